This is an optimization exercise on Yosys and OpenROAD, whose aim is small area and a short achievable clock period, not a production implementation.
At most, simulation tests tie the RTL to the original design; equivalence was not proved.
Runs are listed by start time; runs that overlapped did not see each other's results, and the first one shown may already differ from the original design.
The series may have gaps, and a smaller design here may also do less where the tests do not look.
For run 1, only the layout was checked, not whether the RTL still works.

## run.sh

```bash
#!/bin/bash
# synth_recipe.tcl (not shown) runs the flow's synth.tcl, then flattens the netlist and writes it again
# the make line also repeats each setting of config.mk as NAME=value (left out here)
make -C /OpenROAD-flow-scripts/flow DESIGN_CONFIG=/design/flow/config.mk WORK_HOME=/design/flow/orfs CLKGATE_MAP_FILE= SYNTH_SCRIPT=/design/flow/synth_recipe.tcl finish
```

## config.mk

```make
export PLATFORM = sky130hd
export DESIGN_NAME = dlfloat16_fpu
export DESIGN_NICKNAME = dlfloat16_fpu
export VERILOG_FILES = /design/flow/design.v
export SDC_FILE = /design/flow/constraint.sdc
export NUM_CORES = 4
export LEC_CHECK = 0
export CAP_MARGIN = 20
export CORE_MARGIN = 2
export CORE_UTILIZATION = 40
export SLEW_MARGIN = 20
```

## constraint.sdc

```tcl
create_clock -name core_clock -period 200.0 [get_ports {clk}]
set_input_delay 40.0000 -clock core_clock [delete_from_list [all_inputs] [get_ports {clk}]]
set_output_delay 40.0000 -clock core_clock [all_outputs]
set_load 0.01 [all_outputs]
```

## design.v

```verilog
module dl_add_sub(input [15:0] a, input [15:0] b,input op,output reg [19:0] c_out, input clk);
  reg [19:0] c_add;
    reg    [5:0] Num_shift_80; 
    reg    [5:0]  Larger_exp_80,Final_expo_80;
    reg    [9:0] Small_exp_mantissa_80,S_mantissa_80,L_mantissa_80,Large_mantissa_80;
  reg    [12:0] Final_mant_80;
    reg    [10:0] Add_mant_80,Add1_mant_80;
    reg    [5:0]  e1_80,e2_80;
    reg    [8:0] m1_80,m2_80;
    reg          s1_80,s2_80,Final_sign_80;
    reg    [8:0]  renorm_shift_80;
    reg signed [5:0] renorm_exp_80;
    reg signed [5:0] larger_expo_neg;
  always@(posedge clk)
    begin
      c_out<=c_add;
    end
    always@(*) begin
     	     e1_80 = a[14:9];
    	     e2_80 = b[14:9];
             m1_80 = a[8:0];
     	     m2_80 = b[8:0];
             s1_80 = a[15];
           if(op) begin
             s2_80 = ~b[15];  
           end
           else begin
              s2_80 = b[15];
            end
	       Num_shift_80=6'b0;
           if (e1_80  > e2_80) begin
              Num_shift_80           = e1_80 - e2_80;
              Larger_exp_80          = e1_80;                     
              Small_exp_mantissa_80  = {1'b1,m2_80};
              Large_mantissa_80      = {1'b1,m1_80};
           end
           else begin
             Num_shift_80           = e2_80 - e1_80;
             Larger_exp_80          = e2_80;
             Small_exp_mantissa_80  = {1'b1,m1_80};
             Large_mantissa_80      = {1'b1,m2_80};
           end
	    if (e1_80 == 0 | e2_80 ==0) begin
	        Num_shift_80 = 0;
	       Small_exp_mantissa_80 = 10'd512;  
	    end
	    else begin
	        Num_shift_80 = Num_shift_80;
	    end
	    Small_exp_mantissa_80  = (Small_exp_mantissa_80 >> Num_shift_80);
            if (Small_exp_mantissa_80  < Large_mantissa_80) begin
		   S_mantissa_80 = Small_exp_mantissa_80;
	    	   L_mantissa_80 = Large_mantissa_80;
            end
            else begin
		   S_mantissa_80 = Large_mantissa_80;
		   L_mantissa_80 = Small_exp_mantissa_80;
            end       
            Add_mant_80=11'b0;
	    if (e1_80!=0 & e2_80!=0) begin
		   if (s1_80 == s2_80) begin
        		Add_mant_80 = S_mantissa_80 + L_mantissa_80;
		    end else begin
			   Add_mant_80 = L_mantissa_80 - S_mantissa_80;
		    end
	    end	
 	    else begin
		    Add_mant_80 ={1'b0, L_mantissa_80};
	    end
	   renorm_exp_80=6'd0;
	   renorm_shift_80=9'd0;
	   Add1_mant_80=Add1_mant_80;
           if (Add_mant_80[10] ) begin
		   Add1_mant_80= Add_mant_80 >> 1;
		   renorm_exp_80 = 6'd1;
	   end
           else begin 
              if (Add_mant_80[9])begin
	   	     renorm_shift_80 = 0;
	   	     renorm_exp_80 = 0;		
	      end
              else if (Add_mant_80[8])begin
	   	     renorm_shift_80 = 9'd1; 
	   	     renorm_exp_80 = -1;
	      end 
              else if (Add_mant_80[7])begin
	      	      renorm_shift_80 = 9'd2; 
	      	      renorm_exp_80 = -2;		
	      end  
              else if (Add_mant_80[6])begin
	    	      renorm_shift_80 = 9'd3; 
	    	      renorm_exp_80 = -3;		
	      end
              else if (Add_mant_80[5])begin
	    	      renorm_shift_80 = 9'd4; 
	   	      renorm_exp_80 = -4;		
	      end
              else if (Add_mant_80[4])begin
	    	      renorm_shift_80 = 9'd5; 
	    	      renorm_exp_80 = -5;		
	      end
              else if (Add_mant_80[3])begin
	   	      renorm_shift_80 = 9'd6; 
	   	      renorm_exp_80 = -6;		
	      end
              else if (Add_mant_80[2])begin
	   	      renorm_shift_80 = 9'd7; 
	   	      renorm_exp_80 = -7;		
	       end
              else if (Add_mant_80[1])begin
	   	      renorm_shift_80 = 9'd8; 
	    	      renorm_exp_80 = -8;		
	      end
              else if (Add_mant_80[0])begin
	    	      renorm_shift_80 = 9'd9; 
	    	      renorm_exp_80 = -9;		
	      end
	      else begin
		      renorm_exp_80=6'd0;
	              renorm_shift_80=9'd0;
	              Add1_mant_80=Add1_mant_80;
	      end
              Add1_mant_80 = Add_mant_80 << renorm_shift_80;
          end
          Final_expo_80 = 6'd0; 
	      Final_mant_80 = 9'd0; 
	      Final_sign_80=0; 
          larger_expo_neg = -Larger_exp_80;
	       if (s1_80 == s2_80) begin
		     Final_sign_80 = s1_80;
	       end 
	       else begin    
	          if (e1_80 > e2_80) begin
	       	     Final_sign_80 = s1_80;	
	          end 
	          else if (e2_80 > e1_80) begin
		     Final_sign_80 = s2_80;
	          end
	          else begin
                     if (m1_80 > m2_80) begin
			            Final_sign_80 = s1_80;		
		             end
		            else if (m1_80 < m2_80) begin
			           Final_sign_80 = s2_80;
		            end
		           else begin
		              Final_sign_80 = 0;
		           end	  
                 end
	           end
               Final_expo_80 =  Larger_exp_80 + renorm_exp_80;
      	       if(Final_expo_80 == 6'b0) begin
                     c_add=16'b0;
               end
               else if( Final_expo_80 == 63) begin
                     c_add=16'hFFFF;
               end      
      Final_mant_80 = {Add1_mant_80,2'b00}; 
               if( a==16'hFFFF | b==16'hFFFF) begin
                 c_add = 16'hFFFF;
               end
               else begin
                 c_add = (a==0 & b==0)?0:{Final_sign_80,Final_expo_80,Final_mant_80};
               end 
  end  
endmodule
module dl_mult(a,b,c_mul,clk);
  input  [15:0]a,b;
  input clk;
  output  reg[19:0]c_mul;
    reg [9:0]ma,mb;  
  reg [12:0] mant;
    reg [19:0]m_temp;  
    reg [5:0] ea,eb,e_temp,exp;
    reg sa,sb,s;
  reg [19:0] c_mul1;
  always @(posedge clk) begin
      c_mul<=c_mul1;
  end	
  always@(*) begin
        ma ={1'b1,a[8:0]};
        mb= {1'b1,b[8:0]};
        sa = a[15];
        sb = b[15];
        ea = a[14:9];
        eb = b[14:9];
  	e_temp = 6'b0;
  	m_temp = 20'b0;
  	mant=9'b0;
  	exp= 6'b0;
  	s=0;
    if (  (ea + eb) <= 31 ) begin
  		c_mul1=16'b0; 
  	end
    else if ( (ea + eb) > 94) begin
      if( (sa ^ sb) ) begin
          c_mul1=16'hFDFE; 
        end
      else begin
          c_mul1=16'h7DFE; 
      end
    end
  	else if ( (ea + eb) == 94 ) begin
		c_mul1=16'hFFFF; 
 	end
        else begin	
        e_temp = ea + eb - 31;
        m_temp = ma * mb;
          mant = m_temp[19] ? m_temp[18:6] : m_temp[17:5];
        exp = m_temp[19] ? e_temp+1'b1 : e_temp;	
        s=sa ^ sb;
         if( a==16'hFFFF | b==16'hFFFF ) begin
            c_mul1 =16'hFFFF;
         end
        else begin
           c_mul1 = (a==0 | b==0) ? 0 :{s,exp,mant};
         end 
 	end 
    end 
	wire _unused = &{m_temp[8:0], 9'b0};
endmodule 
module dlfloat_div(
    input [15:0] a, b,
    input clk, rst_n,
    output reg [19:0] c_div,          
    output reg [4:0] exception_flags 
);
    reg [9:0] ma, mb;       
    reg [12:0] mant;        
  reg [15:0] m_temp;     
    reg [5:0] ea, eb, e_temp, exp;
    reg sa, sb, s;
    reg [19:0] c_div1;      
    reg div_by_zero, underflow, overflow, inexact, invalid;
    always @(posedge clk) begin
        if (!rst_n) begin
            c_div <= 20'b0;
            exception_flags <= 5'b0;
        end else begin
            c_div <= c_div1;
            exception_flags <= {invalid, inexact, overflow, underflow, div_by_zero};
        end
    end
    always @(*) begin
        ma = {1'b1, a[8:0]}; 
        mb = {1'b1, b[8:0]}; 
        sa = a[15];
        sb = b[15];
        ea = a[14:9];
        eb = b[14:9];
        e_temp = 6'b0;
        m_temp = 16'b0;
        mant = 13'b0;
        exp = 6'b0;
        s = 0;
        c_div1 = 20'b0; 
        div_by_zero = 1'b0;
        underflow = 1'b0;
        overflow = 1'b0;
        inexact = 1'b0;
        invalid = 1'b0;
        if(( b == 16'b0 || b==16'b1000000000000000) &&(a==16'b0 || a==16'b1000000000000000))  
            begin
              c_div1 = {sa ^sb,15'b111111111111111,4'b0};
              invalid = 1'b1;
            end
        else if (b == 16'b0 || b == 16'b1000000000000000) begin  
            div_by_zero = 1'b1;
            c_div1 = {sa ^ sb, 15'b111111111111111, 4'b0};
        end else if (a == 16'hffff || a == 16'h7fff) begin  
            if (b == 16'hFfff || b == 16'h7fff) begin  
                invalid = 1'b1;
            c_div1 = {sa ^sb,15'b111111111111111,4'b0}; 
            end else begin
                c_div1 = {sa ^ sb, 15'b111111111111111, 4'b0}; 
            end
        end else if (b == 16'hffff || b == 16'h7fff) begin  
            c_div1 = {sa ^ sb, 19'b0};
        end else if (a == 16'b0 || a == 16'b1000000000000000) begin
            c_div1 = {sa ^ sb, 19'b0};
        end else begin
            e_temp = ea - eb + 31;
          m_temp = {ma, 15'b0} / mb; 
          if (m_temp[15]) begin
            mant = m_temp[14:2]; 
                exp = e_temp + 1'b1;
            end else begin
              mant = m_temp[13:1]; 
                exp = e_temp;
            end
            s = sa ^ sb;
          if (m_temp[3:0] != 4'b0) begin
                inexact = 1'b1;
            end
            if (exp < 0) begin
                underflow = 1'b1;
                c_div1 = 20'b0; 
            end else if (exp > 63) begin
                overflow = 1'b1;
                c_div1 = s ? 20'hFDFE0 : 20'h7DFE0; 
            end else begin
                c_div1 = {s, exp, mant};
            end
        end
    end
endmodule
module dlfloat16_sqrt (
    input  [15:0] dl_in,
    output reg [19:0] dl_out,
    output reg [4:0] exception_flags
);
    wire sign = dl_in[15];
    wire [5:0] exp_in = dl_in[14:9];
    wire [8:0] mant_in = dl_in[8:0];
    wire [9:0] mant_norm = {1'b1, mant_in};
    reg [5:0] exp_out;
    reg [13:0] root;
    reg [27:0] rad;
    reg [15:0] rem;
    reg [15:0] trial;
    integer i;
    reg invalid, overflow, underflow, inexact;
    wire div_by_zero = 1'b0;
    always @(*) begin
        invalid = 0;
        overflow = 0;
        underflow = 0;
        inexact = 0;
        exp_out = 6'b0;
        root = 14'b0;
        rem = 16'b0;
        trial = 16'b0;
        rad = exp_in[0] ? {mant_norm, 18'b0} >> 1 : {mant_norm, 18'b0};
        for (i = 13; i >= 0; i = i - 1) begin
            rem = {rem[13:0], rad[2*i+1 -: 2]};
            trial = {root[13:0], 2'b01};
            if (rem >= trial) begin
                rem = rem - trial;
                root = {root[12:0], 1'b1};
            end else begin
                root = {root[12:0], 1'b0};
            end
        end
        if (dl_in == 16'h0000) begin
            dl_out = 20'h00000;   
        end else if (sign == 1'b1) begin
            dl_out = 20'hFFFFF;   
            invalid = 1'b1;
        end else if (exp_in == 6'b0) begin
            underflow = 1'b1;
            dl_out = 20'h00000;
        end else if (exp_in == 6'b111111) begin
            dl_out = {dl_in, 4'b0};
        end else begin
            exp_out = ({1'b0, exp_in} + 7'd31) >> 1;
            inexact = (rem != 16'b0);
            dl_out = {1'b0, exp_out, root[12:0]};
        end
        exception_flags = {invalid, inexact, overflow, underflow, div_by_zero};
    end
endmodule
module dl_mac(a,b,d,c_out,clk);
  input clk;
  input [15:0]a,b,d;
  output reg [19:0]c_out;
  wire [15:0]fprod,fadd;
  reg [19:0] c_mac;
  fpmac_mult mul(a,b,fprod);
  fpmac_adder add(fprod,d,c_mac);
  always@(posedge clk)
    c_out<=c_mac;
endmodule 
module fpmac_mult(a,b,c_mul1);
  input  [15:0]a,b;
  output  reg[15:0]c_mul1;
    reg [9:0]ma,mb;  
    reg [8:0] mant;
    reg [19:0]m_temp;  
    reg [5:0] ea,eb,e_temp,exp;
    reg sa,sb,s;
  always@(*) begin
        ma ={1'b1,a[8:0]};
        mb= {1'b1,b[8:0]};
        sa = a[15];
        sb = b[15];
        ea = a[14:9];
        eb = b[14:9];
  	e_temp = 6'b0;
  	m_temp = 20'b0;
  	mant=9'b0;
  	exp= 6'b0;
  	s=0;
    if (  (ea + eb) <= 31 ) begin
  		c_mul1=16'b0; 
  	end
    else if ( (ea + eb) > 94) begin
      if( (sa ^ sb) ) begin
          c_mul1=16'hFDFE; 
        end
      else begin
          c_mul1=16'h7DFE; 
      end
    end
  	else if ( (ea + eb) == 94 ) begin
		c_mul1=16'hFFFF; 
 	end
        else begin	
        e_temp = ea + eb - 31;
        m_temp = ma * mb;
        mant = m_temp[19] ? m_temp[18:10] : m_temp[17:9];
        exp = m_temp[19] ? e_temp+1'b1 : e_temp;	
        s=sa ^ sb;
         if( a==16'hFFFF | b==16'hFFFF ) begin
            c_mul1 =16'hFFFF;
         end
        else begin
           c_mul1 = (a==0 | b==0) ? 0 :{s,exp,mant};
         end 
 	end 
    end 
	wire _unused = &{m_temp[8:0], 9'b0};
endmodule 
module fpmac_adder(input [15:0] a1, input [15:0] b1,output reg [19:0] c_add);
    reg    [5:0] Num_shift_80; 
    reg    [5:0]  Larger_exp_80,Final_expo_80;
    reg    [9:0] Small_exp_mantissa_80,S_mantissa_80,L_mantissa_80,Large_mantissa_80;
    reg    [8:0] Final_mant_80;
    reg    [10:0] Add_mant_80,Add1_mant_80;
    reg    [5:0]  e1_80,e2_80;
    reg    [8:0] m1_80,m2_80;
    reg          s1_80,s2_80,Final_sign_80;
    reg    [8:0]  renorm_shift_80;
    reg signed [5:0] renorm_exp_80;
    reg signed [5:0] larger_expo_neg;
    always@(*) begin
     	     e1_80 = a1[14:9];
    	     e2_80 = b1[14:9];
             m1_80 = a1[8:0];
     	     m2_80 = b1[8:0];
             s1_80 = a1[15];
       	     s2_80 = b1[15];
	    Num_shift_80=6'b0;
           if (e1_80  > e2_80) begin
              Num_shift_80           = e1_80 - e2_80;
              Larger_exp_80          = e1_80;                     
              Small_exp_mantissa_80  = {1'b1,m2_80};
              Large_mantissa_80      = {1'b1,m1_80};
           end
           else begin
             Num_shift_80           = e2_80 - e1_80;
             Larger_exp_80          = e2_80;
             Small_exp_mantissa_80  = {1'b1,m1_80};
             Large_mantissa_80      = {1'b1,m2_80};
           end
	    if (e1_80 == 0 | e2_80 ==0) begin
	        Num_shift_80 = 0;
	        Small_exp_mantissa_80 = 10'd512;  
	    end
	    else begin
	        Num_shift_80 = Num_shift_80;
	    end
	    Small_exp_mantissa_80  = (Small_exp_mantissa_80 >> Num_shift_80);
            if (Small_exp_mantissa_80  < Large_mantissa_80) begin
		   S_mantissa_80 = Small_exp_mantissa_80;
	    	   L_mantissa_80 = Large_mantissa_80;
            end
            else begin
		   S_mantissa_80 = Large_mantissa_80;
		   L_mantissa_80 = Small_exp_mantissa_80;
            end       
            Add_mant_80=11'b0;
	    if (e1_80!=0 & e2_80!=0) begin
		   if (s1_80 == s2_80) begin
        		Add_mant_80 = S_mantissa_80 + L_mantissa_80;
		    end else begin
			   Add_mant_80 = L_mantissa_80 - S_mantissa_80;
		    end
	    end	
 	    else begin
		    Add_mant_80 ={1'b0, L_mantissa_80};
	    end
	   renorm_exp_80=6'd0;
	   renorm_shift_80=9'd0;
	   Add1_mant_80=Add1_mant_80;
           if (Add_mant_80[10] ) begin
		   Add1_mant_80= Add_mant_80 >> 1;
		   renorm_exp_80 = 6'd1;
	   end
           else begin 
              if (Add_mant_80[9])begin
	   	     renorm_shift_80 = 0;
	   	     renorm_exp_80 = 0;		
	      end
              else if (Add_mant_80[8])begin
	   	     renorm_shift_80 = 9'd1; 
	   	     renorm_exp_80 = -1;
	      end 
              else if (Add_mant_80[7])begin
	      	      renorm_shift_80 = 9'd2; 
	      	      renorm_exp_80 = -2;		
	      end  
              else if (Add_mant_80[6])begin
	    	      renorm_shift_80 = 9'd3; 
	    	      renorm_exp_80 = -3;		
	      end
              else if (Add_mant_80[5])begin
	    	      renorm_shift_80 = 9'd4; 
	   	      renorm_exp_80 = -4;		
	      end
              else if (Add_mant_80[4])begin
	    	      renorm_shift_80 = 9'd5; 
	    	      renorm_exp_80 = -5;		
	      end
              else if (Add_mant_80[3])begin
	   	      renorm_shift_80 = 9'd6; 
	   	      renorm_exp_80 = -6;		
	      end
              else if (Add_mant_80[2])begin
	   	      renorm_shift_80 = 9'd7; 
	   	      renorm_exp_80 = -7;		
	       end
              else if (Add_mant_80[1])begin
	   	      renorm_shift_80 = 9'd8; 
	    	      renorm_exp_80 = -8;		
	      end
              else if (Add_mant_80[0])begin
	    	      renorm_shift_80 = 9'd9; 
	    	      renorm_exp_80 = -9;		
	      end
	      else begin
		      renorm_exp_80=6'd0;
	              renorm_shift_80=9'd0;
	              Add1_mant_80=Add1_mant_80;
	      end
              Add1_mant_80 = Add_mant_80 << renorm_shift_80;
          end
          Final_expo_80 = 6'd0; 
	  Final_mant_80 = 9'd0; 
	  Final_sign_80=0; 
          larger_expo_neg = -Larger_exp_80;
	       if (s1_80 == s2_80) begin
		     Final_sign_80 = s1_80;
	       end 
	       else begin    
	          if (e1_80 > e2_80) begin
	       	     Final_sign_80 = s1_80;	
	          end 
	          else if (e2_80 > e1_80) begin
		     Final_sign_80 = s2_80;
	          end
	          else begin
                     if (m1_80 > m2_80) begin
			            Final_sign_80 = s1_80;		
		             end
		            else if (m1_80 < m2_80) begin
			           Final_sign_80 = s2_80;
		            end
		           else begin
		              Final_sign_80 = 0;
		           end	  
                 end
	       end
           if(  Larger_exp_80 == 63 & renorm_exp_80 == 1) begin  
             if (  Final_sign_80 ) begin
                c_add=16'hFDFE; 
             end
             else begin
               c_add=16'h7DFE; 
             end
           end
           else if ((Larger_exp_80 >= 1) & (Larger_exp_80 <= 8) & (renorm_exp_80 <  larger_expo_neg)) begin  
             if (  Final_sign_80 ) begin
               c_add=16'h8201; 
               end
             else begin
               c_add=16'd513; 
             end
            end 
           else begin
               Final_expo_80 =  Larger_exp_80 + renorm_exp_80;
      	       if(Final_expo_80 == 6'b0) begin
                     c_add=16'b0;
               end
               else if( Final_expo_80 == 63) begin
                     c_add=16'hFFFF;
               end      
             Final_mant_80 = {Add1_mant_80,2'b00}; 
               if( a1==16'hFFFF | b1==16'hFFFF) begin
                 c_add = 16'hFFFF;
               end
               else begin
                 c_add = (a1==0 & b1==0)?0:{Final_sign_80,Final_expo_80,Final_mant_80};
               end 
           end 
  end  
endmodule
module invert_sign (
  input [15:0] in1, 
  input [15:0] in2,  
  input [1:0] sel,
  input clk,
  output reg [15:0] out
);
  reg [15:0] out_comb;
  always @(*) begin
    case (sel)
      2'b00: out_comb = {~in1[15], in1[14:0]};  
      2'b01: out_comb = {in1[15], in2[14:0]};   
      2'b10: out_comb = {~in1[15], in2[14:0]};  
      2'b11: out_comb = {in1[15] ^ in2[15], in2[14:0]};  
      default: out_comb = 16'h0000;
    endcase
  end
  always @(posedge clk) begin
    out <= out_comb;
  end
endmodule
module fp_compare( input [15:0] a1,
                  input [15:0] b1,
                  input [1:0] opcode,
                  input clk,
                  output reg [15:0] c_out
                 );
  wire lt_80,gt_80,eq_80;
  wire [15:0] c_1;
  compare fp_comp ( a1,b1,lt_80,gt_80,eq_80 );
  compare_out comp_out ( lt_80,gt_80,eq_80,opcode,c_1);
 always @(posedge clk) begin
  c_out <= c_1;
 end
endmodule
module compare( input [15:0]in1,
               input [15:0]in2,
               output reg lt,
               output reg eq,
               output reg gt
              );
  reg s1, s2;
  reg [5:0] exp1, exp2;  
  reg [8:0] mant1, mant2;
  always @(*) begin
    s1 = in1[15];
    s2 = in2[15];
    exp1 = in1[14:9];
    exp2 = in2[14:9];
    mant1 = in1[8:0];
    mant2 = in2[8:0];
    lt=0;
    gt=0;
    eq=0;
    if(s1 != s2) begin
      if(s1) begin
        lt = 1;
      end else begin
        gt = 1;
      end
    end 
    else begin
      if(exp1 > exp2) begin
         gt = !s1;
         lt = s1;
      end
      else if (exp1 < exp2) begin
        lt = !s1;
        gt = s1;
      end
      else begin
        if(mant1 > mant2) begin
          gt = !s1;
          lt = s1;
        end 
        else if (mant1 < mant2) begin
          lt = !s1;
          gt = s1;
        end
        else begin
          eq = 1;
        end
      end
    end
  end
endmodule
module compare_out ( 
      input lt,gt,eq,
      input [1:0] opcode,
      output reg [15:0] out 
    );
      always @(*) begin
        case (opcode)
          2'b00: out = {16{lt}}; 
          2'b01: out = {16{gt}};
          2'b10: out = {16{eq}};
          default: out = 16'b0;
        endcase
      end
endmodule
module fp_int2float(
  input signed [31:0] in_int, 
  input clk,
  output reg [15:0] float_out1  
);
    reg [5:0] exponent;   
    reg [8:0] mantissa;    
    reg sign;             
    reg [31:0] abs_input;
    reg [15:0] float_out;
    integer i;
    always @(posedge clk) begin
       float_out1 <= float_out;
     end 
    always @(*) begin
      if (in_int == 32'b0) begin
        float_out = 16'b0;
      end
      sign = (in_int < 0) ? 1 : 0;
      abs_input = (in_int < 0) ? -in_int : in_int;
        exponent = 0;
        mantissa = 0;
       for (i = 0; i < 32 ; i = i + 1) begin
        if (abs_input >= (1 << (exponent + 1))) begin
            exponent = exponent + 1; 
        end
       end        
        if ( exponent <= 9) begin
          mantissa = abs_input << (9 - exponent);   
           end else begin
             mantissa = abs_input >> (exponent - 9); 
           end
        exponent = exponent + 31;
      float_out = {sign,exponent,mantissa};
      end 
endmodule
module float16_to_int32(
  input [15:0] float_in,
  output reg signed [31:0] int_out
);
  reg sign;
  reg [5:0] exponent;
  reg [9:0] mantissa; 
  reg signed [5:0] actual_exponent;
  reg signed [31:0] result;
  always @(*) begin
    sign = float_in[15];
    exponent = float_in[14:9];
    mantissa = {1'b1, float_in[8:0]}; 
    actual_exponent = 6'sd0;
    result = 32'sd0;
    if (exponent == 0) begin
      int_out = 0;
    end  
    else if (exponent == 6'b111111) begin
      int_out = sign ? -32'h80000000 : 32'h7FFFFFFF;
    end else begin
      actual_exponent = exponent - 31;  
      if (actual_exponent <=9) begin
        result = {23'b0, mantissa >> ( 9 - actual_exponent)};
        end else begin
        result = mantissa << (actual_exponent - 9);
      end 
      int_out = sign ? -result : result;
      if (int_out > 32'h7FFFFFFF) int_out = 32'h7FFFFFFF;
      if (int_out < -32'h80000000) int_out = -32'h80000000; 
    end
  end
endmodule
module fp_round_unit ( input [19:0] in1,
                      input [2:0] rm,
                      input rst_n,
                      input clk,
                      output reg [15:0] out);
  reg G_bit,R_bit, S1_bit , S2_bit, S_bit;
  reg [15:0]out1;
  reg sign;
  reg [5:0] exp;
  reg [9:0] mant1;
  reg [8:0] mant;
  reg [2:0] rm1;
  always@(posedge clk) begin
    if(!rst_n) begin
      out<= 16'b0;
    end else begin
      out <= out1; 
    end
  end
    always@(*) begin   
      G_bit  = in1[3];
      R_bit  = in1[2];
      S1_bit = in1[1];
      S2_bit = in1[0];
      mant1  = {1'b0, in1[12:4]};
      exp    = in1[18:13];
      sign   = in1[19];
      rm1    = rm;
      mant   = mant1[8:0];
      S_bit  = S1_bit | S2_bit;
      case(rm) 
        000: begin
          if(!G_bit) begin
            mant = mant1[8:0]; 
          end
          else begin
            if ( R_bit + S_bit) begin
              if(in1[4])begin  
                mant1 = mant1 + 1;
                mant = mant1[8:0];
                exp = mant1[9]? exp+1'b1: exp;
              end
              else begin
                mant = mant1[8:0]; 
              end
            end
            else begin  
                mant1 = mant1 + 1;
                mant = mant1[8:0];
                exp = mant1[9]? exp+1'b1: exp;
            end
          end 
        end 
        001: begin 
          mant = mant1[8:0]; 
        end  
        010: begin
          if (G_bit + R_bit + S_bit) begin
            if(!sign)begin  
                mant1 = mant1 + 1;
                mant = mant1[8:0];
                exp = mant1[9]? exp+1'b1: exp;
            end
            else begin  
              mant = mant1[8:0];
            end
          end
          else begin  
            mant = mant1[8:0];
          end
       end 
        011: begin
           if (G_bit + R_bit + S_bit) begin
             if(sign)begin  
                mant1 = mant1 + 1;
                mant = mant1[8:0];
                exp = mant1[9]? exp+1'b1: exp;
             end
            else begin  
              mant = mant1[8:0];
            end
          end
          else begin  
            mant = mant1[8:0];
          end
        end 
        default: rm1 = 3'b0;
      endcase
      out1 = {sign,exp,mant}; 
    end
endmodule  
module dlfloat16_fpu (
  input             clk,
  input             rst_n,
  input      [3:0]  op,
  input      [2:0]  rm,
  input      [31:0] op1,
  input      [15:0] op2,
  input      [15:0] op3,
  output     [31:0] result,
  output            invalid,
  output            inexact,
  output            overflow,
  output            underflow,
  output            div_by_zero
);
  localparam OP_ADD   = 4'd0;
  localparam OP_SUB   = 4'd1;
  localparam OP_MUL   = 4'd2;
  localparam OP_DIV   = 4'd3;
  localparam OP_SQRT  = 4'd4;
  localparam OP_FMA   = 4'd5;
  localparam OP_FMS   = 4'd6;
  localparam OP_SGNJ  = 4'd7;
  localparam OP_SGNJN = 4'd8;
  localparam OP_SGNJX = 4'd9;
  localparam OP_NEG   = 4'd10;
  localparam OP_FLT   = 4'd11;
  localparam OP_FEQ   = 4'd12;
  localparam OP_FGT   = 4'd13;
  localparam OP_F2I   = 4'd14;
  localparam OP_I2F   = 4'd15;
  wire [15:0] src1 = op1[15:0];
  wire [15:0] src2 = op2;
  wire [15:0] src3 = op3;
  reg [1:0] sel_sign;
  reg [1:0] sel_cmp;
  always @(*) begin
    case (op)
      OP_SGNJ:  sel_sign = 2'b01;
      OP_SGNJN: sel_sign = 2'b10;
      OP_SGNJX: sel_sign = 2'b11;
      default:  sel_sign = 2'b00;
    endcase
    case (op)
      OP_FEQ:  sel_cmp = 2'b01;
      OP_FGT:  sel_cmp = 2'b10;
      default: sel_cmp = 2'b00;
    endcase
  end
  wire [15:0] addend = (op == OP_FMS) ? {~src3[15], src3[14:0]} : src3;
  wire [19:0] out_add_sub, out_mul, out_div, out_mac;
  wire [15:0] out_sign, out_cmp, out_i2f;
  wire [4:0]  div_flags;
  wire [19:0] sqrt_c;
  wire [4:0]  sqrt_c_flags;
  wire [31:0] f2i_c;
  dl_add_sub u_add_sub (.a(src1), .b(src2), .op(op == OP_SUB), .c_out(out_add_sub), .clk(clk));
  dl_mult u_mul (.a(src1), .b(src2), .c_mul(out_mul), .clk(clk));
  dlfloat_div u_div (.a(src1), .b(src2), .clk(clk), .rst_n(rst_n), .c_div(out_div), .exception_flags(div_flags));
  dl_mac u_mac (.a(src1), .b(src2), .d(addend), .c_out(out_mac), .clk(clk));
  invert_sign u_sign (.in1(src1), .in2(src2), .sel(sel_sign), .clk(clk), .out(out_sign));
  fp_compare u_cmp (.a1(src1), .b1(src2), .opcode(sel_cmp), .clk(clk), .c_out(out_cmp));
  fp_int2float u_i2f (.in_int(op1), .clk(clk), .float_out1(out_i2f));
  dlfloat16_sqrt u_sqrt (.dl_in(src1), .dl_out(sqrt_c), .exception_flags(sqrt_c_flags));
  float16_to_int32 u_f2i (.float_in(src1), .int_out(f2i_c));
  reg [19:0] out_sqrt;
  reg [4:0]  sqrt_flags;
  reg [31:0] out_f2i;
  reg [3:0]  op_s1;
  reg [2:0]  rm_s1;
  always @(posedge clk) begin
    out_sqrt   <= sqrt_c;
    sqrt_flags <= sqrt_c_flags;
    out_f2i    <= f2i_c;
    op_s1      <= op;
    rm_s1      <= rm;
  end
  reg [19:0] to_round;
  reg        use_round;
  reg [31:0] direct;
  reg [4:0]  flags_s1;
  always @(*) begin
    to_round  = 20'b0;
    use_round = 1'b1;
    direct    = 32'b0;
    flags_s1  = 5'b0;
    case (op_s1)
      OP_ADD, OP_SUB: to_round = out_add_sub;
      OP_MUL:         to_round = out_mul;
      OP_DIV:         begin to_round = out_div; flags_s1 = div_flags; end
      OP_SQRT:        begin to_round = out_sqrt; flags_s1 = sqrt_flags; end
      OP_FMA, OP_FMS: to_round = out_mac;
      OP_SGNJ, OP_SGNJN, OP_SGNJX, OP_NEG:
                      begin use_round = 1'b0; direct = {16'b0, out_sign}; end
      OP_FLT, OP_FEQ, OP_FGT:
                      begin use_round = 1'b0; direct = {16'b0, out_cmp}; end
      OP_F2I:         begin use_round = 1'b0; direct = out_f2i; end
      default:        begin use_round = 1'b0; direct = {16'b0, out_i2f}; end
    endcase
  end
  wire [15:0] rounded;
  fp_round_unit u_round (.in1(to_round), .rm(rm_s1), .rst_n(rst_n), .clk(clk), .out(rounded));
  reg        use_round_s2;
  reg [31:0] direct_s2;
  reg [4:0]  flags_s2;
  always @(posedge clk) begin
    if (!rst_n) begin
      use_round_s2 <= 1'b1;
      direct_s2    <= 32'b0;
      flags_s2     <= 5'b0;
    end else begin
      use_round_s2 <= use_round;
      direct_s2    <= direct;
      flags_s2     <= flags_s1;
    end
  end
  assign result = use_round_s2 ? {16'b0, rounded} : direct_s2;
  assign {invalid, inexact, overflow, underflow, div_by_zero} = flags_s2;
endmodule
```

==> impl_metrics.json, run 1 <==
{
  "final_common_cell": "ha_1",
  "r2r_end": "u_round.out[13]$_SDFF_PN0_",
  "fin_nets": 11400,
  "htree_levels": 1,
  "start_util_pct": 40.4,
  "report.final.hold_viol_count": 0,
  "grt_pass1_vias": 69200,
  "die_area_um2": 179000,
  "drtIter0Drc": 5143,
  "synth_xor_area_share_pct": 7.86,
  "synth_flop_cell": "dfxtp_1",
  "grt_use_total_pct": 25.6,
  "finalSetupViolations": 0,
  "clockRootBuffer": "clkbuf_16",
  "clock_latency_ns": 0.57,
  "crit_cells": 1135,
  "synth_area_leaders": "ha_1, nand2_1, dfxtp_1",
  "synthSimpleGateAreaFrac_pct": 26.8,
  "synth_top_area_share_pct": 25.5,
  "period_needed_ns": 188.34,
  "core_area_um2": 174000,
  "tightest_slew_ns": 1.08,
  "yosysUniqueCellTypes": 137,
  "worst-path-buf-inv": 38,
  "min_path_cells": 1,
  "status": "timing/DRC/antenna clean",
  "start_kind": "primary input",
  "crit_required_ns": 200.43,
  "fin_crit_sh_pct": 94.2,
  "cts_tree": "yes",
  "worstSetupPathType": "in -> reg",
  "mostFrequentLayoutCells": "ha_1, nand2_1, nor2_1",
  "syn_area_per_cell_um2": 7.27,
  "routedWlPerCell_um": 19.7,
  "crit_family": "compound AO/OA/AOI/OAI gates",
  "syn-instance-count": 9687,
  "drtAntennaViolNets": 0,
  "arrival_ns": 188.77,
  "cap_violations": 0,
  "cp_max_fo": 36,
  "pin_count": 110,
  "fp-row-count": 153,
  "finalWirelength_um": 240000,
  "finClkSkew_ns": 0.0242,
  "synth-adder-area-share_pct": 27.7,
  "ys_ff_latch": 227,
  "syn_area_um2": 70400,
  "cp_common_cell": "a21o_1",
  "critPathSlowestCell": "nor4_4",
  "dieWidth_um": 424,
  "port_buffers": 109,
  "synth_edf_count": 0,
  "min_from": "u_div.exception_flags[2]$_SDFF_PP0_",
  "r2r_slack_ns": 196.33,
  "clock_path_buffers": 3,
  "synthArstFlopShare_pct": 0,
  "fillCellCount": 18000,
  "hold_end": "flags_s2[2]$_SDFF_PN0_",
  "rr_startpoint": "op_s1[3]$_DFF_P_",
  "drive_gt1_share_pct": 6.15,
  "grt_max_degree": 60,
  "synth_mux_area_share_pct": 3.72,
  "cp_slowest_stage_delay_ns": 0.61,
  "globalplace.congestion": 0.951,
  "yosysTopAreaCell": "ha_1",
  "clk_pin_slew_ns": 0.06,
  "drtPass1Iterations": 8,
  "end_kind": "register",
  "finalMaxSlewViolations": 0,
  "dieHeight_um": 424,
  "fmax_mhz": 5.31,
  "drc": 0,
  "via_per_inst": 5.87,
  "rr_worst_depth": 12,
  "synth_top_family_by_area": "adder cells",
  "hold_path.class": "reg -> reg",
  "cts.sinks": 227,
  "crit_path_end": "u_i2f.float_out1[5]$_DFF_P_",
  "numCtsBuffers": 26,
  "cp-startpoint": "op1[2]",
  "antenna_found_initial": 4,
  "final_util_pct": 44.0,
  "dr_total_vias": 71700,
  "relSlewSlack_pct": 27.5,
  "ctsHoldBuffers": 0,
  "areaGrowthSynthToFinish_pct": 8.95,
  "ys_warn_count": 15,
  "synth_compound_area_share_pct": 23.5,
  "grt-ovfl-total": 0,
  "grt_pass1_wl_um": 378000,
  "dp_hpwl_um": 183000,
  "seq_area_frac_synth_pct": 6.45
}
## final cells by class
class	instances	area [um2]	area share [%]
clock inverters	14	174	0.227
multi-input cells	8911	64500	84.1
well taps	2325	2910	3.79
repair inverters	2	12.5	0.0163
diodes	4	10.0	0.0130
inverters	423	1600	2.08
flip-flops and latches	227	4540	5.92
clock buffers	33	697	0.908
repair buffers	267	2280	2.98
## cell families after synthesis
kind of cell	after synthesis
simple gates	3905
mux	244
xor+xnor	554
fa+ha+maj	1514
compound gates	2529
buf+inv	712
other cells	2
flops	227
## cell usage after synthesis (22+ instances only)
cell type,count
a211o_1,33
o21a_1,99
and2_1,221
or3_1,58
nor2b_1,238
nand2b_1,232
o21bai_1,59
a31oi_1,58
buf_1,68
nand4_1,157
xor2_1,184
dfxtp_1,227
nor3_1,238
nor2_1,711
a22oi_1,65
inv_1,402
o31ai_1,70
a211oi_1,85
clkbuf_1,183
xnor2_1,318
a21o_1,449
o211ai_1,71
o21ai_0,522
mux2i_1,144
or2_2,50
a221oi_1,33
mux2_2,86
nor4_1,59
o22ai_1,35
nand2_1,1430
ha_1,1434
and3_1,116
buf_2,27
nand3_1,238
o21ai_1,36
a21oi_1,631
fa_1,77
o2111ai_1,22
a21boi_0,22
## repair_timing
action / CTS / global route
resized for setup: 0 / 92
endpoints found under the setup margin: 0 / 15
buffers inserted: 0 / 25
## per-stage QoR
stage                     worst slack (ns)  TNS, ns  hold WS, ns  cell area, um2  std cells
after floorplan                      21.58        0        0.422           71000       9850
after global placement                8.07        0        0.436           75000      12100
after detailed placement              3.39        0        0.434           75100      12100
after CTS                             3.37        0        0.448           75900      12200
after global routing                -0.414    -2.82        0.464           76700      12200
final                                11.66        0        0.448           76700      12200
## state kept, by name, summed over array words and instances (netlist names)
signal,cells
out_sqrt,20
direct_s2,32
u_sign.out,16
sqrt_flags,2
u_div.c_div,20
out_f2i,32
flags_s2,5
u_mul.c_mul,20
rm_s1,3
u_mac.c_out,16
use_round_s2,1
u_add_sub.c_out,19
u_round.out,16
u_div.exception_flags,4
op_s1,4
u_cmp.c_out,1
u_i2f.float_out1,16
## routing by layer
layer,wire length [um],track usage [%],part of all wire (%)
met5,0,0,0
met4,9740,9.69,4.1
met3,12600,2.54,5.2
met2,113000,44.3,47
met1,105000,32.7,44
Power of run 1 is not shown: the default activity estimate is doubtful for this run.
==> run 2, diff against run 1 <==
==> design.v (replaced) <==
module fp_add (
  input  [15:0] x,
  input  [15:0] y,
  input         ys,
  output [19:0] add_pre,
  output [19:0] fma_pre
);
  wire [5:0] e1 = x[14:9];
  wire [5:0] e2 = y[14:9];
  wire [8:0] m1 = x[8:0];
  wire [8:0] m2 = y[8:0];
  wire       s1 = x[15];
  wire       s2 = ys;
  wire [6:0] d12 = {1'b0, e1} - {1'b0, e2};
  wire       gt  = ~d12[6] & (d12[5:0] != 6'd0);    
  wire       eqe = (e1 == e2);
  wire [5:0] nsh = gt ? d12[5:0] : (6'd0 - d12[5:0]);
  wire       m_lt = (m1 < m2);
  wire       m_eq = (m1 == m2);
  wire       z   = (e1 == 6'd0) | (e2 == 6'd0);
  wire       same = (s1 == s2);
  wire       xbig = gt | (eqe & ~m_lt & ~z);
  wire [5:0] lexp = gt ? e1 : e2;
  wire [9:0] big  = xbig ? {1'b1, m1} : {1'b1, m2};
  wire [9:0] sml  = xbig ? {1'b1, m2} : {1'b1, m1};
  wire [9:0] smlsh = z ? 10'd0 : (sml >> nsh);
  wire       dosub = ~same & ~z;
  wire [10:0] sum = dosub ? ({1'b0, big} - {1'b0, smlsh}) : ({1'b0, big} + {1'b0, smlsh});
  reg [3:0] lsh;
  always @(*) begin
    casez (sum[9:0])
      10'b1?????????: lsh = 4'd0;
      10'b01????????: lsh = 4'd1;
      10'b001???????: lsh = 4'd2;
      10'b0001??????: lsh = 4'd3;
      10'b00001?????: lsh = 4'd4;
      10'b000001????: lsh = 4'd5;
      10'b0000001???: lsh = 4'd6;
      10'b00000001??: lsh = 4'd7;
      10'b000000001?: lsh = 4'd8;
      10'b0000000001: lsh = 4'd9;
      default:        lsh = 4'd0;
    endcase
  end
  wire [9:0] nrm = sum[10] ? sum[10:1] : (sum[9:0] << lsh);
  wire [5:0] fexp = sum[10] ? lexp + 6'd1 : lexp - {2'b0, lsh};
  wire sgn = same ? s1 : (~eqe ? (gt ? s1 : s2) : (m_eq ? 1'b0 : (m_lt ? s2 : s1)));
  wire add_inf  = (x == 16'hFFFF) | (y == 16'hFFFF);
  wire add_zero = (x == 16'h0000) & (y == 16'h0000);
  assign add_pre = add_inf ? 20'h0FFFF : add_zero ? 20'h0 : {sgn, fexp, 1'b0, nrm, 2'b00};
  wire ovf = (lexp == 6'd63) & sum[10];
  wire unf = (lexp >= 6'd1) & (lexp <= 6'd8) & ~sum[10] & ({2'b0, lsh} > lexp);
  wire [15:0] f16 = ovf ? (sgn ? 16'hFDFE : 16'h7DFE)
                  : unf ? (sgn ? 16'h8201 : 16'h0201)
                  : add_inf ? 16'hFFFF : add_zero ? 16'h0000 : {sgn, fexp, nrm[6:0], 2'b00};
  assign fma_pre = {4'b0, f16};
endmodule
module fp_mul (
  input  [15:0] a,
  input  [15:0] b,
  output [19:0] mul_pre,    
  output [15:0] fprod       
);
  wire [9:0] ma = {1'b1, a[8:0]};
  wire [9:0] mb = {1'b1, b[8:0]};
  wire       s  = a[15] ^ b[15];
  wire [6:0] esum = {1'b0, a[14:9]} + {1'b0, b[14:9]};
  wire [19:0] p = ma * mb;
  wire [5:0] e_temp = esum[5:0] - 6'd31;
  wire [5:0] exp = e_temp + {5'b0, p[19]};
  wire [12:0] mant = p[19] ? p[18:6] : p[17:5];
  reg        spec;
  reg [15:0] k;
  always @(*) begin
    spec = 1'b1;
    if (esum <= 7'd31)                    k = 16'h0000;
    else if (esum > 7'd94)                k = s ? 16'hFDFE : 16'h7DFE;
    else if (esum == 7'd94)               k = 16'hFFFF;
    else if (a == 16'hFFFF || b == 16'hFFFF) k = 16'hFFFF;
    else if (a == 16'h0000 || b == 16'h0000) k = 16'h0000;
    else begin spec = 1'b0; k = 16'h0000; end
  end
  assign mul_pre = spec ? {4'b0, k} : {s, exp, mant};
  assign fprod   = spec ? k : {s, exp, mant[12:4]};
endmodule
module fp_div (
  input  [15:0] a,
  input  [15:0] b,
  output reg [19:0] pre,
  output reg [4:0]  flags     
);
  wire [9:0] ma = {1'b1, a[8:0]};
  wire [9:0] mb = {1'b1, b[8:0]};
  wire s = a[15] ^ b[15];
  wire az = (a[14:0] == 15'd0);
  wire bz = (b[14:0] == 15'd0);
  wire ainf = (a[14:0] == 15'h7FFF);
  wire binf = (b[14:0] == 15'h7FFF);
  reg [15:0] q;
  reg [9:0]  r;
  reg [10:0] t, d;
  integer i;
  always @(*) begin
    q[15] = (ma >= mb);
    r = q[15] ? (ma - mb) : ma;
    for (i = 14; i >= 0; i = i - 1) begin
      t = {r, 1'b0};
      d = t - {1'b0, mb};
      q[i] = (t >= {1'b0, mb});
      r = q[i] ? d[9:0] : t[9:0];
    end
  end
  wire [5:0]  e_temp = a[14:9] - b[14:9] + 6'd31;
  wire [5:0]  exp  = e_temp + {5'b0, q[15]};
  wire [12:0] mant = q[15] ? q[14:2] : q[13:1];
  always @(*) begin
    flags = 5'b0;
    if (bz & az)        begin pre = {s, 15'h7FFF, 4'b0}; flags[4] = 1'b1; end
    else if (bz)        begin pre = {s, 15'h7FFF, 4'b0}; flags[0] = 1'b1; end
    else if (ainf)      begin pre = {s, 15'h7FFF, 4'b0}; flags[4] = binf; end
    else if (binf | az) begin pre = {s, 19'b0}; end
    else                begin pre = {s, exp, mant}; flags[3] = (q[3:0] != 4'b0); end
  end
endmodule
module fp_sqrt (
  input  [15:0] a,
  output reg [19:0] pre,
  output reg [4:0]  flags     
);
  wire [5:0]  e = a[14:9];
  wire [27:0] rad = e[0] ? {1'b0, 1'b1, a[8:0], 17'b0} : {1'b1, a[8:0], 18'b0};
  reg [13:0] root;
  reg [15:0] rem, trial;
  integer i;
  always @(*) begin
    root = 14'b0;
    rem  = 16'b0;
    for (i = 13; i >= 0; i = i - 1) begin
      rem = {rem[13:0], rad[2*i+1 -: 2]};
      trial = {root[13:0], 2'b01};
      if (rem >= trial) begin
        rem  = rem - trial;
        root = {root[12:0], 1'b1};
      end else begin
        root = {root[12:0], 1'b0};
      end
    end
  end
  wire [6:0] eo = ({1'b0, e} + 7'd31) >> 1;
  always @(*) begin
    flags = 5'b0;
    if (a == 16'h0000)      pre = 20'h00000;
    else if (a[15])         begin pre = 20'hFFFFF; flags[4] = 1'b1; end
    else if (e == 6'd0)     begin pre = 20'h00000; flags[1] = 1'b1; end
    else if (e == 6'd63)    pre = {a, 4'b0};
    else                    begin pre = {1'b0, eo[5:0], root[12:0]}; flags[3] = (rem != 16'b0); end
  end
endmodule
module fp_sign (
  input  [15:0] a,
  input  [15:0] b,
  input  [1:0]  op,
  output [15:0] out
);
  wire neg = (op == 2'b10);
  wire sgn = (op == 2'b11) ? a[15] : (op == 2'b00) ? ~a[15] : (op == 2'b01) ? (a[15] ^ b[15]) : ~a[15];
  assign out = {sgn, neg ? a[14:0] : b[14:0]};
endmodule
module fp_cmp (
  input  [15:0] a,
  input  [15:0] b,
  input  [1:0]  op,
  output [15:0] out
);
  wire mgt = (a[14:0] > b[14:0]);
  wire meq = (a[14:0] == b[14:0]);
  wire eq  = (a[15] == b[15]) & meq;
  wire gt  = (a[15] != b[15]) ? ~a[15] : (~meq & (mgt ^ a[15]));
  wire lt  = ~eq & ~gt;
  wire r = (op == 2'b11) ? lt : (op == 2'b00) ? eq : gt;
  assign out = {16{r}};
endmodule
module fp_i2f (
  input  [31:0] in_int,
  output [15:0] out
);
  wire sign = in_int[31];
  wire [31:0] ab = sign ? (32'd0 - in_int) : in_int;
  wire [31:0] n0 = ab;
  wire s4 = (n0[31:16] == 16'd0);
  wire [31:0] n1 = s4 ? {n0[15:0], 16'd0} : n0;
  wire s3 = (n1[31:24] == 8'd0);
  wire [31:0] n2 = s3 ? {n1[23:0], 8'd0} : n1;
  wire s2 = (n2[31:28] == 4'd0);
  wire [31:0] n3 = s2 ? {n2[27:0], 4'd0} : n2;
  wire s1 = (n3[31:30] == 2'd0);
  wire [31:0] n4 = s1 ? {n3[29:0], 2'd0} : n3;
  wire s0 = ~n4[31];
  wire [31:0] n5 = s0 ? {n4[30:0], 1'd0} : n4;
  wire [4:0] lz = {s4, s3, s2, s1, s0};
  wire intmin = ab[31];
  wire [5:0] ex = (ab == 32'd0) ? 6'd31 : 6'd62 - {1'b0, lz};
  assign out = intmin ? 16'hFF00 : {sign, ex, n5[30:22]};
endmodule
module fp_f2i (
  input  [15:0] a,
  output hi31,    
  output hi,      
  output lo       
);
  wire ez = (a[14:9] == 6'd0);
  wire pinf = (a[14:9] == 6'd63) & ~a[15];
  assign hi31 = ~ez & ~pinf;
  assign hi = pinf;
  assign lo = pinf;
endmodule
module fp_round (
  input  [19:0] in1,
  input         rn,
  output [15:0] out
);
  wire g = in1[3];
  wire r = in1[2];
  wire s = in1[1] | in1[0];
  wire inc = rn & g & (~(r ^ s) | in1[4]);
  assign out = {in1[19], in1[18:4] + {14'b0, inc}};
endmodule
module dlfloat16_fpu (
  input             clk,
  input             rst_n,
  input      [3:0]  op,
  input      [2:0]  rm,
  input      [31:0] op1,
  input      [15:0] op2,
  input      [15:0] op3,
  output     [31:0] result,
  output            invalid,
  output            inexact,
  output            overflow,
  output            underflow,
  output            div_by_zero
);
  localparam OP_ADD   = 4'd0;
  localparam OP_SUB   = 4'd1;
  localparam OP_MUL   = 4'd2;
  localparam OP_DIV   = 4'd3;
  localparam OP_SQRT  = 4'd4;
  localparam OP_FMA   = 4'd5;
  localparam OP_FMS   = 4'd6;
  localparam OP_SGNJ  = 4'd7;
  localparam OP_SGNJN = 4'd8;
  localparam OP_SGNJX = 4'd9;
  localparam OP_NEG   = 4'd10;
  localparam OP_FLT   = 4'd11;
  localparam OP_FEQ   = 4'd12;
  localparam OP_FGT   = 4'd13;
  localparam OP_F2I   = 4'd14;
  localparam OP_I2F   = 4'd15;
  reg [3:0]  q_op;
  reg        q_rn;
  reg [15:0] q_a, q_b, q_c;
  always @(posedge clk) begin
    q_op <= op;
    q_rn <= (rm == 3'd0);
    q_a  <= op1[15:0];
    q_b  <= op2;
    q_c  <= (op == OP_I2F) ? op1[31:16] : op3;
  end
  wire is_sub  = (q_op == OP_SUB);
  wire is_fma  = (q_op == OP_FMA) | (q_op == OP_FMS);
  wire is_fms  = (q_op == OP_FMS);
  wire [19:0] mul_pre;
  wire [15:0] fprod;
  fp_mul u_mul (.a(q_a), .b(q_b), .mul_pre(mul_pre), .fprod(fprod));
  wire [15:0] addend = {q_c[15] ^ is_fms, q_c[14:0]};
  wire [15:0] ax = is_fma ? fprod  : q_a;
  wire [15:0] ay = is_fma ? addend : q_b;
  wire        ys = is_fma ? addend[15] : (q_b[15] ^ is_sub);
  wire [19:0] add_pre, fma_pre;
  fp_add u_add (.x(ax), .y(ay), .ys(ys), .add_pre(add_pre), .fma_pre(fma_pre));
  wire [19:0] div_pre, sqrt_pre;
  wire [4:0]  div_flags, sqrt_flags;
  fp_div  u_div  (.a(q_a), .b(q_b), .pre(div_pre), .flags(div_flags));
  fp_sqrt u_sqrt (.a(q_a), .pre(sqrt_pre), .flags(sqrt_flags));
  reg [19:0] to_round;
  always @(*) begin
    case (q_op)
      OP_ADD, OP_SUB: to_round = add_pre;
      OP_MUL:         to_round = mul_pre;
      OP_DIV:         to_round = div_pre;
      OP_SQRT:        to_round = sqrt_pre;
      default:        to_round = fma_pre;
    endcase
  end
  wire [15:0] rounded;
  fp_round u_round (.in1(to_round), .rn(q_rn), .out(rounded));
  wire [15:0] sgn_out;
  fp_sign u_sign (.a(q_a), .b(q_b), .op(q_op[1:0]), .out(sgn_out));
  wire [15:0] cmp_out;
  fp_cmp u_cmp (.a(q_a), .b(q_b), .op(q_op[1:0]), .out(cmp_out));
  wire [15:0] i2f_out;
  fp_i2f u_i2f (.in_int({q_c, q_a}), .out(i2f_out));
  wire f2i_hi31, f2i_hi, f2i_lo;
  fp_f2i u_f2i (.a(q_a), .hi31(f2i_hi31), .hi(f2i_hi), .lo(f2i_lo));
  reg [15:0] res_lo;
  always @(*) begin
    case (q_op)
      OP_SGNJ, OP_SGNJN, OP_SGNJX, OP_NEG: res_lo = sgn_out;
      OP_FLT, OP_FEQ, OP_FGT:              res_lo = cmp_out;
      OP_F2I:                              res_lo = {16{f2i_lo}};
      OP_I2F:                              res_lo = i2f_out;
      default:                             res_lo = rounded;
    endcase
  end
  wire is_f2i  = (q_op == OP_F2I);
  wire is_div  = (q_op == OP_DIV);
  wire is_sqrt = (q_op == OP_SQRT);
  wire [4:0] flags = is_div ? div_flags : is_sqrt ? sqrt_flags : 5'b0;
  reg [15:0] r_lo;
  reg        r_31, r_hi;
  reg        r_inv, r_inx, r_unf, r_dbz;
  always @(posedge clk) begin
    if (!rst_n) begin
      r_lo <= 16'b0; r_31 <= 1'b0; r_hi <= 1'b0;
      r_inv <= 1'b0; r_inx <= 1'b0; r_unf <= 1'b0; r_dbz <= 1'b0;
    end else begin
      r_lo  <= res_lo;
      r_31  <= is_f2i & f2i_hi31;
      r_hi  <= is_f2i & f2i_hi;
      r_inv <= flags[4];
      r_inx <= flags[3];
      r_unf <= flags[1];
      r_dbz <= flags[0];
    end
  end
  assign result      = {r_31, {15{r_hi}}, r_lo};
  assign invalid     = r_inv;
  assign inexact     = r_inx;
  assign overflow    = 1'b0;    
  assign underflow   = r_unf;
  assign div_by_zero = r_dbz;
endmodule
==> run 2 against run 1 <==
Effect of this change:
- still clean on timing, DRC and antenna
- critical path depth shrank 934
- sequential share of layout area shrank 0.97 points
- flip-flop and latch count shrank 152
- global-route usage grew 1.2 points
- clock skew grew 0.011 ns
- utilization shrank 0.43 points
- critical path type is now reg -> reg
==> impl_metrics.json, run 2 <==
{
  "syn_area_um2": 28000,
  "mostFrequentLayoutCells": "ha_1, a21oi_1, nor2_1",
  "cp_common_cell": "a21o_1",
  "use_met3_pct": 3.35,
  "arrival_ns": 43.45,
  "synth_top_area_share_pct": 15.5,
  "grt_use_total_pct": 26.9,
  "end_kind": "register",
  "finClkSkew_ns": 0.0355,
  "fin_nets": 4386,
  "report.final.hold_viol_count": 0,
  "areaGrowthSynthToFinish_pct": 8.29,
  "synth.most_common_cell": "ha_1",
  "synth_edf_count": 0,
  "routedWlPerCell_um": 20.5,
  "synth_common_cells": "ha_1, a21oi_1, nor2_1",
  "status": "timing/DRC/antenna clean",
  "finalMaxSlewViolations": 0,
  "numCtsBuffers": 9,
  "ys_ff_latch": 75,
  "seq_area_frac_synth_pct": 5.36,
  "tightest_slew_ns": 1.06,
  "cp_slowest_stage_delay_ns": 0.83,
  "finalWirelength_um": 99000,
  "die_area_um2": 72200,
  "dieWidth_um": 269,
  "start_kind": "register",
  "worstSetupPathType": "reg -> reg",
  "dp_hpwl_um": 78100,
  "drc": 0,
  "syn-instance-count": 3869,
  "antenna_found_initial": 3,
  "finalSetupViolations": 0,
  "htree_levels": 3,
  "post_cts_buffers": 0,
  "final_common_cell": "ha_1",
  "grt_use_met2_pct": 44.0,
  "synthArstFlopShare_pct": 0,
  "cap_violations": 0,
  "cp-startpoint": "q_b[1]$_DFF_P_",
  "synth_area_leaders": "ha_1, a21oi_1, dfxtp_1",
  "rr_startpoint": "q_b[1]$_DFF_P_",
  "fillCellCount": 7274,
  "pin_count": 110,
  "grt_max_degree": 40,
  "fin_crit_sh_pct": 21.6,
  "fmax_mhz": 23.1,
  "drive_gt1_share_pct": 7.18,
  "rsz0062_at_grt": "false",
  "cts-resized-gates": 0,
  "period_needed_ns": 43.20,
  "ys_warn_count": 5,
  "drtPass1Iterations": 6,
  "yosysUniqueCellTypes": 115,
  "syn_area_per_cell_um2": 7.24,
  "ctsHoldBuffers": 0,
  "dr_total_vias": 29300,
  "clock_path_buffers": 2,
  "clockRootBuffer": "clkbuf_16",
  "core_area_um2": 69700,
  "antenna_cells": 0,
  "dieHeight_um": 269,
  "clock_latency_ns": 0.41,
  "drtAntennaViolNets": 0,
  "via_per_inst": 6.05,
  "cp_max_fo": 20,
  "port_buffers": 108,
  "start_util_pct": 40.2,
  "cts.sinks": 75,
  "min_from": "q_rn$_DFF_P_",
  "globalplace.congestion": 1.03,
  "grt_pass1_wl_um": 155000,
  "synth_flop_cell": "dfxtp_1",
  "critPathSlowestCell": "a211oi_2",
  "grt_pass1_vias": 27600,
  "relSlewSlack_pct": 27.3,
  "fin_tns_setup_ns": 0,
  "grt_busiest_layer": "met2",
  "drtIter0Drc": 2299,
  "cts_tree": "yes",
  "grtUsageMet1_pct": 36.5,
  "fp-row-count": 97,
  "hold_path.class": "reg -> reg",
  "yosysTopAreaCell": "ha_1",
  "crit_required_ns": 200.25,
  "clk_pin_slew_ns": 0.09,
  "grt-ovfl-total": 0
}
## run 2: cell families (layout without fill, tap and decap cells)
kind of cell,after synthesis,in the layout,share of synthesized area [%]
other cells,2,14,0.0268
buf+inv,401,419,5.87
compound gates,1272,1272,30.6
fa+ha+maj,419,419,20.6
xor+xnor,246,246,7.74
mux,198,198,7.63
flops,75,75,5.36
simple gates,1256,1256,22.1
## run 2: final timing paths
| check | end | slack, ns | depth (start not counted) |
|---|---|---|---|
| max reg2reg | r_inx$_SDFF_PN0_ | 156.80 | 201 |
| min | r_lo[0]$_SDFF_PN0_ | 0.78 | 3 |
| max | r_inx$_SDFF_PN0_ | 156.80 | 201 |
| min reg2reg | r_lo[0]$_SDFF_PN0_ | 0.78 | 3 |
## run 2: worst max-delay path, delay by kind of cell, from the launching register on
| family | cells | cell delay, ns |
|---|---|---|
| buffers and inverters | 7 | 1.49 |
| and+or+nand+nor | 44 | 8.56 |
| AOI/OAI and AO/OA | 127 | 25.20 |
| DFF | 1 | 0.32 |
| muxes | 7 | 2.08 |
| adders and majority gates | 16 | 5.33 |
## run 2: area by class of cell
| type | instances | area (um2) | share of cell area [%] |
|---|---|---|---|
| clock inverters | 7 | 93.8 | 0.309 |
| clock buffers | 9 | 225 | 0.742 |
| flip-flops and latches | 75 | 1500 | 4.95 |
| inverters | 246 | 923 | 3.04 |
| well taps | 940 | 1180 | 3.88 |
| repair buffers | 157 | 1450 | 4.77 |
| multi-input cells | 3405 | 25000 | 82.3 |
## run 2: per-layer routing
layer  wire (um)  share of wire, %
met5           0                 0
met1       44900                45
met2       44500                45
met3        6630               6.7
met4        3020               3.1
## run 2: metrics by stage
step	cell area, um2	hold slack (ns)	worst slack, ns	cells	util (%)
after floorplan	28100	0.596	158.93	3881	-
after global routing	30300	0.815	152.90	4839	43.6
final	30300	0.781	156.80	4839	43.6
after global placement	30000	0.757	157.98	4823	43.1
after detailed placement	30000	0.751	157.37	4823	43.1
after CTS	30300	0.775	157.26	4839	43.5
Power of run 2 is left out: the tool's default activity adds up to more than one toggle a clock period on the data nets, which glitch-free logic cannot reach.
==> run 3, diff against run 2 <==
--- a/config.mk
+++ b/config.mk
@@ -6,6 +6,7 @@
 export NUM_CORES = 4
 export LEC_CHECK = 0
+export ABC_AREA = 1
 export CAP_MARGIN = 20
 export CORE_MARGIN = 2
-export CORE_UTILIZATION = 40
+export CORE_UTILIZATION = 60
 export SLEW_MARGIN = 20
==> run 3 against run 2 <==
Effect of this change:
- cell area down 5.6%
- first-iteration DRC count up 23%
- final cell count up 5.1%
- non-clock buffer count down 13
- still clean
- highest routed layer unchanged
- register-to-register slack better by 3.3 ns
- flip-flop and latch count unchanged
- clock skew down 0.026 ns
- wire length down 14%
- die area down 36%
- count of clock-buffer cells in the layout unchanged
- critical path type is now reg -> out
- critical endpoint is now result[29]
- utilization up 21 points
- worst hold slack better by 0.058 ns
==> impl_metrics.json, run 3 <==
{
  "finalMaxSlewViolations": 0,
  "fin_tns_setup_ns": 0,
  "drc": 0,
  "fin_crit_sh_pct": 20.8,
  "crit_family": "buffers and inverters",
  "fmax_mhz": 24.1,
  "finalSetupViolations": 0,
  "dp_hpwl_um": 68700,
  "ys_ff_latch": 75,
  "cp_slowest_stage_delay_ns": 0.63,
  "fp-row-count": 77,
  "hold_end": "r_31$_SDFF_PN0_",
  "grt_pass1_wl_um": 139000,
  "post_cts_buffers": 0,
  "status": "timing/DRC/antenna clean",
  "fin_nets": 4982,
  "mostFrequentLayoutCells": "nand2_1, inv_1, o21ai_0",
  "tightest_slew_ns": 0.935,
  "grt_max_degree": 39,
  "dr_total_vias": 29400,
  "synthArstFlopShare_pct": 0,
  "start_util_pct": 60.7,
  "synth_top_area_share_pct": 16.2,
  "clock_latency_ns": 0.37,
  "areaGrowthSynthToFinish_pct": 6.82,
  "dieWidth_um": 215,
  "worstSetupPathType": "reg -> out",
  "arrival_ns": 1.55,
  "htree_levels": 3,
  "ys_warn_count": 5,
  "clk_pin_slew_ns": 0.06,
  "cts-resized-gates": 0,
  "pin_count": 110,
  "min_path_cells": 4,
  "grt_use_total_pct": 36.5,
  "synth_area_leaders": "ha_1, nand2_1, inv_1",
  "report.final.hold_viol_count": 0,
  "finalWirelength_um": 85400,
  "r2r_slack_ns": 160.10,
  "final_common_cell": "nand2_1",
  "relSlewSlack_pct": 37.7,
  "grt-ovfl-total": 0,
  "numCtsBuffers": 9,
  "cts_tree": "yes",
  "rr_startpoint": "q_b[2]$_DFF_P_",
  "yosysUniqueCellTypes": 70,
  "r2r_end": "r_inx$_SDFF_PN0_",
  "end_kind": "output port",
  "via_per_inst": 5.77,
  "core_area_um2": 44200,
  "globalplace.congestion": 1.03,
  "drtPass1Iterations": 7,
  "drive_gt1_share_pct": 4.76,
  "port_buffers": 108,
  "antenna_found_initial": 0,
  "finClkSkew_ns": 0.00971,
  "start_kind": "register",
  "yosysTopAreaCell": "ha_1",
  "syn_area_um2": 26800,
  "grt_pass1_vias": 27300,
  "rr_worst_depth": 226,
  "period_needed_ns": 41.55,
  "drtAntennaViolNets": 0,
  "synth_common_cells": "nand2_1, inv_1, o21ai_0",
  "critPathSlowestCell": "clkdlybuf4s50_1",
  "rsz0062_at_grt": "false",
  "cts.sinks": 75,
  "worst-path-buf-inv": 1,
  "die_area_um2": 46400,
  "seq_area_frac_synth_pct": 5.60,
  "hold_path.class": "reg -> reg",
  "cp_max_fo": 15,
  "clockRootBuffer": "clkbuf_16",
  "synth_flop_cell": "dfxtp_1",
  "syn-instance-count": 4444,
  "cap_violations": 0,
  "syn_area_per_cell_um2": 6.04,
  "ctsHoldBuffers": 0,
  "synth.most_common_cell": "nand2_1",
  "routedWlPerCell_um": 16.8,
  "min_from": "q_op[3]$_DFF_P_",
  "drtIter0Drc": 2828,
  "synth_edf_count": 0,
  "antenna_cells": 0,
  "dieHeight_um": 215,
  "crit_required_ns": 160.00,
  "path_cells": "clkdlybuf4s50_1",
  "clock_path_buffers": 2
}
-- run 3: changes by cell type after synthesis, sizes merged, moves of 67 or more --
cell and delta:
nand2 +801, inv +432, nand3 +237, o21ai +156
a21o -116, mux2i -90, xor2 +86, mux2 -85
xnor2 -80, and2 -67
-- run 3: area by class of cell --
type,count,area [um2]
Inverter,681,2560
Clock inverter,7,80.1
Multi-Input combinational cell,3579,22200
Tap cell,592,741
Sequential cell,75,1500
Clock buffer,9,225
Timing Repair Buffer,144,1350
Fill cell,4370,15600
-- run 3: layer usage --
metal / global-route usage (%) / wire length (um) / vias up / part of all wire [%]
li1: - / - / 14800 / -
met1: 49.3 / 37500 / 13200 / 44
met2: 60.3 / 37600 / 1193 / 44
met3: 5.55 / 7900 / 156 / 9.2
met4: 10.2 / 2440 / 0 / 2.9
met5: 0 / 0 / - / 0
-- run 3: kinds of logic after synthesis --
family	count (synthesis)	synth area share, %
flops	75	5.60
xor+xnor	251	8.19
mux	22	0.895
compound gates	903	19.3
buf+inv	802	11.8
fa+ha+maj	419	21.6
other cells	2	0.0280
simple gates	1970	32.6
-- run 3: how the worst max path moves through the flow --
stage	startpoint	endpoint	slack [ns]	cells past startpoint
after global routing	q_b[2]$_DFF_P_	r_inx$_SDFF_PN0_	155.48	233
after floorplan	op[3]	q_c[10]$_DFF_P_	158.77	4
after detailed placement	rst_n	r_unf$_SDFF_PP0_	158.44	3
final	r_hi$_SDFF_PN0_	result[29]	158.45	1
after CTS	r_hi$_SDFF_PN0_	result[29]	158.42	1
after global placement	rst_n	r_lo[4]$_SDFF_PN0_	158.48	5
-- run 3: worst reg2reg max path, delay by kind of cell, from the launching register on --
family	cells	cell delay, ns
flops	1	0.83
fa+ha+maj	16	6.07
simple gates	57	7.25
buf+inv	23	5.97
compound gates	130	19.61
-- run 3: through the flow --
stage | util, % | std cells | setup slack [ns] | hold WS, ns | cell area [um2]
final | 64.8 | 5087 | 158.45 | 0.840 | 28700
after global routing | 64.8 | 5087 | 155.48 | 0.857 | 28700
after CTS | 64.8 | 5087 | 158.42 | 0.799 | 28700
after detailed placement | 64.1 | 5071 | 158.44 | 0.800 | 28400
after global placement | 64.1 | 5071 | 158.48 | 0.787 | 28400
after floorplan | - | 4456 | 158.77 | 0.556 | 26900
Power of run 3 is left out for the same reason.
==> run 4, diff against run 3 <==
--- a/design.v
+++ b/design.v
@@ -1,2 +1,20 @@
+module rc_add #(parameter W = 8) (
+  input  [W-1:0] a,
+  input  [W-1:0] b,
+  input          ci,
+  output [W-1:0] s,
+  output         co
+);
+  wire [W:0] c;
+  assign c[0] = ci;
+  genvar i;
+  generate
+    for (i = 0; i < W; i = i + 1) begin : bc
+      assign s[i]   = a[i] ^ b[i] ^ c[i];
+      assign c[i+1] = (a[i] & b[i]) | (c[i] & (a[i] ^ b[i]));
+    end
+  endgenerate
+  assign co = c[W];
+endmodule
 module fp_add (
   input  [15:0] x,
@@ -12,19 +30,33 @@
   wire       s1 = x[15];
   wire       s2 = ys;
-  wire [6:0] d12 = {1'b0, e1} - {1'b0, e2};
-  wire       gt  = ~d12[6] & (d12[5:0] != 6'd0);    
-  wire       eqe = (e1 == e2);
-  wire [5:0] nsh = gt ? d12[5:0] : (6'd0 - d12[5:0]);
-  wire       m_lt = (m1 < m2);
-  wire       m_eq = (m1 == m2);
-  wire       z   = (e1 == 6'd0) | (e2 == 6'd0);
+  wire [5:0] u;
+  wire       gt;
+  rc_add #(6) u_ediff (.a(e1), .b(~e2), .ci(1'b0), .s(u), .co(gt));
+  wire       eqe = &u;
+  wire       m_lt, m_eq;
+  wire [8:0] mdif;
+  wire       mge;
+  rc_add #(9) u_mcmp (.a(m1), .b(~m2), .ci(1'b1), .s(mdif), .co(mge));
+  assign m_lt = ~mge;
+  assign m_eq = (m1 == m2);
+  wire       z    = (e1 == 6'd0) | (e2 == 6'd0);
   wire       same = (s1 == s2);
-  wire       xbig = gt | (eqe & ~m_lt & ~z);
+  wire       xbig = gt | (eqe & mge & ~z);
   wire [5:0] lexp = gt ? e1 : e2;
-  wire [9:0] big  = xbig ? {1'b1, m1} : {1'b1, m2};
-  wire [9:0] sml  = xbig ? {1'b1, m2} : {1'b1, m1};
-  wire [9:0] smlsh = z ? 10'd0 : (sml >> nsh);
+  wire [8:0] bigm = xbig ? m1 : m2;
+  wire [9:0] smlp = gt ? {2'b01, m2[8:1]} : {1'b1, (xbig ? m2 : m1)};
+  wire [5:0] amt  = gt ? u : ~u;
+  wire       far  = (amt[5:4] != 2'b00) | (amt[3] & (amt[2] | amt[1]));
+  wire [9:0] sh1  = amt[0] ? {1'b0, smlp[9:1]} : smlp;
+  wire [9:0] sh2  = amt[1] ? {2'b0, sh1[9:2]} : sh1;
+  wire [9:0] sh4  = amt[2] ? {4'b0, sh2[9:4]} : sh2;
+  wire [9:0] sh8  = amt[3] ? {8'b0, sh4[9:8]} : sh4;
+  wire [9:0] smlsh = (z | far) ? 10'd0 : sh8;
   wire       dosub = ~same & ~z;
-  wire [10:0] sum = dosub ? ({1'b0, big} - {1'b0, smlsh}) : ({1'b0, big} + {1'b0, smlsh});
+  wire [9:0] sum_l;
+  wire       sum_c;
+  rc_add #(10) u_add (.a({1'b1, bigm}), .b(smlsh ^ {10{dosub}}), .ci(dosub), .s(sum_l), .co(sum_c));
+  wire       sum10 = sum_c & ~dosub;
+  wire [10:0] sum = {sum10, sum_l};
   reg [3:0] lsh;
   always @(*) begin
@@ -43,12 +75,19 @@
     endcase
   end
-  wire [9:0] nrm = sum[10] ? sum[10:1] : (sum[9:0] << lsh);
-  wire [5:0] fexp = sum[10] ? lexp + 6'd1 : lexp - {2'b0, lsh};
-  wire sgn = same ? s1 : (~eqe ? (gt ? s1 : s2) : (m_eq ? 1'b0 : (m_lt ? s2 : s1)));
-  wire add_inf  = (x == 16'hFFFF) | (y == 16'hFFFF);
-  wire add_zero = (x == 16'h0000) & (y == 16'h0000);
+  wire [3:0] lshe = sum10 ? 4'd0 : lsh;
+  wire [9:0] n0 = sum10 ? sum[10:1] : sum[9:0];
+  wire [9:0] n1 = lshe[0] ? {n0[8:0], 1'b0} : n0;
+  wire [9:0] n2 = lshe[1] ? {n1[7:0], 2'b0} : n1;
+  wire [9:0] n3 = lshe[2] ? {n2[5:0], 4'b0} : n2;
+  wire [9:0] nrm = lshe[3] ? {n3[1:0], 8'b0} : n3;
+  wire [5:0] fexp;
+  wire       fexp_c;
+  rc_add #(6) u_fexp (.a(lexp), .b(sum10 ? 6'd0 : ~{2'b0, lsh}), .ci(1'b1), .s(fexp), .co(fexp_c));
+  wire sgn = same ? s1 : (eqe & m_eq) ? 1'b0 : (gt | (eqe & mge)) ? s1 : s2;
+  wire add_inf  = (&x) | (&y);
+  wire add_zero = ~(|x) & ~(|y);
   assign add_pre = add_inf ? 20'h0FFFF : add_zero ? 20'h0 : {sgn, fexp, 1'b0, nrm, 2'b00};
-  wire ovf = (lexp == 6'd63) & sum[10];
-  wire unf = (lexp >= 6'd1) & (lexp <= 6'd8) & ~sum[10] & ({2'b0, lsh} > lexp);
+  wire ovf = (lexp == 6'd63) & sum10;
+  wire unf = (lexp >= 6'd1) & (lexp <= 6'd8) & ~sum10 & ({2'b0, lsh} > lexp);
   wire [15:0] f16 = ovf ? (sgn ? 16'hFDFE : 16'h7DFE)
                   : unf ? (sgn ? 16'h8201 : 16'h0201)
@@ -66,21 +105,42 @@
   wire       s  = a[15] ^ b[15];
   wire [6:0] esum = {1'b0, a[14:9]} + {1'b0, b[14:9]};
-  wire [19:0] p = ma * mb;
-  wire [5:0] e_temp = esum[5:0] - 6'd31;
-  wire [5:0] exp = e_temp + {5'b0, p[19]};
+  wire [9:0]  acc [0:9];
+  wire [9:0]  cy;
+  wire [19:0] p;
+  assign acc[0] = ma & {10{mb[0]}};
+  assign cy[0]  = 1'b0;
+  assign p[0]   = acc[0][0];
+  genvar j, k;
+  generate
+    for (j = 1; j < 10; j = j + 1) begin : row
+      wire [9:0]  x = {cy[j-1], acc[j-1][9:1]};
+      wire [9:0]  y = ma & {10{mb[j]}};
+      wire [10:0] c;
+      assign c[0] = 1'b0;
+      for (k = 0; k < 10; k = k + 1) begin : bc
+        assign acc[j][k] = x[k] ^ y[k] ^ c[k];
+        assign c[k+1]    = (x[k] & y[k]) | (c[k] & (x[k] ^ y[k]));
+      end
+      assign cy[j] = c[10];
+      assign p[j]  = acc[j][0];
+    end
+  endgenerate
+  assign p[19:10] = {cy[9], acc[9][9:1]};
+  wire [5:0]  e_temp = esum[5:0] - 6'd31;
+  wire [5:0]  exp = e_temp + {5'b0, p[19]};
   wire [12:0] mant = p[19] ? p[18:6] : p[17:5];
   reg        spec;
-  reg [15:0] k;
+  reg [15:0] kc;
   always @(*) begin
     spec = 1'b1;
-    if (esum <= 7'd31)                    k = 16'h0000;
-    else if (esum > 7'd94)                k = s ? 16'hFDFE : 16'h7DFE;
-    else if (esum == 7'd94)               k = 16'hFFFF;
-    else if (a == 16'hFFFF || b == 16'hFFFF) k = 16'hFFFF;
-    else if (a == 16'h0000 || b == 16'h0000) k = 16'h0000;
-    else begin spec = 1'b0; k = 16'h0000; end
+    if (esum <= 7'd31)                       kc = 16'h0000;
+    else if (esum > 7'd94)                   kc = s ? 16'hFDFE : 16'h7DFE;
+    else if (esum == 7'd94)                  kc = 16'hFFFF;
+    else if (a == 16'hFFFF || b == 16'hFFFF) kc = 16'hFFFF;
+    else if (a == 16'h0000 || b == 16'h0000) kc = 16'h0000;
+    else begin spec = 1'b0; kc = 16'h0000; end
   end
-  assign mul_pre = spec ? {4'b0, k} : {s, exp, mant};
-  assign fprod   = spec ? k : {s, exp, mant[12:4]};
+  assign mul_pre = spec ? {4'b0, kc} : {s, exp, mant};
+  assign fprod   = spec ? kc : {s, exp, mant[12:4]};
 endmodule
 module fp_div (
@@ -123,4 +183,60 @@
   end
 endmodule
+module sub_w #(parameter W = 4, parameter FAST = 1) (input [W-1:0] a, input [W-1:0] b, input ci, output [W-1:0] d, output ok);
+  generate if (FAST) begin : f
+    wire [W:0] t = {1'b0, a} + {1'b0, ~b} + {{W{1'b0}}, ci};
+    assign d = t[W-1:0];
+    assign ok = t[W];
+  end else begin : r
+    wire [W:0] c;
+    wire [W-1:0] nb = ~b;
+    assign c[0] = ci;
+    genvar i;
+    for (i = 0; i < W; i = i + 1) begin : bc
+      assign d[i] = a[i] ^ nb[i] ^ c[i];
+      assign c[i+1] = (a[i] & nb[i]) | (c[i] & (a[i] ^ nb[i]));
+    end
+    assign ok = c[W];
+  end endgenerate
+endmodule
+module sq_core #(parameter FASTMASK = 13'h1F00) (input [9:0] i, output [13:0] o);
+  wire odd = i[9];
+  wire [8:0] m = i[8:0];
+  wire [1:0] pr [0:12];
+  assign pr[12] = odd ? m[8:7] : m[7:6];
+  assign pr[11] = odd ? m[6:5] : m[5:4];
+  assign pr[10] = odd ? m[4:3] : m[3:2];
+  assign pr[9]  = odd ? m[2:1] : m[1:0];
+  assign pr[8]  = {odd & m[0], 1'b0};
+  wire [13:0] rt;
+  assign rt[13] = 1'b1;
+  wire [15:0] rem [0:13];
+  assign rem[13] = {14'd0, ~odd & m[8], ~odd & ~m[8]};
+  genvar k;
+  generate
+    for (k = 12; k >= 0; k = k - 1) begin : row
+      localparam NB = 13 - k;           
+      wire [NB-1:0] root = rt[13 -: NB];
+      wire [NB:0]   rp = rem[k+1][NB:0];
+      if (k >= 8) begin : d
+        wire [NB+2:0] rin = {rp, pr[k]};
+        wire [NB+2:0] dif;
+        wire q;
+        sub_w #(NB+3, FASTMASK[k]) s(.a(rin), .b({1'b0, root, 2'b01}), .ci(1'b1), .d(dif), .ok(q));
+        assign rt[k] = q;
+        wire [NB+1:0] nr = q ? dif[NB+1:0] : rin[NB+1:0];
+        assign rem[k] = {{(16-NB-2){1'b0}}, nr};
+      end else begin : z
+        wire [NB:0] dif;
+        wire q;
+        sub_w #(NB+1, FASTMASK[k]) s(.a(rp), .b({1'b0, root}), .ci(1'b0), .d(dif), .ok(q));
+        assign rt[k] = q;
+        wire [NB+1:0] nr = q ? {dif[NB-1:0], 2'b11} : {rp, 2'b00};
+        assign rem[k] = {{(16-NB-2){1'b0}}, nr};
+      end
+    end
+  endgenerate
+  assign o = {rt[0] | (rem[1] != 16'd0), rt[12:0]};
+endmodule
 module fp_sqrt (
   input  [15:0] a,
@@ -129,22 +245,6 @@
 );
   wire [5:0]  e = a[14:9];
-  wire [27:0] rad = e[0] ? {1'b0, 1'b1, a[8:0], 17'b0} : {1'b1, a[8:0], 18'b0};
-  reg [13:0] root;
-  reg [15:0] rem, trial;
-  integer i;
-  always @(*) begin
-    root = 14'b0;
-    rem  = 16'b0;
-    for (i = 13; i >= 0; i = i - 1) begin
-      rem = {rem[13:0], rad[2*i+1 -: 2]};
-      trial = {root[13:0], 2'b01};
-      if (rem >= trial) begin
-        rem  = rem - trial;
-        root = {root[12:0], 1'b1};
-      end else begin
-        root = {root[12:0], 1'b0};
-      end
-    end
-  end
+  wire [13:0] sq;
+  sq_core u_core (.i({e[0], a[8:0]}), .o(sq));
   wire [6:0] eo = ({1'b0, e} + 7'd31) >> 1;
   always @(*) begin
@@ -154,5 +254,5 @@
     else if (e == 6'd0)     begin pre = 20'h00000; flags[1] = 1'b1; end
     else if (e == 6'd63)    pre = {a, 4'b0};
-    else                    begin pre = {1'b0, eo[5:0], root[12:0]}; flags[3] = (rem != 16'b0); end
+    else                    begin pre = {1'b0, eo[5:0], sq[12:0]}; flags[3] = sq[13]; end
   end
 endmodule
==> run 4 against run 3 <==
Effect of this change:
- first-iteration DRC count shrank 15%
- worst hold slack lost 0.026 ns
- register-to-register slack gained 2.3 ns
- non-clock buffer count shrank 5
- synthesized cell count shrank 20%
- sequential share of layout area grew 0.98 points
- flip-flop and latch count is the same
- clock skew shrank 0.0061 ns
- via count shrank 16%
- critical path type unchanged
==> impl_metrics.json, run 4 <==
{
  "numCtsBuffers": 9,
  "finish.instance_area_um2": 24200,
  "post_cts_buffers": 0,
  "report.final.hold_viol_count": 0,
  "multiInputGateArea_um2": 18400,
  "dieHeight_um": 198,
  "drtAntennaViolNets": 0,
  "routedWlPerCell_um": 18.9,
  "syn-instance-count": 3556,
  "dieWidth_um": 198,
  "fin_tns_setup_ns": 0,
  "crit_required_ns": 160.00,
  "finalMaxSlewViolations": 0,
  "regArea_um2": 1500,
  "syn_area_um2": 22500,
  "arrival_ns": 1.54,
  "start_kind": "register",
  "grtUsageMet1_pct": 50.4,
  "cap_violations": 0,
  "grt_pass1_wl_um": 122000,
  "cts.sinks": 75,
  "clock_latency_ns": 0.36,
  "final_util_pct": 65.7,
  "fin_nets": 4031,
  "mostFrequentLayoutCells": "nand2_1, inv_1, o21ai_0",
  "synth_top_area_share_pct": 14.9,
  "crit_family": "buffers and inverters",
  "grt_max_degree": 48,
  "globalplace.congestion": 1.11,
  "grt_use_met2_pct": 65.0,
  "grt_pass1_vias": 23600,
  "fmax_mhz": 24.1,
  "grt-ovfl-total": 0,
  "final_common_cell": "nand2_1",
  "ys_warn_count": 6,
  "rsz0062_at_grt": "false",
  "clk_pin_slew_ns": 0.06,
  "yosysUniqueCellTypes": 70,
  "seq_area_frac_synth_pct": 6.68,
  "die_area_um2": 39000,
  "drtPass1Iterations": 8,
  "synth_flop_cell": "dfxtp_1",
  "finalWirelength_um": 76800,
  "drc": 0,
  "antenna_found_initial": 1,
  "cp_max_fo": 15,
  "finalSetupViolations": 0,
  "pin_count": 110,
  "hold_path.class": "reg -> reg",
  "clock_path_buffers": 2,
  "start_util_pct": 61.1,
  "worst-path-buf-inv": 1,
  "cp_slowest_stage_delay_ns": 0.62,
  "critPathSlowestCell": "clkdlybuf4s50_1",
  "drtIter0Drc": 2394,
  "via_per_inst": 6.04,
  "dp_hpwl_um": 62500,
  "synth_area_leaders": "nand2_1, ha_1, fa_1",
  "path_cells": "clkdlybuf4s50_1",
  "grt_busiest_layer": "met2",
  "htree_levels": 3,
  "fin_crit_sh_pct": 20.8,
  "finClkSkew_ns": 0.00364,
  "cts_tree": "yes",
  "fillCellCount": 3383,
  "ys_ff_latch": 75,
  "core_area_um2": 36800,
  "relSlewSlack_pct": 14.8,
  "dpl_cell_area_um2": 23800,
  "period_needed_ns": 41.54,
  "dr_total_vias": 24600,
  "synth_common_cells": "nand2_1, inv_1, o21ai_0",
  "use_met3_pct": 8.84,
  "synthArstFlopShare_pct": 0,
  "areaGrowthSynthToFinish_pct": 7.46,
  "ctsHoldBuffers": 0,
  "yosysTopAreaCell": "nand2_1",
  "status": "timing/DRC/antenna clean",
  "tightest_slew_ns": 1.25,
  "synth.most_common_cell": "nand2_1",
  "grt_use_total_pct": 39.5,
  "synth_edf_count": 0,
  "drive_gt1_share_pct": 5.61,
  "port_buffers": 108,
  "end_kind": "output port",
  "fp-row-count": 70,
  "syn_area_per_cell_um2": 6.32,
  "cts-resized-gates": 0,
  "worstSetupPathType": "reg -> out",
  "clockRootBuffer": "clkbuf_16"
}
==> run 4: cells by family (layout without fill, tap and decap cells) <==
logic type	Yosys count	count (layout)	share of synthesized area (%)
other cells	1	2	0.0167
compound gates	688	688	17.8
xor+xnor	183	183	7.13
buf+inv	657	701	11.6
flops	75	75	6.68
fa+ha+maj	363	363	24.8
simple gates	1560	1560	30.6
mux	29	29	1.38
==> run 4: stage by stage <==
stage	instances	setup WS (ns)	hold WS [ns]
final	4069	158.46	0.813
after global placement	4052	158.05	0.768
after floorplan	3556	158.77	0.572
after global routing	4068	158.37	0.844
after detailed placement	4052	157.95	0.770
after CTS	4068	158.32	0.779
==> run 4: path summary, 6_finish.rpt <==
path	endpoint	from	depth (start not counted)	slack [ns]
max	result[27]	r_hi$_SDFF_PN0_	1	158.46
min	r_31$_SDFF_PN0_	q_op[3]$_DFF_P_	4	0.81
max reg2reg	r_inx$_SDFF_PN0_	q_a[0]$_DFF_P_	221	162.40
min reg2reg	r_31$_SDFF_PN0_	q_op[3]$_DFF_P_	4	0.81
==> run 4: area by class of cell <==
type,instances,area share [%]
multi-input cells,2824,76.1
inverters,546,8.49
flip-flops and latches,75,6.22
repair buffers,139,5.44
well taps,468,2.42
clock buffers,11,0.964
clock inverters,5,0.352
diodes,1,0.0104
==> run 4: per-layer routing <==
layer  routed length (um)  vias up
met2                34600     1235
li1                     -    11700
met5                    0        -
met4                 3040        0
met1                31300    11400
met3                 7940      228
Power of run 4 is left out for the same reason.
==> run 5, diff against run 4 <==
--- a/design.v
+++ b/design.v
@@ -22,5 +22,7 @@
   input         ys,
   output [19:0] add_pre,
-  output [19:0] fma_pre
+  output [19:0] fma_pre,
+  output        mag_gt,     
+  output        mag_eq      
 );
   wire [5:0] e1 = x[14:9];
@@ -40,4 +42,6 @@
   assign m_lt = ~mge;
   assign m_eq = (m1 == m2);
+  assign mag_gt = gt | (eqe & mge & ~m_eq);
+  assign mag_eq = eqe & m_eq;
   wire       z    = (e1 == 6'd0) | (e2 == 6'd0);
   wire       same = (s1 == s2);
@@ -268,13 +272,13 @@
 endmodule
 module fp_cmp (
-  input  [15:0] a,
-  input  [15:0] b,
+  input         sa,
+  input         sb,
+  input         mgt,
+  input         meq,
   input  [1:0]  op,
   output [15:0] out
 );
-  wire mgt = (a[14:0] > b[14:0]);
-  wire meq = (a[14:0] == b[14:0]);
-  wire eq  = (a[15] == b[15]) & meq;
-  wire gt  = (a[15] != b[15]) ? ~a[15] : (~meq & (mgt ^ a[15]));
+  wire eq  = (sa == sb) & meq;
+  wire gt  = (sa != sb) ? ~sa : (~meq & (mgt ^ sa));
   wire lt  = ~eq & ~gt;
   wire r = (op == 2'b11) ? lt : (op == 2'b00) ? eq : gt;
@@ -286,20 +290,26 @@
 );
   wire sign = in_int[31];
-  wire [31:0] ab = sign ? (32'd0 - in_int) : in_int;
-  wire [31:0] n0 = ab;
-  wire s4 = (n0[31:16] == 16'd0);
-  wire [31:0] n1 = s4 ? {n0[15:0], 16'd0} : n0;
-  wire s3 = (n1[31:24] == 8'd0);
+  wire [31:0] low;    
+  wire [31:0] ab;
+  assign low[0] = 1'b0;
+  genvar i;
+  generate
+    for (i = 1; i < 32; i = i + 1) begin : lo
+      assign low[i] = low[i-1] | in_int[i-1];
+    end
+  endgenerate
+  assign ab = in_int ^ ({32{sign}} & low);
+  wire s4 = ~|ab[31:16];
+  wire [31:0] n1 = s4 ? {ab[15:0], 16'd0} : ab;
+  wire s3 = ~|n1[31:24];
   wire [31:0] n2 = s3 ? {n1[23:0], 8'd0} : n1;
-  wire s2 = (n2[31:28] == 4'd0);
+  wire s2 = ~|n2[31:28];
   wire [31:0] n3 = s2 ? {n2[27:0], 4'd0} : n2;
-  wire s1 = (n3[31:30] == 2'd0);
+  wire s1 = ~|n3[31:30];
   wire [31:0] n4 = s1 ? {n3[29:0], 2'd0} : n3;
   wire s0 = ~n4[31];
   wire [31:0] n5 = s0 ? {n4[30:0], 1'd0} : n4;
-  wire [4:0] lz = {s4, s3, s2, s1, s0};
-  wire intmin = ab[31];
-  wire [5:0] ex = (ab == 32'd0) ? 6'd31 : 6'd62 - {1'b0, lz};
-  assign out = intmin ? 16'hFF00 : {sign, ex, n5[30:22]};
+  wire [5:0] ex = 6'd62 - {1'b0, s4, s3, s2, s1, s0};
+  assign out = ab[31] ? 16'hFF00 : {sign, ex, n5[30:22]};
 endmodule
 module fp_f2i (
@@ -378,5 +388,6 @@
   wire        ys = is_fma ? addend[15] : (q_b[15] ^ is_sub);
   wire [19:0] add_pre, fma_pre;
-  fp_add u_add (.x(ax), .y(ay), .ys(ys), .add_pre(add_pre), .fma_pre(fma_pre));
+  wire mag_gt, mag_eq;
+  fp_add u_add (.x(ax), .y(ay), .ys(ys), .add_pre(add_pre), .fma_pre(fma_pre), .mag_gt(mag_gt), .mag_eq(mag_eq));
   wire [19:0] div_pre, sqrt_pre;
   wire [4:0]  div_flags, sqrt_flags;
@@ -398,5 +409,5 @@
   fp_sign u_sign (.a(q_a), .b(q_b), .op(q_op[1:0]), .out(sgn_out));
   wire [15:0] cmp_out;
-  fp_cmp u_cmp (.a(q_a), .b(q_b), .op(q_op[1:0]), .out(cmp_out));
+  fp_cmp u_cmp (.sa(q_a[15]), .sb(q_b[15]), .mgt(mag_gt), .meq(mag_eq), .op(q_op[1:0]), .out(cmp_out));
   wire [15:0] i2f_out;
   fp_i2f u_i2f (.in_int({q_c, q_a}), .out(i2f_out));
==> flow/run.sh (new file) <==
#!/bin/bash
# Own flow: the standard layout (standard.sh, all steps), with one change in synthesis:
# ABC maps the logic with flow/area.abc, an area-oriented script, instead of ORFS's script.
# Everything else (Yosys passes, flattening, renaming, registers, floorplan to routing) is
# the standard flow's own.
set -euo pipefail
W="$(cd "$(dirname "${BASH_SOURCE[0]}")/.." && pwd)"
cd "$W"
{
  head -n 1 synth_recipe.tcl
  echo "proc abc {args} { set i [lsearch \$args -script]; lset args [expr {\$i + 1}] {$W/flow/area.abc}; yosys abc {*}\$args }"
  tail -n +2 synth_recipe.tcl
} > own_synth.tcl
sed "s#SYNTH_SCRIPT=[^ ]*#SYNTH_SCRIPT=$W/own_synth.tcl#" standard.sh > own_standard.sh
grep -q "SYNTH_SCRIPT=$W/own_synth.tcl" own_standard.sh
bash own_standard.sh > own_flow.log 2>&1
==> flow/area.abc (new file) <==
strash
dch
map -a
topo
stime -c
dnsize -c
==> standard.sh (new file) <==
#!/bin/bash
# synth_recipe.tcl (not shown) runs the flow's synth.tcl, then flattens the netlist and writes it again
# the make line also repeats each setting of config.mk as NAME=value (left out here)
make -C /OpenROAD-flow-scripts/flow DESIGN_CONFIG=/design/flow/config.mk WORK_HOME=/design/flow/orfs CLKGATE_MAP_FILE= SYNTH_SCRIPT=/design/flow/synth_recipe.tcl "${@:-finish}"
--- a/config.mk
+++ b/config.mk
@@ -6,5 +6,4 @@
 export NUM_CORES = 4
 export LEC_CHECK = 0
-export ABC_AREA = 1
 export CAP_MARGIN = 20
 export CORE_MARGIN = 2
removed: run.sh
==> run 5 against run 4 <==
Effect of this change:
- non-clock buffer count increased by 9
- area after synthesis fell by 11%
- clock skew grew 0.024 ns
- final cell count decreased by 11%
- sequential share of layout area grew 0.60 points
- wire length fell by 8.5%
- via count decreased by 8.1%
- critical path depth rose by 2
- synthesized cell count shrank 14%
- cell area decreased by 8.8%
- critical endpoint is now r_unf$_SDFF_PP0_
- global-route usage increased by 1.6 points
- still clean on timing, DRC and antenna
- first-iteration DRC count fell by 11%
==> impl_metrics.json, run 5 <==
{
  "port_buffers": 108,
  "syn-instance-count": 3044,
  "globalplace.congestion": 1.10,
  "drc": 0,
  "clock_latency_ns": 0.40,
  "syn_area_um2": 19900,
  "antenna_found_initial": 1,
  "cp_max_fo": 19,
  "fin_crit_sh_pct": 20.9,
  "synth_common_cells": "nor2_1, nand2_1, clkinv_1",
  "arrival_ns": 42.04,
  "finalMaxSlewViolations": 0,
  "status": "timing/DRC/antenna clean",
  "hold_ws_ns": 0.723,
  "numCtsBuffers": 9,
  "clock_path_buffers": 2,
  "drtAntennaViolNets": 0,
  "worstSetupPathType": "in -> reg",
  "seq_area_frac_synth_pct": 7.54,
  "rr_worst_depth": 274,
  "antenna_cells": 0,
  "grt_pass1_vias": 21400,
  "clk_pin_slew_ns": 0.07,
  "fmax_mhz": 23.9,
  "cts.sinks": 75,
  "min_path_cells": 2,
  "synth_edf_count": 0,
  "crit_required_ns": 200.27,
  "finClkSkew_ns": 0.0275,
  "cts_tree": "yes",
  "fin_nets": 3617,
  "clockRootBuffer": "clkbuf_16",
  "synthArstFlopShare_pct": 0,
  "cts-resized-gates": 0,
  "finish.instance_area_um2": 22000,
  "hold_path.class": "reg -> reg",
  "dr_total_vias": 22600,
  "drtIter0Drc": 2132,
  "dieHeight_um": 186,
  "routedWlPerCell_um": 19.4,
  "fillCellCount": 2935,
  "fp-row-count": 66,
  "ys_warn_count": 6,
  "grt-ovfl-total": 0,
  "dp_hpwl_um": 55800,
  "period_needed_ns": 41.77,
  "finalWirelength_um": 70300,
  "final_common_cell": "nor2_1",
  "areaGrowthSynthToFinish_pct": 10.6,
  "dpl_cell_area_um2": 21700,
  "post_cts_buffers": 0,
  "rsz0062_at_grt": "false",
  "synth.most_common_cell": "nor2_1",
  "grt_use_total_pct": 41.1,
  "finalSetupViolations": 0,
  "yosysUniqueCellTypes": 48,
  "synth_flop_cell": "dfxtp_1",
  "drtPass1Iterations": 8,
  "tightest_slew_ns": 1.09,
  "grt_pass1_wl_um": 111000,
  "synth_top_area_share_pct": 13.9,
  "relSlewSlack_pct": 26.6,
  "htree_levels": 3,
  "die_area_um2": 34700,
  "synth_area_leaders": "ha_1, fa_1, nor2_1",
  "dieWidth_um": 186,
  "fin_tns_setup_ns": 0,
  "drive_gt1_share_pct": 3.32,
  "via_per_inst": 6.21,
  "core_area_um2": 32600,
  "ys_ff_latch": 75,
  "cap_violations": 0,
  "mostFrequentLayoutCells": "nor2_1, nand2_1, clkinv_1",
  "ctsHoldBuffers": 0,
  "pin_count": 110,
  "syn_area_per_cell_um2": 6.55,
  "report.final.hold_viol_count": 0,
  "start_kind": "primary input",
  "yosysTopAreaCell": "ha_1",
  "start_util_pct": 61.1,
  "end_kind": "register",
  "grt_max_degree": 39
}
==> run 5: path summary, 6_finish.rpt <==
path,slack (ns),startpoint,to
max,158.23,rst_n,r_unf$_SDFF_PP0_
min reg2reg,0.72,q_b[5]$_DFF_P_,r_lo[5]$_SDFF_PN0_
min,0.72,q_b[5]$_DFF_P_,r_lo[5]$_SDFF_PN0_
max reg2reg,158.29,q_b[3]$_DFF_P_,r_inx$_SDFF_PN0_
==> run 5: cell families after synthesis <==
kind of cell,after synthesis,share of synthesized area (%)
AO/OA/AOI/OAI,788,22.6
AND/OR/NAND/NOR,1221,25.2
multiplexers,30,1.61
XOR/XNOR,172,7.56
adder cells (fa/ha/maj),358,27.6
other,1,0.0188
flip-flops,75,7.54
buffers and inverters,399,7.84
==> run 5: cell type report <==
class	count	area, um2	share of cell area (%)
multi-input combinational	2570	16900	76.6
sequential	75	1500	6.81
inverter	382	1430	6.51
timing repair buffer	148	1390	6.29
tap	442	553	2.51
clock buffer	9	225	1.02
clock inverter	7	65.1	0.295
==> run 5: routing by layer <==
layer  GRT usage, %  routed length [um]  part of all wire (%)
met2           65.4               30500                    43
met1           53.2               28800                    41
met3           11.2                8380                    12
met5              0                   0                     0
met4           15.5                2610                   3.7
==> run 5: critical path, cell delays in order <==
cell             delay [ns]
clkdlybuf4s50_1        0.68
clkinv_1               0.79
nor4_1                 0.57
==> run 5: stage by stage <==
| stage | utilization, % | setup WS [ns] | std cells |
|---|---|---|---|
| final | 67.6 | 158.23 | 3633 |
| after global routing | 67.6 | 153.52 | 3633 |
| after CTS | 67.5 | 158.37 | 3632 |
| after detailed placement | 66.6 | 157.96 | 3616 |
| after global placement | 66.6 | 158.08 | 3616 |
| after floorplan | - | 158.95 | 3044 |
Power of run 5 is left out for the same reason.
==> run 6, diff against run 5 <==
--- a/design.v
+++ b/design.v
@@ -161,21 +161,24 @@
   wire ainf = (a[14:0] == 15'h7FFF);
   wire binf = (b[14:0] == 15'h7FFF);
-  reg [15:0] q;
-  reg [9:0]  r;
-  reg [10:0] t, d;
-  integer i;
-  always @(*) begin
-    q[15] = (ma >= mb);
-    r = q[15] ? (ma - mb) : ma;
-    for (i = 14; i >= 0; i = i - 1) begin
-      t = {r, 1'b0};
-      d = t - {1'b0, mb};
-      q[i] = (t >= {1'b0, mb});
-      r = q[i] ? d[9:0] : t[9:0];
+  wire [15:3] q;
+  wire [9:0]  r [3:15];
+  wire [10:0] d15 = {1'b0, ma} - {1'b0, mb};
+  assign q[15] = ~d15[10];
+  assign r[15] = q[15] ? d15[9:0] : ma;
+  genvar i;
+  generate
+    for (i = 14; i >= 3; i = i - 1) begin : row
+      wire [10:0] t = {r[i+1], 1'b0};
+      wire [11:0] dif = {1'b0, t} - {2'b0, mb};
+      assign q[i] = ~dif[11];
+      assign r[i] = q[i] ? dif[9:0] : t[9:0];
     end
-  end
+  endgenerate
+  wire st_hi = ({r[4], 2'b00} >= {2'b00, mb});
+  wire st_lo = ({r[3], 2'b00} >= {2'b00, mb});
+  wire nz4   = ({r[4], 4'b0000} >= {4'b0000, mb});
   wire [5:0]  e_temp = a[14:9] - b[14:9] + 6'd31;
   wire [5:0]  exp  = e_temp + {5'b0, q[15]};
-  wire [12:0] mant = q[15] ? q[14:2] : q[13:1];
+  wire [12:0] mant = q[15] ? {q[14:4], st_hi, 1'b0} : {q[13:3], st_lo, 1'b0};
   always @(*) begin
     flags = 5'b0;
@@ -184,5 +187,5 @@
     else if (ainf)      begin pre = {s, 15'h7FFF, 4'b0}; flags[4] = binf; end
     else if (binf | az) begin pre = {s, 19'b0}; end
-    else                begin pre = {s, exp, mant}; flags[3] = (q[3:0] != 4'b0); end
+    else                begin pre = {s, exp, mant}; flags[3] = nz4; end
   end
 endmodule
@@ -375,5 +378,5 @@
     q_a  <= op1[15:0];
     q_b  <= op2;
-    q_c  <= (op == OP_I2F) ? op1[31:16] : op3;
+    q_c  <= op[3] ? op1[31:16] : op3;    
   end
   wire is_sub  = (q_op == OP_SUB);
==> flow/area.abc (replaced) <==
strash
ifraig
scorr
dc2
strash
dch -f
map -a
topo
stime -c
dnsize -c
==> run 6 against run 5 <==
Effect of this change:
- worst hold slack improved by 0.0026 ns
- flip-flop and latch count unchanged
- area after synthesis is 6.0% lower
- sequential share of layout area is 0.41 points higher
- critical path depth shrank 2
==> impl_metrics.json, run 6 <==
{
  "yosysUniqueCellTypes": 50,
  "synth_common_cells": "nand2_1, nor2_1, clkinv_1",
  "synth_xor_area_share_pct": 7.29,
  "worst-path-buf-inv": 1,
  "crit_required_ns": 160.00,
  "tightest_slew_ns": 1.16,
  "numCtsBuffers": 9,
  "fin_tns_setup_ns": 0,
  "dr_total_vias": 21000,
  "syn-instance-count": 2836,
  "end_kind": "output port",
  "cts-resized-gates": 0,
  "grt_pass1_wl_um": 107000,
  "status": "timing/DRC/antenna clean",
  "synth_compound_area_share_pct": 23.1,
  "syn_area_um2": 18700,
  "synth_flop_cell": "dfxtp_1",
  "synth_top_family_by_area": "adder cells",
  "grt_max_degree": 48,
  "dp_hpwl_um": 54000,
  "start_kind": "register",
  "start_util_pct": 61.1,
  "ctsHoldBuffers": 0,
  "dieWidth_um": 181,
  "synth-adder-area-share_pct": 29.0,
  "synth_mux_area_share_pct": 1.74,
  "pin_count": 110,
  "rsz0062_at_grt": "false",
  "grt_use_total_pct": 41.0,
  "relSlewSlack_pct": 21.7,
  "critPathSlowestCell": "clkdlybuf4s50_1",
  "seq_area_frac_synth_pct": 8.02,
  "finalSetupViolations": 0,
  "cap_violations": 0,
  "cp_slowest_stage_delay_ns": 0.63,
  "fin_crit_sh_pct": 20.8,
  "period_needed_ns": 41.57,
  "die_area_um2": 32600,
  "cts.sinks": 75,
  "clockRootBuffer": "clkbuf_16",
  "setup_slack_ns": 158.43,
  "fp-row-count": 64,
  "globalplace.congestion": 1.04,
  "crit_family": "buffers and inverters",
  "pre_cts_slack_ns": 158.24,
  "report.final.hold_viol_count": 0,
  "htree_levels": 3,
  "dieHeight_um": 181,
  "synth_top_area_share_pct": 14.5,
  "ys_warn_count": 6,
  "synth.most_common_cell": "nand2_1",
  "finalMaxSlewViolations": 0,
  "core_area_um2": 30700,
  "clock_path_buffers": 2,
  "mostFrequentLayoutCells": "nand2_1, nor2_1, clkinv_1",
  "via_per_inst": 6.22,
  "fillCellCount": 2730,
  "ys_ff_latch": 75,
  "cp_max_fo": 15,
  "post_cts_buffers": 0,
  "drtAntennaViolNets": 0,
  "yosysTopAreaCell": "fa_1",
  "port_buffers": 108,
  "path_cells": "clkdlybuf4s50_1",
  "antenna_found_initial": 0,
  "grt-ovfl-total": 0,
  "finClkSkew_ns": 0.0205,
  "areaGrowthSynthToFinish_pct": 11.0,
  "fin_nets": 3403,
  "clk_pin_slew_ns": 0.08,
  "finalWirelength_um": 67900,
  "final_common_cell": "nand2_1",
  "synth_edf_count": 0,
  "clock_latency_ns": 0.39,
  "worstSetupPathType": "reg -> out",
  "routedWlPerCell_um": 20.1,
  "fmax_mhz": 24.1,
  "grt_busiest_layer": "met2",
  "grt_pass1_vias": 20100,
  "cts_tree": "yes",
  "synthSimpleGateAreaFrac_pct": 22.8,
  "arrival_ns": 1.57,
  "drc": 0,
  "hold_path.class": "reg -> reg",
  "drtPass1Iterations": 6,
  "use_met3_pct": 8.45,
  "synthArstFlopShare_pct": 0,
  "drtIter0Drc": 2134,
  "syn_area_per_cell_um2": 6.60,
  "grt_use_met2_pct": 66.3,
  "grtUsageMet1_pct": 52.1,
  "synth_area_leaders": "fa_1, ha_1, nand2_1",
  "drive_gt1_share_pct": 3.35
}
## run 6: final cells by class
type | instances | area [um2] | share of cell area [%]
antenna | 3 | 7.51 | 0.0361
clock inverter | 7 | 75.1 | 0.361
tap | 396 | 495 | 2.38
timing repair buffer | 149 | 1390 | 6.68
inverter | 370 | 1390 | 6.68
clock buffer | 9 | 225 | 1.08
multi-input combinational | 2373 | 15700 | 75.6
sequential | 75 | 1500 | 7.22
## run 6: worst min-delay path, stage by stage, from the launching register on
cell and delay, ns:
dfxtp_1 0.34, nand2_1 0.11, nor2_1 0.11, nand3_1 0.09, nor2_1 0.05
## run 6: final timing paths
check	startpoint	to	slack (ns)	cells past startpoint
hold reg to reg	q_op[2]$_DFF_P_	r_31$_SDFF_PN0_	0.73	4
hold / removal	q_op[2]$_DFF_P_	r_31$_SDFF_PN0_	0.73	4
setup reg to reg	q_b[1]$_DFF_P_	r_lo[0]$_SDFF_PN0_	163.21	188
setup / recovery	r_hi$_SDFF_PN0_	result[30]	158.43	1
## run 6: logic make-up (layout without fill, tap and decap cells)
family,after synthesis,in the layout
muxes,30,30
AOI/OAI and AO/OA,787,787
xor gates and xnor gates,156,156
buffers and inverters,388,535
and+or+nand+nor,1047,1047
other,1,4
DFF,75,75
adders and majority gates,352,352
## run 6: per-stage QoR
stage                     hold WS [ns]  cell area (um2)  std cells  utilization (%)
final                            0.726            20800       3382             67.8
after global routing             0.746            20800       3379             67.8
after CTS                        0.715            20800       3379             67.8
after detailed placement         0.728            20500       3363             66.8
after global placement           0.727            20500       3363             66.8
after floorplan                  0.565            18700       2836                -
## run 6: metal layers
layer,vias to the layer above,wire [um]
met5,-,0
met1,9743,26600
met3,252,7180
li1,9887,-
met2,1143,30600
met4,0,3480
Power of run 6 is left out for the same reason.
==> run 7, diff against run 6 <==
==> flow/run.sh (replaced) <==
#!/bin/bash
# Own flow: the standard layout (standard.sh, all steps) with these changes:
#  - synthesis keeps the large units (SYNTH_HIERARCHICAL 1, SYNTH_MINIMUM_KEEP_SIZE 1000)
#    until ABC has mapped them, then flattens as synth_recipe.tcl does;
#  - ABC maps the divider (module fp_div, the critical path) with flow/fast.abc and every
#    other module with flow/area.abc, an area-oriented script, instead of ORFS's script;
#  - no full-adder extraction before ABC (ADDER_MAP_FILE empty), so ABC maps the adders;
#  - port buffers are sky130_fd_sc_hd__buf_1 (BUFFER_PORTS_ARGS) instead of the default.
# Registers, floorplan, placement, CTS and routing are the standard flow's own.
set -euo pipefail
W="$(cd "$(dirname "${BASH_SOURCE[0]}")/.." && pwd)"
cd "$W"
{
  head -n 1 synth_recipe.tcl
  cat <<TCL
proc abc {args} {
  set i [lsearch \$args -script]
  set fast \$args
  lset fast [expr {\$i + 1}] {$W/flow/fast.abc}
  set area \$args
  lset area [expr {\$i + 1}] {$W/flow/area.abc}
  yosys tee -o {$W/abc_modules.log} ls
  if {[catch { yosys abc {*}\$fast fp_div } err]} { puts "abc fp_div: \$err" }
  foreach m {dlfloat16_fpu fp_sqrt sq_core fp_mul fp_add fp_i2f fp_round fp_sign fp_cmp fp_f2i} {
    if {[catch { yosys abc {*}\$area \$m } err]} { puts "abc \$m: \$err" }
  }
}
TCL
  tail -n +2 synth_recipe.tcl
} > own_synth.tcl
sed -e "s#SYNTH_SCRIPT=[^ ]*#SYNTH_SCRIPT=$W/own_synth.tcl SYNTH_HIERARCHICAL=1 SYNTH_MINIMUM_KEEP_SIZE=1000 ADDER_MAP_FILE= BUFFER_PORTS_ARGS='-buffer_cell sky130_fd_sc_hd__buf_1'#" standard.sh > own_standard.sh
grep -q "SYNTH_SCRIPT=$W/own_synth.tcl" own_standard.sh
bash own_standard.sh > own_flow.log 2>&1
==> flow/area.abc (replaced) <==
strash
balance
rewrite
refactor
balance
rewrite
rewrite -z
balance
refactor -z
rewrite -z
balance
dch -f
amap
topo
stime -c
dnsize -c
==> flow/fast.abc (new file) <==
strash
ifraig
scorr
dc2
strash
dch -f
map -a
topo
stime -c
dnsize -c
--- a/config.mk
+++ b/config.mk
@@ -8,4 +8,5 @@
 export CAP_MARGIN = 20
 export CORE_MARGIN = 2
-export CORE_UTILIZATION = 60
+export CORE_UTILIZATION = 70
+export PLACE_DENSITY = 0.8
 export SLEW_MARGIN = 20
==> run 7 against run 6 <==
Effect of this change:
- synthesized cell count increased by 20%
- register-to-register slack got worse by 0.02 ns
- clock skew increased by 0.012 ns
- first-iteration DRC count increased by 100%
- cell area decreased by 7.0%
- critical path type is now in -> reg
- area after synthesis decreased by 3.5%
- critical path depth increased by 2
- die area decreased by 17%
- worst setup slack improved by 0.19 ns
- highest routed layer unchanged
==> impl_metrics.json, run 7 <==
{
  "final_common_cell": "nand2_1",
  "areaGrowthSynthToFinish_pct": 6.92,
  "drive_gt1_share_pct": 2.41,
  "cts.sinks": 75,
  "critPathSlowestCell": "clkinv_1",
  "cts-resized-gates": 0,
  "fmax_mhz": 24.2,
  "drtIter0Drc": 4368,
  "grt_use_total_pct": 51.0,
  "syn-instance-count": 3393,
  "grt_max_degree": 36,
  "globalplace.congestion": 1.04,
  "antenna_found_initial": 1,
  "rr_startpoint": "q_b[0]$_DFF_P_",
  "worstSetupPathType": "in -> reg",
  "dieHeight_um": 165,
  "ys_warn_count": 20,
  "min_from": "q_op[3]$_DFF_P_",
  "start_kind": "primary input",
  "clock_path_buffers": 2,
  "finalSetupViolations": 0,
  "fp-row-count": 58,
  "cp_max_fo": 19,
  "fin_crit_sh_pct": 20.7,
  "dr_total_vias": 26600,
  "crit_required_ns": 200.23,
  "rsz0062_at_grt": "false",
  "cts_tree": "yes",
  "die_area_um2": 27100,
  "path_cells": "buf_1 > clkinv_1 > a221oi_1",
  "clock_latency_ns": 0.39,
  "antenna_cells": 0,
  "drtPass1Iterations": 12,
  "relSlewSlack_pct": 29.8,
  "hold_path.class": "reg -> reg",
  "cap_violations": 0,
  "via_per_inst": 6.89,
  "status": "timing/DRC/antenna clean",
  "grt-ovfl-total": 0,
  "fin_tns_setup_ns": 0,
  "grt_pass1_wl_um": 113000,
  "syn_area_um2": 18100,
  "grt_pass1_vias": 24000,
  "numCtsBuffers": 9,
  "crit_family": "buffers and inverters",
  "report.final.hold_viol_count": 0,
  "worst-path-buf-inv": 2,
  "drtAntennaViolNets": 0,
  "ctsHoldBuffers": 0,
  "core_area_um2": 25300,
  "port_buffers": 108,
  "syn_area_per_cell_um2": 5.33,
  "start_util_pct": 71.6,
  "finalWirelength_um": 71500,
  "htree_levels": 3,
  "finalMaxSlewViolations": 0,
  "cp_slowest_stage_delay_ns": 0.85,
  "fin_nets": 3601,
  "mostFrequentLayoutCells": "nand2_1, nor2_1, clkinv_1",
  "tightest_slew_ns": 1.05,
  "pin_count": 110,
  "arrival_ns": 41.61,
  "cp-startpoint": "rst_n",
  "clk_pin_slew_ns": 0.08,
  "drc": 0,
  "end_kind": "register",
  "dp_hpwl_um": 53000,
  "period_needed_ns": 41.38,
  "finClkSkew_ns": 0.0327,
  "dieWidth_um": 165,
  "routedWlPerCell_um": 18.5,
  "clockRootBuffer": "clkbuf_16",
  "post_cts_buffers": 0
}
==> run 7: layer usage <==
layer	routed length, um	GRT usage [%]	vias to the layer above	share of wire, %
li1	-	-	12300	-
met3	10800	17.4	672	15
met1	25000	58.8	11500	35
met4	5680	33.5	0	7.9
met5	0	0	-	0
met2	29900	80.2	2131	42
==> run 7: area by class of cell <==
cell class              count  area, um2
multi-input cells        2896      14900
fillers                  2048       5920
flip-flops and latches     75       1500
inverters                 400       1500
repair buffers            146        691
well taps                 330        413
clock buffers               9        225
clock inverters             7       66.3
==> run 7: worst register-to-register path: cells and delay by family, from the launching register on <==
kind / cells / cell delay, ns
AOI/OAI and AO/OA: 62 / 13.89
DFF: 1 / 0.34
and+or+nand+nor: 101 / 14.48
buffers and inverters: 33 / 7.84
xor gates and xnor gates: 1 / 0.14
==> run 7: path summary, 6_finish.rpt <==
path	end	slack (ns)	cells after the start
hold reg to reg	r_31$_SDFF_PN0_	0.56	2
hold / removal	r_31$_SDFF_PN0_	0.56	2
setup / recovery	r_lo[1]$_SDFF_PN0_	158.62	3
setup reg to reg	r_lo[0]$_SDFF_PN0_	163.19	197
==> run 7: through the flow <==
step / util, % / instance area, um2 / instances / hold slack (ns) / setup slack (ns)
after floorplan: - / 18100 / 3394 / 0.490 / 159.30
after CTS: 76.5 / 19300 / 3863 / 0.563 / 158.78
final: 76.5 / 19300 / 3863 / 0.560 / 158.62
after global routing: 76.5 / 19300 / 3863 / 0.580 / 158.62
after detailed placement: 75.4 / 19000 / 3847 / 0.545 / 158.43
after global placement: 75.4 / 19000 / 3847 / 0.547 / 158.54
Power of run 7 is left out for the same reason.
==> run 8, diff against run 7 <==
==> flow/fast.abc (replaced) <==
strash
dc2
dch -f
map -a
topo
stime -c
dnsize -c
--- a/config.mk
+++ b/config.mk
@@ -8,5 +8,4 @@
 export CAP_MARGIN = 20
 export CORE_MARGIN = 2
-export CORE_UTILIZATION = 70
-export PLACE_DENSITY = 0.8
+export CORE_UTILIZATION = 60
 export SLEW_MARGIN = 20
==> run 8 against run 7 <==
Effect of this change:
- still clean on timing, DRC and antenna
- utilization down 11 points
- synthesized cell count shrank 4.6%
- die area up 12%
- worst setup slack better by 0.19 ns
- global-route usage fell by 9.1 points
- sequential share of layout area is 0.20 points higher
- largest cell class unchanged
- highest routed layer is now met5
==> impl_metrics.json, run 8 <==
{
  "status": "timing/DRC/antenna clean",
  "grt_pass1_wl_um": 105000,
  "crit_family": "buffers and inverters",
  "tightest_slew_ns": 1.11,
  "cts.sinks": 75,
  "htree_levels": 3,
  "dieHeight_um": 175,
  "start_util_pct": 60.8,
  "drtPass1Iterations": 10,
  "period_needed_ns": 41.19,
  "ctsHoldBuffers": 0,
  "cts_tree": "yes",
  "syn_area_per_cell_um2": 5.39,
  "path_cells": "buf_1 > clkinv_1 > nor4_1",
  "finalWirelength_um": 67300,
  "report.final.hold_viol_count": 0,
  "die_area_um2": 30500,
  "clockRootBuffer": "clkbuf_16",
  "syn_area_um2": 17400,
  "fin_crit_sh_pct": 20.6,
  "dp_hpwl_um": 50800,
  "clock_path_buffers": 2,
  "dieWidth_um": 175,
  "cp_max_fo": 19,
  "core_area_um2": 28700,
  "finClkSkew_ns": 0.0162,
  "final_common_cell": "nand2_1",
  "pin_count": 110,
  "grt-ovfl-total": 0,
  "finish.instance_area_um2": 18800,
  "relSlewSlack_pct": 25.9,
  "cap_violations": 0,
  "finalSetupViolations": 0,
  "cts-resized-gates": 0,
  "post_cts_buffers": 0,
  "worstSetupPathType": "in -> reg",
  "cp_slowest_stage_delay_ns": 0.76,
  "routedWlPerCell_um": 17.9,
  "fmax_mhz": 24.3,
  "antenna_found_initial": 0,
  "mostFrequentLayoutCells": "nand2_1, nor2_1, clkinv_1",
  "grt_use_total_pct": 41.9,
  "drive_gt1_share_pct": 2.40,
  "worst-path-buf-inv": 2,
  "fin_nets": 3449,
  "via_per_inst": 6.52,
  "fin_tns_setup_ns": 0,
  "drtIter0Drc": 2882,
  "port_buffers": 108,
  "start_kind": "primary input",
  "dpl_cell_area_um2": 18500,
  "clk_pin_slew_ns": 0.06,
  "hold_path.class": "reg -> reg",
  "areaGrowthSynthToFinish_pct": 8.02,
  "antenna_cells": 0,
  "final_util_pct": 65.7,
  "ys_warn_count": 20,
  "globalplace.congestion": 1.06,
  "clock_latency_ns": 0.37,
  "critPathSlowestCell": "clkinv_1",
  "crit_required_ns": 200.25,
  "grt_max_degree": 36,
  "rsz0062_at_grt": "false",
  "arrival_ns": 41.44,
  "fp-row-count": 62,
  "fillCellCount": 2752,
  "grt_pass1_vias": 21300,
  "drc": 0,
  "syn-instance-count": 3237,
  "drtAntennaViolNets": 0,
  "end_kind": "register",
  "finalMaxSlewViolations": 0,
  "dr_total_vias": 24500,
  "numCtsBuffers": 9
}
-- run 8: final timing paths --
| kind | from | end | depth (start not counted) | slack [ns] |
|---|---|---|---|---|
| max | rst_n | r_31$_SDFF_PN0_ | 3 | 158.81 |
| min | q_op[3]$_DFF_P_ | r_31$_SDFF_PN0_ | 2 | 0.66 |
| max reg2reg | q_b[0]$_DFF_P_ | r_lo[0]$_SDFF_PN0_ | 222 | 161.46 |
| min reg2reg | q_op[3]$_DFF_P_ | r_31$_SDFF_PN0_ | 2 | 0.66 |
-- run 8: area by class of cell --
type	count	area, um2	share of cell area [%]
multi-input cells	2792	14500	76.9
flip-flops and latches	75	1500	7.97
inverters	348	1310	6.93
repair buffers	150	721	3.82
well taps	384	480	2.55
clock buffers	11	243	1.29
clock inverters	4	98.8	0.525
-- run 8: worst register-to-register path: cells and delay by family, from the launching register on --
family	cells	cell delay (ns)
AND/OR/NAND/NOR	116	15.10
AO/OA/AOI/OAI	68	14.84
buffers and inverters	35	7.27
flip-flops	1	0.31
adder cells (fa/ha/maj)	2	0.77
XOR/XNOR	1	0.23
-- run 8: layer usage --
metal  up-vias  global-route usage [%]  wire length [um]
met4         2                    27.1              4980
met5         -                       0                20
met1     10900                    51.3             25800
met2      1510                    68.0             29000
li1      11800                       -                 -
met3       398                    7.11              7540
-- run 8: per-stage QoR --
stage / setup slack [ns] / std cells / hold WS, ns
floorplan: 159.30 / 3238 / 0.490
global placement: 158.58 / 3749 / 0.611
detailed placement: 158.46 / 3749 / 0.604
CTS: 158.83 / 3764 / 0.611
global route: 156.92 / 3764 / 0.635
finish: 158.81 / 3764 / 0.658
Power of run 8 is left out for the same reason.
==> run 9, diff against run 8 <==
--- a/flow/run.sh
+++ b/flow/run.sh
@@ -3,5 +3,6 @@
 #  - synthesis keeps the large units (SYNTH_HIERARCHICAL 1, SYNTH_MINIMUM_KEEP_SIZE 1000)
 #    until ABC has mapped them, then flattens as synth_recipe.tcl does;
-#  - ABC maps the divider (module fp_div, the critical path) with flow/fast.abc and every
+#  - ABC maps the divider (module fp_div, the critical path) with flow/fast.abc (delay
+#    target 22 ns) and every
 #    other module with flow/area.abc, an area-oriented script, instead of ORFS's script;
 #  - no full-adder extraction before ABC (ADDER_MAP_FILE empty), so ABC maps the adders;
==> flow/area.abc (replaced) <==
strash
&get -n
&deepsyn -T 20
&put
dch -f
amap
topo
stime -c
dnsize -c
==> flow/fast.abc (replaced) <==
strash
&get -n
&deepsyn -T 20
&put
dch -f
map -D 22000
topo
stime -c
dnsize -c
==> run 9 against run 8 <==
Effect of this change:
- sequential share of layout area up 0.80 points
- worst setup slack lost 0.50 ns
- critical endpoint is now r_lo[6]$_SDFF_PN0_
- register-to-register slack improved by 0.86 ns
- maximum frequency down 1.2%
- utilization grew 0.088 points
- non-clock buffer count is 10 lower
- count of clock-buffer cells in the layout did not move
- synthesized cell count fell by 9.4%
- final cell count decreased by 9.6%
- wire length is 7.7% lower
- worst hold slack improved by 0.14 ns
- global-route usage rose by 0.73 points
==> impl_metrics.json, run 9 <==
{
  "status": "timing/DRC/antenna clean",
  "clock_latency_ns": 0.37,
  "via_per_inst": 6.57,
  "mostFrequentLayoutCells": "nor2_1, nand2_1, o21ai_0",
  "clockRootBuffer": "clkbuf_16",
  "fp-row-count": 59,
  "fin_nets": 3135,
  "antenna_found_initial": 2,
  "post_cts_buffers": 0,
  "start_kind": "primary input",
  "clk_pin_slew_ns": 0.08,
  "fmax_mhz": 24.0,
  "numCtsBuffers": 9,
  "cp-startpoint": "rst_n",
  "dieHeight_um": 167,
  "cap_violations": 0,
  "fin_crit_sh_pct": 20.8,
  "drc": 0,
  "dieWidth_um": 167,
  "period_needed_ns": 41.70,
  "rsz0062_at_grt": "false",
  "pin_count": 110,
  "cp_slowest_stage_delay_ns": 0.73,
  "tightest_slew_ns": 1.06,
  "finalWirelength_um": 62100,
  "dr_total_vias": 22400,
  "grt_pass1_vias": 19600,
  "dp_hpwl_um": 47400,
  "start_util_pct": 61.1,
  "htree_levels": 3,
  "grt_use_total_pct": 42.7,
  "pre_cts_slack_ns": 158.06,
  "cts_tree": "yes",
  "ys_warn_count": 20,
  "cp_max_fo": 18,
  "port_buffers": 108,
  "drtIter0Drc": 2749,
  "clock_path_buffers": 2,
  "report.final.hold_viol_count": 0,
  "drtPass1Iterations": 8,
  "setup_slack_ns": 158.30,
  "cp_common_cell": "clkinv_1",
  "globalplace.congestion": 1.07,
  "regArea_um2": 1500,
  "crit_required_ns": 200.26,
  "end_kind": "register",
  "grt_max_degree": 31,
  "critPathSlowestCell": "clkinv_1",
  "fillCellCount": 2546,
  "syn_area_per_cell_um2": 5.43,
  "grt-ovfl-total": 0,
  "final_common_cell": "nor2_1",
  "syn-instance-count": 2933,
  "finalMaxSlewViolations": 0,
  "hold_path.class": "reg -> reg",
  "finalSetupViolations": 0,
  "fin_tns_setup_ns": 0,
  "path_cells": "buf_1 > clkinv_1 > nor2_1 > clkinv_1 > o32ai_1",
  "syn_area_um2": 15900,
  "min_from": "q_op[2]$_DFF_P_",
  "areaGrowthSynthToFinish_pct": 7.62,
  "drtAntennaViolNets": 0,
  "cts.sinks": 75,
  "core_area_um2": 26100,
  "finClkSkew_ns": 0.0286,
  "cts-resized-gates": 0,
  "arrival_ns": 41.96,
  "drive_gt1_share_pct": 1.99,
  "routedWlPerCell_um": 18.3,
  "multiInputGateArea_um2": 13300,
  "worstSetupPathType": "in -> reg",
  "die_area_um2": 27900,
  "ctsHoldBuffers": 0,
  "relSlewSlack_pct": 27.6,
  "rr_startpoint": "q_b[0]$_DFF_P_",
  "grt_pass1_wl_um": 98000
}
==> run 9: critical path: cells and delay by family <==
kind,cells,cell delay (ns)
AOI/OAI and AO/OA,1,0.30
buffers and inverters,3,1.30
and+or+nand+nor,1,0.36
==> run 9: layout make-up <==
cell class                      instances  share of cell area, %
Tap cell                              335                   2.45
Clock inverter                          5                  0.365
Clock buffer                           11                   1.42
Timing Repair Buffer                  140                   3.77
Inverter                              262                   5.74
Multi-Input combinational cell       2574                   77.5
Antenna cell                            1                 0.0146
Sequential cell                        75                   8.76
==> run 9: routing by layer <==
metal / GRT usage (%) / share of wire (%) / vias up / routed length, um
li1: - / - / 10800 / -
met1: 53.1 / 38 / 9791 / 23700
met2: 68.6 / 43 / 1393 / 26600
met3: 8.34 / 12 / 359 / 7550
met4: 24.7 / 6.9 / 2 / 4260
met5: 0 / 0.021 / - / 13
==> run 9: path summary, 6_finish.rpt <==
check                           slack [ns]                  to  depth (start not counted)
worst min register to register        0.80     r_31$_SDFF_PN0_                          3
worst max-delay path                158.30  r_lo[6]$_SDFF_PN0_                          5
worst max register to register      162.32  r_lo[0]$_SDFF_PN0_                        239
worst min-delay path                  0.80     r_31$_SDFF_PN0_                          3
==> run 9: through the flow <==
stage          utilization (%)  area, um2  hold WS, ns  instances
2_1_floorplan                -      15900        0.613       2934
3_3_place_gp              64.6      16800        0.768       3386
3_5_place_dp              64.6      16800        0.763       3386
4_1_cts                   65.7      17100        0.784       3402
5_1_grt                   65.7      17100        0.818       3402
6_report                  65.7      17100        0.800       3403
Power of run 9 is left out for the same reason.
==> run 10, diff against run 9 <==
--- a/flow/run.sh
+++ b/flow/run.sh
@@ -3,6 +3,5 @@
 #  - synthesis keeps the large units (SYNTH_HIERARCHICAL 1, SYNTH_MINIMUM_KEEP_SIZE 1000)
 #    until ABC has mapped them, then flattens as synth_recipe.tcl does;
-#  - ABC maps the divider (module fp_div, the critical path) with flow/fast.abc (delay
-#    target 22 ns) and every
+#  - ABC maps the divider (module fp_div, the critical path) with flow/fast.abc and every
 #    other module with flow/area.abc, an area-oriented script, instead of ORFS's script;
 #  - no full-adder extraction before ABC (ADDER_MAP_FILE empty), so ABC maps the adders;
==> flow/fast.abc (replaced) <==
strash
ifraig
scorr
dc2
strash
dch -f
map -a
topo
stime -c
dnsize -c
==> run 10 against run 9 <==
Effect of this change:
- worst setup slack worse by 0.25 ns
- cell area grew 8.2%
- non-clock buffer count is 2 higher
- area after synthesis increased by 8.3%
- maximum frequency is 0.60% lower
- count of clock-buffer cells in the layout down 2
- highest routed layer unchanged
- first-iteration DRC count up 13%
- die area is 8.1% higher
- utilization is 0.61 points lower
- critical path depth did not move
- largest cell class unchanged
==> impl_metrics.json, run 10 <==
{
  "use_met3_pct": 8.20,
  "clock_path_buffers": 2,
  "finalMaxSlewViolations": 0,
  "syn-instance-count": 3299,
  "die_area_um2": 30100,
  "drc": 0,
  "status": "timing/DRC/antenna clean",
  "core_area_um2": 28500,
  "pin_count": 110,
  "dieWidth_um": 173,
  "crit_required_ns": 200.22,
  "final_common_cell": "nor2_1",
  "relSlewSlack_pct": 20.1,
  "start_kind": "primary input",
  "rr_worst_depth": 194,
  "r2r_end": "r_lo[0]$_SDFF_PN0_",
  "dr_total_vias": 24400,
  "grt_pass1_wl_um": 107000,
  "hold_path.class": "reg -> reg",
  "r2r_slack_ns": 163.77,
  "period_needed_ns": 41.95,
  "htree_levels": 3,
  "post_cts_buffers": 0,
  "areaGrowthSynthToFinish_pct": 7.58,
  "drive_gt1_share_pct": 2.36,
  "syn_area_um2": 17200,
  "pre_cts_slack_ns": 157.79,
  "grt_max_degree": 31,
  "start_util_pct": 60.5,
  "syn_area_per_cell_um2": 5.22,
  "fin_crit_sh_pct": 21.0,
  "ys_warn_count": 20,
  "rr_startpoint": "q_b[0]$_DFF_P_",
  "drtAntennaViolNets": 0,
  "cap_violations": 0,
  "drtPass1Iterations": 9,
  "end_kind": "register",
  "fillCellCount": 2863,
  "routedWlPerCell_um": 17.8,
  "rsz0062_at_grt": "false",
  "finalWirelength_um": 68100,
  "cts.sinks": 75,
  "finish.instance_area_um2": 18500,
  "dieHeight_um": 173,
  "placed_cells": 3803,
  "min_from": "q_op[2]$_DFF_P_",
  "grt_use_met2_pct": 68.4,
  "instances_no_fill": 3821,
  "arrival_ns": 42.17,
  "clock_latency_ns": 0.38,
  "fmax_mhz": 23.8,
  "drtIter0Drc": 3119,
  "cts_tree": "yes",
  "cp_max_fo": 18,
  "fp-row-count": 62,
  "via_per_inst": 6.39,
  "tightest_slew_ns": 1.19,
  "grt_use_total_pct": 43.5,
  "worstSetupPathType": "in -> reg",
  "mostFrequentLayoutCells": "nor2_1, nand2_1, o21ai_0",
  "dp_hpwl_um": 52100,
  "antenna_found_initial": 2,
  "hold_end": "r_31$_SDFF_PN0_",
  "cts-resized-gates": 0,
  "setup_slack_ns": 158.05,
  "ctsHoldBuffers": 0,
  "finalSetupViolations": 0,
  "grt_pass1_vias": 21500,
  "clk_pin_slew_ns": 0.07,
  "numCtsBuffers": 9,
  "fin_nets": 3503,
  "port_buffers": 108,
  "grtUsageMet1_pct": 54.7,
  "min_path_cells": 3,
  "globalplace.congestion": 1.06,
  "fin_tns_setup_ns": 0,
  "grt-ovfl-total": 0,
  "grt_busiest_layer": "met2",
  "report.final.hold_viol_count": 0,
  "clockRootBuffer": "clkbuf_16",
  "finClkSkew_ns": 0.0154,
  "dpl_cell_area_um2": 18200
}
[run 10: area by class of cell]
cell class / instances / area [um2] / share of cell area (%)
multi-input combinational: 2816 / 14100 / 76.3
sequential: 75 / 1500 / 8.10
inverter: 386 / 1450 / 7.81
timing repair buffer: 142 / 661 / 3.56
tap: 384 / 480 / 2.59
clock buffer: 9 / 225 / 1.21
clock inverter: 7 / 75.1 / 0.405
antenna: 2 / 5.00 / 0.0270
[run 10: through the flow]
step	hold slack (ns)	util (%)
final	0.790	65.1
after global routing	0.845	65.1
after CTS	0.765	65.0
after detailed placement	0.736	64.0
after global placement	0.761	64.0
after floorplan	0.613	-
[run 10: critical path, stage by stage]
cell	delay [ns]
buf_1	0.25
clkinv_1	0.69
nor2_1	0.38
clkinv_1	0.25
o32ai_1	0.59
[run 10: worst max path at each step]
stage,to,depth (start not counted),start,slack (ns)
2_1_floorplan,r_lo[11]$_SDFF_PN0_,4,rst_n,159.07
3_3_place_gp,r_lo[12]$_SDFF_PN0_,5,rst_n,157.92
3_5_place_dp,r_lo[12]$_SDFF_PN0_,5,rst_n,157.79
4_1_cts,r_lo[12]$_SDFF_PN0_,5,rst_n,158.18
5_1_grt,r_lo[12]$_SDFF_PN0_,5,rst_n,157.97
6_report,r_lo[12]$_SDFF_PN0_,5,rst_n,158.05
[run 10: per-layer routing]
layer / wire, um / share of wire (%)
met5: 13 / 0.019
met4: 4850 / 7.1
met3: 8290 / 12
met2: 28600 / 42
met1: 26400 / 39
Power of run 10 is left out for the same reason.
==> run 11, diff against run 10 <==
--- a/flow/run.sh
+++ b/flow/run.sh
@@ -3,5 +3,6 @@
 #  - synthesis keeps the large units (SYNTH_HIERARCHICAL 1, SYNTH_MINIMUM_KEEP_SIZE 1000)
 #    until ABC has mapped them, then flattens as synth_recipe.tcl does;
-#  - ABC maps the divider (module fp_div, the critical path) with flow/fast.abc and every
+#  - ABC maps the divider (module fp_div, the critical path) with flow/fast.abc (delay
+#    target 22 ns) and every
 #    other module with flow/area.abc, an area-oriented script, instead of ORFS's script;
 #  - no full-adder extraction before ABC (ADDER_MAP_FILE empty), so ABC maps the adders;
==> flow/fast.abc (replaced) <==
strash
&get -n
&deepsyn -T 20
&put
dch -f
map -D 22000
topo
stime -c
dnsize -c
--- a/config.mk
+++ b/config.mk
@@ -9,3 +9,3 @@
 export CORE_MARGIN = 2
 export CORE_UTILIZATION = 60
-export SLEW_MARGIN = 20
+export SLEW_MARGIN = 60
==> run 11 against run 10 <==
Effect of this change:
- global-route usage decreased by 0.58 points
- die area decreased by 7.5%
- sequential share of layout area increased by 0.60 points
- final cell count decreased by 11%
- wire length decreased by 7.6%
- worst hold slack got worse by 0.0048 ns
- critical path depth unchanged
- synthesized cell count decreased by 11%
- cell area decreased by 6.3%
- non-clock buffer count increased by 2
- area after synthesis decreased by 7.6%
- utilization increased by 1.5 points
==> impl_metrics.json, run 11 <==
{
  "status": "timing/DRC/antenna clean",
  "cp-startpoint": "rst_n",
  "dieWidth_um": 167,
  "dp_hpwl_um": 47700,
  "dieHeight_um": 167,
  "start_util_pct": 61.1,
  "antenna_found_initial": 0,
  "grt-ovfl-total": 0,
  "finalSetupViolations": 0,
  "finalWirelength_um": 62900,
  "grt_use_total_pct": 42.9,
  "multiInputGateArea_um2": 13500,
  "post_cts_buffers": 0,
  "drtAntennaViolNets": 0,
  "ctsHoldBuffers": 0,
  "end_kind": "register",
  "via_per_inst": 6.65,
  "crit_required_ns": 200.27,
  "worstSetupPathType": "in -> reg",
  "mostFrequentLayoutCells": "nor2_1, nand2_1, o21ai_0",
  "clockRootBuffer": "clkbuf_16",
  "rr_startpoint": "q_b[0]$_DFF_P_",
  "fp-row-count": 59,
  "drc": 0,
  "fin_nets": 3139,
  "cp_max_fo": 18,
  "r2r_slack_ns": 163.51,
  "finClkSkew_ns": 0.0164,
  "fin_tns_setup_ns": 0,
  "clock_latency_ns": 0.37,
  "arrival_ns": 41.61,
  "port_buffers": 108,
  "htree_levels": 3,
  "globalplace.congestion": 1.07,
  "hold_path.class": "reg -> reg",
  "core_area_um2": 26100,
  "routedWlPerCell_um": 18.5,
  "r2r_end": "r_lo[0]$_SDFF_PN0_",
  "critPathSlowestCell": "clkinv_2",
  "rr_worst_depth": 237,
  "grt_max_degree": 31,
  "final_common_cell": "nor2_1",
  "syn_area_um2": 15900,
  "drive_gt1_share_pct": 4.07,
  "hold_ws_ns": 0.785,
  "tightest_slew_ns": 0.659,
  "fillCellCount": 2503,
  "ys_warn_count": 20,
  "grt_pass1_wl_um": 98700,
  "fin_crit_sh_pct": 20.7,
  "areaGrowthSynthToFinish_pct": 9.13,
  "clock_path_buffers": 2,
  "drtPass1Iterations": 11,
  "finalMaxSlewViolations": 0,
  "fmax_mhz": 24.2,
  "start_kind": "primary input",
  "dr_total_vias": 22700,
  "grt_pass1_vias": 19900,
  "syn-instance-count": 2933,
  "rsz0062_at_grt": "false",
  "pin_count": 110,
  "cts-resized-gates": 0,
  "cp_slowest_stage_delay_ns": 0.46,
  "die_area_um2": 27900,
  "report.final.hold_viol_count": 0,
  "clk_pin_slew_ns": 0.08,
  "period_needed_ns": 41.34,
  "min_path_cells": 3,
  "drtIter0Drc": 2833,
  "numCtsBuffers": 9,
  "cap_violations": 0,
  "crit_path_end": "r_lo[4]$_SDFF_PN0_",
  "cts_tree": "yes",
  "cts.sinks": 75,
  "regArea_um2": 1510,
  "syn_area_per_cell_um2": 5.43,
  "relSlewSlack_pct": 55.7,
  "path_cells": "buf_1 > clkinv_2 > nor2_1 > clkinv_1 > o32ai_1"
}
[run 11: cell count changes in the layout (fill, tap and decap cells not counted), sizes merged, moves of 5 or more]
cell    change
xnor2      +26
a31oi      -20
a21oi      +15
or2        -10
nor3b       +5
nand3b     +41
nand3      +27
o22ai       -9
o21ai      -39
nor2      -119
xor2       -13
nand2     -128
clkinv    -129
[run 11: routing by layer]
layer / vias to the layer above / track usage, % / wire (um)
met5: - / 0 / 0
met4: 0 / 25.6 / 4630
met3: 426 / 10.8 / 7780
met2: 1390 / 68.5 / 26700
met1: 10000 / 52.1 / 23800
li1: 10800 / - / -
[run 11: area by class of cell]
type                       instances  share of cell area, %
multi-input combinational       2574                   77.5
sequential                        75                   8.70
inverter                         262                   5.74
timing repair buffer             144                   3.82
tap                              335                   2.41
clock buffer                       9                   1.30
clock inverter                     7                  0.475
antenna                            1                 0.0144
[run 11: worst min path at each step]
stage / from / end / slack [ns]
after floorplan: q_op[3]$_DFF_P_ / r_hi$_SDFF_PN0_ / 0.61
after global placement: q_a[15]$_DFF_P_ / r_inv$_SDFF_PN0_ / 0.77
after detailed placement: q_op[2]$_DFF_P_ / r_lo[9]$_SDFF_PN0_ / 0.78
after CTS: q_op[2]$_DFF_P_ / r_lo[9]$_SDFF_PN0_ / 0.80
after global routing: q_op[2]$_DFF_P_ / r_31$_SDFF_PN0_ / 0.85
final: q_op[2]$_DFF_P_ / r_31$_SDFF_PN0_ / 0.79
[run 11: per-stage QoR]
stage                     cells  worst slack, ns  instance area, um2  util (%)
after floorplan            2934           159.07               15900         -
after global placement     3386           158.15               16800      64.6
after detailed placement   3388           158.42               17000      65.2
after CTS                  3404           158.80               17300      66.4
after global routing       3406           158.64               17400      66.7
final                      3407           158.66               17400      66.7
[run 11: worst max-delay path, delay by kind of cell]
family,cells,cell delay [ns]
and+or+nand+nor,1,0.26
AOI/OAI and AO/OA,1,0.29
buffers and inverters,3,1.04
Power of run 11 is left out for the same reason.
==> run 12, diff against run 11 <==
--- a/design.v
+++ b/design.v
@@ -380,4 +380,60 @@
     q_c  <= op[3] ? op1[31:16] : op3;    
   end
+  wire [15:0] res_lo;
+  wire        nx_31, nx_hi;
+  wire [4:0]  flags;
+  fpu_comb u_comb (.q_op(q_op), .q_rn(q_rn), .q_a(q_a), .q_b(q_b), .q_c(q_c),
+                   .res_lo(res_lo), .nx_31(nx_31), .nx_hi(nx_hi), .flags(flags));
+  reg [15:0] r_lo;
+  reg        r_31, r_hi;
+  reg        r_inv, r_inx, r_unf, r_dbz;
+  always @(posedge clk) begin
+    if (!rst_n) begin
+      r_lo <= 16'b0; r_31 <= 1'b0; r_hi <= 1'b0;
+      r_inv <= 1'b0; r_inx <= 1'b0; r_unf <= 1'b0; r_dbz <= 1'b0;
+    end else begin
+      r_lo  <= res_lo;
+      r_31  <= nx_31;
+      r_hi  <= nx_hi;
+      r_inv <= flags[4];
+      r_inx <= flags[3];
+      r_unf <= flags[1];
+      r_dbz <= flags[0];
+    end
+  end
+  assign result      = {r_31, {15{r_hi}}, r_lo};
+  assign invalid     = r_inv;
+  assign inexact     = r_inx;
+  assign overflow    = 1'b0;    
+  assign underflow   = r_unf;
+  assign div_by_zero = r_dbz;
+endmodule
+module fpu_comb (
+  input  [3:0]  q_op,
+  input         q_rn,
+  input  [15:0] q_a,
+  input  [15:0] q_b,
+  input  [15:0] q_c,
+  output [15:0] res_lo,
+  output        nx_31,
+  output        nx_hi,
+  output [4:0]  flags
+);
+  localparam OP_ADD   = 4'd0;
+  localparam OP_SUB   = 4'd1;
+  localparam OP_MUL   = 4'd2;
+  localparam OP_DIV   = 4'd3;
+  localparam OP_SQRT  = 4'd4;
+  localparam OP_FMA   = 4'd5;
+  localparam OP_FMS   = 4'd6;
+  localparam OP_SGNJ  = 4'd7;
+  localparam OP_SGNJN = 4'd8;
+  localparam OP_SGNJX = 4'd9;
+  localparam OP_NEG   = 4'd10;
+  localparam OP_FLT   = 4'd11;
+  localparam OP_FEQ   = 4'd12;
+  localparam OP_FGT   = 4'd13;
+  localparam OP_F2I   = 4'd14;
+  localparam OP_I2F   = 4'd15;
   wire is_sub  = (q_op == OP_SUB);
   wire is_fma  = (q_op == OP_FMA) | (q_op == OP_FMS);
@@ -417,12 +473,12 @@
   wire f2i_hi31, f2i_hi, f2i_lo;
   fp_f2i u_f2i (.a(q_a), .hi31(f2i_hi31), .hi(f2i_hi), .lo(f2i_lo));
-  reg [15:0] res_lo;
+  reg [15:0] res_lo_r;
   always @(*) begin
     case (q_op)
-      OP_SGNJ, OP_SGNJN, OP_SGNJX, OP_NEG: res_lo = sgn_out;
-      OP_FLT, OP_FEQ, OP_FGT:              res_lo = cmp_out;
-      OP_F2I:                              res_lo = {16{f2i_lo}};
-      OP_I2F:                              res_lo = i2f_out;
-      default:                             res_lo = rounded;
+      OP_SGNJ, OP_SGNJN, OP_SGNJX, OP_NEG: res_lo_r = sgn_out;
+      OP_FLT, OP_FEQ, OP_FGT:              res_lo_r = cmp_out;
+      OP_F2I:                              res_lo_r = {16{f2i_lo}};
+      OP_I2F:                              res_lo_r = i2f_out;
+      default:                             res_lo_r = rounded;
     endcase
   end
@@ -430,27 +486,7 @@
   wire is_div  = (q_op == OP_DIV);
   wire is_sqrt = (q_op == OP_SQRT);
-  wire [4:0] flags = is_div ? div_flags : is_sqrt ? sqrt_flags : 5'b0;
-  reg [15:0] r_lo;
-  reg        r_31, r_hi;
-  reg        r_inv, r_inx, r_unf, r_dbz;
-  always @(posedge clk) begin
-    if (!rst_n) begin
-      r_lo <= 16'b0; r_31 <= 1'b0; r_hi <= 1'b0;
-      r_inv <= 1'b0; r_inx <= 1'b0; r_unf <= 1'b0; r_dbz <= 1'b0;
-    end else begin
-      r_lo  <= res_lo;
-      r_31  <= is_f2i & f2i_hi31;
-      r_hi  <= is_f2i & f2i_hi;
-      r_inv <= flags[4];
-      r_inx <= flags[3];
-      r_unf <= flags[1];
-      r_dbz <= flags[0];
-    end
-  end
-  assign result      = {r_31, {15{r_hi}}, r_lo};
-  assign invalid     = r_inv;
-  assign inexact     = r_inx;
-  assign overflow    = 1'b0;    
-  assign underflow   = r_unf;
-  assign div_by_zero = r_dbz;
+  assign flags = is_div ? div_flags : is_sqrt ? sqrt_flags : 5'b0;
+  assign res_lo = res_lo_r;
+  assign nx_31 = is_f2i & f2i_hi31;
+  assign nx_hi = is_f2i & f2i_hi;
 endmodule
--- a/flow/run.sh
+++ b/flow/run.sh
@@ -23,5 +23,5 @@
   yosys tee -o {$W/abc_modules.log} ls
   if {[catch { yosys abc {*}\$fast fp_div } err]} { puts "abc fp_div: \$err" }
-  foreach m {dlfloat16_fpu fp_sqrt sq_core fp_mul fp_add fp_i2f fp_round fp_sign fp_cmp fp_f2i} {
+  foreach m {dlfloat16_fpu fpu_comb fp_sqrt sq_core fp_mul fp_add fp_i2f fp_round fp_sign fp_cmp fp_f2i} {
     if {[catch { yosys abc {*}\$area \$m } err]} { puts "abc \$m: \$err" }
   }
==> run 12 against run 11 <==
Effect of this change:
- still clean on timing, DRC and antenna
- maximum frequency rose by 0.55%
- critical path depth is 4 lower
- clock skew is 0.0018 ns higher
- non-clock buffer count decreased by 3
- synthesized cell count shrank 1.3%
- global-route usage up 1.2 points
- register-to-register slack gained 0.35 ns
- die area rose by 0.41%
- count of clock-buffer cells in the layout increased by 2
- first-iteration DRC count up 7.9%
- critical endpoint is now result[27]
- highest routed layer is now met5
==> impl_metrics.json, run 12 <==
{
  "status": "timing/DRC/antenna clean",
  "pin_count": 110,
  "fin_tns_setup_ns": 0,
  "cap_violations": 0,
  "crit_family": "flip-flops",
  "drtIter0Drc": 3058,
  "rsz0062_at_grt": "false",
  "start_kind": "register",
  "hold_ws_ns": 0.775,
  "die_area_um2": 28000,
  "cts.sinks": 75,
  "finalSetupViolations": 0,
  "rr_startpoint": "q_b[1]$_DFF_P_",
  "grt_pass1_vias": 19800,
  "period_needed_ns": 41.11,
  "htree_levels": 3,
  "globalplace.congestion": 1.06,
  "relSlewSlack_pct": 53.3,
  "finalWirelength_um": 64200,
  "fin_nets": 3099,
  "clockRootBuffer": "clkbuf_16",
  "drive_gt1_share_pct": 4.52,
  "drtPass1Iterations": 19,
  "cts_tree": "yes",
  "fmax_mhz": 24.3,
  "antenna_found_initial": 1,
  "drc": 0,
  "critPathSlowestCell": "dfxtp_1",
  "clock_latency_ns": 0.37,
  "cp_slowest_stage_delay_ns": 0.55,
  "dieHeight_um": 167,
  "post_cts_buffers": 0,
  "ys_warn_count": 21,
  "start_util_pct": 61.2,
  "crit_required_ns": 160.00,
  "drtAntennaViolNets": 0,
  "syn-instance-count": 2896,
  "fin_crit_sh_pct": 20.6,
  "grt_max_degree": 34,
  "core_area_um2": 26100,
  "cts-resized-gates": 0,
  "numCtsBuffers": 9,
  "syn_area_per_cell_um2": 5.52,
  "grt_use_total_pct": 44.1,
  "dp_hpwl_um": 49300,
  "routedWlPerCell_um": 19.1,
  "areaGrowthSynthToFinish_pct": 9.41,
  "dr_total_vias": 22400,
  "grt-ovfl-total": 0,
  "cp_max_fo": 15,
  "fp-row-count": 59,
  "final_common_cell": "nor2_1",
  "path_cells": "buf_1",
  "tightest_slew_ns": 0.701,
  "port_buffers": 108,
  "end_kind": "output port",
  "mostFrequentLayoutCells": "nor2_1, nand2_1, o21ai_0",
  "finalMaxSlewViolations": 0,
  "clock_path_buffers": 2,
  "worst-path-buf-inv": 1,
  "arrival_ns": 1.11,
  "worstSetupPathType": "reg -> out",
  "min_from": "q_op[2]$_DFF_P_",
  "ctsHoldBuffers": 0,
  "via_per_inst": 6.66,
  "syn_area_um2": 16000,
  "cp-startpoint": "r_hi$_SDFF_PN0_",
  "dieWidth_um": 167,
  "clk_pin_slew_ns": 0.07,
  "report.final.hold_viol_count": 0,
  "grt_pass1_wl_um": 100000,
  "finClkSkew_ns": 0.0183,
  "hold_path.class": "reg -> reg"
}
run 12: changes by cell type in the layout (fill, tap and decap cells not counted), moves of 11 or more:
cell / delta
a21oi_1: +28
a222oi_1: +11
nand2_1: -23
nand3_1: -21
nor2_1: -27
nor2b_1: +27
o21ai_0: -40
o22a_1: +28
o22ai_1: -17
o32ai_1: -11
run 12: layer usage:
metal  track usage [%]  up-vias  share of wire (%)
li1                  -    10700                  -
met1              52.1     9957                 38
met2              71.5     1376                 44
met3              9.90      400                 11
met4              29.9        2                7.8
met5                 0        -              0.017
run 12: metrics by stage:
step	std cells	utilization (%)	setup WS, ns	instance area, um2
after floorplan	2897	-	159.30	16000
after global placement	3348	64.6	158.88	16900
after detailed placement	3348	65.1	158.88	17000
after CTS	3364	66.4	158.89	17300
after global routing	3366	66.9	158.80	17500
final	3369	66.9	158.89	17500
run 12: path summary, 6_finish.rpt:
| path | to | slack (ns) | cells after the start |
|---|---|---|---|
| min reg2reg | r_hi$_SDFF_PN0_ | 0.77 | 3 |
| max reg2reg | r_lo[0]$_SDFF_PN0_ | 163.86 | 228 |
| max | result[27] | 158.89 | 1 |
| min | r_hi$_SDFF_PN0_ | 0.77 | 3 |
run 12: area by class of cell:
cell class | instances | area (um2)
Antenna cell | 3 | 7.51
Clock buffer | 11 | 243
Clock inverter | 5 | 85.1
Fill cell | 2434 | 8640
Inverter | 255 | 966
Multi-Input combinational cell | 2544 | 13600
Sequential cell | 75 | 1510
Tap cell | 335 | 419
Timing Repair Buffer | 141 | 648
Power of run 12 is left out for the same reason.
==> run 13, diff against run 12 <==
--- a/config.mk
+++ b/config.mk
@@ -9,3 +9,3 @@
 export CORE_MARGIN = 2
 export CORE_UTILIZATION = 60
-export SLEW_MARGIN = 60
+export SLEW_MARGIN = 20
==> run 13 against run 12 <==
Effect of this change:
- worst hold slack worse by 0.029 ns
- critical endpoint is now result[17]
- area after synthesis unchanged
- final cell count shrank 0.15%
- maximum frequency about the same
- non-clock buffer count decreased by 2
- sequential share of layout area increased by 0.067 points
- still clean on timing, DRC and antenna
- global-route usage increased by 0.064 points
- utilization is 1.1 points lower
- count of clock-buffer cells in the layout unchanged
- flip-flop and latch count did not move
- via count rose by 0.30%
- critical path depth unchanged
==> impl_metrics.json, run 13 <==
{
  "cts.sinks": 75,
  "drtAntennaViolNets": 0,
  "cp_max_fo": 15,
  "drive_gt1_share_pct": 2.24,
  "regArea_um2": 1500,
  "globalplace.congestion": 1.06,
  "finalMaxSlewViolations": 0,
  "cts_tree": "yes",
  "rsz0062_at_grt": "false",
  "grt_use_total_pct": 44.2,
  "finalSetupViolations": 0,
  "drtIter0Drc": 2902,
  "via_per_inst": 6.69,
  "grt_pass1_vias": 19700,
  "end_kind": "output port",
  "worstSetupPathType": "reg -> out",
  "cts-resized-gates": 0,
  "crit_family": "flip-flops",
  "relSlewSlack_pct": 29.8,
  "fp-row-count": 59,
  "core_area_um2": 26100,
  "worst-path-buf-inv": 1,
  "fin_tns_setup_ns": 0,
  "numCtsBuffers": 9,
  "grt_max_degree": 34,
  "routedWlPerCell_um": 19.1,
  "die_area_um2": 28000,
  "areaGrowthSynthToFinish_pct": 7.67,
  "htree_levels": 3,
  "arrival_ns": 1.11,
  "fin_nets": 3097,
  "final_common_cell": "nor2_1",
  "tightest_slew_ns": 1.04,
  "syn_area_per_cell_um2": 5.52,
  "dieWidth_um": 167,
  "mostFrequentLayoutCells": "nor2_1, nand2_1, o21ai_0",
  "crit_required_ns": 160.00,
  "ys_warn_count": 21,
  "port_buffers": 108,
  "fin_crit_sh_pct": 20.6,
  "cp_slowest_stage_delay_ns": 0.54,
  "status": "timing/DRC/antenna clean",
  "finalWirelength_um": 64300,
  "pin_count": 110,
  "start_util_pct": 61.2,
  "hold_path.class": "reg -> reg",
  "cap_violations": 0,
  "clk_pin_slew_ns": 0.09,
  "syn-instance-count": 2896,
  "clockRootBuffer": "clkbuf_16",
  "dieHeight_um": 167,
  "grt_pass1_wl_um": 100000,
  "clock_path_buffers": 2,
  "drtPass1Iterations": 12,
  "fmax_mhz": 24.3,
  "period_needed_ns": 41.11,
  "syn_area_um2": 16000,
  "antenna_cells": 0,
  "start_kind": "register",
  "drc": 0,
  "dr_total_vias": 22500,
  "dp_hpwl_um": 49500,
  "clock_latency_ns": 0.37,
  "ctsHoldBuffers": 0,
  "multiInputGateArea_um2": 13400,
  "fillCellCount": 2497,
  "critPathSlowestCell": "dfxtp_1",
  "post_cts_buffers": 0,
  "path_cells": "buf_1",
  "report.final.hold_viol_count": 0,
  "finClkSkew_ns": 0.0238,
  "antenna_found_initial": 1,
  "grt-ovfl-total": 0
}
run 13: cell types whose count changed in the layout (fill, tap and decap cells not counted), sizes merged:
cell,previous run,this run
buf,140,139
clkbuf,12,11
diode,3,0
inv,6,1
clkinv,251,256
run 13: worst paths after layout:
path                    from                 end  slack [ns]  cells past startpoint
max          r_hi$_SDFF_PN0_          result[17]      158.89                      1
max reg2reg   q_b[3]$_DFF_P_  r_lo[0]$_SDFF_PN0_      161.59                    222
min          q_op[2]$_DFF_P_     r_31$_SDFF_PN0_        0.75                      3
min reg2reg  q_op[2]$_DFF_P_     r_31$_SDFF_PN0_        0.75                      3
run 13: routing by layer:
metal  vias to the layer above  GRT usage (%)  part of all wire (%)
met1                      9946           53.9                    38
met5                         -              0                     0
met2                      1467           71.6                    43
met4                         0           28.4                   7.6
li1                      10700              -                     -
met3                       390           8.25                    12
run 13: layout make-up:
| class | count | area share (%) |
|---|---|---|
| clock inverter | 5 | 0.494 |
| sequential | 75 | 8.72 |
| clock buffer | 11 | 1.41 |
| timing repair buffer | 139 | 3.71 |
| multi-input combinational | 2544 | 77.7 |
| inverter | 255 | 5.56 |
| tap | 335 | 2.44 |
run 13: stage by stage:
step	instances	setup slack [ns]	instance area, um2	util [%]	hold WS (ns)
CTS	3364	158.89	17200	65.9	0.743
detailed placement	3348	158.75	16900	64.6	0.736
floorplan	2897	159.30	16000	-	0.615
finish	3364	158.89	17200	65.9	0.745
global placement	3348	158.88	16900	64.6	0.740
global route	3364	157.67	17200	65.9	0.777
run 13: worst register-to-register path: cells and delay by family, from the launching register on:
family | cells | cell delay, ns
and+or+nand+nor | 123 | 17.17
AOI/OAI and AO/OA | 87 | 17.12
buffers and inverters | 9 | 2.27
DFF | 1 | 0.96
adders and majority gates | 1 | 0.40
xor gates and xnor gates | 2 | 0.40
Power of run 13 is left out for the same reason.
==> run 14, diff against run 13 <==
--- a/flow/run.sh
+++ b/flow/run.sh
@@ -4,5 +4,5 @@
 #    until ABC has mapped them, then flattens as synth_recipe.tcl does;
 #  - ABC maps the divider (module fp_div, the critical path) with flow/fast.abc (delay
-#    target 22 ns) and every
+#    target 24 ns) and every
 #    other module with flow/area.abc, an area-oriented script, instead of ORFS's script;
 #  - no full-adder extraction before ABC (ADDER_MAP_FILE empty), so ABC maps the adders;
==> flow/fast.abc (replaced) <==
strash
&get -n
&deepsyn -T 20
&put
dch -f
map -D 24000
topo
stime -c
dnsize -c
==> run 14 against run 13 <==
Effect of this change:
- still clean
- utilization down 0.50 points
- global-route usage down 1.1 points
- clock skew down 0.0058 ns
- worst hold slack worse by 0.0090 ns
- wire length down 4.2%
- non-clock buffer count down 4
- worst setup slack worse by 0.099 ns
- critical path depth up 2
- sequential share of layout area up 0.092 points
- synthesized cell count down 0.83%
- die area down 0.62%
- highest routed layer is now met5
==> impl_metrics.json, run 14 <==
{
  "r2r_slack_ns": 160.97,
  "fin_nets": 3069,
  "areaGrowthSynthToFinish_pct": 7.22,
  "drtIter0Drc": 2786,
  "clock_latency_ns": 0.37,
  "relSlewSlack_pct": 26.7,
  "cts-resized-gates": 0,
  "regArea_um2": 1500,
  "fillCellCount": 2571,
  "min_from": "q_op[2]$_DFF_P_",
  "tightest_slew_ns": 1.10,
  "ys_warn_count": 21,
  "hold_path.class": "reg -> reg",
  "period_needed_ns": 41.21,
  "via_per_inst": 6.56,
  "grt_max_degree": 33,
  "cap_violations": 0,
  "grt_pass1_vias": 19200,
  "clk_pin_slew_ns": 0.07,
  "multiInputGateArea_um2": 13300,
  "drtAntennaViolNets": 0,
  "r2r_end": "r_lo[0]$_SDFF_PN0_",
  "arrival_ns": 41.45,
  "rr_startpoint": "q_b[3]$_DFF_P_",
  "min_path_cells": 3,
  "syn_area_um2": 15900,
  "end_kind": "register",
  "die_area_um2": 27800,
  "setup_slack_ns": 158.79,
  "syn-instance-count": 2872,
  "finalWirelength_um": 61700,
  "antenna_found_initial": 3,
  "fin_crit_sh_pct": 20.6,
  "grt_pass1_wl_um": 98000,
  "pre_cts_slack_ns": 158.40,
  "report.final.hold_viol_count": 0,
  "dieWidth_um": 167,
  "instances_no_fill": 3337,
  "cp_max_fo": 18,
  "crit_required_ns": 200.24,
  "clockRootBuffer": "clkbuf_16",
  "syn_area_per_cell_um2": 5.53,
  "finalSetupViolations": 0,
  "core_area_um2": 26100,
  "start_kind": "primary input",
  "rr_worst_depth": 242,
  "port_buffers": 108,
  "pin_count": 110,
  "fmax_mhz": 24.3,
  "globalplace.congestion": 1.18,
  "dr_total_vias": 21900,
  "mostFrequentLayoutCells": "nor2_1, nand2_1, o21ai_0",
  "finClkSkew_ns": 0.0180,
  "fp-row-count": 59,
  "status": "timing/DRC/antenna clean",
  "drive_gt1_share_pct": 2.13,
  "finalMaxSlewViolations": 0,
  "placed_cells": 3320,
  "drtPass1Iterations": 6,
  "rsz0062_at_grt": "false",
  "htree_levels": 3,
  "numCtsBuffers": 9,
  "worstSetupPathType": "in -> reg",
  "dieHeight_um": 167,
  "drc": 0,
  "routedWlPerCell_um": 18.5,
  "final_util_pct": 65.4,
  "cts.sinks": 75,
  "ctsHoldBuffers": 0,
  "start_util_pct": 61.0,
  "fin_tns_setup_ns": 0,
  "dp_hpwl_um": 46700,
  "grt-ovfl-total": 0,
  "cts_tree": "yes",
  "final_common_cell": "nor2_1",
  "clock_path_buffers": 2,
  "grt_use_total_pct": 43.0,
  "hold_end": "r_hi$_SDFF_PN0_",
  "post_cts_buffers": 0
}
-- run 14: worst max-delay path by stage --
stage | startpoint | end | slack (ns) | cells past startpoint
2_1_floorplan | r_hi$_SDFF_PN0_ | result[16] | 159.30 | 1
3_3_place_gp | op[3] | q_c[11]$_DFF_P_ | 158.58 | 3
3_5_place_dp | op[3] | q_c[9]$_DFF_P_ | 158.40 | 3
4_1_cts | op[3] | q_c[11]$_DFF_P_ | 158.76 | 3
5_1_grt | q_b[3]$_DFF_P_ | r_lo[0]$_SDFF_PN0_ | 155.59 | 242
6_report | op[3] | q_c[11]$_DFF_P_ | 158.79 | 3
-- run 14: metal layers --
metal  vias to the layer above  share of wire, %  track usage, %
met3                       330                12            10.0
met1                      9595                38            53.3
met5                         -             0.044               0
met2                      1369                43            68.3
met4                         4               6.9            25.3
li1                      10600                 -               -
-- run 14: area by class of cell --
type,count,share of cell area (%)
multi-input combinational,2519,77.9
tap,335,2.46
clock buffer,11,1.37
sequential,75,8.82
inverter,256,5.64
clock inverter,5,0.235
timing repair buffer,135,3.57
antenna,1,0.0147
-- run 14: metrics by stage --
step | instance area (um2) | hold WS (ns)
3_5_place_dp | 16800 | 0.714
6_report | 17000 | 0.736
4_1_cts | 17000 | 0.724
5_1_grt | 17000 | 0.741
2_1_floorplan | 15900 | 0.615
3_3_place_gp | 16800 | 0.726
-- run 14: worst max-delay path, cell delays in order --
cell      delay, ns
buf_1          0.53
clkinv_1       0.59
o22a_1         0.32
Power of run 14 is left out for the same reason.

## what the ideal ports hide
The flow's constraints put no driver on any port. The routed layouts listed below were extracted and timed again, unchanged, in two steps.
Step 1 assumes that a clkbuf_16 drives the clock port and a buf_2 every other input.
Step 2 moves the port delays by t, midway between the first and last clock arrival at a register: inputs arrive t later, outputs are due t later. That takes back most of the time a late clock gives input paths.
Slacks: no drivers / after step 1 / after step 2; pairs: no drivers / after step 1.
run	t, ns	slack for setup (ns)	worst setup path at the end	latest minus earliest clock arrival (ns)	pins driven straight from the clock port
run 1	0.607	11.662 / 11.691 / 11.083	input to register	0.024 / 0.025	1
run 2	0.451	156.799 / 156.799 / 156.799	register to register	0.036 / 0.036	1
run 3	0.414	158.449 / 158.399 / 158.391	input to register	0.010 / 0.010	1
run 4	0.413	158.462 / 158.410 / 158.247	input to register	0.004 / 0.004	1
run 5	0.436	158.230 / 158.254 / 157.818	input to register	0.028 / 0.028	1
run 6	0.422	158.425 / 158.381 / 158.152	input to register	0.022 / 0.022	1
run 7	0.422	158.615 / 158.639 / 158.217	input to register	0.033 / 0.033	1
run 8	0.414	158.807 / 158.825 / 158.423	input to register	0.016 / 0.016	1
run 9	0.413	158.302 / 158.331 / 157.917	input to register	0.029 / 0.028	1
run 10	0.426	158.049 / 158.074 / 157.648	input to register	0.016 / 0.016	1
run 11	0.410	158.660 / 158.688 / 158.278	input to register	0.017 / 0.017	1
run 12	0.409	158.886 / 158.835 / 158.875	input to register	0.020 / 0.020	1
run 13	0.407	158.893 / 158.842 / 158.709	input to register	0.024 / 0.024	1
run 14	0.412	158.794 / 158.820 / 158.408	input to register	0.019 / 0.018	1
After both steps setup and hold are still met in every run listed. The setup slack of run 1, which loses most, moves by +0.029 ns with the drivers and by -0.579 ns with both steps.
